This design comes from an exercise in tuning for small area on the open sky130 flow, not from production work.
Where RTL was checked, it was by simulation tests only, not by an equivalence proof against the original.
Runs are listed by start time; runs that overlapped did not see each other's results, and the first one shown may already differ from the original design.
Not every run is shown, and edits may drop behaviour that the tests do not exercise.
Function not checked in runs 2, 6 and 10 to 13: the RTL went through the layout flow alone.
The clock port is modelled as an ideal driver; clocking choices that lean on that would not hold on a real chip.

## design.v

```verilog
module ConvolutionModule (
    input [199:0] matrix_a,      
    input [199:0] matrix_b,      
    input [1:0] matrix_size,     
    output reg signed [15:0] result_out
);
    function [7:0] get_pixel;
        input [199:0] matrix;
        input [4:0] index;
        begin
            get_pixel = matrix[(index*8) +: 8];
        end
    endfunction
    function signed [7:0] get_kernel;
        input [199:0] matrix;
        input [4:0] index;
        begin
            get_kernel = matrix[(index*8) +: 8];
        end
    endfunction
    function [4:0] get_index;
        input [2:0] row;
        input [2:0] col;
        begin
            get_index = row * 5 + col;  
        end
    endfunction
    function is_valid_coord;
        input [2:0] row;
        input [2:0] col;
        input [1:0] size;
        begin
            case (size)
                2'b00: is_valid_coord = (row < 2) && (col < 2);  
                2'b01: is_valid_coord = (row < 3) && (col < 3);  
                2'b10: is_valid_coord = (row < 4) && (col < 4);  
                2'b11: is_valid_coord = (row < 5) && (col < 5);  
                default: is_valid_coord = 0;
            endcase
        end
    endfunction
    function signed [15:0] optimized_convolution;
        input [199:0] pixels;
        input [199:0] kernel;
        input [1:0] size;
        reg signed [19:0] sum;  
        reg [7:0] pixel_val;
        reg signed [7:0] kernel_val;
        reg [2:0] row, col;
        reg [4:0] idx;
        begin
            sum = 20'sb0;
            for (row = 0; row < 5; row = row + 1) begin
                for (col = 0; col < 5; col = col + 1) begin
                    if (is_valid_coord(row, col, size)) begin
                        idx = get_index(row, col);
                        pixel_val = get_pixel(pixels, idx);
                        kernel_val = get_kernel(kernel, idx);
                        sum = sum + ($signed({1'b0, pixel_val}) * kernel_val);
                    end
                end
            end
            if (sum > 20'sd32767) 
                optimized_convolution = 16'sd32767;
            else if (sum < -20'sd32768)
                optimized_convolution = -16'sd32768;
            else
                optimized_convolution = sum[15:0];
        end
    endfunction
    always @(*) begin
        result_out = optimized_convolution(matrix_a, matrix_b, matrix_size);
    end
endmodule
module sqrt (
    input  wire [31:0] in,
    output reg  [15:0] out   
);
    integer i;
    reg [15:0] x;
    reg [31:0] temp;
    always @(*) begin
        x = 16'h0;
        for (i = 15; i >= 0; i = i - 1) begin
            temp = (x | (1 << i));
            if ((temp * temp) <= in) begin
                x = temp;
            end
        end
        out = x;
    end
endmodule
module Coprocessor (
    input [2:0] op_code,                     
    input [1:0] matrix_size,                 
    input [199:0] matrix_a,                  
    input [199:0] matrix_b,                  
    input [199:0] matrix_c,                  
    output reg process_Done,                
    output reg [199:0] result_final                                  
);
    wire signed [15:0] conv_gx, conv_gy;
    wire signed [15:0] conv_laplacian;
    ConvolutionModule conv_gx_unit (
        .matrix_a(matrix_a),
        .matrix_b(matrix_b),
        .matrix_size(matrix_size),
        .result_out(conv_gx)
    );
    ConvolutionModule conv_gy_unit (
        .matrix_a(matrix_a),
        .matrix_b(matrix_c),
        .matrix_size(matrix_size),
        .result_out(conv_gy)
    );
    ConvolutionModule conv_laplacian_unit (
        .matrix_a(matrix_a),
        .matrix_b(matrix_b),
        .matrix_size(matrix_size),
        .result_out(conv_laplacian)
    );
    wire signed [31:0] gx_squared, gy_squared, sum_squares;
    wire signed [15:0] sqrt_result;
    wire [7:0] saturated_result_gradient, saturated_result_laplacian;
    assign gx_squared = conv_gx * conv_gx;
    assign gy_squared = conv_gy * conv_gy; 
    assign sum_squares = gx_squared + gy_squared;
    sqrt sqrt_unit (
        .in(sum_squares),
        .out(sqrt_result)           
    );
    assign saturated_result_gradient = (sqrt_result > 16'd255) ? 8'd255 : 
                                      (sqrt_result < 16'd0) ? 8'd0 : 
                                      sqrt_result[7:0];
    assign saturated_result_laplacian = (conv_laplacian > 16'sd255) ? 8'd255 : 
                                       (conv_laplacian < -16'sd255) ? 8'd0 :
                                       (conv_laplacian < 16'sd0) ? 8'd0 :
                                       conv_laplacian[7:0];
    always @(*) begin
        case (op_code)
            3'b110: begin  
                result_final = {192'b0, saturated_result_laplacian};   
                process_Done = 1'b1;                     
            end
            3'b111: begin  
                result_final = {192'b0, saturated_result_gradient};   
                process_Done = 1'b1;                     
            end
            default: begin 
                result_final = 200'b0;
                process_Done = 1'b0;
            end
        endcase
    end
endmodule
	module ControlUnit (
	input  wire        clk,
	input  wire [31:0] data_in,    
	output reg  [31:0] data_out     
	);
	localparam IDLE      = 2'b00,
				RECEIVING   = 2'b01,
				PROCESSING  = 2'b10,
				SENDING     = 2'b11;
	reg [2:0] state;
	reg fpga_wait;      					 
	reg [2:0] hps_ready_sync;
	reg hps_ready_prev;  				 
	reg [4:0] index;    					 
	reg [2:0] op_code;
	reg [1:0] matrix_size;
	reg start_flag;
	reg [7:0] matrix_a [0:24];
	reg signed [7:0] matrix_b [0:24];
	reg signed [7:0] matrix_c [0:24];
	reg signed [7:0] matrix_result [0:24];
	wire [199:0] matrix_a_flat, matrix_b_flat, matrix_c_flat;
	wire [199:0] matrix_out;
	wire done_signal;
	wire [7:0]  val_a     = data_in[7:0];
	wire [7:0]  val_b     = data_in[15:8];
	wire [2:0]  opcode_in = data_in[18:16];
	wire [1:0]  size_in   = data_in[20:19];
	wire [7:0]  val_c		 = data_in[28:21];
	wire 			reset     = data_in[29];
	wire        start_in  = data_in[30];
	integer i;  
	always @(posedge clk or posedge reset) begin
		 if (reset) begin
			  hps_ready_sync <= 3'b000;
			  hps_ready_prev <= 1'b0;  										 
		 end else begin
			  hps_ready_sync <= {hps_ready_sync[1:0], data_in[31]};   
			  hps_ready_prev <= hps_ready_sync[2];  					 	 
		 end
	end
   wire hps_ready_edge = hps_ready_sync[2] && !hps_ready_prev;
	always @(posedge clk or posedge reset) begin : main_fsm
		if (reset) begin
			state <= IDLE;
			index <= 0;
			fpga_wait <= 0;
			for (i = 0; i < 25; i = i + 1) begin
				matrix_a[i] <= 8'b0;
				matrix_b[i] <= 8'b0;
			end
		end 
		else begin
			case (state)
				IDLE: begin
					if (start_in) begin
						index       <= 0;
						state  		<= RECEIVING;
					end 
				end
				RECEIVING: begin 
					if (hps_ready_edge) begin
						op_code     <= opcode_in;
						matrix_size <= size_in;
						matrix_a[index] <= val_a;
						matrix_b[index] <= val_b;
						matrix_c[index] <= val_c;
						index <= index + 1;
						if (index == 24) begin
							index       <= 0;
							state <= PROCESSING;
                  end
               end
				end
				PROCESSING: begin
					if (done_signal) begin
						for (i = 0; i < 25; i = i + 1) begin
							matrix_result[i] <= matrix_out[(i*8) +: 8];
						end
						index <= 0;
						state <= SENDING;
					end 
				end
				SENDING: begin
					if (hps_ready_edge) begin
						if (index == 25) begin
							state <= IDLE;
						end
						index <= index + 1; 
					end
				end
			endcase
			fpga_wait <= (state != IDLE) && hps_ready_sync[2];
		end
	end
	always @(posedge clk or posedge reset) begin
		if (reset) begin
			data_out <= 32'b0;
		end else begin
			data_out <= {fpga_wait, 23'b0, (state == SENDING) ? matrix_result[index-1] : 8'b0};
		end
	end
	generate
		genvar j;
		for (j = 0; j < 25; j = j + 1) begin : matrix_flatten
			assign matrix_a_flat[(j*8) +: 8] = matrix_a[j];
			assign matrix_b_flat[(j*8) +: 8] = matrix_b[j];
			assign matrix_c_flat[(j*8) +: 8] = matrix_c[j];
		end
	endgenerate
	Coprocessor matrix_coprocessor (
		.op_code(op_code),
		.matrix_size(matrix_size),
		.matrix_a(matrix_a_flat),
		.matrix_b(matrix_b_flat),
		.matrix_c(matrix_c_flat),
		.result_final(matrix_out),
		.process_Done(done_signal)
	);
endmodule
```

## run.sh

```bash
#!/bin/bash
# synth_recipe.tcl (not shown) runs the flow's synth.tcl, then flattens the netlist and writes it again
# the make line also repeats each setting of config.mk as NAME=value (left out here)
make -C /OpenROAD-flow-scripts/flow DESIGN_CONFIG=/design/flow/config.mk WORK_HOME=/design/flow/orfs CLKGATE_MAP_FILE= SYNTH_SCRIPT=/design/flow/synth_recipe.tcl finish
```

## config.mk

```make
export PLATFORM = sky130hd
export DESIGN_NAME = ControlUnit
export DESIGN_NICKNAME = ControlUnit
export VERILOG_FILES = /design/flow/design.v
export SDC_FILE = /design/flow/constraint.sdc
export NUM_CORES = 8
export LEC_CHECK = 0
export CAP_MARGIN = 20
export CORE_MARGIN = 2
export CORE_UTILIZATION = 40
export PLACE_DENSITY_LB_ADDON = 0.1
export SLEW_MARGIN = 20
```

## constraint.sdc

```tcl
create_clock -name core_clock -period 200.0 [get_ports {clk}]
set_input_delay 40.0000 -clock core_clock [delete_from_list [all_inputs] [get_ports {clk}]]
set_output_delay 40.0000 -clock core_clock [all_outputs]
set_load 0.01 [all_outputs]
```

==> results of run 1 <==
[state kept, by name, indices dropped and copies added, names as in the netlist, 2 cells and up]
name            count
index               5
matrix_result       8
matrix_size         2
state               2
matrix_b          200
hps_ready_sync      3
matrix_a          200
matrix_c          200
op_code             3
data_out            9
[metrics by stage]
stage	utilization	hold slack, ps	instances	setup WS (ps)
final	0.427	347	31425	12190
after global routing	0.426	366	31335	1930
after CTS	0.426	349	31319	13160
after detailed placement	0.420	336	31141	13670
after global placement	0.420	338	31138	16020
after floorplan	-	331	24107	28950
[final cells by class]
type,count,area [sq um],area share
Tap cell,7261,9080,0.0388
Timing Repair Buffer,359,2810,0.0120
Clock inverter,57,698,0.00298
Inverter,5210,19600,0.0835
Antenna cell,103,258,0.00110
Multi-Input combinational cell,17680,182000,0.778
Sequential cell,634,16900,0.0722
Clock buffer,121,2720,0.0116
[cell families after synthesis]
group                      count (synthesis)  synth area share
other                                      1         0.0000170
and+or+nand+nor                         5635             0.130
DFF                                      634            0.0767
AOI/OAI and AO/OA                       3026            0.0856
xor gates and xnor gates                1059            0.0430
buffers and inverters                   5793            0.0992
adders and majority gates               7439             0.540
muxes                                    498            0.0254
[per-layer routing]
metal	GRT usage	vias up
li1	-	75878
met1	0.403	83164
met2	0.412	4384
met3	0.0378	576
met4	0.0517	4
met5	0	-
[layout by cell type, fill, tap and decap left out, types with 18 or more instances in the layout]
master / Yosys / final
inv_1: 5194 / 5192
ha_1: 3973 / 3972
fa_1: 3466 / 3466
and2_1: 1900 / 1899
nand2_1: 1751 / 1748
a21oi_1: 899 / 884
nor2_1: 807 / 800
xnor2_1: 752 / 740
o21ai_0: 739 / 731
a21o_1: 505 / 505
mux2_2: 476 / 476
nand2b_1: 437 / 437
dfrtp_1: 421 / 420
buf_4: 29 / 336
xor2_1: 289 / 283
edfxtp_1: 213 / 213
o21bai_1: 171 / 171
o21a_1: 129 / 128
nor3_1: 125 / 125
a21boi_0: 123 / 120
nor2b_1: 116 / 116
nand3_1: 112 / 109
diode_2: 0 / 103
clkbuf_16: 0 / 103
or3_1: 78 / 78
and3_1: 77 / 77
o31ai_1: 76 / 75
a31oi_1: 70 / 69
nand4_1: 60 / 60
or2_2: 53 / 53
a211oi_1: 40 / 39
nor3b_1: 27 / 27
nor4_1: 26 / 26
conb_1: 1 / 23
a31o_2: 20 / 20
o31a_1: 18 / 18
o211ai_1: 18 / 18
==> metrics.cfg, run 1 <==
[run_status]
status=timing/DRC/antenna clean

[cts]
cts_setup_buffers=0
root_buffer=clkbuf_16
ctsResizeCount=0
postCtsHoldBufs=0
clk_latency_ps=940
cts_tree=done
cts_htree_levels=3
path_clk_slew_ps=60
cts_sinks=634
cts_buffers=99
clockBufferDepth=4

[grt]
grt_pass1_vias=170296
antenna_found_initial=98
grt_max_degree=83
gr-usage-all-layers=0.269
grt_pass1_wl_mm=1120
grt_overflow=0

[sta]
max_freq_mhz=5.32
layout_min_cycle_time_ps=187810
rsz0062_at_grt=no
worstMarginPinSlew_ps=1280
clock_skew_ps=96.0
finalHoldViolCount=0
finalSetupViolCount=0
setup_tns_ps=0
post-route-period-util=0.939
maxSlewViolCount=0
relSlewSlack=0.141

[logic_synthesis]
synth.most_common_cell=inv_1
ys.flop_type=dfrtp_1
synth-edff-count=213
synth.distinct_cells=110
ys_warn_count=8
synthArstFlopShare=0.664
yosys.area.top_type=fa_1
ys_seq_elements=634
synth_area_sq_mm=0.221
synthTopCellsByArea=fa_1 (31%), ha_1 (23%), inv_1 (8.8%), and2_1 (5.4%), dfrtp_1 (4.8%)
synth_top_area_frac=0.314
synth_seq_area_share=0.0767
syn_inst=24085
synth_commonest_cells=inv_1 (5194), ha_1 (3973), fa_1 (3466)
avgSynthCellArea_sq_um=9.16

[routing]
dr.pass1.iters=8
first_iter_violations=12053
met3_length_mm=51.8
vias_per_cell=5.22
ant_nets=0
highest_layer=met5
vias=164006
route.met2.wl_mm=319
wl_per_cell_microns=23.6
totalWireLength_mm=743
drc_errors=0
met1Wirelength_mm=356

[critical_path]
cp-endpoint=matrix_result[0][5]$_DFFE_PP_
cp.depth=681
worstPathArrival_ps=188400
required_ps=200590
cp-startpoint=matrix_a[0][4]$_DFFE_PP0P_
slowest_stage=a2111oi_0
r2r_cells=681
worstSetupStartpointType=flip-flop
cp.buffers_inverters=114
crit_family=adder cells
end_kind=flip-flop
critical_path_class=reg2reg
r2r_start=matrix_a[0][4]$_DFFE_PP0P_
crit_fanout=54
r2r_end=matrix_result[0][5]$_DFFE_PP_
cpPeakStageDelay_ps=970
cpMostUsedCell=fa_1
r2r_slack_ps=12190

[floorplan]
dieArea_sq_mm=0.558
initial_core_util=0.402
core_sq_mm=0.549
rows=272
die_y_microns=747
die_x_microns=747
design.portCount=65

[flow_run]
maxCapViolCount=0

[hold_path]
min_path_type=reg2reg
worstHoldStart=hps_ready_sync[1]$_DFF_PP0_
hold_end=hps_ready_sync[2]$_DFF_PP0_
min_path_cells=0

[place]
dpl.hpwl_mm=608
globalplace.congestion=0.903
place_area_sq_mm=0.231
io_buffers=41

[finish]
n_fill_cell=55030
design_area_sq_mm=0.234
final_nets=31456
area_growth_pct=6.24
layout-drive-gt1-share=0.0484

Power of run 1 is not shown: the default activity estimate is doubtful for this run.
==> run 2: changes to the inputs <==
==> design.v (replaced) <==
module ControlUnit (
    input  wire        clk,
    input  wire [31:0] data_in,
    output wire [31:0] data_out
);
    wire rst = data_in[29];
    wire req = data_in[31];
    reg         P;       
    reg         half;    
    reg  [2:0]  J;       
    reg  [2:0]  row, col;
    reg         ack;
    reg         op7;
    reg  [8:0]  R;
    reg  [19:0] X, Y;
    wire fin  = (row == 3'd5);
    wire sqx  = fin & (col == 3'd0);
    wire sqy  = fin & (col == 3'd1);
    wire sqr  = fin & (col == 3'd2);
    wire run  = fin ? (col <= 3'd2) : (req & ~ack);
    wire step = run & (half == P);
    wire apass = step & ~P;
    wire bpass = step & P;
    wire last = (J == 3'd7);
    wire j1   = (J == 3'd1);
    wire [2:0] n1 = {1'b0, data_in[20:19]} + 3'd1;
    wire used = (row <= n1) & (col <= n1);
    wire corr = R[8];
    wire rj   = R[J];
    wire mac_bit = (P ? data_in[21 + J] : data_in[8 + J]) & used;
    wire sq_on   = sqx | (sqy & op7);
    wire sq_bit  = sq_on & (rj | (j1 & corr));
    wire en  = fin ? (apass & (sqr | sq_bit)) : (step & mac_bit);
    wire sub = en & (fin ? (sqr & ~X[19]) : last);
    wire cin = sub | (en & fin & ~sqr & j1 & corr);
    wire [2:0] iJ = ~J;
    wire [8:0] oh_i  = 9'd1 << iJ;
    wire [8:0] oh_i1 = 9'd2 << iJ;
    wire [8:0] m = ~fin ? {1'b0, data_in[7:0]} :
                   sqr  ? (R | oh_i | (X[19] ? oh_i1 : 9'd0)) :
                          {1'b0, R[7:0]};
    wire [2:0] sh = sqr ? iJ : ((fin & j1 & rj & corr) ? 3'd2 : J);
    wire [19:0] shd = {11'd0, m} << sh;
    wire [19:0] addend = en ? (sub ? ~shd : shd) : 20'd0;
    wire clr = (~fin & (row == 3'd0) & (col == 3'd0) & (J == 3'd0) & step) |
               (sqx & (J == 3'd0) & apass);
    wire [19:0] S = (clr ? 20'd0 : X) + addend + {19'd0, cin};
    wire neg = Y[19];
    wire oor = ~((&Y[19:8]) | ~(|Y[19:8]));
    wire z   = ~op7 & neg;
    wire f   = oor & ~z;
    wire [7:0] w = z ? 8'd0 : f ? 8'hFF : (Y[7:0] ^ {8{neg}});
    wire [8:0] lv = {op7 & neg & ~oor, w};
    always @(posedge clk) begin
        X <= Y;
        Y <= S;
    end
    always @(posedge clk) begin
        if (rst) begin
            P <= 1'b0;
            half <= 1'b0;
            J <= 3'd0;
            row <= 3'd0;
            col <= 3'd0;
            ack <= 1'b0;
            op7 <= 1'b0;
        end else begin
            P <= ~P;
            op7 <= op7 | (req & data_in[16]);
            if (step) begin
                half <= ~half;
                if (P) J <= J + 3'd1;
            end
            if (bpass & last) begin
                if (~fin) begin
                    col <= (col == 3'd4) ? 3'd0 : col + 3'd1;
                    if (col == 3'd4) row <= row + 3'd1;
                end else
                    col <= col + 3'd1;
            end else if (fin & (col == 3'd3) & ~req & ack)
                col <= 3'd4;
            if (req)
                ack <= ack | (~fin & bpass & last) | (fin & (col >= 3'd3));
            else
                ack <= ack & ~(~fin | (col >= 3'd2) | ((col == 3'd1) & J[2]));
        end
    end
    always @(posedge clk) begin
        if (~fin)
            R <= lv;
        else if (sqx & apass & last)
            R <= lv;
        else if (sqy & apass & last)
            R <= 9'd0;
        else if (sqr & bpass)
            R <= R | ((~Y[19]) ? (9'd1 << (4'd8 - {1'b0, J})) : 9'd0);
    end
    assign data_out = {ack, 23'd0, R[8:1] & {8{~col[2]}}};
endmodule
==> metrics.cfg, run 2 <==
[routing]
first_iter_violations=303
vias_per_cell=5.61
totalWireLength_mm=14.4
ant_nets=0
drc_errors=0
vias=4567
wl_per_cell_microns=17.7
dr.pass1.iters=4

[flow_run]
maxCapViolCount=0

[finish]
final_common_cell=dfxtp_1
layout-drive-gt1-share=0.0561
final_nets=713
area_growth_pct=14.2
largestRegisters=X (20), Y (20), R (9)
diodes=0
layout_common_cells=dfxtp_1 (53), a21oi_1 (48), nor2_1 (45)

[critical_path]
crit_fanout=14
worstPathArrival_ps=44710
r2r_end=Y[19]$_DFF_P_
worstSetupStartpointType=input pin
end_kind=flip-flop
r2r_cells=17
r2r_slack_ps=194490
critical_path_class=in2reg
r2r_start=J[0]$_SDFFE_PP0P_
required_ps=200220

[cts]
path_clk_slew_ps=50
cts_buffers=9
clk_latency_ps=350
ctsResizeCount=0
cts_sinks=62
cts_tree=done
cts_htree_levels=3
cts_setup_buffers=0
clockBufferDepth=2
root_buffer=clkbuf_16
postCtsHoldBufs=0

[sta]
relSlewSlack=0.375
holdWs_ps=362
setup_tns_ps=0
clock_skew_ps=13.2
finalSetupViolCount=0
worstMarginPinSlew_ps=937
finalHoldViolCount=0
layout_min_cycle_time_ps=44490
maxSlewViolCount=0
max_freq_mhz=22.5
rsz0062_at_grt=no
post-route-period-util=0.222

[logic_synthesis]
synth_seq_area_share=0.262
synth.distinct_cells=69
synth_top_area_frac=0.209
ys_warn_count=1
synth.most_common_cell=dfxtp_1
ys_seq_elements=62
synth_area_sq_mm=0.00509
ys.flop_type=dfxtp_1
syn_inst=612
yosys.area.top_type=dfxtp_1
synthArstFlopShare=0
avgSynthCellArea_sq_um=8.31
synth-edff-count=9
synth_commonest_cells=dfxtp_1 (53), a21oi_1 (48), nor2_1 (45)
synthTopCellsByArea=dfxtp_1 (21%), ha_1 (9.8%), xnor2_1 (5.3%), edfxtp_1 (5.3%), a21oi_1 (4.7%)

[floorplan]
die_y_microns=117
dieArea_sq_mm=0.0136
core_sq_mm=0.0125
design.portCount=65
rows=41
initial_core_util=0.407
die_x_microns=117

[run_status]
status=timing/DRC/antenna clean

[grt]
top_usage_layer=met2
gr-usage-all-layers=0.219
antenna_found_initial=0
grt_overflow=0
grt_pass1_vias=4404
grt_max_degree=26
met1_usage=0.302
grtUsageMet3=0.0381
grt_pass1_wl_mm=22.8
gr-usage-met2=0.348

[place]
dpl.hpwl_mm=10.7
io_buffers=38
globalplace.congestion=0.885

[hold_path]
min_path_cells=0
min_path_type=reg2reg
hold_end=X[11]$_DFF_P_
worstHoldStart=Y[11]$_DFF_P_

run 2: cell count changes after synthesis, sizes merged, moves of 474 or more:
cell   before  now
nand2    1751   44
nor2      808   45
ha       3973   40
fa       3466    2
a21oi     900   48
xnor2     755   31
and2     1904    2
a21o      505    9
mux2      477    3
inv      5203   26
o21ai     752   31
run 2: worst max-delay path by stage:
stage,startpoint,end,slack (ps),depth (start not counted)
3_5_place_dp,data_in[19],Y[19]$_DFF_P_,155200,18
3_3_place_gp,data_in[19],Y[19]$_DFF_P_,155190,18
6_report,data_in[19],Y[19]$_DFF_P_,155510,18
2_1_floorplan,data_in[19],Y[18]$_DFF_P_,156630,17
5_1_grt,data_in[19],Y[18]$_DFF_P_,155120,19
4_1_cts,data_in[19],Y[19]$_DFF_P_,155540,18
run 2: logic make-up after synthesis:
logic type | share of synthesized area
buf+inv | 0.0775
simple gates | 0.183
other cells | 0.000737
compound gates | 0.231
mux | 0.0720
xor+xnor | 0.0637
fa+ha+maj | 0.110
flops | 0.262
run 2: critical path: stages:
cell,delay [ps]
clkdlybuf4s50_1,480
ha_1,150
inv_1,50
ha_1,290
o211ai_1,80
a2111oi_0,510
a32oi_1,180
buf_4,220
nand2b_1,350
o21ai_0,300
fa_1,330
a211oi_1,100
o31a_1,320
o31ai_1,390
o21ai_0,260
o21a_1,270
o31ai_1,290
xnor2_1,130
run 2: cell type report:
class                           count  area (sq um)
Clock buffer                       11           243
Clock inverter                      4          47.5
Fill cell                        1308          6700
Inverter                           28           105
Multi-Input combinational cell    493          3450
Sequential cell                    62          1330
Tap cell                          172           215
Timing Repair Buffer               44           425
run 2: per-stage QoR:
step	setup WS, ps	instances	instance area [sq um]	util
detailed placement	155200	799	5520	0.441
floorplan	156630	634	5170	-
finish	155510	814	5810	0.464
global route	155120	814	5810	0.464
global placement	155190	799	5520	0.441
CTS	155540	814	5810	0.464
run 2: routing by layer:
layer | part of all wire | up-vias
met5 | 0 | -
met4 | 0.020 | 0
met3 | 0.053 | 18
met2 | 0.45 | 137
met1 | 0.48 | 2174
li1 | - | 2238
Power of run 2 is not shown: the default activity estimate is doubtful for this run.
==> run 3: changes to the inputs <==
==> design.v (replaced) <==
module ControlUnit (
    input  wire        clk,
    input  wire [31:0] data_in,
    output wire [31:0] data_out
);
    wire rst = data_in[29];
    wire req = data_in[31];
    reg         P;       
    reg         half;    
    reg  [2:0]  J;       
    reg  [2:0]  row, col;
    reg         ack;
    reg         op7;
    reg  [8:0]  R;
    reg  [19:0] X, Y;
    wire fin  = (row == 3'd5);
    wire sqx  = fin & (col == 3'd0);
    wire sqy  = fin & (col == 3'd1);
    wire sqr  = fin & (col == 3'd2);
    wire run  = fin ? ~col[2] & ~(col[1] & col[0]) : (req & ~ack);
    wire step = run & (half == P);
    wire apass = step & ~P;
    wire bpass = step & P;
    wire last = (J == 3'd7);
    wire j1   = (J == 3'd1);
    wire [1:0] sz = data_in[20:19];
    wire row_ok = ~row[2] & ~row[1] | (row == 3'd2) & (sz != 2'd0) |
                  (row == 3'd3) & sz[1] | (row == 3'd4) & (sz == 2'd3);
    wire col_ok = ~col[2] & ~col[1] | (col == 3'd2) & (sz != 2'd0) |
                  (col == 3'd3) & sz[1] | (col == 3'd4) & (sz == 2'd3);
    wire used = row_ok & col_ok;
    wire corr = R[8];
    wire rj   = R[J];
    wire aj   = data_in[J];
    wire sq_on = sqx | (sqy & op7);
    wire sq_bit = sq_on & (rj | (j1 & corr));
    wire en  = fin ? (apass & (sqr | sq_bit)) : (step & aj & used);
    wire sub = sqr & ~X[19];
    wire cin = en & (sub | (sq_on & j1 & corr));
    wire [8:0] oh_i  = 9'd1 << (~J);
    wire [8:0] oh_i1 = 9'd2 << (~J);
    wire [7:0] bc = P ? data_in[28:21] : data_in[15:8];
    wire [8:0] m = ~fin ? {bc[7], bc} :
                   sqr  ? (R | oh_i | (X[19] ? oh_i1 : 9'd0)) :
                          {1'b0, R[7:0]};
    wire msign = ~fin & bc[7];
    wire [8:0] mx = en ? (m ^ {9{sub}}) : 9'd0;
    wire sx = en & (msign ^ sub);
    wire lf = en & sub;
    wire [2:0] sh = sqr ? ~J : ((fin & j1 & rj & corr) ? 3'd2 : J);
    wire [9:0]  s1 = sh[0] ? {mx, lf} : {sx, mx};
    wire [11:0] s2 = sh[1] ? {s1, lf, lf} : {sx, sx, s1};
    wire [15:0] s3 = sh[2] ? {s2, lf, lf, lf, lf} : {sx, sx, sx, sx, s2};
    wire [19:0] addend = {sx, sx, sx, sx, s3};
    wire clr = (~fin & (row == 3'd0) & (col == 3'd0) & (J == 3'd0) & step) |
               (sqx & (J == 3'd0) & apass);
    wire [19:0] Xg = clr ? 20'd0 : X;
    wire [20:0] cy;
    wire [19:0] S;
    assign cy[0] = cin;
    genvar k;
    generate
        for (k = 0; k < 20; k = k + 1) begin : rca
            assign S[k] = Xg[k] ^ addend[k] ^ cy[k];
            assign cy[k+1] = (Xg[k] & addend[k]) | (cy[k] & (Xg[k] ^ addend[k]));
        end
    endgenerate
    wire neg = Y[19];
    wire oor = ~((&Y[19:8]) | ~(|Y[19:8]));
    wire z   = ~op7 & neg;
    wire f   = oor & ~z;
    wire [7:0] w = z ? 8'd0 : f ? 8'hFF : (Y[7:0] ^ {8{neg}});
    wire [8:0] lv = {op7 & neg & ~oor, w};
    always @(posedge clk) begin
        X <= Y;
        Y <= S;
    end
    wire rd_done = fin & (col == 3'd3) & ~req & ack;
    always @(posedge clk) begin
        if (rst) begin
            P <= 1'b0;
            half <= 1'b0;
            J <= 3'd0;
            row <= 3'd0;
            col <= 3'd0;
            ack <= 1'b0;
            op7 <= 1'b0;
        end else begin
            P <= ~P;
            op7 <= op7 | (req & data_in[16]);
            if (step) begin
                half <= ~half;
                if (P) J <= J + 3'd1;
            end
            if (bpass & last) begin
                if (~fin) begin
                    col <= (col == 3'd4) ? 3'd0 : col + 3'd1;
                    if (col == 3'd4) row <= row + 3'd1;
                end else
                    col <= col + 3'd1;
            end
            if (req)
                ack <= ack | (~fin & bpass & last) | (fin & col[1] & col[0]);
            else
                ack <= ack & ~(~fin | col[1] | (col[0] & J[2]));
        end
    end
    always @(posedge clk) begin
        if (~fin | (sqx & apass & last))
            R <= lv;
        else if ((sqy & apass & last) | rd_done)
            R <= 9'd0;
        else if (sqr & bpass & ~Y[19])
            R <= R | oh_i1;
    end
    assign data_out = {ack, 23'd0, R[8:1]};
endmodule
==> metrics.cfg, run 3 <==
[place]
io_buffers=38
dpl.hpwl_mm=7.57
globalplace.congestion=0.871

[logic_synthesis]
yosys.area.top_type=dfxtp_1
synthArstFlopShare=0
synth_top_area_frac=0.252
synth_area_sq_mm=0.00421
synth.distinct_cells=60
ys.flop_type=dfxtp_1
synthTopCellsByArea=dfxtp_1 (25%), fa_1 (9.0%), edfxtp_1 (6.4%), buf_4 (5.7%), ha_1 (5.1%)
synth-edff-count=9
ys_warn_count=1
synth_commonest_cells=dfxtp_1 (53), nor2_1 (41), o21ai_0 (36)
avgSynthCellArea_sq_um=9.17
synth.most_common_cell=dfxtp_1
synth_seq_area_share=0.316
ys_seq_elements=62
syn_inst=459

[hold_path]
min_path_cells=0
min_path_type=reg2reg
worstHoldStart=Y[3]$_DFF_P_

[grt]
grt_overflow=0
gr-usage-met2=0.302
grt_pass1_vias=3178
grt_pass1_wl_mm=16.4
met1_usage=0.255
grtUsageMet3=0.0310
grt_max_degree=26
gr-usage-all-layers=0.188
antenna_found_initial=0
top_usage_layer=met2

[routing]
vias_per_cell=5.25
drc_errors=0
first_iter_violations=192
ant_nets=0
totalWireLength_mm=9.83
vias=3260
dr.pass1.iters=4
wl_per_cell_microns=15.8

[finish]
layout-drive-gt1-share=0.0619
final_common_cell=dfxtp_1
layout_common_cells=dfxtp_1 (53), nor2_1 (41), clkdlybuf4s50_1 (38)
largestRegisters=X (20), Y (20), R (9)
final_nets=549
diodes=0
area_growth_pct=11.5

[sta]
clock_skew_ps=13.9
relSlewSlack=0.434
finalSetupViolCount=0
finalHoldViolCount=0
maxSlewViolCount=0
rsz0062_at_grt=no
max_freq_mhz=20.4
setup_tns_ps=0
worstMarginPinSlew_ps=848
layout_min_cycle_time_ps=48990
post-route-period-util=0.245

[cts]
cts_tree=done
clk_latency_ps=350
cts_htree_levels=3
ctsResizeCount=0
root_buffer=clkbuf_8
clockBufferDepth=2
path_clk_slew_ps=70
cts_setup_buffers=0
cts_sinks=62
postCtsHoldBufs=0
cts_buffers=9

[floorplan]
rows=37
initial_core_util=0.410
die_x_microns=107
core_sq_mm=0.0103
design.portCount=65
die_y_microns=107
dieArea_sq_mm=0.0114

[critical_path]
cp-startpoint=data_in[2]
r2r_end=Y[18]$_DFF_P_
r2r_slack_ps=189960
required_ps=200290
r2r_cells=30
crit_fanout=10
worstPathArrival_ps=49280
cp-endpoint=Y[18]$_DFF_P_
critical_path_class=in2reg
worstSetupStartpointType=input pin
r2r_start=row[1]$_SDFFE_PP0P_
end_kind=flip-flop

[run_status]
status=timing/DRC/antenna clean

[flow_run]
maxCapViolCount=0

## run 3: worst min-delay path by stage
stage | endpoint | slack (ps)
floorplan | X[0]$_DFF_P_ | 350
global placement | X[5]$_DFF_P_ | 350
detailed placement | X[7]$_DFF_P_ | 350
CTS | X[3]$_DFF_P_ | 360
global route | X[3]$_DFF_P_ | 370
finish | X[3]$_DFF_P_ | 360
## run 3: area by class of cell
cell class / count / area (sq um)
multi-input combinational: 349 / 2560
timing repair buffer: 39 / 388
tap: 136 / 170
clock inverter: 5 / 31.3
sequential: 62 / 1330
clock buffer: 11 / 141
inverter: 19 / 71.3
fill: 1023 / 5580
## run 3: logic make-up after synthesis
family | Yosys count | share of synthesized area
xor gates and xnor gates | 18 | 0.0374
buffers and inverters | 70 | 0.0948
adders and majority gates | 36 | 0.141
DFF | 62 | 0.316
other | 1 | 0.000891
and+or+nand+nor | 124 | 0.145
muxes | 29 | 0.0859
AOI/OAI and AO/OA | 119 | 0.179
## run 3: routing by layer
layer,wire length [microns],vias up,part of all wire
met1,4570,1551,0.46
met2,4570,90,0.46
li1,-,1600,-
met3,485,19,0.049
met4,208,0,0.021
met5,0,-,0
## run 3: critical path, stage by stage
cell,delay [ps]
clkdlybuf4s50_1,420
mux4_1,500
mux2i_1,280
a311oi_1,90
o21ai_0,240
and2_1,450
a21oi_1,110
fa_1,440
fa_1,400
fa_1,390
fa_1,400
fa_1,390
fa_1,400
fa_1,390
fa_1,380
fa_1,380
fa_1,390
fa_1,390
fa_1,380
fa_1,400
fa_1,390
fa_1,390
fa_1,370
inv_1,70
fa_1,180
fa_1,180
fa_1,410
inv_1,60
## run 3: metrics by stage
stage	utilization	hold slack [ps]	setup slack, ps	cell area, sq um	std cells
2_1_floorplan	-	349	151850	4290	481
3_3_place_gp	0.440	353	150720	4520	605
3_5_place_dp	0.440	354	150610	4520	605
4_1_cts	0.457	365	150980	4700	621
5_1_grt	0.457	366	150580	4700	621
6_report	0.457	362	151010	4700	621
Power of run 3 is not shown: the default activity estimate is doubtful for this run.
==> run 4: changes to the inputs <==
--- a/config.mk
+++ b/config.mk
@@ -9,4 +9,7 @@
 export CORE_MARGIN = 2
 export CORE_UTILIZATION = 40
+export CTS_BUF_LIST = sky130_fd_sc_hd__clkbuf_4
+export CTS_CLUSTER_DIAMETER = 100
+export CTS_CLUSTER_SIZE = 30
 export PLACE_DENSITY_LB_ADDON = 0.1
 export SLEW_MARGIN = 20
==> metrics.cfg, run 4 <==
[run_status]
status=timing/DRC/antenna clean

[place]
io_buffers=38
dpl.hpwl_mm=7.57
globalplace.congestion=0.871
place_area_sq_mm=0.00452

[critical_path]
cp-startpoint=data_in[2]
end_kind=flip-flop
worstSetupStartpointType=input pin
r2r_start=row[1]$_SDFFE_PP0P_
critical_path_class=in2reg
r2r_end=Y[18]$_DFF_P_
crit_fanout=10
cpMostUsedCell=fa_1
required_ps=200360
worstPathArrival_ps=49270
r2r_slack_ps=189940
cp.buffers_inverters=3
slowest_stage=mux4_1
r2r_cells=30
cpPeakStageDelay_ps=500
crit_family=adder cells

[finish]
layout_common_cells=dfxtp_1 (53), nor2_1 (41), clkdlybuf4s50_1 (38)
n_fill_cell=1025
layout-drive-gt1-share=0.0619
design_area_sq_mm=0.00463
area_growth_pct=10.0
diodes=0
largestRegisters=X (20), Y (20), R (9)
final_nets=549
final_common_cell=dfxtp_1

[logic_synthesis]
ys.flop_type=dfxtp_1
synth_area_sq_mm=0.00421
synth-edff-count=9
syn_inst=459
synth_top_area_frac=0.252
synth_seq_area_share=0.316
yosys.area.top_type=dfxtp_1
synth.most_common_cell=dfxtp_1
synthArstFlopShare=0
synthTopCellsByArea=dfxtp_1 (25%), fa_1 (9.0%), edfxtp_1 (6.4%), buf_4 (5.7%), ha_1 (5.1%)
avgSynthCellArea_sq_um=9.17
synth_commonest_cells=dfxtp_1 (53), nor2_1 (41), o21ai_0 (36)
synth.distinct_cells=60
ys_warn_count=1
ys_seq_elements=62

[cts]
cts_setup_buffers=0
ctsResizeCount=0
cts_htree_levels=3
clockBufferDepth=2
root_buffer=clkbuf_4
clk_latency_ps=410
cts_buffers=9
cts_tree=done
cts_sinks=62
path_clk_slew_ps=110
postCtsHoldBufs=0

[flow_run]
maxCapViolCount=0

[sta]
max_freq_mhz=20.4
layout_min_cycle_time_ps=48910
post-route-period-util=0.245
maxSlewViolCount=0
relSlewSlack=0.434
clock_skew_ps=16.4
rsz0062_at_grt=no
finalHoldViolCount=0
worstMarginPinSlew_ps=848
finalSetupViolCount=0
setup_tns_ps=0

[floorplan]
die_x_microns=107
dieArea_sq_mm=0.0114
rows=37
die_y_microns=107
core_sq_mm=0.0103
initial_core_util=0.410
design.portCount=65

[routing]
drc_errors=0
ant_nets=0
wl_per_cell_microns=15.9
totalWireLength_mm=9.86
dr.pass1.iters=6
first_iter_violations=225
vias=3298
vias_per_cell=5.31

[hold_path]
worstHoldStart=Y[3]$_DFF_P_
min_path_cells=0
hold_end=X[3]$_DFF_P_
min_path_type=reg2reg

[grt]
grt_pass1_wl_mm=16.5
grt_overflow=0
antenna_found_initial=0
grt_pass1_vias=3174
gr-usage-all-layers=0.189
grt_max_degree=26

## run 4: cell counts after synthesis
Identical to the previous run, type by type.
## run 4: logic make-up (layout without fill, tap and decap cells)
| kind of cell | after synthesis | count (layout) | share of synthesized area |
|---|---|---|---|
| AO/OA/AOI/OAI | 119 | 119 | 0.179 |
| XOR/XNOR | 18 | 18 | 0.0374 |
| adder cells (fa/ha/maj) | 36 | 36 | 0.141 |
| buffers and inverters | 70 | 74 | 0.0948 |
| flip-flops | 62 | 62 | 0.316 |
| multiplexers | 29 | 29 | 0.0859 |
| other | 1 | 23 | 0.000891 |
| AND/OR/NAND/NOR | 124 | 124 | 0.145 |
## run 4: layer usage
metal	GRT usage	part of all wire	vias up
met5	0	0	-
met4	0.0686	0.021	0
met3	0.0304	0.052	16
met2	0.302	0.47	116
met1	0.258	0.46	1561
li1	-	-	1605
## run 4: worst max path at each step
stage,endpoint,slack [ps],cells after the start
after floorplan,Y[18]$_DFF_P_,151850,28
after global placement,Y[19]$_DFF_P_,150720,29
after detailed placement,Y[19]$_DFF_P_,150610,29
after CTS,Y[19]$_DFF_P_,151060,29
after global routing,Y[19]$_DFF_P_,150670,29
final,Y[18]$_DFF_P_,151090,28
## run 4: metrics by stage
step | hold slack, ps | instances | setup WS, ps | util
after global routing | 372 | 621 | 150670 | 0.451
after floorplan | 349 | 481 | 151850 | -
after CTS | 370 | 621 | 151060 | 0.451
after global placement | 353 | 605 | 150720 | 0.440
after detailed placement | 354 | 605 | 150610 | 0.440
final | 368 | 621 | 151090 | 0.451
## run 4: final cells by class
| cell class | count | area (sq um) | share of cell area |
|---|---|---|---|
| Multi-Input combinational cell | 349 | 2560 | 0.553 |
| Sequential cell | 62 | 1330 | 0.287 |
| Timing Repair Buffer | 39 | 388 | 0.0837 |
| Tap cell | 136 | 170 | 0.0367 |
| Clock buffer | 10 | 75.1 | 0.0162 |
| Inverter | 19 | 71.3 | 0.0154 |
| Clock inverter | 6 | 35.0 | 0.00756 |
Power of run 4 is not shown: the default activity estimate is doubtful for this run.
==> run 5: changes to the inputs <==
--- a/config.mk
+++ b/config.mk
@@ -6,10 +6,8 @@
 export NUM_CORES = 8
 export LEC_CHECK = 0
+export ABC_AREA = 1
 export CAP_MARGIN = 20
 export CORE_MARGIN = 2
 export CORE_UTILIZATION = 40
-export CTS_BUF_LIST = sky130_fd_sc_hd__clkbuf_4
-export CTS_CLUSTER_DIAMETER = 100
-export CTS_CLUSTER_SIZE = 30
 export PLACE_DENSITY_LB_ADDON = 0.1
 export SLEW_MARGIN = 20
==> metrics.cfg, run 5 <==
[flow_run]
maxCapViolCount=0

[critical_path]
cpMostUsedCell=fa_1
r2r_end=Y[19]$_DFF_P_
end_kind=flip-flop
r2r_start=row[1]$_SDFFE_PP0P_
slowest_stage=clkdlybuf4s50_1
worstPathArrival_ps=49100
worstSetupStartpointType=input pin
cpPeakStageDelay_ps=470
required_ps=200240
critical_path_class=in2reg
r2r_slack_ps=190070
r2r_cells=35
crit_fanout=24

[finish]
largestRegisters=X (20), Y (20), R (9)
layout-drive-gt1-share=0.0647
diodes=0
final_nets=667
layout_common_cells=nand2_1 (108), nand3_1 (81), inv_1 (66)
final_common_cell=nand2_1
area_growth_pct=11.6

[cts]
cts_sinks=62
path_clk_slew_ps=80
postCtsHoldBufs=0
clockBufferDepth=2
cts_buffers=9
cts_tree=done
clk_latency_ps=350
root_buffer=clkbuf_8
cts_setup_buffers=0
cts_htree_levels=3
ctsResizeCount=0

[floorplan]
core_sq_mm=0.0107
initial_core_util=0.406
rows=38
design.portCount=65
die_x_microns=108
die_y_microns=108
dieArea_sq_mm=0.0117

[sta]
maxSlewViolCount=0
layout_min_cycle_time_ps=48860
post-route-period-util=0.244
setup_tns_ps=0
worstMarginPinSlew_ps=728
relSlewSlack=0.512
rsz0062_at_grt=no
layout_setup_ws_ps=151140
max_freq_mhz=20.5
finalSetupViolCount=0
clock_skew_ps=13.1
finalHoldViolCount=0

[routing]
vias_per_cell=4.97
vias=3696
first_iter_violations=295
ant_nets=0
totalWireLength_mm=10.6
dr.pass1.iters=5
wl_per_cell_microns=14.3
drc_errors=0

[logic_synthesis]
synthTopCellsByArea=dfxtp_1 (24%), nand2_1 (9.3%), nand3_1 (9.3%), fa_1 (8.8%), edfxtp_1 (6.2%)
synthArstFlopShare=0
avgSynthCellArea_sq_um=7.52
synth_seq_area_share=0.307
synth_top_area_frac=0.244
synth.most_common_cell=nand2_1
yosys.area.top_type=dfxtp_1
synth_area_sq_mm=0.00434
ys_seq_elements=62
synth_commonest_cells=nand2_1 (108), nand3_1 (81), inv_1 (66)
ys.flop_type=dfxtp_1
ys_warn_count=1
syn_inst=577
synth.distinct_cells=46
synth-edff-count=9

[hold_path]
min_path_type=reg2reg
worstHoldStart=Y[3]$_DFF_P_
hold_end=X[3]$_DFF_P_
min_path_cells=0

[place]
dpl.hpwl_mm=8.02
dp_slack_ps=150800
globalplace.congestion=0.886
io_buffers=38

[grt]
grt_max_degree=25
grt_pass1_wl_mm=17.3
grt_overflow=0
antenna_found_initial=0
gr-usage-all-layers=0.194
grt_pass1_vias=3390

[run_status]
status=timing/DRC/antenna clean

## run 5: cell count changes in the layout (fill, tap and decap cells not counted), moves of 13 or more
cell,delta
mux2i_1,-20
nand3_1,+74
a21oi_1,-13
nand2_1,+85
nor2b_1,-23
inv_1,+49
## run 5: kinds of logic (layout without fill, tap and decap cells)
family                   count (synthesis)  count (layout)  share of synthesized area
XOR/XNOR                                13              13                     0.0280
buffers and inverters                  121             125                      0.143
AND/OR/NAND/NOR                        263             263                      0.276
flip-flops                              62              62                      0.307
AO/OA/AOI/OAI                           81              81                      0.110
other                                    1              23                   0.000864
adder cells (fa/ha/maj)                 36              36                      0.137
## run 5: metrics by stage
step | instance area, sq um | hold WS (ps) | util | std cells
6_report | 4850 | 362 | 0.453 | 743
5_1_grt | 4850 | 374 | 0.453 | 743
4_1_cts | 4840 | 366 | 0.453 | 743
3_5_place_dp | 4630 | 355 | 0.433 | 727
3_3_place_gp | 4630 | 352 | 0.433 | 727
2_1_floorplan | 4420 | 349 | - | 599
## run 5: how the worst max path moves through the flow
| stage | start | to | depth (start not counted) |
|---|---|---|---|
| after floorplan | data_in[20] | Y[19]$_DFF_P_ | 33 |
| after global placement | data_in[20] | Y[19]$_DFF_P_ | 33 |
| after detailed placement | data_in[20] | Y[19]$_DFF_P_ | 35 |
| after CTS | data_in[20] | Y[19]$_DFF_P_ | 33 |
| after global routing | data_in[20] | Y[19]$_DFF_P_ | 33 |
| final | data_in[20] | Y[19]$_DFF_P_ | 33 |
## run 5: layout make-up
class	count	area, sq um
tap	140	175
inverter	71	270
multi-input combinational	416	2480
clock inverter	3	21.3
timing repair buffer	38	380
fill	1103	5850
sequential	62	1330
clock buffer	13	191
## run 5: metal layers
| metal | vias to the layer above | global-route usage | share of wire |
|---|---|---|---|
| met4 | 0 | 0.0467 | 0.011 |
| met2 | 121 | 0.300 | 0.44 |
| met1 | 1688 | 0.277 | 0.50 |
| met3 | 9 | 0.0422 | 0.054 |
| met5 | - | 0 | 0 |
| li1 | 1878 | - | - |
## run 5: critical path: cells and delay by family
family	cells	cell delay (ps)
compound gates	3	530
xor+xnor	1	140
fa+ha+maj	19	6920
buf+inv	3	600
simple gates	7	900
Power of run 5 is not shown: the default activity estimate is doubtful for this run.
==> run 6: changes to the inputs <==
--- a/design.v
+++ b/design.v
@@ -23,4 +23,5 @@
     wire bpass = step & P;
     wire last = (J == 3'd7);
+    wire j0   = (J == 3'd0);
     wire j1   = (J == 3'd1);
     wire [1:0] sz = data_in[20:19];
@@ -31,28 +32,31 @@
     wire used = row_ok & col_ok;
     wire corr = R[8];
-    wire rj   = R[J];
+    wire rj   = R[J] ^ corr;
     wire aj   = data_in[J];
-    wire sq_on = sqx | (sqy & op7);
+    wire sq_on = (sqx & (op7 | ~X[19])) | (sqy & op7);
     wire sq_bit = sq_on & (rj | (j1 & corr));
     wire en  = fin ? (apass & (sqr | sq_bit)) : (step & aj & used);
-    wire sub = sqr & ~X[19];
-    wire cin = en & (sub | (sq_on & j1 & corr));
-    wire [8:0] oh_i  = 9'd1 << (~J);
-    wire [8:0] oh_i1 = 9'd2 << (~J);
+    wire sub = ~X[19] | j0;                 
+    wire cin = en & sq_on & j1 & corr;
+    wire [2:0] i = ~J;
+    reg  [8:0] msq;
+    integer q;
+    always @* begin
+        for (q = 0; q < 9; q = q + 1)
+            msq[q] = (q == i) | (q == i + 1) | ((q > i + 1) & (R[q] ^ sub));
+    end
     wire [7:0] bc = P ? data_in[28:21] : data_in[15:8];
     wire [8:0] m = ~fin ? {bc[7], bc} :
-                   sqr  ? (R | oh_i | (X[19] ? oh_i1 : 9'd0)) :
-                          {1'b0, R[7:0]};
-    wire msign = ~fin & bc[7];
-    wire [8:0] mx = en ? (m ^ {9{sub}}) : 9'd0;
-    wire sx = en & (msign ^ sub);
-    wire lf = en & sub;
-    wire [2:0] sh = sqr ? ~J : ((fin & j1 & rj & corr) ? 3'd2 : J);
-    wire [9:0]  s1 = sh[0] ? {mx, lf} : {sx, mx};
-    wire [11:0] s2 = sh[1] ? {s1, lf, lf} : {sx, sx, s1};
-    wire [15:0] s3 = sh[2] ? {s2, lf, lf, lf, lf} : {sx, sx, sx, sx, s2};
-    wire [19:0] addend = {sx, sx, sx, sx, s3};
-    wire clr = (~fin & (row == 3'd0) & (col == 3'd0) & (J == 3'd0) & step) |
-               (sqx & (J == 3'd0) & apass);
+                   sqr  ? msq : {1'b0, R[7:0] ^ {8{corr}}};
+    wire msign = ~fin ? bc[7] : (sqr & sub);
+    wire [8:0] mx = en ? m : 9'd0;
+    wire sx = en & msign;
+    wire [2:0] sh = sqr ? i : ((fin & j1 & rj & corr) ? 3'd2 : J);
+    wire [10:0] v1 = sh[0] ? {sx, mx, 1'b0} : {sx, sx, mx};
+    wire [12:0] v2 = sh[1] ? {v1, 2'b0} : {{2{sx}}, v1};
+    wire [16:0] v3 = sh[2] ? {v2, 4'b0} : {{4{sx}}, v2};
+    wire [19:0] addend = {{3{sx}}, v3};
+    wire clr = (~fin & (row == 3'd0) & (col == 3'd0) & j0 & step) |
+               (j0 & apass & ((sqx & (op7 | ~X[19])) | (sqr & X[19])));
     wire [19:0] Xg = clr ? 20'd0 : X;
     wire [20:0] cy;
@@ -68,8 +72,5 @@
     wire neg = Y[19];
     wire oor = ~((&Y[19:8]) | ~(|Y[19:8]));
-    wire z   = ~op7 & neg;
-    wire f   = oor & ~z;
-    wire [7:0] w = z ? 8'd0 : f ? 8'hFF : (Y[7:0] ^ {8{neg}});
-    wire [8:0] lv = {op7 & neg & ~oor, w};
+    wire [8:0] lv = {neg & ~oor, Y[7:0] | {8{oor}}};
     always @(posedge clk) begin
         X <= Y;
@@ -77,4 +78,19 @@
     end
     wire rd_done = fin & (col == 3'd3) & ~req & ack;
+    reg [2:0] Jn, coln, rown;
+    always @* begin
+        case (J)
+            3'd0: Jn = 3'd1; 3'd1: Jn = 3'd2; 3'd2: Jn = 3'd3; 3'd3: Jn = 3'd4;
+            3'd4: Jn = 3'd5; 3'd5: Jn = 3'd6; 3'd6: Jn = 3'd7; default: Jn = 3'd0;
+        endcase
+        case (col)
+            3'd0: coln = 3'd1; 3'd1: coln = 3'd2; 3'd2: coln = 3'd3; 3'd3: coln = 3'd4;
+            default: coln = 3'd0;
+        endcase
+        case (row)
+            3'd0: rown = 3'd1; 3'd1: rown = 3'd2; 3'd2: rown = 3'd3; 3'd3: rown = 3'd4;
+            default: rown = 3'd5;
+        endcase
+    end
     always @(posedge clk) begin
         if (rst) begin
@@ -91,12 +107,9 @@
             if (step) begin
                 half <= ~half;
-                if (P) J <= J + 3'd1;
+                if (P) J <= Jn;
             end
             if (bpass & last) begin
-                if (~fin) begin
-                    col <= (col == 3'd4) ? 3'd0 : col + 3'd1;
-                    if (col == 3'd4) row <= row + 3'd1;
-                end else
-                    col <= col + 3'd1;
+                col <= coln;
+                if (~fin & (col == 3'd4)) row <= rown;
             end
             if (req)
@@ -112,5 +125,5 @@
             R <= 9'd0;
         else if (sqr & bpass & ~Y[19])
-            R <= R | oh_i1;
+            R <= R | (9'd2 << i);
     end
     assign data_out = {ack, 23'd0, R[8:1]};
==> flow/run.sh (new file) <==
#!/bin/bash
# Own layout flow: the standard ORFS flow, with an area-oriented ABC script,
# small port buffers and a small clock tree.
set -euo pipefail
W=$(pwd)
F=$W/flow
# ORFS synthesis, but with our ABC script
sed 's#^source \$::env(SCRIPTS_DIR)/synth_preamble.tcl#source $::env(SCRIPTS_DIR)/synth_preamble.tcl\nlset abc_args 1 '"$F"'/area.abc#' \
    "$FLOW_HOME/scripts/synth.tcl" > "$W/own_synth.tcl"
grep -q "lset abc_args 1" "$W/own_synth.tcl"
sed 's#\$::env(SCRIPTS_DIR)/synth.tcl#'"$W"'/own_synth.tcl#' "$W/synth_recipe.tcl" > "$W/own_synth_recipe.tcl"
grep -q own_synth.tcl "$W/own_synth_recipe.tcl"
bash "$W/standard.sh" \
    SYNTH_SCRIPT="$W/own_synth_recipe.tcl" \
    BUFFER_PORTS_ARGS="-buffer_cell sky130_fd_sc_hd__buf_1" \
    ${OWN_CTS_ARGS:+CTS_ARGS="$OWN_CTS_ARGS"} \
    finish > "$W/own_flow.log" 2>&1
==> flow/area.abc (new file) <==
strash
dch -f
amap
==> standard.sh (new file) <==
#!/bin/bash
# synth_recipe.tcl (not shown) runs the flow's synth.tcl, then flattens the netlist and writes it again
# the make line also repeats each setting of config.mk as NAME=value (left out here)
make -C /OpenROAD-flow-scripts/flow DESIGN_CONFIG=/design/flow/config.mk WORK_HOME=/design/flow/orfs CLKGATE_MAP_FILE= SYNTH_SCRIPT=/design/flow/synth_recipe.tcl "${@:-finish}"
--- a/config.mk
+++ b/config.mk
@@ -6,5 +6,4 @@
 export NUM_CORES = 8
 export LEC_CHECK = 0
-export ABC_AREA = 1
 export CAP_MARGIN = 20
 export CORE_MARGIN = 2
removed: run.sh
==> metrics.cfg, run 6 <==
[run_status]
status=timing/DRC/antenna clean

[logic_synthesis]
yosys.area.top_type=dfxtp_1
ys_warn_count=1
synth_commonest_cells=clkinv_1 (54), nor2_1 (54), dfxtp_1 (53)
avgSynthCellArea_sq_um=8.62
ys.flop_type=dfxtp_1
synth_area_sq_mm=0.00378
syn_inst=438
synth-edff-count=9
synth_seq_area_share=0.353
synth.distinct_cells=43
synthTopCellsByArea=dfxtp_1 (28%), fa_1 (10%), edfxtp_1 (7.2%), buf_4 (6.4%), clkinv_1 (5.4%)
synth_top_area_frac=0.281
synthArstFlopShare=0
ys_seq_elements=62

[critical_path]
r2r_end=Y[19]$_DFF_P_
r2r_cells=33
cpMostUsedCell=fa_1
worstPathArrival_ps=48700
r2r_slack_ps=189890
end_kind=flip-flop
cpPeakStageDelay_ps=660
cp-startpoint=data_in[31]
crit_fanout=20
cp-endpoint=Y[19]$_DFF_P_
r2r_start=J[0]$_SDFFE_PP0P_
worstSetupStartpointType=input pin
required_ps=200240
slowest_stage=and3_1
critical_path_class=in2reg

[finish]
layout_common_cells=clkinv_1 (54), nor2_1 (54), dfxtp_1 (53)
layout-drive-gt1-share=0.0432
diodes=0
area_growth_pct=10.3
final_nets=540
largestRegisters=X (20), Y (20), R (9)

[sta]
setup_tns_ps=0
layout_min_cycle_time_ps=48460
holdWs_ps=348
maxSlewViolCount=0
post-route-period-util=0.242
max_freq_mhz=20.6
clock_skew_ps=11.3
relSlewSlack=0.356
rsz0062_at_grt=no
finalSetupViolCount=0
worstMarginPinSlew_ps=942
finalHoldViolCount=0

[floorplan]
die_x_microns=101
rows=35
dieArea_sq_mm=0.0102
core_sq_mm=0.00920
initial_core_util=0.411
design.portCount=65
die_y_microns=101

[cts]
cts_tree=done
cts_sinks=62
ctsResizeCount=0
clockBufferDepth=2
cts_buffers=9
root_buffer=clkbuf_8
cts_htree_levels=3
clk_latency_ps=350
postCtsHoldBufs=0
path_clk_slew_ps=80
cts_setup_buffers=0

[routing]
vias_per_cell=5.65
drc_errors=0
first_iter_violations=171
vias=3371
dr.pass1.iters=6
ant_nets=0
wl_per_cell_microns=17.1
totalWireLength_mm=10.2

[grt]
antenna_found_initial=0
gr-usage-all-layers=0.211
grt_pass1_vias=3074
grt_max_degree=21
grt_pass1_wl_mm=16.4
grt_overflow=0

[hold_path]
min_path_type=reg2reg
worstHoldStart=Y[2]$_DFF_P_

[flow_run]
maxCapViolCount=0

[place]
dpl.hpwl_mm=7.74
io_buffers=38
globalplace.congestion=0.917

run 6: changes by cell type after synthesis, moves of 11 or more:
cell / change
o22a_1: +13
nor2b_1: +12
inv_1: -66
nand2_1: -89
o22ai_1: +30
a221oi_1: +11
nand3_1: -77
clkinv_1: +54
run 6: worst min path at each step:
stage	to	slack (ps)	depth (start not counted)
2_1_floorplan	X[1]$_DFF_P_	330	0
5_1_grt	X[1]$_DFF_P_	360	0
6_report	X[2]$_DFF_P_	350	0
3_5_place_dp	X[2]$_DFF_P_	340	0
4_1_cts	X[1]$_DFF_P_	350	0
3_3_place_gp	X[1]$_DFF_P_	330	0
run 6: cell families (layout without fill, tap and decap cells):
kind of cell	after synthesis	after routing	synth area share
compound gates	142	142	0.257
simple gates	121	121	0.148
buf+inv	86	112	0.117
flops	62	62	0.353
fa+ha+maj	26	26	0.124
other cells	1	23	0.000993
run 6: final cells by class:
cell class / instances / area, sq um
clock buffers: 9 / 124
well taps: 111 / 139
repair buffers: 42 / 173
flip-flops and latches: 62 / 1330
multi-input cells: 312 / 2090
fillers: 961 / 5030
clock inverters: 7 / 104
inverters: 54 / 203
run 6: per-layer routing:
metal / global-route usage / wire length (microns) / up-vias
met5: 0 / 0 / -
met1: 0.314 / 5080 / 1607
met3: 0.0421 / 542 / 15
met2: 0.306 / 4420 / 113
li1: - / - / 1636
met4: 0.0707 / 175 / 0
run 6: critical path, delay by kind of cell:
kind,cells,cell delay (ps)
AO/OA/AOI/OAI,5,900
adder cells (fa/ha/maj),19,6070
buffers and inverters,5,540
AND/OR/NAND/NOR,4,1150
run 6: metrics by stage:
stage | setup slack [ps] | util | cells | area (sq um)
floorplan | 152240 | - | 460 | 3860
global placement | 151210 | 0.427 | 581 | 3930
detailed placement | 151140 | 0.427 | 581 | 3930
CTS | 151480 | 0.452 | 597 | 4160
global route | 151000 | 0.453 | 597 | 4170
finish | 151540 | 0.453 | 597 | 4170
Power of run 6 is not shown: the default activity estimate is doubtful for this run.
==> run 7: changes to the inputs <==
--- a/design.v
+++ b/design.v
@@ -6,4 +6,5 @@
     wire rst = data_in[29];
     wire req = data_in[31];
+    wire op7 = data_in[16];      
     reg         P;       
     reg         half;    
@@ -11,5 +12,4 @@
     reg  [2:0]  row, col;
     reg         ack;
-    reg         op7;
     reg  [8:0]  R;
     reg  [19:0] X, Y;
@@ -30,33 +30,29 @@
     wire col_ok = ~col[2] & ~col[1] | (col == 3'd2) & (sz != 2'd0) |
                   (col == 3'd3) & sz[1] | (col == 3'd4) & (sz == 2'd3);
-    wire used = row_ok & col_ok;
+    wire used = row_ok & col_ok & (~P | op7);
     wire corr = R[8];
-    wire rj   = R[J] ^ corr;
+    wire sub  = ~X[19];                  
+    wire [8:0] rx = R ^ {9{sqr ? sub : corr}};
+    wire rj   = rx[J];
     wire aj   = data_in[J];
-    wire sq_on = (sqx & (op7 | ~X[19])) | (sqy & op7);
+    wire sq_on = sqx | sqy;
     wire sq_bit = sq_on & (rj | (j1 & corr));
     wire en  = fin ? (apass & (sqr | sq_bit)) : (step & aj & used);
-    wire sub = ~X[19] | j0;                 
     wire cin = en & sq_on & j1 & corr;
     wire [2:0] i = ~J;
-    reg  [8:0] msq;
-    integer q;
-    always @* begin
-        for (q = 0; q < 9; q = q + 1)
-            msq[q] = (q == i) | (q == i + 1) | ((q > i + 1) & (R[q] ^ sub));
-    end
     wire [7:0] bc = P ? data_in[28:21] : data_in[15:8];
     wire [8:0] m = ~fin ? {bc[7], bc} :
-                   sqr  ? msq : {1'b0, R[7:0] ^ {8{corr}}};
+                   sqr  ? {rx[6:0], 2'b11} : {1'b0, rx[7:0]};
     wire msign = ~fin ? bc[7] : (sqr & sub);
     wire [8:0] mx = en ? m : 9'd0;
     wire sx = en & msign;
-    wire [2:0] sh = sqr ? i : ((fin & j1 & rj & corr) ? 3'd2 : J);
+    wire [3:0] sh = sqr ? {i, 1'b0} : {1'b0, (fin & j1 & rj & corr) ? 3'd2 : J};
     wire [10:0] v1 = sh[0] ? {sx, mx, 1'b0} : {sx, sx, mx};
     wire [12:0] v2 = sh[1] ? {v1, 2'b0} : {{2{sx}}, v1};
     wire [16:0] v3 = sh[2] ? {v2, 4'b0} : {{4{sx}}, v2};
-    wire [19:0] addend = {{3{sx}}, v3};
+    wire [19:0] v3x = {{3{sx}}, v3};
+    wire [19:0] addend = sh[3] ? {v3x[11:0], 8'b0} : v3x;
     wire clr = (~fin & (row == 3'd0) & (col == 3'd0) & j0 & step) |
-               (j0 & apass & ((sqx & (op7 | ~X[19])) | (sqr & X[19])));
+               (sqx & j0 & apass);
     wire [19:0] Xg = clr ? 20'd0 : X;
     wire [20:0] cy;
@@ -72,5 +68,6 @@
     wire neg = Y[19];
     wire oor = ~((&Y[19:8]) | ~(|Y[19:8]));
-    wire [8:0] lv = {neg & ~oor, Y[7:0] | {8{oor}}};
+    wire z   = ~fin & neg & ~op7;
+    wire [8:0] lv = {neg & ~oor, Y[7:0] | {8{oor}}} & {9{~z}};
     always @(posedge clk) begin
         X <= Y;
@@ -101,8 +98,6 @@
             col <= 3'd0;
             ack <= 1'b0;
-            op7 <= 1'b0;
         end else begin
             P <= ~P;
-            op7 <= op7 | (req & data_in[16]);
             if (step) begin
                 half <= ~half;
@@ -124,7 +119,7 @@
         else if ((sqy & apass & last) | rd_done)
             R <= 9'd0;
-        else if (sqr & bpass & ~Y[19])
-            R <= R | (9'd2 << i);
+        else if (sqr & bpass)
+            R <= {R[7:0], ~Y[19]};
     end
-    assign data_out = {ack, 23'd0, R[8:1]};
+    assign data_out = {ack, 23'd0, R[7:0]};
 endmodule
--- a/flow/run.sh
+++ b/flow/run.sh
@@ -14,4 +14,4 @@
     SYNTH_SCRIPT="$W/own_synth_recipe.tcl" \
     BUFFER_PORTS_ARGS="-buffer_cell sky130_fd_sc_hd__buf_1" \
-    ${OWN_CTS_ARGS:+CTS_ARGS="$OWN_CTS_ARGS"} \
+    CTS_ARGS="-sink_clustering_enable -repair_clock_nets -dont_use_dummy_load -buf_list sky130_fd_sc_hd__clkbuf_4" \
     finish > "$W/own_flow.log" 2>&1
--- a/config.mk
+++ b/config.mk
@@ -9,4 +9,5 @@
 export CORE_MARGIN = 2
 export CORE_UTILIZATION = 40
+export GPL_TIMING_DRIVEN = 0
 export PLACE_DENSITY_LB_ADDON = 0.1
 export SLEW_MARGIN = 20
==> metrics.cfg, run 7 <==
[run_status]
status=timing/DRC/antenna clean

[routing]
dr.pass1.iters=5
drc_errors=0
wl_per_cell_microns=15.0
ant_nets=0
totalWireLength_mm=8.65
first_iter_violations=197
vias_per_cell=5.39
vias=3097

[logic_synthesis]
ys.flop_type=dfxtp_1
yosys.area.top_type=dfxtp_1
ys_seq_elements=61
synth_commonest_cells=dfxtp_1 (52), nor2_1 (46), clkinv_1 (44)
synth.most_common_cell=dfxtp_1
ys_warn_count=1
synthTopCellsByArea=dfxtp_1 (30%), fa_1 (11%), edfxtp_1 (7.7%), o22ai_1 (6.6%), buf_4 (5.2%)
synth_seq_area_share=0.375
synth.distinct_cells=37
avgSynthCellArea_sq_um=8.82
syn_inst=396
synthArstFlopShare=0
synth_top_area_frac=0.298
synth-edff-count=9
synth_area_sq_mm=0.00349

[sta]
relSlewSlack=0.396
layout_min_cycle_time_ps=48980
setup_tns_ps=0
worstMarginPinSlew_ps=903
holdWs_ps=338
finalHoldViolCount=0
rsz0062_at_grt=no
clock_skew_ps=44.3
finalSetupViolCount=0
max_freq_mhz=20.4
layout_setup_ws_ps=151020
post-route-period-util=0.245
maxSlewViolCount=0

[hold_path]
min_path_type=reg2reg
worstHoldStart=Y[2]$_DFF_P_
hold_end=X[2]$_DFF_P_
min_path_cells=0

[floorplan]
core_sq_mm=0.00859
die_y_microns=97.4
rows=34
design.portCount=65
dieArea_sq_mm=0.00949
die_x_microns=97.4
initial_core_util=0.406

[place]
dp_slack_ps=150550
io_buffers=38
globalplace.congestion=0.888
dpl.hpwl_mm=6.75

[cts]
postCtsHoldBufs=0
cts_sinks=61
ctsResizeCount=0
clk_latency_ps=410
root_buffer=clkbuf_4
path_clk_slew_ps=120
cts_htree_levels=3
cts_tree=done
clockBufferDepth=2
cts_setup_buffers=0
cts_buffers=9

[critical_path]
worstSetupStartpointType=input pin
slowest_stage=nor3_2
worstPathArrival_ps=49240
required_ps=200260
critical_path_class=in2reg
r2r_end=Y[19]$_DFF_P_
r2r_slack_ps=187330
crit_fanout=12
end_kind=flip-flop
r2r_start=row[0]$_SDFFE_PP0P_
cpMostUsedCell=fa_1
cpPeakStageDelay_ps=530
r2r_cells=38

[finish]
layout-drive-gt1-share=0.0814
largestRegisters=X (20), Y (20), R (9)
area_growth_pct=13.2
layout_common_cells=dfxtp_1 (52), nor2_1 (46), clkinv_1 (44)
n_fill_cell=890
final_common_cell=dfxtp_1
final_nets=521
diodes=0

[grt]
grt_max_degree=17
antenna_found_initial=0
grt_pass1_wl_mm=14.3
grt_pass1_vias=2919
grt_overflow=0
gr-usage-all-layers=0.189

[flow_run]
maxCapViolCount=0

[run 7: cell count changes in the layout (fill, tap and decap cells not counted), moves of 8 or more]
cell and change:
a221oi_1 -10, a22oi_1 -9, buf_4 +20, clkbuf_4 +9, clkbuf_8 -9, clkinv_1 -10
nor2_1 -8, o21ai_0 -20
[run 7: through the flow]
step	cells	util	instance area, sq um
finish	575	0.460	3950
global route	575	0.460	3950
CTS	574	0.460	3950
detailed placement	565	0.452	3880
global placement	564	0.448	3850
floorplan	418	-	3570
[run 7: critical path, delay by kind of cell]
kind / cells / cell delay [ps]
xor gates and xnor gates: 1 / 170
buffers and inverters: 6 / 710
adders and majority gates: 19 / 6510
and+or+nand+nor: 4 / 1090
AOI/OAI and AO/OA: 3 / 760
[run 7: final cells by class]
cell class | instances | area, sq um | share of cell area
well taps | 108 | 135 | 0.0342
repair buffers | 40 | 159 | 0.0402
plain buffers | 24 | 180 | 0.0456
multi-input cells | 289 | 1940 | 0.490
flip-flops and latches | 61 | 1310 | 0.332
inverters | 44 | 165 | 0.0418
clock buffers | 9 | 67.6 | 0.0171
[run 7: how the worst max path moves through the flow]
| stage | from | endpoint | slack, ps |
|---|---|---|---|
| 2_1_floorplan | data_in[31] | Y[19]$_DFF_P_ | 151010 |
| 3_3_place_gp | data_in[31] | Y[19]$_DFF_P_ | 149540 |
| 3_5_place_dp | data_in[31] | Y[19]$_DFF_P_ | 150550 |
| 4_1_cts | data_in[31] | Y[19]$_DFF_P_ | 150950 |
| 5_1_grt | data_in[31] | Y[19]$_DFF_P_ | 150430 |
| 6_report | data_in[31] | Y[19]$_DFF_P_ | 151020 |
[run 7: kinds of logic (layout without fill, tap and decap cells)]
logic type / after synthesis / count (layout) / share of synthesized area
buffers and inverters: 68 / 117 / 0.0989
AOI/OAI and AO/OA: 129 / 129 / 0.254
adders and majority gates: 19 / 19 / 0.109
DFF: 61 / 61 / 0.375
and+or+nand+nor: 117 / 117 / 0.159
xor gates and xnor gates: 1 / 1 / 0.00251
other: 1 / 23 / 0.00107
[run 7: layer usage]
layer  part of all wire  global-route usage  up-vias
met5                  0                   0        -
met4              0.013              0.0748        0
met1               0.49               0.264     1446
met2               0.45               0.293       93
li1                   -                   -     1547
met3              0.046              0.0317       11
Power of run 7 is not shown: the default activity estimate is doubtful for this run.
==> run 8: changes to the inputs <==
==> run.sh (new file) <==
#!/bin/bash
# synth_recipe.tcl (not shown) runs the flow's synth.tcl, then flattens the netlist and writes it again
# the make line also repeats each setting of config.mk as NAME=value (left out here)
make -C /OpenROAD-flow-scripts/flow DESIGN_CONFIG=/design/flow/config.mk WORK_HOME=/design/flow/orfs CLKGATE_MAP_FILE= SYNTH_SCRIPT=/design/flow/synth_recipe.tcl finish
--- a/config.mk
+++ b/config.mk
@@ -9,5 +9,4 @@
 export CORE_MARGIN = 2
 export CORE_UTILIZATION = 40
-export GPL_TIMING_DRIVEN = 0
 export PLACE_DENSITY_LB_ADDON = 0.1
 export SLEW_MARGIN = 20
removed: flow/run.sh
removed: flow/area.abc
removed: standard.sh
==> metrics.cfg, run 8 <==
[finish]
largestRegisters=X (20), Y (20), R (9)
n_fill_cell=1056
design_area_sq_mm=0.00479
layout-drive-gt1-share=0.0849
final_nets=565
final_common_cell=dfxtp_1
diodes=0
area_growth_pct=11.5
seq_area_sq_mm=0.00131
layout_common_cells=dfxtp_1 (52), nor2_1 (50), clkdlybuf4s50_1 (38)
multiInputGateArea_sq_mm=0.00269

[routing]
first_iter_violations=198
drc_errors=0
ant_nets=0
dr.pass1.iters=4
vias_per_cell=5.60
totalWireLength_mm=11.5
vias=3663
wl_per_cell_microns=17.6

[grt]
grt_pass1_wl_mm=18.3
grt_overflow=0
antenna_found_initial=0
gr-usage-all-layers=0.209
grt_max_degree=21
grt_pass1_vias=3447

[sta]
layout_min_cycle_time_ps=48990
finalHoldViolCount=0
holdWs_ps=354
max_freq_mhz=20.4
setup_tns_ps=0
clock_skew_ps=12.4
rsz0062_at_grt=no
maxSlewViolCount=0
worstMarginPinSlew_ps=854
post-route-period-util=0.245
finalSetupViolCount=0
relSlewSlack=0.429

[critical_path]
cpPeakStageDelay_ps=470
slowest_stage=fa_1
required_ps=200290
end_kind=flip-flop
critical_path_class=in2reg
worstSetupStartpointType=input pin
crit_fanout=8
worstPathArrival_ps=49280
cpMostUsedCell=fa_1

[logic_synthesis]
ys_seq_elements=61
ys_warn_count=1
yosys.area_share.simple=0.220
synth_adder_area_share=0.0887
yosys.area.top_type=dfxtp_1
synth.most_common_cell=dfxtp_1
synth_commonest_cells=dfxtp_1 (52), nor2_1 (50), nand2_1 (36)
synthTopCellsByArea=dfxtp_1 (24%), fa_1 (8.9%), edfxtp_1 (6.3%), nor2_1 (4.4%), buf_4 (4.2%)
synth_top_area_frac=0.243
syn_inst=497
synth_mux_area_frac=0.0580
synthArstFlopShare=0
synth_top_family_by_area=simple AND/OR/NAND/NOR gates
synth.distinct_cells=69
synth_xor_area_frac=0.0449
synth_seq_area_share=0.306
ys.flop_type=dfxtp_1
synth_area_sq_mm=0.00429
synth-edff-count=9
synth_compound_area_frac=0.193
avgSynthCellArea_sq_um=8.63

[place]
dpl.hpwl_mm=8.44
place_area_sq_mm=0.00461
io_buffers=38
globalplace.congestion=0.881

[cts]
cts_tree=done
path_clk_slew_ps=80
clockBufferDepth=2
postCtsHoldBufs=0
clk_latency_ps=360
cts_setup_buffers=0
cts_sinks=61
ctsResizeCount=0
cts_htree_levels=3
cts_buffers=9
root_buffer=clkbuf_8

[floorplan]
design.portCount=65
core_sq_mm=0.0104
die_x_microns=108
initial_core_util=0.414
rows=37
die_y_microns=108
dieArea_sq_mm=0.0116

[run_status]
status=timing/DRC/antenna clean

[hold_path]
min_path_type=reg2reg

[flow_run]
maxCapViolCount=0

==> run 8: cell count changes after synthesis, sizes merged, moves of 17 or more <==
cell	change
o21ai	+20
nand2	+21
o22ai	-33
mux2i	+17
clkinv	-44
buf	+17
==> run 8: final timing paths <==
kind,start,endpoint,cells after the start,slack (ps)
setup / recovery,data_in[4],Y[19]$_DFF_P_,32,151010
hold reg to reg,Y[1]$_DFF_P_,X[1]$_DFF_P_,0,350
hold / removal,Y[1]$_DFF_P_,X[1]$_DFF_P_,0,350
setup reg to reg,row[2]$_SDFFE_PP0P_,Y[19]$_DFF_P_,32,189800
==> run 8: cells by family after synthesis <==
logic type	after synthesis
xor gates and xnor gates	22
buffers and inverters	70
muxes	23
DFF	61
and+or+nand+nor	184
other	1
AOI/OAI and AO/OA	117
adders and majority gates	19
==> run 8: through the flow <==
step / utilization / cells / setup slack (ps)
5_1_grt: 0.462 / 654 / 150560
6_report: 0.462 / 654 / 151010
2_1_floorplan: - / 519 / 151800
3_3_place_gp: 0.445 / 638 / 150750
3_5_place_dp: 0.445 / 638 / 150690
4_1_cts: 0.462 / 654 / 151020
==> run 8: final cells by class <==
cell class | instances | area share
inverters | 13 | 0.0102
repair buffers | 40 | 0.0826
well taps | 136 | 0.0356
flip-flops and latches | 61 | 0.274
multi-input cells | 388 | 0.561
clock inverters | 7 | 0.0107
clock buffers | 9 | 0.0259
==> run 8: worst max-delay path: cells and delay by family <==
kind,cells,cell delay [ps]
AOI/OAI and AO/OA,4,950
xor gates and xnor gates,2,330
adders and majority gates,19,6670
buffers and inverters,4,570
muxes,1,450
and+or+nand+nor,2,290
==> run 8: metal layers <==
metal	GRT usage	vias to the layer above	wire [microns]
met3	0.0278	19	634
met5	0	-	0
li1	-	1752	-
met2	0.332	121	5280
met1	0.287	1771	5300
met4	0.0842	0	263
Power of run 8 is not shown: the default activity estimate is doubtful for this run.
==> run 9: changes to the inputs <==
==> flow/run.sh (new file) <==
#!/bin/bash
# Own layout flow: the standard ORFS flow (standard.sh), with
#  - synthesis: ORFS's synth.tcl, only the ABC script replaced by flow/area.abc
#  - 1x port buffers, one tie cell per constant, no timing-driven placement
#    buffers, and a small clock tree without dummy loads.
set -euo pipefail
W=$(pwd)
F=$W/flow
sed 's#^source \$::env(SCRIPTS_DIR)/synth_preamble.tcl#source $::env(SCRIPTS_DIR)/synth_preamble.tcl\nlset abc_args 1 '"$F"'/area.abc#' \
    "$FLOW_HOME/scripts/synth.tcl" > "$W/own_synth.tcl"
grep -q "lset abc_args 1" "$W/own_synth.tcl"
sed 's#\$::env(SCRIPTS_DIR)/synth.tcl#'"$W"'/own_synth.tcl#' "$W/synth_recipe.tcl" > "$W/own_synth_recipe.tcl"
grep -q own_synth.tcl "$W/own_synth_recipe.tcl"
bash "$W/standard.sh" \
    SYNTH_SCRIPT="$W/own_synth_recipe.tcl" \
    BUFFER_PORTS_ARGS="-buffer_cell sky130_fd_sc_hd__buf_1" \
    SKIP_REPAIR_TIE_FANOUT=1 \
    REMOVE_ABC_BUFFERS=1 \
    GPL_TIMING_DRIVEN=0 \
    CTS_ARGS="-sink_clustering_enable -repair_clock_nets -dont_use_dummy_load -buf_list sky130_fd_sc_hd__clkbuf_4" \
    finish > "$W/own_flow.log" 2>&1
==> flow/area.abc (new file) <==
strash
dch -f
amap
strash
dch -f
amap
==> standard.sh (new file) <==
#!/bin/bash
# synth_recipe.tcl (not shown) runs the flow's synth.tcl, then flattens the netlist and writes it again
# the make line also repeats each setting of config.mk as NAME=value (left out here)
make -C /OpenROAD-flow-scripts/flow DESIGN_CONFIG=/design/flow/config.mk WORK_HOME=/design/flow/orfs CLKGATE_MAP_FILE= SYNTH_SCRIPT=/design/flow/synth_recipe.tcl "${@:-finish}"
removed: run.sh
==> metrics.cfg, run 9 <==
[run_status]
status=timing/DRC/antenna clean

[routing]
vias=2959
wl_per_cell_microns=16.2
ant_nets=0
first_iter_violations=207
drc_errors=0
dr.pass1.iters=4
vias_per_cell=5.59
totalWireLength_mm=8.59

[floorplan]
core_sq_mm=0.00830
design.portCount=65
rows=33
die_x_microns=97.1
initial_core_util=0.417
die_y_microns=97.1
dieArea_sq_mm=0.00942

[critical_path]
r2r_cells=39
r2r_slack_ps=187500
cpPeakStageDelay_ps=620
cpMostUsedCell=fa_1
r2r_end=Y[19]$_DFF_P_
required_ps=200270
r2r_start=row[0]$_SDFFE_PP0P_
slowest_stage=nor3_2
crit_fanout=11
end_kind=flip-flop
worstPathArrival_ps=48990
critical_path_class=in2reg
worstSetupStartpointType=input pin

[cts]
postCtsHoldBufs=0
cts_tree=done
root_buffer=clkbuf_4
cts_buffers=9
path_clk_slew_ps=100
ctsResizeCount=0
clk_latency_ps=380
clockBufferDepth=2
cts_setup_buffers=0
cts_sinks=61
cts_htree_levels=3

[place]
globalplace.congestion=0.886
io_buffers=38
dp_slack_ps=150870
dpl.hpwl_mm=6.66

[sta]
post-route-period-util=0.244
layout_setup_ws_ps=151280
worstMarginPinSlew_ps=1070
max_freq_mhz=20.5
finalHoldViolCount=0
layout_min_cycle_time_ps=48720
relSlewSlack=0.285
setup_tns_ps=0
rsz0062_at_grt=no
finalSetupViolCount=0
clock_skew_ps=26.3
maxSlewViolCount=0

[grt]
grt_pass1_vias=2880
antenna_found_initial=0
gr-usage-all-layers=0.191
grt_overflow=0
grt_pass1_wl_mm=14.4
grt_max_degree=24

[logic_synthesis]
synth_top_area_frac=0.300
ys_warn_count=1
synth_area_sq_mm=0.00346
synth_commonest_cells=nor2_1 (62), dfxtp_1 (52), clkinv_1 (40)
yosys.area_share.simple=0.181
synth.most_common_cell=nor2_1
ys.flop_type=dfxtp_1
synth_xor_area_frac=0.00253
avgSynthCellArea_sq_um=8.66
synth_adder_area_share=0.110
synthTopCellsByArea=dfxtp_1 (30%), fa_1 (11%), edfxtp_1 (7.8%), nor2_1 (6.7%), o22ai_1 (5.8%)
synth.distinct_cells=37
yosys.area.top_type=dfxtp_1
synth_mux_area_frac=0
synth_compound_area_frac=0.231
synth_seq_area_share=0.378
synth_top_family_by_area=compound AO/OA/AOI/OAI gates
synthArstFlopShare=0
syn_inst=400
synth-edff-count=9
ys_seq_elements=61

[finish]
final_common_cell=nor2_1
layout_common_cells=nor2_1 (62), dfxtp_1 (52), clkinv_1 (40)
layout-drive-gt1-share=0.0307
area_growth_pct=5.49
final_nets=478
diodes=0
largestRegisters=X (20), Y (20), R (9)

[hold_path]
hold_end=X[3]$_DFF_P_
min_path_cells=0
min_path_type=reg2reg
worstHoldStart=Y[3]$_DFF_P_

[flow_run]
maxCapViolCount=0

## run 9: cell types whose count changed after synthesis, moves of 13 or more
cell | previous run | this run
clkbuf_1 | 16 | 0
clkinv_1 | 0 | 40
inv_1 | 13 | 0
mux2i_1 | 17 | 0
o21ai_0 | 31 | 17
o22a_1 | 0 | 13
o22ai_1 | 4 | 32
## run 9: logic make-up after synthesis
kind of cell               after synthesis
adders and majority gates               19
DFF                                     61
AOI/OAI and AO/OA                      116
and+or+nand+nor                        138
buffers and inverters                   64
other                                    1
xor gates and xnor gates                 1
## run 9: cell type report
type / count / area, sq um
clock buffer: 9 / 67.6
fill: 826 / 4640
inverter: 40 / 150
multi-input combinational: 275 / 1840
sequential: 61 / 1310
tap: 105 / 131
timing repair buffer: 39 / 154
## run 9: metrics by stage
step	instance area, sq um	instances	utilization	hold WS, ps
detailed placement	3590	520	0.432	338
CTS	3650	529	0.440	332
floorplan	3280	376	-	331
finish	3650	529	0.440	339
global route	3650	529	0.440	351
global placement	3560	519	0.429	336
## run 9: per-layer routing
layer | GRT usage | part of all wire | wire [microns] | vias to the layer above
met5 | 0 | 0 | 0 | -
met4 | 0.0791 | 0.023 | 195 | 0
met3 | 0.0511 | 0.068 | 585 | 19
li1 | - | - | - | 1461
met2 | 0.285 | 0.43 | 3730 | 111
met1 | 0.263 | 0.47 | 4080 | 1368
## run 9: worst max-delay path by stage
stage / from / endpoint / slack (ps) / cells after the start
4_1_cts: data_in[31] / Y[19]$_DFF_P_ / 151270 / 32
6_report: data_in[31] / Y[19]$_DFF_P_ / 151280 / 32
3_5_place_dp: data_in[31] / Y[19]$_DFF_P_ / 150870 / 32
3_3_place_gp: data_in[31] / Y[19]$_DFF_P_ / 149640 / 32
5_1_grt: data_in[31] / Y[19]$_DFF_P_ / 150600 / 32
2_1_floorplan: data_in[31] / Y[19]$_DFF_P_ / 151250 / 31
## run 9: critical path, delay by kind of cell
family,cells,cell delay [ps]
adders and majority gates,19,6550
AOI/OAI and AO/OA,4,790
buffers and inverters,4,370
and+or+nand+nor,5,1270
Power of run 9 is not shown: the default activity estimate is doubtful for this run.
==> run 10: changes to the inputs <==
--- a/design.v
+++ b/design.v
@@ -14,9 +14,11 @@
     reg  [8:0]  R;
     reg  [19:0] X, Y;
-    wire fin  = (row == 3'd5);
-    wire sqx  = fin & (col == 3'd0);
-    wire sqy  = fin & (col == 3'd1);
-    wire sqr  = fin & (col == 3'd2);
-    wire run  = fin ? ~col[2] & ~(col[1] & col[0]) : (req & ~ack);
+    wire c0   = ~col[2] & ~col[1] & ~col[0];
+    wire c3   = col[1] & col[0];
+    wire fin  = row[2] & row[0];
+    wire sqx  = fin & c0;
+    wire sqy  = fin & ~col[1] & col[0];
+    wire sqr  = fin & col[1] & ~col[0];
+    wire run  = fin ? ~col[2] & ~c3 : (req & ~ack);
     wire step = run & (half == P);
     wire apass = step & ~P;
@@ -26,12 +28,12 @@
     wire j1   = (J == 3'd1);
     wire [1:0] sz = data_in[20:19];
-    wire row_ok = ~row[2] & ~row[1] | (row == 3'd2) & (sz != 2'd0) |
-                  (row == 3'd3) & sz[1] | (row == 3'd4) & (sz == 2'd3);
-    wire col_ok = ~col[2] & ~col[1] | (col == 3'd2) & (sz != 2'd0) |
-                  (col == 3'd3) & sz[1] | (col == 3'd4) & (sz == 2'd3);
+    wire row_ok = ~row[2] & ~row[1] | row[1] & ~row[0] & (sz != 2'd0) |
+                  row[1] & row[0] & sz[1] | row[2] & sz[1] & sz[0];
+    wire col_ok = ~col[2] & ~col[1] | col[1] & ~col[0] & (sz != 2'd0) |
+                  col[1] & col[0] & sz[1] | col[2] & sz[1] & sz[0];
     wire used = row_ok & col_ok & (~P | op7);
     wire corr = R[8];
     wire sub  = ~X[19];                  
-    wire [8:0] rx = R ^ {9{sqr ? sub : corr}};
+    wire [8:0] rx = R ^ (sqr ? {{7{sub}}, 2'b00} : {9{corr}});
     wire rj   = rx[J];
     wire aj   = data_in[J];
@@ -42,6 +44,5 @@
     wire [2:0] i = ~J;
     wire [7:0] bc = P ? data_in[28:21] : data_in[15:8];
-    wire [8:0] m = ~fin ? {bc[7], bc} :
-                   sqr  ? {rx[6:0], 2'b11} : {1'b0, rx[7:0]};
+    wire [8:0] m = ~fin ? {bc[7], bc} : rx;
     wire msign = ~fin ? bc[7] : (sqr & sub);
     wire [8:0] mx = en ? m : 9'd0;
@@ -53,5 +54,5 @@
     wire [19:0] v3x = {{3{sx}}, v3};
     wire [19:0] addend = sh[3] ? {v3x[11:0], 8'b0} : v3x;
-    wire clr = (~fin & (row == 3'd0) & (col == 3'd0) & j0 & step) |
+    wire clr = (~row[2] & ~row[1] & ~row[0] & c0 & j0 & step) |
                (sqx & j0 & apass);
     wire [19:0] Xg = clr ? 20'd0 : X;
@@ -74,5 +75,5 @@
         Y <= S;
     end
-    wire rd_done = fin & (col == 3'd3) & ~req & ack;
+    wire rd_done = fin & c3 & ~req & ack;
     reg [2:0] Jn, coln, rown;
     always @* begin
@@ -106,5 +107,5 @@
             if (bpass & last) begin
                 col <= coln;
-                if (~fin & (col == 3'd4)) row <= rown;
+                if (~fin & col[2]) row <= rown;
             end
             if (req)
@@ -117,9 +118,11 @@
         if (~fin | (sqx & apass & last))
             R <= lv;
-        else if ((sqy & apass & last) | rd_done)
+        else if (sqy & apass & last)
+            R <= 9'd3;
+        else if (rd_done)
             R <= 9'd0;
         else if (sqr & bpass)
-            R <= {R[7:0], ~Y[19]};
+            R <= last ? {R[8:2], ~Y[19], R[0]} : {R[7:2], ~Y[19], 2'b11};
     end
-    assign data_out = {ack, 23'd0, R[7:0]};
+    assign data_out = {ack, 23'd0, R[8:1]};
 endmodule
--- a/config.mk
+++ b/config.mk
@@ -8,5 +8,5 @@
 export CAP_MARGIN = 20
 export CORE_MARGIN = 2
-export CORE_UTILIZATION = 40
-export PLACE_DENSITY_LB_ADDON = 0.1
+export CORE_UTILIZATION = 70
+export PLACE_DENSITY = 0.85
 export SLEW_MARGIN = 20
==> metrics.cfg, run 10 <==
[floorplan]
design.portCount=65
dieArea_sq_mm=0.00560
die_y_microns=74.8
core_sq_mm=0.00479
rows=25
die_x_microns=74.8
initial_core_util=0.734

[sta]
clock_skew_ps=43.6
finalHoldViolCount=0
post-route-period-util=0.245
layout_min_cycle_time_ps=48940
finalSetupViolCount=0
layout_setup_ws_ps=151060
relSlewSlack=0.380
worstMarginPinSlew_ps=930
setup_tns_ps=0
rsz0062_at_grt=no
max_freq_mhz=20.4
maxSlewViolCount=0
holdWs_ps=327

[critical_path]
r2r_cells=46
crit_fanout=8
cpMostUsedCell=fa_1
worstSetupStartpointType=input pin
r2r_start=row[0]$_SDFFE_PP0P_
slowest_stage=a31oi_1
r2r_slack_ps=187230
cpPeakStageDelay_ps=590
cp.buffers_inverters=5
crit_family=adder cells
end_kind=flip-flop
r2r_end=Y[19]$_DFF_P_
cp-endpoint=Y[19]$_DFF_P_
cp-startpoint=data_in[19]
worstPathArrival_ps=49220
critical_path_class=in2reg
required_ps=200270
cp.depth=37

[routing]
totalWireLength_mm=7.79
ant_nets=0
vias_per_cell=6.09
vias=2988
first_iter_violations=231
wl_per_cell_microns=15.9
dr.pass1.iters=6
drc_errors=0

[logic_synthesis]
synth_mux_area_frac=0
synth.most_common_cell=nor2_1
synth_adder_area_share=0.108
yosys.area.top_type=dfxtp_1
synth.distinct_cells=36
synth_top_area_frac=0.296
syn_inst=407
synth_area_sq_mm=0.00351
yosys.area_share.simple=0.182
synth-edff-count=9
avgSynthCellArea_sq_um=8.63
synthTopCellsByArea=dfxtp_1 (30%), fa_1 (11%), edfxtp_1 (7.7%), buf_4 (6.8%), nor2_1 (6.7%)
synth_compound_area_frac=0.228
synth_seq_area_share=0.373
synthArstFlopShare=0
ys.flop_type=dfxtp_1
ys_warn_count=1
synth_top_family_by_area=compound AO/OA/AOI/OAI gates
synth_xor_area_frac=0
ys_seq_elements=61
synth_commonest_cells=nor2_1 (63), dfxtp_1 (52), clkinv_1 (37)

[grt]
antenna_found_initial=0
gr-usage-all-layers=0.306
grt_overflow=0
grt_pass1_vias=2810
grt_pass1_wl_mm=12.6
grt_max_degree=24

[cts]
cts_setup_buffers=0
cts_htree_levels=3
ctsResizeCount=0
clk_latency_ps=420
root_buffer=clkbuf_4
cts_tree=done
postCtsHoldBufs=0
cts_sinks=61
clockBufferDepth=2
cts_buffers=9
path_clk_slew_ps=90

[finish]
layout_common_cells=nor2_1 (63), dfxtp_1 (52), buf_1 (39)
final_nets=478
layout-drive-gt1-share=0.0307
largestRegisters=X (20), Y (20), R (9)
diodes=0
area_growth_pct=2.46
n_fill_cell=381
final_common_cell=nor2_1

[hold_path]
worstHoldStart=Y[0]$_DFF_P_
min_path_type=reg2reg

[run_status]
status=timing/DRC/antenna clean

[place]
dpl.hpwl_mm=6.02
globalplace.congestion=1.05
dp_slack_ps=150710
io_buffers=38

[flow_run]
maxCapViolCount=0

run 10: final cells by class:
| class | count | area, sq um | share of cell area |
|---|---|---|---|
| multi-input combinational | 277 | 1840 | 0.511 |
| sequential | 61 | 1310 | 0.364 |
| timing repair buffer | 40 | 158 | 0.0438 |
| inverter | 37 | 139 | 0.0386 |
| tap | 67 | 83.8 | 0.0233 |
| clock buffer | 9 | 67.6 | 0.0188 |
run 10: per-stage QoR:
step                instance area, sq um  instances   util
floorplan                           3270        375      -
global placement                    3500        480  0.731
detailed placement                  3520        482  0.736
CTS                                 3590        491  0.750
global route                        3600        491  0.752
finish                              3600        491  0.752
run 10: worst min path at each step:
| stage | endpoint | slack (ps) | depth (start not counted) |
|---|---|---|---|
| after global routing | X[0]$_DFF_P_ | 330 | 0 |
| after global placement | X[3]$_DFF_P_ | 340 | 0 |
| after detailed placement | X[0]$_DFF_P_ | 340 | 0 |
| after CTS | X[0]$_DFF_P_ | 330 | 0 |
| after floorplan | X[2]$_DFF_P_ | 330 | 0 |
| final | X[0]$_DFF_P_ | 330 | 0 |
run 10: cell families (layout without fill, tap and decap cells):
group,after synthesis,count (layout)
AO/OA/AOI/OAI,118,118
AND/OR/NAND/NOR,139,139
adder cells (fa/ha/maj),19,19
other,1,1
buffers and inverters,69,86
flip-flops,61,61
run 10: routing by layer:
metal,global-route usage,up-vias,part of all wire
li1,-,1452,-
met1,0.418,1378,0.45
met2,0.463,130,0.44
met3,0.0710,28,0.076
met4,0.143,0,0.029
met5,0,-,0
Power of run 10 is not shown: the default activity estimate is doubtful for this run.
==> run 11: changes to the inputs <==
--- a/config.mk
+++ b/config.mk
@@ -8,5 +8,5 @@
 export CAP_MARGIN = 20
 export CORE_MARGIN = 2
-export CORE_UTILIZATION = 70
-export PLACE_DENSITY = 0.85
+export CORE_UTILIZATION = 40
+export PLACE_DENSITY_LB_ADDON = 0.1
 export SLEW_MARGIN = 20
==> metrics.cfg, run 11 <==
[critical_path]
cp-startpoint=data_in[19]
worstPathArrival_ps=49190
crit_family=adder cells
required_ps=200270
end_kind=flip-flop
worstSetupStartpointType=input pin
cp.buffers_inverters=5
r2r_start=row[0]$_SDFFE_PP0P_
critical_path_class=in2reg
cpPeakStageDelay_ps=590
slowest_stage=a31oi_1
cpMostUsedCell=fa_1
crit_fanout=8

[routing]
vias=2857
drc_errors=0
vias_per_cell=5.37
wl_per_cell_microns=15.7
ant_nets=0
totalWireLength_mm=8.37
dr.pass1.iters=4
first_iter_violations=148

[finish]
postLayoutCoreUtil=0.423
final_common_cell=nor2_1
design_area_sq_mm=0.00365
diodes=0
multiInputGateArea_sq_mm=0.00184
layout-drive-gt1-share=0.0330
final_nets=478
area_growth_pct=4.02
n_fill_cell=889
seq_area_sq_mm=0.00131
largestRegisters=X (20), Y (20), R (9)
layout_common_cells=nor2_1 (63), dfxtp_1 (52), buf_1 (38)

[place]
dpl.hpwl_mm=6.56
place_area_sq_mm=0.00359
io_buffers=38
globalplace.congestion=0.876

[cts]
postCtsHoldBufs=0
cts_htree_levels=3
root_buffer=clkbuf_4
cts_tree=done
cts_buffers=9
cts_sinks=61
cts_setup_buffers=0
ctsResizeCount=0
clk_latency_ps=410
clockBufferDepth=2
path_clk_slew_ps=80

[hold_path]
worstHoldStart=Y[0]$_DFF_P_
min_path_type=reg2reg

[floorplan]
rows=34
die_y_microns=97.7
die_x_microns=97.7
design.portCount=65
dieArea_sq_mm=0.00955
initial_core_util=0.407
core_sq_mm=0.00864

[logic_synthesis]
synth.most_common_cell=nor2_1
ys_seq_elements=61
avgSynthCellArea_sq_um=8.63
ys.flop_type=dfxtp_1
synth_seq_area_share=0.373
synthArstFlopShare=0
yosys.area.top_type=dfxtp_1
synth_commonest_cells=nor2_1 (63), dfxtp_1 (52), clkinv_1 (37)
syn_inst=407
synth_top_area_frac=0.296
synthTopCellsByArea=dfxtp_1 (30%), fa_1 (11%), edfxtp_1 (7.7%), buf_4 (6.8%), nor2_1 (6.7%)
ys_warn_count=1
synth-edff-count=9
synth.distinct_cells=36
synth_area_sq_mm=0.00351

[grt]
grt_max_degree=24
grt_overflow=0
antenna_found_initial=0
grt_pass1_wl_mm=13.5
gr-usage-all-layers=0.181
grt_pass1_vias=2699

[sta]
finalHoldViolCount=0
setup_tns_ps=0
finalSetupViolCount=0
relSlewSlack=0.361
worstMarginPinSlew_ps=957
max_freq_mhz=20.4
post-route-period-util=0.245
layout_min_cycle_time_ps=48920
rsz0062_at_grt=no
clock_skew_ps=43.6
maxSlewViolCount=0

[run_status]
status=timing/DRC/antenna clean

[flow_run]
maxCapViolCount=0

## run 11: cell count changes in the layout (fill, tap and decap cells not counted)
cell,delta
buf_4,+1
buf_1,-1
## run 11: worst reg2reg max path: cells and delay by family (launching register included)
kind	cells	cell delay, ps
AO/OA/AOI/OAI	8	1420
flip-flops	1	340
adder cells (fa/ha/maj)	19	6610
buffers and inverters	8	1780
AND/OR/NAND/NOR	11	2500
## run 11: routing by layer
metal	wire length, microns	up-vias	share of wire	track usage
li1	-	1454	-	-
met1	4120	1311	0.49	0.259
met2	3690	80	0.44	0.278
met3	423	12	0.051	0.0288
met4	137	0	0.016	0.0673
met5	0	-	0	0
## run 11: stage by stage
stage	setup slack, ps	cells	hold WS [ps]
global route	150540	532	360
global placement	148840	521	337
finish	151080	532	353
floorplan	150540	375	326
CTS	151060	532	354
detailed placement	150640	523	337
## run 11: cells by family after synthesis
family | Yosys count | share of synthesized area
buffers and inverters | 69 | 0.108
other | 1 | 0.00107
DFF | 61 | 0.373
adders and majority gates | 19 | 0.108
AOI/OAI and AO/OA | 118 | 0.228
and+or+nand+nor | 139 | 0.182
## run 11: area by class of cell
class                           instances  share of cell area
Timing Repair Buffer                   40              0.0442
Multi-Input combinational cell        277               0.504
Inverter                               37              0.0380
Clock buffer                            9              0.0185
Tap cell                              108              0.0370
Sequential cell                        61               0.359
## run 11: path summary, 6_finish.rpt
kind / to / slack (ps) / cells past startpoint
worst max register to register: Y[19]$_DFF_P_ / 187240 / 46
worst min-delay path: X[0]$_DFF_P_ / 350 / 0
worst max-delay path: Y[19]$_DFF_P_ / 151080 / 37
worst min register to register: X[0]$_DFF_P_ / 350 / 0
Power of run 11 is not shown: the default activity estimate is doubtful for this run.
==> run 12: changes to the inputs <==
==> flow/area.abc (replaced) <==
strash
&get -n
&deepsyn -T 120 -S 2
&put
dch -f
amap
strash
dch -f
amap
--- a/config.mk
+++ b/config.mk
@@ -8,5 +8,5 @@
 export CAP_MARGIN = 20
 export CORE_MARGIN = 2
-export CORE_UTILIZATION = 40
-export PLACE_DENSITY_LB_ADDON = 0.1
+export CORE_UTILIZATION = 70
+export PLACE_DENSITY = 0.85
 export SLEW_MARGIN = 20
==> metrics.cfg, run 12 <==
[cts]
cts_setup_buffers=0
cts_tree=done
postCtsHoldBufs=0
clk_latency_ps=420
cts_buffers=9
cts_htree_levels=3
cts_sinks=61
root_buffer=clkbuf_4
path_clk_slew_ps=120
clockBufferDepth=2
ctsResizeCount=0

[sta]
finalSetupViolCount=0
maxSlewViolCount=0
finalHoldViolCount=0
clock_skew_ps=47.5
setup_tns_ps=0
worstMarginPinSlew_ps=1240
relSlewSlack=0.167
layout_min_cycle_time_ps=48900
rsz0062_at_grt=no
layout_setup_ws_ps=151100
post-route-period-util=0.244
max_freq_mhz=20.5

[critical_path]
required_ps=200270
slowest_stage=fa_1
crit_family=adder cells
end_kind=flip-flop
worstPathArrival_ps=49170
cpMostUsedCell=fa_1
critical_path_class=in2reg
worstSetupStartpointType=input pin
cpPeakStageDelay_ps=480
cp.buffers_inverters=4
crit_fanout=8

[logic_synthesis]
synth-edff-count=9
synth.distinct_cells=42
synth_seq_area_share=0.382
avgSynthCellArea_sq_um=8.77
synth.most_common_cell=nor2_1
synth_top_area_frac=0.303
synth_commonest_cells=nor2_1 (54), dfxtp_1 (52), clkinv_1 (45)
yosys.area.top_type=dfxtp_1
ys_warn_count=1
syn_inst=391
ys_seq_elements=61
synth_area_sq_mm=0.00343
synthTopCellsByArea=dfxtp_1 (30%), fa_1 (11%), edfxtp_1 (7.9%), buf_4 (7.0%), nor2_1 (5.9%)
ys.flop_type=dfxtp_1
synthArstFlopShare=0

[grt]
antenna_found_initial=0
gr-usage-met2=0.504
grt_overflow=0
met1_usage=0.416
gr-usage-all-layers=0.315
top_usage_layer=met2
grt_pass1_vias=2753
grtUsageMet3=0.0556
grt_max_degree=24
grt_pass1_wl_mm=12.8

[floorplan]
design.portCount=65
rows=25
core_sq_mm=0.00472
dieArea_sq_mm=0.00548
initial_core_util=0.726
die_x_microns=74.0
die_y_microns=74.0

[finish]
final_nets=464
seq_area_sq_mm=0.00131
n_fill_cell=367
largestRegisters=X (20), Y (20), R (9)
diodes=0
layout_common_cells=nor2_1 (54), dfxtp_1 (52), clkinv_1 (45)
layout-drive-gt1-share=0.0366
multiInputGateArea_sq_mm=0.00172
area_growth_pct=2.55
final_common_cell=nor2_1

[routing]
vias_per_cell=6.27
first_iter_violations=407
drc_errors=0
totalWireLength_mm=8.17
vias=2992
ant_nets=0
dr.pass1.iters=6
wl_per_cell_microns=17.1

[run_status]
status=timing/DRC/antenna clean

[hold_path]
min_path_type=reg2reg

[flow_run]
maxCapViolCount=0

[place]
io_buffers=38
globalplace.congestion=1.01
dp_slack_ps=150710
dpl.hpwl_mm=6.31

## run 12: cell types whose count changed after synthesis, moves of 5 or more
cell / delta
a22oi_1: +6
or2_0: -5
o22ai_1: -5
o22a_1: -10
o21ai_0: -9
and3_1: +5
a221o_1: +6
a222oi_1: +5
nor2_1: -9
clkinv_1: +8
## run 12: area by class of cell
| cell class | count | area share |
|---|---|---|
| multi-input cells | 253 | 0.489 |
| well taps | 67 | 0.0238 |
| repair buffers | 42 | 0.0469 |
| clock buffers | 9 | 0.0192 |
| flip-flops and latches | 61 | 0.373 |
| inverters | 45 | 0.0480 |
## run 12: path summary, 6_finish.rpt
check | start | end | slack (ps) | cells after the start
max reg2reg | J[1]$_SDFFE_PP0P_ | Y[19]$_DFF_P_ | 189370 | 38
max | data_in[4] | Y[19]$_DFF_P_ | 151100 | 38
min reg2reg | Y[10]$_DFF_P_ | X[10]$_DFF_P_ | 340 | 0
min | Y[10]$_DFF_P_ | X[10]$_DFF_P_ | 340 | 0
## run 12: cell families (layout without fill, tap and decap cells)
logic type / after synthesis / after routing / share of synthesized area
other: 1 / 1 / 0.00109
AO/OA/AOI/OAI: 104 / 104 / 0.212
AND/OR/NAND/NOR: 129 / 129 / 0.174
flip-flops: 61 / 61 / 0.382
buffers and inverters: 77 / 96 / 0.119
adder cells (fa/ha/maj): 19 / 19 / 0.111
## run 12: per-layer routing
| metal | part of all wire | up-vias |
|---|---|---|
| met4 | 0.032 | 0 |
| met1 | 0.41 | 1373 |
| met5 | 0 | - |
| met3 | 0.093 | 31 |
| met2 | 0.47 | 188 |
| li1 | - | 1400 |
## run 12: stage by stage
stage	hold slack [ps]	cell area [sq um]	std cells	util
after floorplan	331	3190	359	-
after global placement	339	3420	464	0.723
after detailed placement	349	3450	468	0.731
after CTS	339	3520	477	0.745
after global routing	343	3520	477	0.745
final	343	3520	477	0.745
## run 12: worst register-to-register path: cells and delay by family (launching register included)
kind / cells / cell delay (ps)
adder cells (fa/ha/maj): 19 / 6650
buffers and inverters: 5 / 840
flip-flops: 1 / 570
AND/OR/NAND/NOR: 6 / 620
AO/OA/AOI/OAI: 8 / 1860
Power of run 12 is not shown: the default activity estimate is doubtful for this run.
==> run 13: changes to the inputs <==
--- a/flow/run.sh
+++ b/flow/run.sh
@@ -18,4 +18,5 @@
     REMOVE_ABC_BUFFERS=1 \
     GPL_TIMING_DRIVEN=0 \
-    CTS_ARGS="-sink_clustering_enable -repair_clock_nets -dont_use_dummy_load -buf_list sky130_fd_sc_hd__clkbuf_4" \
+    CTS_ARGS="-sink_clustering_enable -repair_clock_nets -dont_use_dummy_load -buf_list sky130_fd_sc_hd__clkbuf_2" \
+    POST_CTS_TCL="$F/post_cts.tcl" \
     finish > "$W/own_flow.log" 2>&1
==> flow/post_cts.tcl (new file) <==
proc own_fix_clock_slew {target} {
  set sizes {sky130_fd_sc_hd__clkbuf_1 sky130_fd_sc_hd__clkbuf_2 sky130_fd_sc_hd__clkbuf_4 sky130_fd_sc_hd__clkbuf_8 sky130_fd_sc_hd__clkbuf_16}
  for {set pass 0} {$pass < 8} {incr pass} {
    estimate_parasitics -placement
    set todo {}
    foreach pin [get_pins -hierarchical */CLK] {
      if {[get_property $pin slew_max] > $target} {
        set net [get_nets -of_objects $pin]
        foreach drv [get_pins -of_objects $net -filter "direction == output"] {
          set name [get_full_name [get_cells -of_objects $drv]]
          if {[lsearch $todo $name] < 0} { lappend todo $name }
        }
      }
    }
    set changed 0
    foreach name $todo {
      set inst [get_cells $name]
      set master [get_property $inst ref_name]
      set idx [lsearch $sizes $master]
      if {$idx >= 0 && $idx < [llength $sizes] - 1} {
        puts "own_fix_clock_slew: $name $master -> [lindex $sizes [expr {$idx + 1}]]"
        replace_cell $inst [lindex $sizes [expr {$idx + 1}]]
        set changed 1
      }
    }
    if {!$changed} break
  }
  detailed_placement
  check_placement -verbose
  estimate_parasitics -placement
}
own_fix_clock_slew 0.105
==> metrics.cfg, run 13 <==
[critical_path]
worstPathArrival_ps=48810
cp.buffers_inverters=5
worstSetupStartpointType=input pin
cpMostUsedCell=fa_1
r2r_slack_ps=190010
r2r_end=Y[19]$_DFF_P_
r2r_cells=40
required_ps=200350
cpPeakStageDelay_ps=510
critical_path_class=in2reg
r2r_start=J[1]$_SDFFE_PP0P_
slowest_stage=a2111oi_2
crit_fanout=6
crit_family=adder cells
end_kind=flip-flop

[logic_synthesis]
synth_commonest_cells=nor2_1 (65), dfxtp_1 (52), clkinv_1 (43)
synth.distinct_cells=40
synth.most_common_cell=nor2_1
ys_warn_count=1
ys_seq_elements=61
ys.flop_type=dfxtp_1
avgSynthCellArea_sq_um=8.62
synth_seq_area_share=0.383
synth-edff-count=9
yosys.area.top_type=dfxtp_1
syn_inst=397
synth_area_sq_mm=0.00342
synthTopCellsByArea=dfxtp_1 (30%), fa_1 (11%), edfxtp_1 (7.9%), nor2_1 (7.1%), buf_4 (7.0%)
synth_top_area_frac=0.304
synthArstFlopShare=0

[place]
dp_slack_ps=151050
dp.cells=472
io_buffers=38
dpl.hpwl_mm=6.07
globalplace.congestion=0.971

[routing]
first_iter_violations=320
vias_per_cell=5.88
wl_per_cell_microns=15.7
dr.pass1.iters=6
totalWireLength_mm=7.57
drc_errors=0
ant_nets=0
vias=2826

[floorplan]
rows=25
die_y_microns=73.9
die_x_microns=73.9
design.portCount=65
core_sq_mm=0.00472
dieArea_sq_mm=0.00546
initial_core_util=0.725

[sta]
setup_tns_ps=0
clock_skew_ps=36.4
rsz0062_at_grt=no
finalHoldViolCount=0
holdWs_ps=353
max_freq_mhz=20.6
layout_setup_ws_ps=151540
finalSetupViolCount=0
worstMarginPinSlew_ps=1130
maxSlewViolCount=0
relSlewSlack=0.238
layout_min_cycle_time_ps=48460
post-route-period-util=0.242

[cts]
clk_latency_ps=470
cts_sinks=61
path_clk_slew_ps=100
cts_tree=done

[grt]
grt_overflow=0
grt_max_degree=24
gr-usage-all-layers=0.304
antenna_found_initial=0
grt_pass1_wl_mm=12.2
grt_pass1_vias=2503

[finish]
area_growth_pct=2.23
layout-drive-gt1-share=0.0314
diodes=0
instances_no_fill=481
layout_common_cells=nor2_1 (65), dfxtp_1 (52), clkinv_1 (43)
final_common_cell=nor2_1
final_nets=468
n_fill_cell=358
largestRegisters=X (20), Y (20), R (9)

[hold_path]
worstHoldStart=Y[2]$_DFF_P_
min_path_cells=0
min_path_type=reg2reg
hold_end=X[2]$_DFF_P_

[flow_run]
maxCapViolCount=0

[run_status]
status=timing/DRC/antenna clean

-- run 13: cell types whose count changed in the layout (fill, tap and decap cells not counted), sizes merged, moves of 2 or more --
cell    previous run  this run
nor3               6         9
buf               42        40
o31ai              4         2
clkinv            45        43
o41ai              2         0
nand3              6         9
and3               5         1
nor2              54        65
a21oi             14        10
nand2             26        30
-- run 13: worst max path at each step --
| stage | from | end | slack [ps] | cells past startpoint |
|---|---|---|---|---|
| after floorplan | data_in[31] | Y[19]$_DFF_P_ | 149970 | 32 |
| after global placement | data_in[31] | Y[19]$_DFF_P_ | 148030 | 33 |
| after detailed placement | data_in[31] | Y[19]$_DFF_P_ | 151050 | 33 |
| after global routing | data_in[31] | Y[19]$_DFF_P_ | 150920 | 32 |
| final | data_in[31] | Y[19]$_DFF_P_ | 151540 | 33 |
-- run 13: layout make-up --
class | instances | area, sq um | share of cell area
inverters | 43 | 161 | 0.0461
clock buffers | 9 | 68.8 | 0.0197
multi-input cells | 261 | 1720 | 0.492
well taps | 67 | 83.8 | 0.0240
flip-flops and latches | 61 | 1310 | 0.375
repair buffers | 40 | 153 | 0.0436
-- run 13: worst register-to-register path: cells and delay by family, from the launching register on --
family | cells | cell delay [ps]
and+or+nand+nor | 10 | 1180
DFF | 1 | 500
AOI/OAI and AO/OA | 6 | 920
buffers and inverters | 5 | 710
adders and majority gates | 19 | 6600
-- run 13: cells by family after synthesis --
logic type,Yosys count,share of synthesized area
other,1,0.00110
DFF,61,0.383
adders and majority gates,19,0.111
and+or+nand+nor,147,0.193
buffers and inverters,75,0.117
AOI/OAI and AO/OA,94,0.194
-- run 13: through the flow --
stage	util	cell area (sq um)
after floorplan	-	3180
after global placement	0.722	3410
after detailed placement	0.725	3420
after global routing	0.741	3500
final	0.741	3500
-- run 13: layer usage --
layer / global-route usage / part of all wire / vias up / routed length, microns
met5: 0 / 0 / - / 0
met4: 0.0566 / 0.0055 / 0 / 42
met3: 0.0631 / 0.087 / 4 / 662
met2: 0.469 / 0.45 / 119 / 3390
met1: 0.449 / 0.46 / 1298 / 3480
li1: - / - / 1405 / -
Power of run 13 is not shown: the default activity estimate is doubtful for this run.
==> run 14: changes to the inputs <==
--- a/design.v
+++ b/design.v
@@ -56,15 +56,6 @@
     wire clr = (~row[2] & ~row[1] & ~row[0] & c0 & j0 & step) |
                (sqx & j0 & apass);
-    wire [19:0] Xg = clr ? 20'd0 : X;
-    wire [20:0] cy;
     wire [19:0] S;
-    assign cy[0] = cin;
-    genvar k;
-    generate
-        for (k = 0; k < 20; k = k + 1) begin : rca
-            assign S[k] = Xg[k] ^ addend[k] ^ cy[k];
-            assign cy[k+1] = (Xg[k] & addend[k]) | (cy[k] & (Xg[k] ^ addend[k]));
-        end
-    endgenerate
+    Adder20 adder (.X(X), .clr(clr), .addend(addend), .cin(cin), .S(S));
     wire neg = Y[19];
     wire oor = ~((&Y[19:8]) | ~(|Y[19:8]));
@@ -127,2 +118,20 @@
     assign data_out = {ack, 23'd0, R[8:1]};
 endmodule
+module Adder20 (
+    input  wire [19:0] X,
+    input  wire        clr,
+    input  wire [19:0] addend,
+    input  wire        cin,
+    output wire [19:0] S
+);
+    wire [19:0] Xg = X & {20{~clr}};
+    wire [20:0] cy;
+    assign cy[0] = cin;
+    genvar k;
+    generate
+        for (k = 0; k < 20; k = k + 1) begin : rca
+            assign S[k] = Xg[k] ^ addend[k] ^ cy[k];
+            assign cy[k+1] = (Xg[k] & addend[k]) | (cy[k] & (Xg[k] ^ addend[k]));
+        end
+    endgenerate
+endmodule
--- a/flow/run.sh
+++ b/flow/run.sh
@@ -17,4 +17,5 @@
     SKIP_REPAIR_TIE_FANOUT=1 \
     REMOVE_ABC_BUFFERS=1 \
+    SYNTH_HIERARCHICAL=1 \
     GPL_TIMING_DRIVEN=0 \
     CTS_ARGS="-sink_clustering_enable -repair_clock_nets -dont_use_dummy_load -buf_list sky130_fd_sc_hd__clkbuf_2" \
==> metrics.cfg, run 14 <==
[hold_path]
worstHoldStart=Y[1]$_DFF_P_
hold_end=X[1]$_DFF_P_
min_path_cells=0
min_path_type=reg2reg

[sta]
finalHoldViolCount=0
layout_min_cycle_time_ps=49570
finalSetupViolCount=0
post-route-period-util=0.248
max_freq_mhz=20.2
setup_tns_ps=0
relSlewSlack=0.477
maxSlewViolCount=0
clock_skew_ps=26.3
rsz0062_at_grt=no
worstMarginPinSlew_ps=764

[logic_synthesis]
synth_mux_area_frac=0
ys.flop_type=dfxtp_1
synth_seq_area_share=0.392
syn_inst=382
synth_area_sq_mm=0.00335
synth_xor_area_frac=0
synthTopCellsByArea=dfxtp_1 (31%), fa_1 (11%), edfxtp_1 (8.1%), buf_4 (7.2%), nor2_1 (5.4%)
synth_adder_area_share=0.114
yosys.area.top_type=dfxtp_1
synthArstFlopShare=0
synth-edff-count=9
yosys.area_share.simple=0.172
ys_warn_count=7
synth_compound_area_frac=0.215
synth.most_common_cell=dfxtp_1
synth_commonest_cells=dfxtp_1 (52), nor2_1 (48), o21ai_0 (34)
synth.distinct_cells=37
synth_top_family_by_area=compound AO/OA/AOI/OAI gates
avgSynthCellArea_sq_um=8.76
ys_seq_elements=61
synth_top_area_frac=0.311

[grt]
antenna_found_initial=0
grt_max_degree=24
grt_pass1_vias=2582
grt_overflow=0
gr-usage-all-layers=0.308
grt_pass1_wl_mm=12.1

[critical_path]
cp.buffers_inverters=2
worstPathArrival_ps=49980
crit_fanout=8
r2r_end=Y[19]$_DFF_P_
critical_path_class=in2reg
crit_family=adder cells
cpMostUsedCell=fa_1
slowest_stage=a222oi_1
end_kind=flip-flop
r2r_slack_ps=188630
r2r_start=col[1]$_SDFFE_PP0P_
required_ps=200400
cpPeakStageDelay_ps=590
r2r_cells=35
worstSetupStartpointType=input pin

[place]
io_buffers=38
dp.cells=444
dpl.hpwl_mm=5.89
globalplace.congestion=0.987

[run_status]
status=timing/DRC/antenna clean

[cts]
cts_tree=done
path_clk_slew_ps=100
cts_sinks=61
clk_latency_ps=510

[finish]
area_growth_pct=1.46
layout_common_cells=dfxtp_1 (52), nor2_1 (48), buf_1 (38)
final_common_cell=dfxtp_1
instances_no_fill=453
largestRegisters=X (20), Y (20), R (9)
final_nets=453
n_fill_cell=360
layout-drive-gt1-share=0.0301
diodes=0

[floorplan]
core_sq_mm=0.00466
die_y_microns=73.2
design.portCount=65
dieArea_sq_mm=0.00535
die_x_microns=73.2
initial_core_util=0.718
rows=25

[routing]
wl_per_cell_microns=16.8
drc_errors=0
vias_per_cell=6.32
totalWireLength_mm=7.59
first_iter_violations=301
ant_nets=0
vias=2863
dr.pass1.iters=5

[flow_run]
maxCapViolCount=0

run 14: changes by cell type after synthesis, moves of 4 or more:
cell,change
o21ai_0,+14
a21oi_1,+5
nor2_1,-17
a22oi_1,-5
o32ai_1,+4
o22a_1,-5
o22ai_1,+11
a221o_1,-4
clkinv_1,-12
nand2b_1,-5
nand3_1,-4
nor2b_1,+6
run 14: layer usage:
metal  routed length [microns]  GRT usage  vias up
li1                          -          -     1378
met3                       662      0.101       28
met4                       186     0.0926        0
met5                         0          0        -
met1                      3170      0.399     1288
met2                      3570      0.491      169
run 14: worst max path at each step:
stage / start / endpoint / cells after the start
2_1_floorplan: data_in[31] / Y[19]$_DFF_P_ / 33
3_3_place_gp: data_in[31] / Y[19]$_DFF_P_ / 34
3_5_place_dp: data_in[31] / Y[19]$_DFF_P_ / 34
5_1_grt: data_in[31] / Y[19]$_DFF_P_ / 34
6_report: data_in[31] / Y[19]$_DFF_P_ / 34
run 14: Yosys stat by module, one instance, submodules excluded:
module | cell area (sq um) | cells inside | flops+latches
Adder20 | 523 | 43 | 0
ControlUnit | 2830 | 339 | 61
run 14: final cells by class:
type | count | area (sq um) | area share
tap | 54 | 67.6 | 0.0199
multi-input combinational | 258 | 1690 | 0.497
clock buffer | 9 | 62.6 | 0.0184
timing repair buffer | 40 | 153 | 0.0449
sequential | 61 | 1310 | 0.386
inverter | 31 | 116 | 0.0343
run 14: cells by family (layout without fill, tap and decap cells):
kind of cell / after synthesis / in the layout
buf+inv: 63 / 80
compound gates: 112 / 112
fa+ha+maj: 19 / 19
other cells: 1 / 1
simple gates: 126 / 126
flops: 61 / 61
run 14: per-stage QoR:
| stage | util | hold slack, ps | cell area, sq um | worst slack, ps |
|---|---|---|---|---|
| 3_3_place_gp | 0.712 | 344 | 3320 | 148190 |
| 2_1_floorplan | - | 326 | 3110 | 149770 |
| 5_1_grt | 0.729 | 363 | 3400 | 149920 |
| 6_report | 0.729 | 356 | 3400 | 150430 |
| 3_5_place_dp | 0.715 | 338 | 3330 | 149940 |
run 14: worst reg2reg max path, delay by kind of cell (launching register included):
kind / cells / cell delay (ps)
and+or+nand+nor: 8 / 1680
AOI/OAI and AO/OA: 7 / 1300
buffers and inverters: 1 / 280
DFF: 1 / 540
adders and majority gates: 19 / 7480
Power of run 14 is not shown: the default activity estimate is doubtful for this run.
==> run 15: changes to the inputs <==
--- a/flow/post_cts.tcl
+++ b/flow/post_cts.tcl
@@ -30,3 +30,3 @@
   estimate_parasitics -placement
 }
-own_fix_clock_slew 0.105
+own_fix_clock_slew 0.09
==> metrics.cfg, run 15 <==
[run_status]
status=timing/DRC/antenna clean

[finish]
final_common_cell=dfxtp_1
area_growth_pct=2.28
layout-drive-gt1-share=0.0301
design_area_sq_mm=0.00342
n_fill_cell=352
postLayoutCoreUtil=0.735
final_nets=453
largestRegisters=X (20), Y (20), R (9)
diodes=0
layout_common_cells=dfxtp_1 (52), nor2_1 (48), buf_1 (38)

[hold_path]
worstHoldStart=Y[1]$_DFF_P_
min_path_type=reg2reg
hold_end=X[1]$_DFF_P_
min_path_cells=0

[grt]
gr-usage-all-layers=0.312
antenna_found_initial=0
grt_pass1_vias=2585
grt_pass1_wl_mm=12.2
grt_max_degree=24
grt_overflow=0

[logic_synthesis]
ys.flop_type=dfxtp_1
synthArstFlopShare=0
synth_commonest_cells=dfxtp_1 (52), nor2_1 (48), o21ai_0 (34)
synth-edff-count=9
yosys.area.top_type=dfxtp_1
ys_warn_count=7
synth_top_area_frac=0.311
synth_area_sq_mm=0.00335
synth_seq_area_share=0.392
avgSynthCellArea_sq_um=8.76
synth.distinct_cells=37
syn_inst=382
synth.most_common_cell=dfxtp_1
ys_seq_elements=61
synthTopCellsByArea=dfxtp_1 (31%), fa_1 (11%), edfxtp_1 (8.1%), buf_4 (7.2%), nor2_1 (5.4%)

[sta]
worstMarginPinSlew_ps=856
rsz0062_at_grt=no
max_freq_mhz=20.2
maxSlewViolCount=0
post-route-period-util=0.248
setup_tns_ps=0
clock_skew_ps=24.0
finalSetupViolCount=0
layout_min_cycle_time_ps=49630
layout_setup_ws_ps=150370
relSlewSlack=0.415
finalHoldViolCount=0

[routing]
vias_per_cell=6.32
dr.pass1.iters=5
ant_nets=0
wl_per_cell_microns=16.9
vias=2863
first_iter_violations=320
totalWireLength_mm=7.66
drc_errors=0

[place]
io_buffers=38
globalplace.congestion=0.987
dpl.hpwl_mm=5.89
place_area_sq_mm=0.00333
dp_slack_ps=149940

[floorplan]
initial_core_util=0.718
die_y_microns=73.2
dieArea_sq_mm=0.00535
core_sq_mm=0.00466
die_x_microns=73.2
rows=25
design.portCount=65

[cts]
path_clk_slew_ps=80
clk_latency_ps=520
cts_sinks=61
cts_tree=done

[critical_path]
cpPeakStageDelay_ps=590
r2r_slack_ps=188540
cpMostUsedCell=fa_1
r2r_cells=35
required_ps=200400
r2r_end=Y[19]$_DFF_P_
r2r_start=col[1]$_SDFFE_PP0P_
cp-startpoint=data_in[31]
worstSetupStartpointType=input pin
worstPathArrival_ps=50020
critical_path_class=in2reg
slowest_stage=a222oi_1
end_kind=flip-flop
crit_fanout=8

[flow_run]
maxCapViolCount=0

-- run 15: changes by cell type in the layout (fill, tap and decap cells not counted) --
cell | before | now
clkbuf_2 | 2 | 1
clkbuf_4 | 7 | 4
clkbuf_8 | 0 | 4
-- run 15: logic make-up after synthesis --
| kind of cell | after synthesis | synth area share |
|---|---|---|
| and+or+nand+nor | 126 | 0.172 |
| AOI/OAI and AO/OA | 112 | 0.215 |
| buffers and inverters | 63 | 0.107 |
| DFF | 61 | 0.392 |
| adders and majority gates | 19 | 0.114 |
| other | 1 | 0.00112 |
-- run 15: worst max-delay path by stage --
stage                         end  depth (start not counted)
floorplan           Y[19]$_DFF_P_                         33
global placement    Y[19]$_DFF_P_                         34
detailed placement  Y[19]$_DFF_P_                         34
global route        Y[19]$_DFF_P_                         34
finish              Y[19]$_DFF_P_                         34
-- run 15: layer usage --
layer	routed length, microns	part of all wire	GRT usage
met5	0	0	0
met4	207	0.027	0.0926
met3	679	0.089	0.101
met2	3650	0.48	0.502
met1	3120	0.41	0.404
-- run 15: stage by stage --
| step | cells | hold slack, ps |
|---|---|---|
| floorplan | 350 | 326 |
| global placement | 442 | 344 |
| detailed placement | 444 | 338 |
| global route | 453 | 363 |
| finish | 453 | 357 |
-- run 15: per-module statistics from Yosys, one instance, submodules excluded --
module	flops+latches	cells inside
Adder20	0	43
ControlUnit	61	339
-- run 15: final cells by class --
class	instances	area, sq um	area share
well taps	54	67.6	0.0197
inverters	31	116	0.0340
flip-flops and latches	61	1310	0.383
multi-input cells	258	1690	0.493
clock buffers	9	90.1	0.0263
repair buffers	40	153	0.0446
-- run 15: critical path, delay by kind of cell --
family	cells	cell delay [ps]
AOI/OAI and AO/OA	5	910
buffers and inverters	2	200
and+or+nand+nor	8	1380
adders and majority gates	19	7520
Power of run 15 is not shown: the default activity estimate is doubtful for this run.
==> run 16: changes to the inputs <==
--- a/flow/post_cts.tcl
+++ b/flow/post_cts.tcl
@@ -30,3 +30,3 @@
   estimate_parasitics -placement
 }
-own_fix_clock_slew 0.09
+own_fix_clock_slew 0.10
==> metrics.cfg, run 16 <==
[finish]
largestRegisters=X (20), Y (20), R (9)
final_common_cell=dfxtp_1
layout-drive-gt1-share=0.0301
instances_no_fill=453
final_nets=453
diodes=0
area_growth_pct=1.53
layout_common_cells=dfxtp_1 (52), nor2_1 (48), buf_1 (38)
design_area_sq_mm=0.00340
postLayoutCoreUtil=0.729

[critical_path]
r2r_cells=35
cpPeakStageDelay_ps=600
cp-endpoint=Y[19]$_DFF_P_
required_ps=200390
end_kind=flip-flop
critical_path_class=in2reg
crit_fanout=8
worstPathArrival_ps=49980
r2r_start=col[1]$_SDFFE_PP0P_
cpMostUsedCell=fa_1
worstSetupStartpointType=input pin
r2r_end=Y[19]$_DFF_P_
r2r_slack_ps=188640
cp-startpoint=data_in[31]
slowest_stage=a222oi_1

[sta]
max_freq_mhz=20.2
post-route-period-util=0.248
worstMarginPinSlew_ps=769
finalSetupViolCount=0
maxSlewViolCount=0
setup_tns_ps=0
rsz0062_at_grt=no
layout_min_cycle_time_ps=49580
clock_skew_ps=19.6
finalHoldViolCount=0
relSlewSlack=0.474

[logic_synthesis]
ys.flop_type=dfxtp_1
yosys.area.top_type=dfxtp_1
synth_commonest_cells=dfxtp_1 (52), nor2_1 (48), o21ai_0 (34)
yosys.area_share.simple=0.172
synth-edff-count=9
ys_seq_elements=61
synth.most_common_cell=dfxtp_1
synth.distinct_cells=37
synthTopCellsByArea=dfxtp_1 (31%), fa_1 (11%), edfxtp_1 (8.1%), buf_4 (7.2%), nor2_1 (5.4%)
synth_top_area_frac=0.311
synth_area_sq_mm=0.00335
synth_top_family_by_area=compound AO/OA/AOI/OAI gates
ys_warn_count=7
avgSynthCellArea_sq_um=8.76
synth_seq_area_share=0.392
synth_mux_area_frac=0
synth_adder_area_share=0.114
synth_compound_area_frac=0.215
synthArstFlopShare=0
syn_inst=382
synth_xor_area_frac=0

[flow_run]
maxCapViolCount=0

[floorplan]
core_sq_mm=0.00466
die_x_microns=73.2
initial_core_util=0.718
rows=25
design.portCount=65
die_y_microns=73.2
dieArea_sq_mm=0.00535

[routing]
vias=2893
drc_errors=0
ant_nets=0
dr.pass1.iters=6
wl_per_cell_microns=16.7
totalWireLength_mm=7.57
first_iter_violations=245
vias_per_cell=6.39

[place]
dp.cells=444
io_buffers=38
dpl.hpwl_mm=5.89
globalplace.congestion=0.987
place_area_sq_mm=0.00333

[run_status]
status=timing/DRC/antenna clean

[grt]
grt_max_degree=24
grt_pass1_wl_mm=12.2
grt_pass1_vias=2593
antenna_found_initial=0
gr-usage-all-layers=0.310
grt_overflow=0

[cts]
path_clk_slew_ps=100
clk_latency_ps=500
cts_sinks=61
cts_tree=done

[hold_path]
min_path_cells=0
min_path_type=reg2reg

-- run 16: kinds of logic after synthesis --
group,count (synthesis)
AO/OA/AOI/OAI,112
adder cells (fa/ha/maj),19
buffers and inverters,63
flip-flops,61
other,1
AND/OR/NAND/NOR,126
-- run 16: per-module statistics from Yosys (local to each module, per instance) --
module	times used	flip-flops and latches
Adder20	1	0
ControlUnit	1	61
-- run 16: worst min path at each step --
stage | start | end | slack (ps)
6_report | Y[1]$_DFF_P_ | X[1]$_DFF_P_ | 360
5_1_grt | Y[0]$_DFF_P_ | X[0]$_DFF_P_ | 360
3_5_place_dp | Y[0]$_DFF_P_ | X[0]$_DFF_P_ | 340
3_3_place_gp | Y[1]$_DFF_P_ | X[1]$_DFF_P_ | 340
2_1_floorplan | Y[0]$_DFF_P_ | X[0]$_DFF_P_ | 330
-- run 16: final cells by class --
type,instances,area [sq um]
clock buffers,9,65.1
fillers,360,1260
inverters,31,116
multi-input cells,258,1690
flip-flops and latches,61,1310
well taps,54,67.6
repair buffers,40,153
-- run 16: through the flow --
stage | setup slack, ps | hold WS [ps]
after detailed placement | 149940 | 338
after global routing | 149920 | 363
after floorplan | 149770 | 326
final | 150420 | 356
after global placement | 148190 | 344
-- run 16: metal layers --
layer / track usage / up-vias / wire length, microns
met5: 0 / - / 0
met4: 0.0926 / 0 / 200
met3: 0.101 / 35 / 572
met2: 0.495 / 165 / 3570
met1: 0.401 / 1316 / 3230
li1: - / 1377 / -
-- run 16: critical path: cells and delay by family --
kind | cells | cell delay [ps]
adders and majority gates | 19 | 7470
and+or+nand+nor | 8 | 1380
buffers and inverters | 2 | 200
AOI/OAI and AO/OA | 5 | 920
Power of run 16 is not shown: the default activity estimate is doubtful for this run.
==> run 17: changes to the inputs <==
--- a/config.mk
+++ b/config.mk
@@ -8,5 +8,5 @@
 export CAP_MARGIN = 20
 export CORE_MARGIN = 2
-export CORE_UTILIZATION = 70
-export PLACE_DENSITY = 0.85
+export CORE_UTILIZATION = 85
+export PLACE_DENSITY = 0.92
 export SLEW_MARGIN = 20
==> metrics.cfg, run 17 <==
[logic_synthesis]
synth_area_sq_mm=0.00335
synth_top_area_frac=0.311
yosys.area.top_type=dfxtp_1
synth.distinct_cells=37
synth_seq_area_share=0.392
synth.most_common_cell=dfxtp_1
syn_inst=382
synthTopCellsByArea=dfxtp_1 (31%), fa_1 (11%), edfxtp_1 (8.1%), buf_4 (7.2%), nor2_1 (5.4%)
ys_seq_elements=61
ys.flop_type=dfxtp_1
synth_commonest_cells=dfxtp_1 (52), nor2_1 (48), o21ai_0 (34)
synth-edff-count=9
synthArstFlopShare=0
avgSynthCellArea_sq_um=8.76
ys_warn_count=7

[cts]
cts_sinks=61
clk_latency_ps=540
cts_tree=done
path_clk_slew_ps=110

[grt]
grt_max_degree=24
gr-usage-all-layers=0.554
grt_pass1_vias=3433
grt_pass1_wl_mm=17.2
grt_overflow=0
antenna_found_initial=0

[sta]
layout_min_cycle_time_ps=50370
worstMarginPinSlew_ps=791
max_freq_mhz=19.9
finalSetupViolCount=0
maxSlewViolCount=0
clock_skew_ps=21.5
finalHoldViolCount=0
relSlewSlack=0.469
rsz0062_at_grt=no
setup_tns_ps=0
post-route-period-util=0.252

[critical_path]
r2r_cells=36
required_ps=200480
cp-startpoint=data_in[31]
end_kind=flip-flop
cpMostUsedCell=fa_1
worstPathArrival_ps=50850
crit_family=adder cells
r2r_start=R[8]$_DFFE_PP_
cp.buffers_inverters=4
slowest_stage=fa_1
crit_fanout=10
r2r_slack_ps=187910
critical_path_class=in2reg
cp.depth=35
cp-endpoint=Y[19]$_DFF_P_
r2r_end=Y[19]$_DFF_P_
cpPeakStageDelay_ps=440
worstSetupStartpointType=input pin

[floorplan]
die_y_microns=66.8
dieArea_sq_mm=0.00446
rows=22
core_sq_mm=0.00372
die_x_microns=66.8
design.portCount=65
initial_core_util=0.901

[place]
io_buffers=38
globalplace.congestion=0.964
dpl.hpwl_mm=7.16
dp.cells=438

[finish]
area_growth_pct=1.31
largestRegisters=X (20), Y (20), R (9)
layout_common_cells=dfxtp_1 (52), nor2_1 (48), buf_1 (38)
final_common_cell=dfxtp_1
layout-drive-gt1-share=0.0301
instances_no_fill=447
final_nets=453
diodes=0

[routing]
ant_nets=0
vias_per_cell=7.57
dr.pass1.iters=13
totalWireLength_mm=10.6
wl_per_cell_microns=23.8
vias=3384
drc_errors=0
first_iter_violations=865

[flow_run]
maxCapViolCount=0

[hold_path]
min_path_type=reg2reg

[run_status]
status=timing/DRC/antenna clean

==> run 17: cell counts after synthesis <==
No cell type changed its count.
==> run 17: kinds of logic after synthesis <==
| logic type | count (synthesis) | synth area share |
|---|---|---|
| fa+ha+maj | 19 | 0.114 |
| buf+inv | 63 | 0.107 |
| flops | 61 | 0.392 |
| other cells | 1 | 0.00112 |
| simple gates | 126 | 0.172 |
| compound gates | 112 | 0.215 |
==> run 17: how the worst min path moves through the flow <==
stage                       from  slack [ps]  cells after the start      endpoint
finish              Y[4]$_DFF_P_         350                      0  X[4]$_DFF_P_
floorplan           Y[0]$_DFF_P_         330                      0  X[0]$_DFF_P_
detailed placement  Y[4]$_DFF_P_         340                      0  X[4]$_DFF_P_
global route        Y[4]$_DFF_P_         360                      0  X[4]$_DFF_P_
global placement    Y[0]$_DFF_P_         340                      0  X[0]$_DFF_P_
==> run 17: layer usage <==
| metal | up-vias | GRT usage | wire length (microns) |
|---|---|---|---|
| li1 | 1364 | - | - |
| met1 | 1474 | 0.568 | 3240 |
| met2 | 408 | 0.826 | 4840 |
| met3 | 138 | 0.275 | 1600 |
| met4 | 0 | 0.480 | 977 |
| met5 | - | 0.0694 | 0 |
==> run 17: cell type report <==
type                    count  area, sq um
flip-flops and latches     61         1310
clock buffers               9         65.1
well taps                  48         60.1
fillers                   151          324
multi-input cells         258         1690
repair buffers             40          153
inverters                  31          116
==> run 17: Yosys stat by module, one instance, submodules excluded <==
| module | copies in the design | cells |
|---|---|---|
| ControlUnit | 1 | 339 |
| Adder20 | 1 | 43 |
==> run 17: metrics by stage <==
step,utilization,worst slack (ps),cell area (sq um),hold slack [ps]
2_1_floorplan,-,149770,3110,326
3_3_place_gp,0.891,148290,3310,337
3_5_place_dp,0.895,149560,3330,336
5_1_grt,0.913,149220,3390,365
6_report,0.913,149630,3390,353
Power of run 17 is not shown: the default activity estimate is doubtful for this run.
==> run 18: changes to the inputs <==
--- a/config.mk
+++ b/config.mk
@@ -8,5 +8,5 @@
 export CAP_MARGIN = 20
 export CORE_MARGIN = 2
-export CORE_UTILIZATION = 85
-export PLACE_DENSITY = 0.92
+export CORE_UTILIZATION = 60
+export PLACE_DENSITY = 0.75
 export SLEW_MARGIN = 20
==> metrics.cfg, run 18 <==
[sta]
setup_tns_ps=0
finalSetupViolCount=0
maxSlewViolCount=0
relSlewSlack=0.244
worstMarginPinSlew_ps=1120
finalHoldViolCount=0
rsz0062_at_grt=no
max_freq_mhz=20.2
layout_min_cycle_time_ps=49560
post-route-period-util=0.248
clock_skew_ps=41.8

[routing]
wl_per_cell_microns=15.6
ant_nets=0
totalWireLength_mm=7.36
vias=2774
vias_per_cell=5.89
drc_errors=0
first_iter_violations=333
dr.pass1.iters=5

[finish]
final_nets=453
area_growth_pct=2.50
layout_common_cells=dfxtp_1 (52), nor2_1 (48), buf_1 (38)
diodes=0
layout-drive-gt1-share=0.0301
final_common_cell=dfxtp_1
largestRegisters=X (20), Y (20), R (9)

[logic_synthesis]
ys.flop_type=dfxtp_1
syn_inst=382
synth-edff-count=9
ys_seq_elements=61
synth.distinct_cells=37
synth_area_sq_mm=0.00335
synthTopCellsByArea=dfxtp_1 (31%), fa_1 (11%), edfxtp_1 (8.1%), buf_4 (7.2%), nor2_1 (5.4%)
synth.most_common_cell=dfxtp_1
synthArstFlopShare=0
synth_seq_area_share=0.392
synth_commonest_cells=dfxtp_1 (52), nor2_1 (48), o21ai_0 (34)
ys_warn_count=7
yosys.area.top_type=dfxtp_1
avgSynthCellArea_sq_um=8.76
synth_top_area_frac=0.311

[floorplan]
design.portCount=65
initial_core_util=0.616
core_sq_mm=0.00544
die_x_microns=78.7
die_y_microns=78.7
rows=27
dieArea_sq_mm=0.00619

[place]
dpl.hpwl_mm=5.92
globalplace.congestion=0.936
io_buffers=38

[cts]
cts_sinks=61
path_clk_slew_ps=90
clk_latency_ps=480
cts_tree=done

[critical_path]
critical_path_class=in2reg
worstPathArrival_ps=49890
end_kind=flip-flop
cp.buffers_inverters=2
worstSetupStartpointType=input pin
required_ps=200340
cpPeakStageDelay_ps=560
cpMostUsedCell=fa_1
crit_family=adder cells
slowest_stage=a222oi_1
crit_fanout=8

[grt]
grt_pass1_wl_mm=12.1
grt_overflow=0
grt_pass1_vias=2588
grt_max_degree=24
gr-usage-all-layers=0.260
antenna_found_initial=0

[flow_run]
maxCapViolCount=0

[hold_path]
min_path_type=reg2reg

[run_status]
status=timing/DRC/antenna clean

[run 18: cell counts after synthesis]
No cell type changed its count.
[run 18: Yosys stat by module (local to each module, per instance)]
module       flip-flops and latches  cells inside  area, sq um
ControlUnit                      61           339         2830
Adder20                           0            43          523
[run 18: path summary, 6_finish.rpt]
check	from	endpoint	slack [ps]	depth (start not counted)
setup reg to reg	R[8]$_DFFE_PP_	Y[19]$_DFF_P_	188560	36
setup / recovery	data_in[31]	Y[19]$_DFF_P_	150440	34
hold reg to reg	Y[0]$_DFF_P_	X[0]$_DFF_P_	360	0
hold / removal	Y[0]$_DFF_P_	X[0]$_DFF_P_	360	0
[run 18: metrics by stage]
step           hold slack [ps]  instances  area (sq um)  utilization  setup WS, ps
3_3_place_gp               343        460          3340        0.614        148110
5_1_grt                    366        471          3430        0.631        149920
2_1_floorplan              326        350          3110            -        149770
3_5_place_dp               344        462          3360        0.617        149970
6_report                   361        471          3430        0.631        150440
[run 18: kinds of logic (layout without fill, tap and decap cells)]
| family | count (synthesis) | after routing | share of synthesized area |
|---|---|---|---|
| and+or+nand+nor | 126 | 126 | 0.172 |
| AOI/OAI and AO/OA | 112 | 112 | 0.215 |
| buffers and inverters | 63 | 80 | 0.107 |
| DFF | 61 | 61 | 0.392 |
| adders and majority gates | 19 | 19 | 0.114 |
| other | 1 | 1 | 0.00112 |
[run 18: final cells by class]
class                           instances  area [sq um]
Clock buffer                            9          75.1
Fill cell                             494          2010
Inverter                               31           116
Multi-Input combinational cell        258          1690
Sequential cell                        61          1310
Tap cell                               72          90.1
Timing Repair Buffer                   40           153
[run 18: worst reg2reg max path: cells and delay by family, from the launching register on]
| kind | cells | cell delay (ps) |
|---|---|---|
| flip-flops | 1 | 460 |
| AND/OR/NAND/NOR | 8 | 1600 |
| adder cells (fa/ha/maj) | 19 | 7470 |
| buffers and inverters | 2 | 410 |
| AO/OA/AOI/OAI | 7 | 1350 |
[run 18: per-layer routing]
metal | vias up | GRT usage | wire [microns]
li1 | 1366 | - | -
met1 | 1267 | 0.349 | 3300
met2 | 117 | 0.403 | 3340
met3 | 24 | 0.0614 | 525
met4 | 0 | 0.111 | 194
met5 | - | 0 | 0
Power of run 18 is not shown: the default activity estimate is doubtful for this run.
==> run 19: changes to the inputs <==
--- a/config.mk
+++ b/config.mk
@@ -6,7 +6,7 @@
 export NUM_CORES = 8
 export LEC_CHECK = 0
-export CAP_MARGIN = 20
+export CAP_MARGIN = 10
 export CORE_MARGIN = 2
-export CORE_UTILIZATION = 60
-export PLACE_DENSITY = 0.75
-export SLEW_MARGIN = 20
+export CORE_UTILIZATION = 70
+export PLACE_DENSITY = 0.85
+export SLEW_MARGIN = 10
==> metrics.cfg, run 19 <==
[floorplan]
core_sq_mm=0.00466
design.portCount=65
die_y_microns=73.2
initial_core_util=0.718
rows=25
dieArea_sq_mm=0.00535
die_x_microns=73.2

[logic_synthesis]
syn_inst=382
ys_seq_elements=61
synth-edff-count=9
avgSynthCellArea_sq_um=8.76
synthArstFlopShare=0
synth.most_common_cell=dfxtp_1
yosys.area.top_type=dfxtp_1
synth_top_area_frac=0.311
synth_commonest_cells=dfxtp_1 (52), nor2_1 (48), o21ai_0 (34)
synthTopCellsByArea=dfxtp_1 (31%), fa_1 (11%), edfxtp_1 (8.1%), buf_4 (7.2%), nor2_1 (5.4%)
synth_area_sq_mm=0.00335
ys.flop_type=dfxtp_1
ys_warn_count=7
synth_seq_area_share=0.392
synth.distinct_cells=37

[critical_path]
cpPeakStageDelay_ps=600
required_ps=200360
r2r_cells=35
cpMostUsedCell=fa_1
slowest_stage=a222oi_1
end_kind=flip-flop
critical_path_class=in2reg
crit_fanout=8
worstSetupStartpointType=input pin
r2r_end=Y[19]$_DFF_P_
r2r_slack_ps=188660
worstPathArrival_ps=49950
r2r_start=col[1]$_SDFFE_PP0P_

[sta]
finalHoldViolCount=0
rsz0062_at_grt=no
post-route-period-util=0.248
layout_setup_ws_ps=150410
layout_min_cycle_time_ps=49590
max_freq_mhz=20.2
worstMarginPinSlew_ps=1030
holdWs_ps=354
finalSetupViolCount=0
maxSlewViolCount=0
setup_tns_ps=0
relSlewSlack=0.303
clock_skew_ps=33.8

[place]
dp_slack_ps=149950
dpl.hpwl_mm=5.93
globalplace.congestion=0.987
io_buffers=38

[finish]
layout_common_cells=dfxtp_1 (52), nor2_1 (48), buf_1 (38)
final_common_cell=dfxtp_1
largestRegisters=X (20), Y (20), R (9)
diodes=0
layout-drive-gt1-share=0.0301
area_growth_pct=1.87
n_fill_cell=344
final_nets=453

[routing]
dr.pass1.iters=5
route.met2.wl_mm=3.51
met1Wirelength_mm=3.10
highest_layer=met4
met3_length_microns=724
first_iter_violations=316
vias_per_cell=6.36
ant_nets=0
vias=2879
totalWireLength_mm=7.60
drc_errors=0
wl_per_cell_microns=16.8

[run_status]
status=timing/DRC/antenna clean

[flow_run]
maxCapViolCount=0

[cts]
clk_latency_ps=480
path_clk_slew_ps=100
cts_sinks=61
cts_tree=done

[hold_path]
min_path_type=reg2reg
worstHoldStart=Y[14]$_DFF_P_
hold_end=X[14]$_DFF_P_
min_path_cells=0

[grt]
grt_pass1_vias=2622
gr-usage-all-layers=0.307
grt_max_degree=24
grt_pass1_wl_mm=12.1
grt_overflow=0
antenna_found_initial=0

[run 19: cell counts after synthesis]
Identical to the previous run, type by type.
[run 19: logic make-up after synthesis]
kind of cell | count (synthesis) | synth area share
other cells | 1 | 0.00112
simple gates | 126 | 0.172
buf+inv | 63 | 0.107
flops | 61 | 0.392
compound gates | 112 | 0.215
fa+ha+maj | 19 | 0.114
[run 19: layer usage]
layer	GRT usage	up-vias
met4	0.113	0
met1	0.397	1285
met3	0.101	32
met5	0	-
met2	0.481	189
li1	-	1373
[run 19: metrics by stage]
stage	instance area, sq um	cells	util
global placement	3320	442	0.712
detailed placement	3340	444	0.717
finish	3410	453	0.732
global route	3410	453	0.732
floorplan	3110	350	-
[run 19: worst max path at each step]
stage                startpoint       endpoint  cells after the start
detailed placement  data_in[31]  Y[19]$_DFF_P_                     34
floorplan           data_in[31]  Y[19]$_DFF_P_                     33
global placement    data_in[31]  Y[19]$_DFF_P_                     34
finish              data_in[31]  Y[19]$_DFF_P_                     34
global route        data_in[31]  Y[19]$_DFF_P_                     34
[run 19: Yosys stat by module (local to each module, per instance)]
module / cells / cell area (sq um) / times used
ControlUnit: 339 / 2830 / 1
Adder20: 43 / 523 / 1
[run 19: layout make-up]
cell class / count / area, sq um / area share
timing repair buffer: 40 / 158 / 0.0462
tap: 54 / 67.6 / 0.0198
inverter: 31 / 116 / 0.0341
sequential: 61 / 1310 / 0.384
multi-input combinational: 258 / 1690 / 0.494
clock buffer: 9 / 71.3 / 0.0209
[run 19: critical path, delay by kind of cell]
kind                     cells  cell delay, ps
AO/OA/AOI/OAI                5             920
buffers and inverters        2             190
AND/OR/NAND/NOR              8            1360
adder cells (fa/ha/maj)     19            7460
Power of run 19 is not shown: the default activity estimate is doubtful for this run.
==> run 20: changes to the inputs <==
--- a/config.mk
+++ b/config.mk
@@ -6,7 +6,7 @@
 export NUM_CORES = 8
 export LEC_CHECK = 0
-export CAP_MARGIN = 10
+export CAP_MARGIN = 0
 export CORE_MARGIN = 2
 export CORE_UTILIZATION = 70
 export PLACE_DENSITY = 0.85
-export SLEW_MARGIN = 10
+export SLEW_MARGIN = 0
==> metrics.cfg, run 20 <==
[routing]
wl_per_cell_microns=16.4
drc_errors=0
dr.pass1.iters=5
ant_nets=0
totalWireLength_mm=7.45
vias_per_cell=6.25
vias=2833
first_iter_violations=258

[critical_path]
r2r_end=Y[19]$_DFF_P_
worstSetupStartpointType=input pin
crit_fanout=8
required_ps=200350
r2r_slack_ps=188560
slowest_stage=a222oi_1
r2r_start=col[1]$_SDFFE_PP0P_
end_kind=flip-flop
cpPeakStageDelay_ps=610
critical_path_class=in2reg
worstPathArrival_ps=49990
cpMostUsedCell=fa_1
r2r_cells=35

[floorplan]
rows=25
initial_core_util=0.718
die_x_microns=73.2
design.portCount=65
dieArea_sq_mm=0.00535
die_y_microns=73.2
core_sq_mm=0.00466

[sta]
post-route-period-util=0.248
layout_min_cycle_time_ps=49640
relSlewSlack=0.183
finalSetupViolCount=0
worstMarginPinSlew_ps=1210
max_freq_mhz=20.1
finalHoldViolCount=0
layout_setup_ws_ps=150360
setup_tns_ps=0
maxSlewViolCount=0
rsz0062_at_grt=no
clock_skew_ps=28.2

[finish]
n_fill_cell=343
final_common_cell=dfxtp_1
layout_common_cells=dfxtp_1 (52), nor2_1 (48), buf_1 (38)
final_nets=453
design_area_sq_mm=0.00341
largestRegisters=X (20), Y (20), R (9)
area_growth_pct=1.87
layout-drive-gt1-share=0.0301
diodes=0
instances_no_fill=453

[logic_synthesis]
ys_seq_elements=61
synth_top_area_frac=0.311
synthTopCellsByArea=dfxtp_1 (31%), fa_1 (11%), edfxtp_1 (8.1%), buf_4 (7.2%), nor2_1 (5.4%)
synth-edff-count=9
ys_warn_count=7
synth_area_sq_mm=0.00335
synthArstFlopShare=0
synth.distinct_cells=37
synth_seq_area_share=0.392
syn_inst=382
avgSynthCellArea_sq_um=8.76
synth_commonest_cells=dfxtp_1 (52), nor2_1 (48), o21ai_0 (34)
synth.most_common_cell=dfxtp_1
ys.flop_type=dfxtp_1
yosys.area.top_type=dfxtp_1

[grt]
grt_pass1_wl_mm=12.0
grt_pass1_vias=2566
grt_max_degree=24
grt_overflow=0
gr-usage-all-layers=0.303
antenna_found_initial=0

[hold_path]
min_path_cells=0
min_path_type=reg2reg
hold_end=X[9]$_DFF_P_
worstHoldStart=Y[9]$_DFF_P_

[place]
globalplace.congestion=0.987
dp_slack_ps=149940
dpl.hpwl_mm=5.83
dp.cells=444
io_buffers=38
place_area_sq_mm=0.00334

[cts]
path_clk_slew_ps=100
cts_sinks=61
cts_tree=done
clk_latency_ps=470

[flow_run]
maxCapViolCount=0

[run_status]
status=timing/DRC/antenna clean

[run 20: layout make-up]
class                      instances  area (sq um)  area share
inverter                          31           116      0.0341
tap                               54          67.6      0.0198
multi-input combinational        258          1690       0.494
clock buffer                       9          71.3      0.0209
timing repair buffer              40           158      0.0462
sequential                        61          1310       0.384
[run 20: kinds of logic after synthesis]
kind of cell    Yosys count  share of synthesized area
simple gates            126                      0.172
other cells               1                    0.00112
flops                    61                      0.392
fa+ha+maj                19                      0.114
buf+inv                  63                      0.107
compound gates          112                      0.215
[run 20: critical path, delay by kind of cell]
kind	cells	cell delay (ps)
buffers and inverters	2	190
and+or+nand+nor	8	1370
AOI/OAI and AO/OA	5	930
adders and majority gates	19	7460
[run 20: per-stage QoR]
stage	util	hold slack, ps
after floorplan	-	326
after global placement	0.712	344
after detailed placement	0.717	332
after global routing	0.732	345
final	0.732	349
[run 20: how the worst max path moves through the flow]
stage	start	endpoint	slack, ps	depth (start not counted)
2_1_floorplan	data_in[31]	Y[19]$_DFF_P_	149770	33
3_5_place_dp	data_in[31]	Y[19]$_DFF_P_	149940	34
3_3_place_gp	data_in[31]	Y[19]$_DFF_P_	148190	34
6_report	data_in[31]	Y[19]$_DFF_P_	150360	34
5_1_grt	data_in[31]	Y[19]$_DFF_P_	149860	34
[run 20: Yosys stat by module (local to each module, per instance)]
module	cell area [sq um]	times used
Adder20	523	1
ControlUnit	2830	1
[run 20: per-layer routing]
metal | up-vias | global-route usage | routed length, microns
met2 | 163 | 0.471 | 3500
met3 | 27 | 0.0525 | 569
li1 | 1374 | - | -
met1 | 1269 | 0.411 | 3160
met5 | - | 0 | 0
met4 | 0 | 0.140 | 218
Power of run 20 is not shown: the default activity estimate is doubtful for this run.

[afterwards: timing with drivers on the ports]
How much do the figures lean on ideal ports? The routed layouts below were timed once more, with nothing changed but the port constraints.
Step 1: set_driving_cell puts a clkbuf_16 on clk and a buf_2 on each other input, an assumption about the parent block.
Step 2 times the ports against the registers' clock, not the clock port: input delays grow and output delays shrink by t, the midpoint of the rising clock arrivals with the driver on.
a / b / c = ideal / step 1 / step 2; a / b = the first two.
| run | shift t [ns] | setup WS [ns] | worst setup path after step 2 | slew at the worst register clock pin (ns) | worst data-port slew with drivers (ns) |
|---|---|---|---|---|---|
| run 1 | 0.999 | 12.192 / 12.192 / 12.192 | register to register | 0.08 / 0.08 | 0.08 |
| run 2 | 0.381 | 155.508 / 155.523 / 155.142 | input to register | 0.06 / 0.06 | 0.05 |
| run 3 | 0.370 | 151.010 / 151.014 / 150.644 | input to register | 0.08 / 0.08 | 0.03 |
| run 4 | 0.438 | 151.092 / 151.099 / 150.661 | input to register | 0.12 / 0.12 | 0.03 |
| run 5 | 0.381 | 151.143 / 151.159 / 150.779 | input to register | 0.09 / 0.09 | 0.04 |
| run 6 | 0.382 | 151.543 / 151.554 / 151.172 | input to register | 0.08 / 0.08 | 0.03 |
| run 7 | 0.421 | 151.020 / 151.027 / 150.606 | input to register | 0.12 / 0.12 | 0.03 |
| run 8 | 0.389 | 151.009 / 151.015 / 150.626 | input to register | 0.08 / 0.08 | 0.04 |
| run 9 | 0.398 | 151.284 / 151.278 / 150.879 | input to register | 0.10 / 0.10 | 0.04 |
| run 10 | 0.426 | 151.056 / 151.063 / 150.637 | input to register | 0.11 / 0.11 | 0.03 |
| run 11 | 0.419 | 151.076 / 151.086 / 150.667 | input to register | 0.12 / 0.12 | 0.03 |
| run 12 | 0.426 | 151.101 / 151.103 / 150.677 | input to register | 0.12 / 0.12 | 0.03 |
| run 13 | 0.475 | 151.536 / 151.533 / 151.058 | input to register | 0.10 / 0.10 | 0.04 |
| run 14 | 0.521 | 150.425 / 150.430 / 149.909 | input to register | 0.12 / 0.12 | 0.03 |
| run 15 | 0.537 | 150.373 / 150.377 / 149.840 | input to register | 0.08 / 0.08 | 0.03 |
| run 16 | 0.514 | 150.416 / 150.421 / 149.907 | input to register | 0.10 / 0.10 | 0.03 |
| run 17 | 0.552 | 149.627 / 149.630 / 149.077 | input to register | 0.11 / 0.11 | 0.06 |
| run 18 | 0.486 | 150.443 / 150.445 / 149.959 | input to register | 0.10 / 0.10 | 0.04 |
| run 19 | 0.492 | 150.409 / 150.413 / 149.921 | input to register | 0.10 / 0.10 | 0.03 |
| run 20 | 0.483 | 150.362 / 150.366 / 149.883 | input to register | 0.10 / 0.10 | 0.03 |
After both steps every run listed still meets setup and hold. For run 17, which loses most, drivers alone change the setup slack by +0.003 ns; drivers and shift together by -0.550 ns.
